This is an optimization exercise on Yosys and OpenROAD, whose aim is a short achievable clock period and few clock cycles, not a production implementation. Where RTL was checked, it was by simulation tests only, not by an equivalence proof against the original. The runs stand in the order in which they began. Some may have run side by side, so a run need not build on the results above it, and the first need not be the original design. Some runs may be left out. An edit can pass the tests and still lose a function that they never use. The RTL of runs 10 and 15 was laid out without a check of its function. Power is estimated from default activity; no workload was simulated.

==> design.v <==
module cpu(clk,reset,in,out,N,V,Z,w,mem_addr,mem_cmd,halt);
  input clk, reset;
  input [15:0] in;
  output [15:0] out;
  output N, V, Z, w;
  output [8:0] mem_addr;
  output [1:0] mem_cmd;
  output halt;
  wire [15:0] current_instruction;
  wire [2:0] opcode;
  wire [1:0] ALUop;
  wire [1:0] nsel1, nsel2;
  wire [15:0] sximm8, sximm5;
  wire [1:0] shift;
  wire [2:0] readnum1, readnum2, writenum;
  wire write;
  wire loada, loadb, loadc, loads;
  wire [1:0] vsel;
  wire asel, bsel;
  wire [2:0] Z_out;
  wire [15:0] mdata;
  wire [8:0] PC;
  reg [8:0] next_pc;
  wire load_pc;
  wire load;
  wire load_addr;
  wire [8:0] address_out;
  wire [1:0] reset_pc;
  wire addr_sel;
  wire [15:0] data_out1, data_out2;
  wire [2:0] cond;
  wire loadab;
  wire strsel;
  wire [15:0] datapath_out;
  assign N = Z_out[1];
  assign Z = Z_out[0];
  assign V = Z_out[2];
  assign out = strsel ? data_out1 : datapath_out;
  register #(9) pc(
    .clk(clk),
    .data_in(reset ? 9'd0 : next_pc),
    .data_out(PC),
    .write_enable(load_pc | reset));
  register #(9) data_address(
    .clk(clk),
    .data_in(reset ? 9'd0 : datapath_out[8:0]),
    .data_out(address_out),
    .write_enable(load_addr | reset));
  register #(16) INSTRUCTION(
    .clk(clk),
    .data_in(in),
    .data_out(current_instruction),
    .write_enable(load));
  instruction_decoder DECODER(
    .decoder_in(current_instruction),
    .nsel1(nsel1),
    .nsel2(nsel2),
    .opcode(opcode),
    .ALUop(ALUop),
    .readnum1(readnum1),
    .readnum2(readnum2),
    .writenum(writenum),
    .shift(shift),
    .sximm8(sximm8),
    .sximm5(sximm5),
    .cond(cond));
  datapath DP(
    .clk(clk),
    .readnum1(readnum1),
    .readnum2(readnum2),
    .vsel(vsel),
    .shift(shift),
    .asel(asel),
    .bsel(bsel),
    .ALUop(ALUop),
    .loadc(loadc),
    .loads(loads),
    .writenum(writenum),
    .write(write),
    .Z_out(Z_out),
    .datapath_out(datapath_out),
    .mdata(in),
    .sximm8(sximm8),
    .sximm5(sximm5),
    .pc(PC),
    .data_out1(data_out1),
	.loadab(loadab));
  state FSM(
    .clk(clk),
    .reset(reset),
    .opcode(opcode),
    .ALUop(ALUop),
    .loadc(loadc),
    .loads(loads),
    .write(write),
    .asel(asel),
    .bsel(bsel),
    .vsel(vsel),
    .nsel1(nsel1),
    .nsel2(nsel2),
    .w(w),
    .load_ir(load),
    .load_addr(load_addr),
    .reset_pc(reset_pc),
    .addr_sel(addr_sel),
    .load_pc(load_pc),
    .mem_cmd(mem_cmd),
    .Z_in(Z_out),
    .cond(cond),
    .halt(halt),
	.loadab(loadab),
	.strsel(strsel));
  always_comb begin
      case(reset_pc)
        2'b00: next_pc = PC + 1;
        2'b01: next_pc = 9'd0;
        2'b10: next_pc = PC + sximm8[8:0];
        2'b11: next_pc = data_out1[8:0];
      endcase
  end
  assign mem_addr = addr_sel ? PC : address_out;
endmodule
module register(clk, data_in, data_out, write_enable);
  parameter n = 1;
  input clk;
  input write_enable;
  input [n-1:0] data_in;
  output reg [n-1:0] data_out;
  always_ff @(posedge clk) begin
    if (write_enable) begin
      data_out <= data_in;
    end
  end
endmodule
module regfile(
		data_in,
		writenum,
		write,
		readnum1,
		readnum2,
		clk,
		data_out1,
		data_out2);
	input [15:0] data_in;
	input [2:0] writenum, readnum1, readnum2;
	input write;
	input clk;
	output reg [15:0] data_out1, data_out2;
	reg [15:0] R0, R1, R2, R3, R4, R5, R6, R7;
	always_ff @(posedge clk) begin
		if (write) begin
			case(writenum)
				3'd0: R0 <= data_in;
				3'd1: R1 <= data_in;
				3'd2: R2 <= data_in;
				3'd3: R3 <= data_in;
				3'd4: R4 <= data_in;
				3'd5: R5 <= data_in;
				3'd6: R6 <= data_in;
				3'd7: R7 <= data_in;
			endcase
		end
	end
	always_comb begin
		case(readnum1)
			3'd0: data_out1 = R0;
			3'd1: data_out1 = R1;
			3'd2: data_out1 = R2;
			3'd3: data_out1 = R3;
			3'd4: data_out1 = R4;
			3'd5: data_out1 = R5;
			3'd6: data_out1 = R6;
			3'd7: data_out1 = R7;
			default: data_out1 = 16'dx;
		endcase
	end
	always_comb begin
		case(readnum2)
			3'd0: data_out2 = R0;
			3'd1: data_out2 = R1;
			3'd2: data_out2 = R2;
			3'd3: data_out2 = R3;
			3'd4: data_out2 = R4;
			3'd5: data_out2 = R5;
			3'd6: data_out2 = R6;
			3'd7: data_out2 = R7;
			default: data_out2 = 16'dx;
		endcase
	end
endmodule
module shifter(in,shift,sout);
    input [15:0] in;
    input [1:0] shift;
    output reg [15:0] sout;
    always_comb begin
        case(shift)
            2'b00 : sout = in;
            2'b01 : begin
                        sout[15:1] = in[14:0];
                        sout[0] = 1'b0;
                    end
            2'b10 : begin
                        sout[14:0] = in[15:1];
                        sout[15] = 1'b0;
                    end
            2'b11 : begin
                        sout[14:0] = in[15:1];
                        sout[15] = in[15];
                    end
            default : sout = 16'bxxxxxxxxxxxxxxxx;
        endcase
    end
endmodule  
module ALU(Ain,Bin,ALUop,out,Z);
    input [15:0] Ain, Bin;
    input [1:0] ALUop;
    output reg [15:0] out;
    output reg [2:0] Z;
    always_comb begin
        case(ALUop)
			2'b00: begin
				out = Ain + Bin;
				Z[2] = ~(Ain[15] ^ Bin[15]) & (Ain[15] ^ out[15]);
			end
			2'b01: begin
				out = Ain - Bin;
				Z[2] = (Ain[15] ^ Bin[15]) & (Ain[15] ^ out[15]);
			end
			2'b10: begin
				out = Ain & Bin;
				Z[2] = 1'b0;
			end
			2'b11: begin
				out = ~Bin;
				Z[2] = 1'b0;
			end
			default : begin
				out = 16'bxxxxxxxxxxxxxxxx;
				Z[2] = 1'b0;
			end
        endcase
		Z[0] = out == 16'd0;
		Z[1] = out[15];
    end
endmodule
module datapath(
		clk,
		readnum1,
		readnum2,
		vsel,
		shift,
		asel,
		bsel,
		ALUop,
		loadc,
		loads,
		loadab,
		writenum,
		write,
		Z_out,
		datapath_out,
		mdata,
		sximm8,
		sximm5,
		pc,
		data_out1);
	input clk;
	input loadab;
	input [2:0] readnum1, readnum2, writenum;
	input [1:0] vsel;
	input loadc, loads;
	input [1:0] shift;
	input asel, bsel;
	input [1:0] ALUop;
	input write;
	input [15:0] mdata;
	input [15:0] sximm8;
	input [15:0] sximm5;
	input [8:0] pc;
	output reg [15:0] datapath_out;
	output reg [2:0] Z_out;
	output reg [15:0] data_out1;
	reg [15:0] data_out2;
	reg [15:0] data_in;
	wire [15:0] sout;
	reg [15:0] aout;
	wire [15:0] Ain, Bin;
	wire [2:0] Z;
	wire [15:0] out;
	wire [15:0] sin;
	regfile REGFILE(
		.data_in(data_in),
		.writenum(writenum),
		.write(write),
		.readnum1(readnum1),
		.readnum2(readnum2),
		.clk(clk),
		.data_out1(data_out1),
		.data_out2(data_out2)
	);
	register #(16) A(
		.clk(clk),
		.data_in(data_out2),
		.data_out(aout),
		.write_enable(loadab));
	register #(16) B(
		.clk(clk),
		.data_in(data_out1),
		.data_out(sin),
		.write_enable(loadab));
	shifter SHIFTER(
		.in(sin),
		.shift(shift),
		.sout(sout)
	);
	ALU alu(
		.Ain(Ain),
		.Bin(Bin),
		.ALUop(ALUop),
		.out(out),
		.Z(Z)
	);
	register #(16) C(
		.clk(clk),
		.data_in(out),
		.data_out(datapath_out),
		.write_enable(loadc)
	);
	register #(3) status(
		.clk(clk),
		.data_in(Z),
		.data_out(Z_out),
		.write_enable(loads)
	);
	always_comb begin
		case(vsel)
			2'b00: data_in = mdata;
			2'b01: data_in = sximm8;
			2'b10: data_in = {8'b0,pc[7:0]};
			2'b11: data_in = datapath_out;
			default: data_in = 16'bx;
		endcase
	end
	assign Ain = (asel) ? 16'd0 : aout;
	assign Bin = (bsel) ? sximm5 : sout;
endmodule
module instruction_decoder(
		decoder_in,
		nsel1,
		opcode,
		ALUop,
		readnum1,
		readnum2,
		writenum,
		shift,
		sximm8,
		sximm5,
		cond,
		nsel2);
    input [15:0] decoder_in;
    input [1:0] nsel1, nsel2;
    output [1:0] ALUop, shift;
    output [15:0] sximm8, sximm5;
    output [2:0] cond;
    output reg [2:0] readnum1, readnum2, writenum, opcode;
    wire [2:0] Rn, Rd, Rm;
    wire [4:0] imm5;
    wire [7:0] imm8;
    reg [2:0] register;
    assign Rn = decoder_in[10:8];
    assign Rd = decoder_in[7:5];
    assign Rm = decoder_in[2:0];
    assign cond = decoder_in[10:8];
    always_comb begin
        case(nsel1)
            2'b00 : register = Rm;
            2'b01 : register = Rd;
            2'b10 : register = Rn;
            default: register = 2'bxx;
        endcase
    end
    always_comb begin
        case(nsel2)
            2'b00 : readnum2 = Rm;
            2'b01 : readnum2 = Rd;
            2'b10 : readnum2 = Rn;
            default: readnum2 = 2'bxx;
        endcase
    end
    assign readnum1 = register;
    assign writenum  = register; 
    assign opcode = decoder_in[15:13];
    assign ALUop = decoder_in[12:11];
    assign shift = decoder_in[15:13] === 3'b100 ? 2'b00 : decoder_in[4:3];
    assign imm8 = decoder_in[7:0];
    assign imm5 = decoder_in[4:0];
    sign_extend #(5) imm5_assign(
        .imm_in(imm5),
        .sximm_out(sximm5)
    );
    sign_extend #(8) imm8_assign(
        .imm_in(imm8),
        .sximm_out(sximm8)
    );
endmodule
module sign_extend(imm_in, sximm_out);
    parameter n = 1;
    input [n-1:0] imm_in;
    output [15:0] sximm_out;
    assign sximm_out = {{(16-n){imm_in[n-1]}}, imm_in};
endmodule
module state(
    clk,
    reset,
    opcode,
    ALUop,
    loadc,
    loads,
	loadab,
    write,
    asel,
    bsel,
    vsel,
    nsel1,
    nsel2,
    w,
    addr_sel,
    load_addr,
    reset_pc,
    load_pc,
    mem_cmd,
    load_ir,
    Z_in,
    cond,
    halt,
	strsel);
  output reg loadc;
  output reg loads;
  output reg loadab;
  output reg write;
  output reg asel;
  output reg bsel;
  output reg [1:0] vsel;
  output reg [1:0] nsel1, nsel2;
  output reg w;
  output reg addr_sel;
  output reg load_addr;
  output reg [1:0] reset_pc;
  output reg [1:0] mem_cmd;
  output reg load_pc;
  output reg load_ir;
  output reg halt;
  input clk;
  input reset;
  output reg strsel;
  input [2:0] opcode;
  input [1:0] ALUop;
  input [2:0] Z_in;
  input [2:0] cond;
  reg [3:0] state;
  wire [3:0] present_state;
  assign present_state = state;
  always_ff @(posedge clk) begin
    if (reset) begin
      state <= 4'd11;
    end else begin
      case(state)
        4'd11: begin
          state <= 4'd06;
        end
        4'd00: begin
          if (opcode !== 3'b111) begin
            if ({opcode,ALUop} === 5'b10100
              | {opcode,ALUop} === 5'b10110
              | {opcode,ALUop} === 5'b10101
              | {opcode,ALUop} === 5'b01100
              | {opcode,ALUop} === 5'b10000
			  | {opcode,ALUop} === 5'b11000
			  | {opcode,ALUop} === 5'b10111) begin
			  state <= 4'd03;
            end else if (opcode === 3'b001) begin
              case(cond)
                3'b000: state <= 4'd12;
                3'b001: state <= Z_in[0] ? 4'd12 : 4'd06;
                3'b010: state <= ~Z_in[0] ? 4'd12 : 4'd06;
                3'b011: state <= Z_in[1] ^ Z_in[2] ? 4'd12 : 4'd06;
                3'b100: state <= Z_in[0] | (Z_in[1] ^ Z_in[2]) ? 4'd12 : 4'd06;
                default: state <= 5'dx;
              endcase
            end else if (opcode === 3'b010) begin
              case(ALUop)
                2'b11: state <= 4'd12;
                2'b00: state <= 4'd06;
                2'b10: state <= 4'd13;
              endcase
            end else if ({opcode,ALUop} === 5'b11010) begin
              state<= 4'd07;
            end else begin
              state <= 4'd04;
            end
          end
        end
        4'd03: begin
          if ({opcode,ALUop} === 5'b10101) begin
            state <= 4'd07;
          end else if ({opcode,ALUop} === 5'b01100
                     | {opcode,ALUop} === 5'b10000) begin
            state <= 4'd08;
          end else begin
            state <= 4'd04;
          end 
        end
        4'd10: begin
          state <= 4'd09;
        end
        4'd04: begin
          if ({opcode,ALUop} === 5'b01011) begin
            state <= 4'd12;
          end else if ({opcode,ALUop} === 5'b01010) begin
            state <= 4'd13;
          end else if ({opcode,ALUop} === 5'b01100) begin
            state <= 4'd06;
          end else begin
            state <= 4'd07;
          end
        end
        4'd06: begin
          state <= 4'd07;
        end
        4'd07: begin
		  state <= 4'd00;
        end
        4'd08: begin
          state <=4'd09;
        end
        4'd09: begin
          if ({opcode,ALUop} === 5'b10000) begin
            state <= 4'd06;
          end else begin
            state <= 4'd04;
          end
        end
        4'd12: begin
          state <= 4'd06;
        end
        4'd13: begin
          state <= 4'd06;
        end
        default: begin
          state <= 3'bxxx;
        end
      endcase
    end
  end
  always_comb begin
    loadc = 1'b0;
    loads = 1'b0;
    write = 1'b0;
    asel = 1'b0;
    bsel = 1'b0;
    vsel = 1'b0;
    nsel1 = 2'b0;
    nsel2 = 2'b0;
    w = 1'b0;
    load_pc = 1'b0;
    reset_pc = 2'b00;
    addr_sel = 1'b0;
    load_ir = 1'b0;
    mem_cmd = 2'b00;
    load_addr = 1'b0;
    halt = 1'b0;
	loadab = 1'b0;
	strsel = 1'b0;
    case(state)
      4'd11: begin
        load_pc <= 1'b1;
        reset_pc <= 2'b01;
        addr_sel = 1'b1;
        mem_cmd = 2'b01;
      end
      4'd00: begin
        w = 1'b1;
        halt = opcode === 3'b111;
        nsel2 = 2'd2;
        nsel1 = {opcode,ALUop} === 5'b10000 ? 2'd1 : 2'd0;
        loadab = 1'b1;
        if ({opcode,ALUop} === 5'b11010) begin
            vsel = 2'b01;
            nsel1 = 2'd2;
            addr_sel = 1'b1;
            mem_cmd = 2'b01;
            write = 1'b1;
        end else if ({opcode, ALUop} === 5'b01011
                    || {opcode, ALUop} === 5'b01010) begin
            write = 1'b1;
            vsel = 2'd2;
            nsel1 = 2'd2;
        end else if ({opcode, ALUop} === 5'b01000) begin
            nsel1 = 3'd1;
            reset_pc = 2'd3;
            load_pc = 1'b1;
        end
      end
      4'd03: begin
        case({opcode,ALUop})
          5'b10101: begin
            loads = 1'b1;
            addr_sel = 1'b1;
            mem_cmd = 2'b01;
          end
          5'b11000: begin
            asel = 1'b1;
            loadc = 1'b1;
          end
          5'b10100: begin
            loadc = 1'b1;
          end
          5'b10110: begin
            loadc = 1'b1;
          end
          5'b10111: begin
            loadc = 1'b1;
          end
          5'b01100: begin
            loadc = 1'b1;
            bsel = 1'b1;
          end
          5'b10000: begin
            loadc = 1'b1;
            bsel = 1'b1;
          end
          default: begin
            loadc = 1'bx;
          end
        endcase
      end
      4'd04: begin
        write = 1'b1;
        case({opcode,ALUop})
          5'b11010: begin
            vsel = 2'b01;
            nsel1 = 2'd2;
            addr_sel = 1'b1;
            mem_cmd = 2'b01;
          end
          5'b11000: begin
            vsel = 2'b11;
            nsel1 = 2'd1;
            addr_sel = 1'b1;
            mem_cmd = 2'b01;
          end
          5'b10111: begin
            vsel = 2'b11;
            nsel1 = 2'd1;
            addr_sel = 1'b1;
            mem_cmd = 2'b01;
          end
          5'b10110: begin
            vsel = 2'b11;
            nsel1 = 2'd1;
            addr_sel = 1'b1;
            mem_cmd = 2'b01;
          end
          5'b10100: begin
            vsel = 2'b11;
            nsel1 = 2'd1;
            addr_sel = 1'b1;
            mem_cmd = 2'b01;
          end
          5'b01100: begin
            vsel = 2'd0;
            nsel1 = 2'd1;
            addr_sel = 1'b0;
            mem_cmd = opcode === 3'b011 ? 2'b01 : 2'b10;
          end
          5'b01011: begin
            nsel1 = 2'd2;
            vsel = 2'd2;
          end
          5'b01010: begin
            nsel1 = 2'd2;
            vsel = 2'd2;
          end
          default: begin
            vsel = 2'bxx;
            nsel1 = 2'd1;
          end
        endcase
      end
      4'd05: begin
        load_pc = 1'b1;
        addr_sel = 1'b1;
        mem_cmd = 2'b01;
      end
      4'd06: begin
        addr_sel = 1'b1;
        mem_cmd = 2'b01;
      end
      4'd07: begin
	  	load_pc = 1'b1;
        load_ir = 1'b1;
        addr_sel = 1'b1;
        mem_cmd = 2'b01;
      end
      4'd08: begin
        load_addr = 1'b1;
        addr_sel = 1'b0;
        mem_cmd = 2'b01;
      end
      4'd09: begin
        addr_sel = 1'b0;
		nsel1 = 3'd1;
		strsel = opcode === 3'b100;
        mem_cmd = opcode === 3'b011 ? 2'b01 : 2'b10;
      end
      4'd10: begin
        bsel = 1'b0;
        asel = 1'b1;
        loadc = 1'b1;
		nsel1 = 3'd1;
      end
      4'd12: begin
        reset_pc = 2'd2;
        load_pc = 1'b1;
      end
      4'd13: begin
        nsel1 = 3'd1;
        reset_pc = 2'd3;
        load_pc = 1'b1;
      end
      default: begin
        loadc = 1'bx;
        loads = 1'bx;
      end
    endcase
  end
endmodule
==> run.sh <==
#!/bin/bash
# synth_recipe.tcl (not shown) runs the flow's synth.tcl, then flattens the netlist and writes it again
# the make line also repeats each setting of config.mk as NAME=value (left out here)
make -C /OpenROAD-flow-scripts/flow DESIGN_CONFIG=/design/flow/config.mk WORK_HOME=/design/flow/orfs CLKGATE_MAP_FILE= SYNTH_SCRIPT=/design/flow/synth_recipe.tcl finish
==> config.mk <==
export PLATFORM = sky130hd
export DESIGN_NAME = cpu
export DESIGN_NICKNAME = cpu
export VERILOG_FILES = /design/flow/design.v
export SDC_FILE = /design/flow/constraint.sdc
export NUM_CORES = 4
export LEC_CHECK = 0
export CAP_MARGIN = 20
export CORE_MARGIN = 2
export CORE_UTILIZATION = 40
export SLEW_MARGIN = 20
==> constraint.sdc <==
create_clock -name core_clock -period 8.0 [get_ports {clk}]
set_input_delay 1.6000 -clock core_clock [delete_from_list [all_inputs] [get_ports {clk}]]
set_output_delay 1.6000 -clock core_clock [all_outputs]
set_load 0.01 [all_outputs]
==> results of run 1 <==
[per-layer routing]
layer / wire [µm] / vias to the layer above
met2: 21110 / 623
met4: 1332 / 0
met3: 3657 / 94
met1: 19270 / 5728
met5: 0 / -
li1: - / 5420
[power groups by stage]
stage | clock network, mW | registers, mW | logic, mW
floorplan | 0 | 1.37 | 0.634
global placement | 0 | 1.41 | 0.923
detailed placement | 0 | 1.41 | 0.931
CTS | 1.23 | 1.39 | 0.937
global route | 1.28 | 1.40 | 1.02
finish | 1.22 | 1.39 | 0.955
[flip-flops by register name, indices dropped and copies added, names as in the netlist]
name                   count
data_address.data_out      9
DP.REGFILE.R5             16
FSM.state                  4
DP.REGFILE.R7             16
DP.REGFILE.R1             16
DP.A.data_out             16
DP.REGFILE.R3             16
INSTRUCTION.data_out      16
DP.REGFILE.R6             16
DP.REGFILE.R0             16
DP.C.data_out             16
DP.status.data_out         3
DP.REGFILE.R2             16
DP.REGFILE.R4             16
pc.data_out                9
DP.B.data_out             16
[placed cells by master, fill, tap and decap left out, types with 7 or more instances in the layout]
| cell | Yosys | layout |
|---|---|---|
| o22ai_1 | 18 | 18 |
| edfxtp_1 | 213 | 213 |
| mux4_2 | 9 | 9 |
| nand2b_1 | 11 | 11 |
| o211ai_1 | 18 | 18 |
| xnor2_1 | 16 | 16 |
| buf_4 | 1 | 35 |
| nor2b_1 | 21 | 21 |
| mux2_2 | 20 | 20 |
| a221oi_1 | 15 | 15 |
| o22a_1 | 8 | 8 |
| o31ai_1 | 18 | 18 |
| nor4_1 | 12 | 8 |
| ha_1 | 42 | 42 |
| nand2_1 | 194 | 194 |
| nor3_1 | 34 | 30 |
| a22oi_1 | 19 | 19 |
| a211oi_1 | 17 | 17 |
| o21ai_0 | 62 | 60 |
| a31oi_1 | 26 | 25 |
| a21oi_1 | 105 | 105 |
| nand3_1 | 57 | 57 |
| clkbuf_16 | 0 | 25 |
| a21o_1 | 17 | 17 |
| mux2i_1 | 24 | 21 |
| clkdlybuf4s50_1 | 0 | 49 |
| inv_1 | 48 | 48 |
| nor2_1 | 160 | 160 |
| o21bai_1 | 8 | 8 |
| o21ai_1 | 10 | 11 |
| and3_1 | 7 | 7 |
| and2_1 | 22 | 22 |
[area by class of cell]
cell class                 count  area, µm²
antenna                        1      2.502
fill                        3192      18080
inverter                      48      180.2
tap                          448      560.5
multi-input combinational   1081       6770
sequential                   217       6476
clock inverter                16      226.5
timing repair buffer          85      760.7
clock buffer                  28      646.9
[synthesized netlist by cell type (18+ instances only)]
master      n
clkbuf_1   80
a22oi_1    19
o31ai_1    18
nand3_1    57
mux2i_1    24
o22ai_1    18
mux2_2     20
a21oi_1   105
o21ai_0    62
inv_1      48
a31oi_1    26
nor3_1     34
o211ai_1   18
and2_1     22
nor2b_1    21
edfxtp_1  213
ha_1       42
nand2_1   194
nor2_1    160
[stage by stage]
stage	setup slack, ns	hold WS (ns)
6_report	0.7825	0.5997
5_1_grt	0.4565	0.6281
4_1_cts	1.035	0.6081
3_5_place_dp	1.108	0.5924
3_3_place_gp	1.152	0.5769
2_1_floorplan	2.764	0.5398
[logic make-up (layout without fill, tap and decap cells)]
group | Yosys count | count (layout) | synth area share [%]
xor+xnor | 22 | 22 | 1.404
buf+inv | 145 | 177 | 4.120
compound gates | 395 | 395 | 19.11
flops | 217 | 217 | 47.17
fa+ha+maj | 44 | 44 | 4.047
simple gates | 561 | 561 | 18.78
mux | 59 | 59 | 5.359
other cells | 0 | 1 | 0
[worst max-delay path, cell delays in order, from the launching register on]
cell and delay [ns]:
edfxtp_1 0.76, nor3b_1 0.73, nor2_1 0.40, inv_1 0.20
ha_1 0.76, o21ai_0 0.37, nand2_1 0.14, nand2_1 0.09
ha_1 0.49, nor3_1 0.46, nand3_1 0.14, a311oi_1 0.41
a22oi_1 0.25, a21boi_1 0.31, a211oi_1 0.17, o311a_1 0.35
o21a_1 0.20, o31ai_1 0.43, and4b_1 0.25
[worst min path at each step]
stage	slack, ns	endpoint
after global routing	0.63	DP.A.data_out[13]
after CTS	0.61	DP.A.data_out[13]
after floorplan	0.54	DP.A.data_out[13]
after detailed placement	0.59	DP.A.data_out[13]
after global placement	0.58	DP.A.data_out[1]
final	0.60	DP.A.data_out[14]
==> results.cfg, run 1 <==
[clocking]
numCtsBuffers = 24
h-tree-depth = 1
insertion_delay_ns = 0.53
cts_hold_buf = 0
cts_tree = yes
postCtsSetupBuffers = 0
clk_pin_slew_ns = 0.06
clkSinkCount = 217
clockRootBuffer = clkbuf_16
clockBufferDepth = 3
cts.repair.resized = 0

[logic_synthesis]
ys_warn_count = 13
synth-edff-count = 213
netlist_area_um2 = 13730
synth_cell_types = 83
syn_inst = 1443
synth.avg_cell_area_um2 = 9.514
synth_nets = 1504
ys.flop_type = edfxtp_1
ys_async_sr_fraction_pct = 0
synth.ff_latch_count = 217
synth_area_leader_cell = edfxtp_1
synthTopCellsByArea = edfxtp_1 (47%), nand2_1 (5.3%), nor2_1 (4.4%), a21oi_1 (3.8%), ha_1 (3.8%)
synth_top_area_share_pct = 46.59
ys_seq_area_share_pct = 47.17

[worst_setup_path]
end_kind = register
reg2reg_from = INSTRUCTION.data_out[15]
reg2reg_to = DP.status.data_out[0]
crit_start = INSTRUCTION.data_out[15]
reg2regPathDepth = 18
cp-endpoint = DP.status.data_out[0]
critPathLaunchType = register
crit_type = register to register
cp_max_fo = 31
cp.required_ns = 8.27
r2r_setup_slack_ns = 0.78
crit_arrival_ns = 7.49

[pwr]
peakVddDrop_uv = 157.5
p_sw_share_pct = 32.00
power.share.clock_pct = 34.2
p_total_mw = 3.566
combPwrFrac_pct = 26.8
p_int_mw = 2.425
power_leakage_nw = 5.618
pwr-share-seq_pct = 39.0
switchingPower_mw = 1.141
power.density_nw_per_um2 = 228.3

[worst_hold_path]
hold_start = DP.REGFILE.R0[14]
hold_path_depth = 2
hp-class = register to register

[global_route]
grt_max_degree = 39
gr-usage-all-layers_pct = 24.76
grt-busiest-layer = met2
antenna_found_initial = 0
grt_pass1_vias = 11113
gr-usage-met3_pct = 3.188
use_met1_pct = 34.59
grt.overflow.total = 0
met2_usage_pct = 40.15
grt_pass1_wl_um = 68230

[detailed_routing]
wl_um = 45370
drc = 0
routed_via_density = 6.167
vias = 11865
first_pass_iters = 6
detail-route-antenna-nets = 0
drt-wirelength-per-cell_um = 23.58
drtIter0Drc = 1367

[floorplan]
dieArea_um2 = 35820
initial_core_util_pct = 40.74
rows = 67
io_pins = 50
fp.dieW_um = 189.3
core_area_um2 = 33700
die_h_um = 189.3

[layout]
finalInstanceArea_um2 = 15620
stdcell_count = 1924
layout.nets = 1518
fin_util_pct = 46.36
drive_gt1_share_pct = 8.814
area_growth_pct = 13.81

[sta]
rsz0062_at_grt = false
final-setup-viol-count = 0
tightest_slew_ns = 1.152
drv_slew = 0
fmax_ghz = 0.1386
finalHoldViolations = 0
fin_crit_sh_pct = 90.22
finalSetupTns_ns = 0
relSlewSlack_pct = 22.92
min_period_ns = 7.217
clock_skew_ns = 0.01798

[placement]
gp_congestion = 0.9458
placed_cells = 1878
portBuffers = 49
dpl_cell_area_um2 = 14740
hpwl_um = 32860

[job]
cap_violations = 0

[outcome]
outcome = timing/DRC/antenna clean
Testbench counts, summed over its fixed seeds: cycles 81,145.
==> run 2, diff against run 1 <==
==> design.v (replaced) <==
module cpu(clk,reset,in,out,N,V,Z,w,mem_addr,mem_cmd,halt);
  input clk, reset;
  input [15:0] in;
  output [15:0] out;
  output N, V, Z, w;
  output [8:0] mem_addr;
  output [1:0] mem_cmd;
  output halt;
  reg [15:0] rf [0:7];
  reg fN, fV, fZ;
  reg p_ld, p_st;           
  reg p_f;                  
  reg [8:0] p_a;            
  reg [2:0] p_rd;           
  reg [15:0] sd;            
  reg [8:0] fpc;            
  reg hold;                 
  reg hp;                   
  reg halt_r;
  reg i_f;                  
  reg [8:0] i_pc;           
  reg i_ld;                 
  reg i_kill;               
  reg [2:0] i_rd;
  reg x_v;
  reg [15:0] x_a, x_b, x_c;
  reg [2:0] x_ra, x_rb, x_rc;
  reg x_pa, x_pb, x_pc;     
  reg [1:0] x_sh;
  reg x_sub, x_and, x_not, x_pass;
  reg x_cmp;
  reg x_wr;
  reg [2:0] x_rd;
  reg x_jmp, x_jreg;
  reg [2:0] x_cond;
  reg [8:0] x_tgt;
  reg x_slow, x_st;
  reg [2:0] x_ldrd;
  reg [15:0] bs;
  always @* begin
    case (x_sh)
      2'b00: bs = x_b;
      2'b01: bs = {x_b[14:0], 1'b0};
      2'b10: bs = {1'b0, x_b[15:1]};
      default: bs = {x_b[15], x_b[15:1]};
    endcase
  end
  wire [15:0] sum = x_a + (x_sub ? ~bs : bs) + {15'd0, x_sub};
  wire [15:0] x_res = x_and ? (x_a & bs) :
                      x_not ? ~bs :
                      x_pass ? bs : sum;
  reg taken;
  always @* begin
    case (x_cond)
      3'b000: taken = 1'b1;
      3'b001: taken = fZ;
      3'b010: taken = ~fZ;
      3'b011: taken = fN ^ fV;
      3'b100: taken = fZ | (fN ^ fV);
      default: taken = 1'b0;
    endcase
  end
  wire pdata = p_ld | p_st;
  wire x_jt = x_v & x_jmp & taken;
  wire x_stall = x_v & (x_pa | x_pb | x_pc | (x_jt & pdata));
  wire x_ex = x_v & ~x_stall;
  wire redirect = x_ex & x_jmp & taken;
  wire [8:0] tgt = x_jreg ? x_c[8:0] : x_tgt;
  wire xw = x_ex & x_wr;
  wire fetch_now = redirect | p_f;
  wire [8:0] fa = redirect ? tgt : fpc;
  assign mem_addr = redirect ? tgt : (pdata ? p_a : fpc);
  assign mem_cmd = p_st ? 2'b10 : 2'b01;
  assign out = sd;
  assign halt = halt_r;
  assign w = halt_r;
  assign N = fN;
  assign V = fV;
  assign Z = fZ;
  wire dv = i_f & ~redirect & ~hp;
  wire [4:0] op = in[15:11];
  wire d_movi = op == 5'b11010;
  wire d_mov  = op == 5'b11000;
  wire d_add  = op == 5'b10100;
  wire d_cmp  = op == 5'b10101;
  wire d_and  = op == 5'b10110;
  wire d_mvn  = op == 5'b10111;
  wire d_ldr  = op == 5'b01100;
  wire d_str  = op == 5'b10000;
  wire d_b    = op == 5'b00100;
  wire d_bl   = op == 5'b01011;
  wire d_bx   = op == 5'b01000;
  wire d_blx  = op == 5'b01010;
  wire d_halt = in[15:13] == 3'b111;
  wire d_mem  = d_ldr | d_str;
  wire d_breg = d_mov | d_add | d_cmp | d_and | d_mvn;
  wire [2:0] rn = in[10:8];
  wire [2:0] rd = in[7:5];
  wire [2:0] rm = in[2:0];
  wire [15:0] sx5 = {{11{in[4]}}, in[4:0]};
  wire [15:0] sx8 = {{8{in[7]}}, in[7:0]};
  wire [8:0] pc1 = i_pc + 9'd1;
  wire [15:0] link = {8'd0, pc1[7:0]};
  wire blx_same = d_blx & (rn == rd);
  wire fw_n = xw & (x_rd == rn);
  wire fw_m = xw & (x_rd == rm);
  wire fw_d = xw & (x_rd == rd);
  wire [15:0] rd_n = fw_n ? x_res : rf[rn];
  wire [15:0] rd_m = fw_m ? x_res : rf[rm];
  wire [15:0] rd_d = fw_d ? x_res : rf[rd];
  wire xl = x_ex & x_slow & ~x_st;
  wire pn_n = ~fw_n & ((p_ld & (p_rd == rn)) | (xl & (x_ldrd == rn)));
  wire pn_m = ~fw_m & ((p_ld & (p_rd == rm)) | (xl & (x_ldrd == rm)));
  wire pn_d = ~fw_d & ((p_ld & (p_rd == rd)) | (xl & (x_ldrd == rd)));
  wire xs = x_ex & x_slow;
  wire d_slow = fw_n | pn_n | (d_str & pn_d) | xs;
  wire [8:0] d_da = rf[rn][8:0] + sx5[8:0];
  wire d_memfast = dv & d_mem & ~d_slow;
  wire d_memslow = dv & d_mem & d_slow;
  wire hold_n = d_memslow | (hold & ~xs);
  wire hp_n = hp | (dv & d_halt);
  always @(posedge clk) begin
    if (xw) rf[x_rd] <= x_res;
    if (i_ld & ~i_kill & ~(xw & (x_rd == i_rd))) rf[i_rd] <= in;
    if (x_ex & x_cmp) begin
      fN <= sum[15];
      fZ <= sum == 16'd0;
      fV <= (x_a[15] ^ bs[15]) & (x_a[15] ^ sum[15]);
    end
    i_pc <= fa;
    i_rd <= p_rd;
    i_kill <= xw & (x_rd == p_rd);
    if (xs) begin
      p_a <= x_res[8:0];
      p_rd <= x_ldrd;
      sd <= x_c;
    end else begin
      p_a <= d_da;
      p_rd <= rd;
      sd <= rd_d;
    end
    if (x_stall) begin
      if (x_pa & i_ld & ~i_kill & (i_rd == x_ra)) begin x_a <= in; x_pa <= 1'b0; end
      if (x_pb & i_ld & ~i_kill & (i_rd == x_rb)) begin x_b <= in; x_pb <= 1'b0; end
      if (x_pc & i_ld & ~i_kill & (i_rd == x_rc)) begin x_c <= in; x_pc <= 1'b0; end
    end else begin
      x_a <= rd_n;
      x_b <= d_breg ? rd_m : d_movi ? sx8 : (d_bl | d_blx) ? link : sx5;
      x_c <= blx_same ? link : rd_d;
      x_ra <= rn;
      x_rb <= rm;
      x_rc <= rd;
      x_pa <= pn_n & (d_add | d_cmp | d_and | d_mem);
      x_pb <= pn_m & d_breg;
      x_pc <= pn_d & (d_str | d_bx | (d_blx & ~blx_same));
      x_sh <= d_breg ? in[4:3] : 2'b00;
      x_sub <= d_cmp;
      x_and <= d_and;
      x_not <= d_mvn;
      x_pass <= d_movi | d_mov | d_bl | d_blx;
      x_cmp <= d_cmp;
      x_wr <= d_movi | d_mov | d_add | d_and | d_mvn | d_bl | d_blx;
      x_rd <= (d_movi | d_bl | d_blx) ? rn : rd;
      x_jmp <= d_b | d_bl | d_bx | d_blx;
      x_jreg <= d_bx | d_blx;
      x_cond <= d_b ? rn : 3'b000;
      x_tgt <= pc1 + sx8[8:0];
      x_slow <= d_mem & d_slow;
      x_st <= d_str;
      x_ldrd <= rd;
    end
    if (reset) begin
      p_ld <= 1'b0;
      p_st <= 1'b0;
      p_f <= 1'b1;
      fpc <= 9'd0;
      hold <= 1'b0;
      hp <= 1'b0;
      halt_r <= 1'b0;
      i_f <= 1'b0;
      i_ld <= 1'b0;
      x_v <= 1'b0;
    end else begin
      fpc <= fetch_now ? fa + 9'd1 : fpc;
      i_f <= fetch_now;
      i_ld <= p_ld;
      hold <= hold_n;
      hp <= hp_n;
      halt_r <= halt_r | (hp_n & ~xs);
      if (xs) begin
        p_ld <= ~x_st;
        p_st <= x_st;
        p_f <= 1'b0;
      end else if (d_memfast) begin
        p_ld <= d_ldr;
        p_st <= d_str;
        p_f <= 1'b0;
      end else begin
        p_ld <= 1'b0;
        p_st <= 1'b0;
        p_f <= ~(hold_n | hp_n);
      end
      if (!x_stall) x_v <= dv & ~d_halt;
    end
  end
endmodule
--- a/config.mk
+++ b/config.mk
@@ -5,7 +5,9 @@
 export SDC_FILE = /design/flow/constraint.sdc
 export NUM_CORES = 4
 export LEC_CHECK = 0
+export ABC_CLOCK_PERIOD_IN_PS = 2500
 export CAP_MARGIN = 20
 export CORE_MARGIN = 2
 export CORE_UTILIZATION = 40
+export SETUP_SLACK_MARGIN = 5
 export SLEW_MARGIN = 20
==> run 2 against run 1 <==
Net effect: synthesized area grew 34%; utilization grew 11 points; sequential power rose by 28%; design area is 66% higher; die area is 33% higher; worst setup slack better by 2.9 ns; non-clock buffer count grew 241; wire length rose by 57%; synthesized cell count is 12% higher; clock power up 23%; global-route usage up 2.5 points; worst hold slack got worse by 0.14 ns; highest routed layer unchanged.
==> results.cfg, run 2 <==
[sta]
rsz0062_at_grt = true
clock_skew_ns = 0.03211
whs_ns = 0.4629
finalHoldViolations = 0
drv_slew = 0
relSlewSlack_pct = 40.63
min_period_ns = 4.353
tightest_slew_ns = 0.8813
finalSetupTns_ns = 0
fmax_ghz = 0.2297
fin_crit_sh_pct = 54.41
final-setup-viol-count = 0

[detailed_routing]
routed_via_density = 6.290
drtIter0Drc = 2049
wl_um = 71350
first_pass_iters = 6
vias = 15561
drc = 0
drt-wirelength-per-cell_um = 28.84
detail-route-antenna-nets = 0

[logic_synthesis]
synth_area_leader_cell = edfxtp_1
synth.avg_cell_area_um2 = 11.34
synth_commonest_cells = edfxtp_1 (217), nand2_1 (176), mux2_2 (121)
ys.flop_type = edfxtp_1
synth.ff_latch_count = 276
syn_inst = 1623
synthTopCellsByArea = edfxtp_1 (35%), mux4_2 (12%), mux2_2 (7.4%), dfxtp_1 (6.4%), nand2_1 (3.6%)
netlist_area_um2 = 18410
ys_async_sr_fraction_pct = 0
yosysMostFrequentCell = edfxtp_1
synth_cell_types = 84
ys_seq_area_share_pct = 41.81
ys_warn_count = 1
synth_top_area_share_pct = 35.39
synth-edff-count = 217
synth_nets = 1677

[global_route]
gr-usage-all-layers_pct = 27.31
grt_max_degree = 53
antenna_found_initial = 0
grt_pass1_vias = 14637
grt_pass1_wl_um = 96800
grt.overflow.total = 0

[worst_setup_path]
crit_top_cell = buf_6
critPathLaunchType = register
crit_arrival_ns = 2.75
slowest_stage = or4b_4
cp_max_fo = 4
cp.required_ns = 6.40
cp_num_buf_inv = 3
end_kind = output port
crit_path_cell_trace = nor4b_4 > nand2_2 > or4b_4 > buf_6 > buf_6 > a31oi_4 > buf_6
cpLargestDelayFamily = simple AND/OR/NAND/NOR gates
cp_slowest_stage_delay_ns = 0.58
crit_type = register to output port

[layout]
largest_register = rf
layout.nets = 1904
antenna_cells = 0
fillers = 3510
layout_common_cells = edfxtp_1 (217), nand2_1 (147), buf_4 (131), mux2_4 (102), mux4_2 (96)
drive_gt1_share_pct = 47.01
stdcell_count = 2474
area_growth_pct = 40.89
layout_commonest_cell = edfxtp_1
largest_reg_flops = 128

[pwr]
pwr-share-seq_pct = 33.6
p_total_mw = 5.307
combPwrFrac_pct = 38.2
peakVddDrop_uv = 172.9
power.share.clock_pct = 28.3
power_leakage_nw = 10.02
p_sw_share_pct = 31.28
switchingPower_mw = 1.660
p_int_mw = 3.647
power.density_nw_per_um2 = 204.6

[floorplan]
io_pins = 50
fp.dieW_um = 218.5
core_area_um2 = 45380
initial_core_util_pct = 40.57
rows = 78
die_h_um = 218.5
dieArea_um2 = 47760

[placement]
portBuffers = 49
hpwl_um = 38710
placed_cells = 2170
gp_congestion = 0.8979

[clocking]
clockRootBuffer = clkbuf_16
insertion_delay_ns = 0.60
clk_pin_slew_ns = 0.07
h-tree-depth = 1
cts_hold_buf = 0
clockBufferDepth = 3
numCtsBuffers = 31
clkSinkCount = 276
cts_tree = yes

[outcome]
outcome = timing/DRC/antenna clean

[job]
cap_violations = 0

[worst_hold_path]
hp-class = register to register
[run 2: changes by cell type in the layout (fill, tap and decap cells not counted), moves of 34 or more]
cell and change:
xor2_1 +34, mux4_2 +87, buf_6 +80, mux2i_1 +39
o21ai_0 -46, clkdlybuf4s50_1 -47, mux2_4 +102, buf_12 +40
nand2_1 -47, a21oi_1 -68, buf_4 +96, nor2_1 -80
dfxtp_1 +54
[run 2: power groups by stage]
stage,Combinational [mW],Sequential [mW],Clock [mW]
4_1_cts,1.75,1.78,1.50
6_report,2.02,1.78,1.50
5_1_grt,2.11,1.79,1.56
3_5_place_dp,1.24,1.81,0
2_1_floorplan,0.992,1.77,0
3_3_place_gp,1.22,1.81,0
[run 2: cell type report]
cell class                 instances  area (µm²)  share of cell area, %
multi-input combinational       1187       12350                  47.62
sequential                       276        7699                  29.68
timing repair buffer             326        3968                  15.30
clock buffer                      41       854.6                  3.295
tap                              600       750.7                  2.894
clock inverter                    16       191.4                 0.7380
inverter                          27       117.6                 0.4534
timing repair inverter             1       5.005                0.01929
[run 2: path summary, 6_finish.rpt]
kind	from	to	slack, ns	depth (start not counted)
max	x_pa	mem_addr[2]	3.65	7
min	x_c[12]	sd[12]	0.46	2
min reg2reg	x_c[12]	sd[12]	0.46	2
max reg2reg	x_sh[0]	x_c[11]	4.27	15
[run 2: worst min-delay path, delay by kind of cell (launching register included)]
kind               cells  cell delay, ns
DFF                    1            0.32
AOI/OAI and AO/OA      1            0.05
and+or+nand+nor        1            0.06
[run 2: routing by layer]
metal | wire length, µm | part of all wire, % | GRT usage, % | vias to the layer above
met3 | 6852 | 9.6 | 4.454 | 253
met5 | 0 | 0 | 0 | -
met2 | 32900 | 46 | 44.50 | 916
met4 | 4237 | 5.9 | 9.841 | 0
li1 | - | - | - | 6617
met1 | 27360 | 38 | 36.69 | 7775
[run 2: repair_timing]
action,4_1_cts,5_1_grt
gates cloned,23,17
pin swaps,90,99
setup endpoints to repair,470,382
gates resized for setup,435,159
buffers inserted,146,61
[run 2: cells by family (layout without fill, tap and decap cells)]
logic type	Yosys count	count (layout)	synth area share, %
DFF	276	276	41.81
AOI/OAI and AO/OA	302	306	11.28
xor gates and xnor gates	101	101	4.805
muxes	303	303	24.39
adders and majority gates	36	36	2.569
and+or+nand+nor	437	441	11.26
buffers and inverters	168	411	3.887
[run 2: stage by stage]
step / instance area (µm²) / setup WS [ns] / utilization [%]
after floorplan: 19510 / 4.157 / -
after global placement: 20010 / 3.053 / 44.10
after detailed placement: 20040 / 2.929 / 44.15
after CTS: 24370 / 3.718 / 53.70
after global routing: 25940 / 3.619 / 57.16
final: 25940 / 3.647 / 57.16
Testbench counts for the RTL of run 2, summed over its fixed seeds: cycles 27,218.
==> run 3, diff against run 2 <==
--- a/config.mk
+++ b/config.mk
@@ -8,6 +8,7 @@
 export ABC_CLOCK_PERIOD_IN_PS = 2500
 export CAP_MARGIN = 20
 export CORE_MARGIN = 2
-export CORE_UTILIZATION = 40
+export CORE_UTILIZATION = 55
 export SETUP_SLACK_MARGIN = 5
 export SLEW_MARGIN = 20
+export TNS_END_PERCENT = 100
==> run 3 against run 2 <==
Net effect: critical path depth up 1; clock power about the same; utilization up 19 points; power increased by 0.45%; largest power group unchanged; critical endpoint is now mem_addr[4]; highest routed layer is now met5; synthesized cell count stayed put; sequential share of layout area increased by 1.3 points; sequential power is essentially flat; worst setup slack better by 0.18 ns; register-to-register slack got worse by 0.12 ns; sequential cell count is the same; fmax rose by 4.4%; synthesized area did not move.
==> results.cfg, run 3 <==
[worst_setup_path]
crit_arrival_ns = 2.57
cp.required_ns = 6.40
crit_cells = 8
cpLargestDelayFamily = simple AND/OR/NAND/NOR gates
crit_type = register to output port
end_kind = output port
critPathLaunchType = register
cp_slowest_stage_delay_ns = 0.53
crit_path_cell_trace = nor4b_4 > buf_4 > nand2_4 > or4b_4 > buf_12 > nor2_4 > a31oi_4 > buf_2
reg2regPathDepth = 10
cp_num_buf_inv = 3
slowest_stage = or4b_4
cp_max_fo = 4

[placement]
gp_congestion = 0.8999
dp_slack_ns = 2.925
portBuffers = 49
placed_cells = 2011
hpwl_um = 37680

[pwr]
power.density_nw_per_um2 = 214.5
p_sw_share_pct = 31.10
pwr-share-seq_pct = 33.5
power.share.clock_pct = 28.2
combPwrFrac_pct = 38.3
power_leakage_nw = 9.539
p_int_mw = 3.673
switchingPower_mw = 1.658
peakVddDrop_uv = 193.8
p_total_mw = 5.330

[worst_hold_path]
hp-class = register to register
hold_path_depth = 2

[layout]
stdcell_count = 2287
largest_register = rf
layout_commonest_cell = edfxtp_1
area_growth_pct = 35.01
largest_reg_flops = 128
drive_gt1_share_pct = 44.52
layout_common_cells = edfxtp_1 (217), nand2_1 (154), buf_4 (139), mux4_2 (96), nor2_1 (81)
layout.nets = 1873

[logic_synthesis]
ys_async_sr_fraction_pct = 0
synth.avg_cell_area_um2 = 11.34
synth-edff-count = 217
synth_area_leader_cell = edfxtp_1
ys_seq_area_share_pct = 41.81
synthTopCellsByArea = edfxtp_1 (35%), mux4_2 (12%), mux2_2 (7.4%), dfxtp_1 (6.4%), nand2_1 (3.6%)
synth_commonest_cells = edfxtp_1 (217), nand2_1 (176), mux2_2 (121)
syn_inst = 1623
synth_cell_types = 84
yosysMostFrequentCell = edfxtp_1
ys.flop_type = edfxtp_1
ys_warn_count = 1
netlist_area_um2 = 18410
synth_nets = 1677
synth_top_area_share_pct = 35.39
synth.ff_latch_count = 276

[detailed_routing]
vias = 15503
drc = 0
routed_via_density = 6.779
drtIter0Drc = 1811
drt-wirelength-per-cell_um = 29.56
detail-route-antenna-nets = 0
wl_um = 67600
first_pass_iters = 6

[floorplan]
io_pins = 50
core_area_um2 = 32780
die_h_um = 187.0
rows = 66
initial_core_util_pct = 56.16
dieArea_um2 = 34950
fp.dieW_um = 187.0

[job]
cap_violations = 0

[sta]
min_period_ns = 4.170
rsz0062_at_grt = true
clock_skew_ns = 0.02269
finalSetupTns_ns = 0
finalHoldViolations = 0
tightest_slew_ns = 1.180
worst_slack_ns = 3.830
relSlewSlack_pct = 21.32
final-setup-viol-count = 0
fin_crit_sh_pct = 52.12
whs_ns = 0.4666
drv_slew = 0
fmax_ghz = 0.2398

[global_route]
grt_pass1_vias = 14584
grt_pass1_wl_um = 93430
grt_max_degree = 50
grt.overflow.total = 0
antenna_found_initial = 2
gr-usage-all-layers_pct = 35.73

[clocking]
h-tree-depth = 2
insertion_delay_ns = 0.54
numCtsBuffers = 34
clkSinkCount = 276
cts_tree = yes
clk_pin_slew_ns = 0.06
clockRootBuffer = clkbuf_16
clockBufferDepth = 3

[outcome]
outcome = timing/DRC/antenna clean
==> run 3: per-stage QoR <==
step | cell area (µm²) | util (%)
floorplan | 19510 | -
global placement | 19820 | 60.46
detailed placement | 19830 | 60.48
CTS | 23550 | 71.83
global route | 24860 | 75.81
finish | 24860 | 75.81
==> run 3: worst paths after layout <==
kind | start | end | slack [ns]
hold reg to reg | x_c[11] | sd[11] | 0.47
hold / removal | x_c[11] | sd[11] | 0.47
setup / recovery | x_pa | mem_addr[4] | 3.83
setup reg to reg | fZ | x_b[13] | 4.15
==> run 3: layout make-up <==
class	instances	area (µm²)
Clock inverter	23	201.4
Clock buffer	38	865.8
Antenna cell	1	2.502
Inverter	27	101.3
Timing Repair Buffer	294	3406
Fill cell	2055	7929
Sequential cell	276	7697
Multi-Input combinational cell	1186	12030
Tap cell	442	553.0
==> run 3: kinds of logic (layout without fill, tap and decap cells) <==
group	Yosys count	after routing	share of synthesized area [%]
xor gates and xnor gates	101	101	4.805
AOI/OAI and AO/OA	302	305	11.28
and+or+nand+nor	437	441	11.26
DFF	276	276	41.81
buffers and inverters	168	382	3.887
muxes	303	303	24.39
other	0	1	0
adders and majority gates	36	36	2.569
==> run 3: power groups by stage <==
| stage | Clock (mW) | Combinational, mW | Sequential [mW] |
|---|---|---|---|
| 2_1_floorplan | 0 | 0.992 | 1.77 |
| 3_3_place_gp | 0 | 1.22 | 1.81 |
| 3_5_place_dp | 0 | 1.24 | 1.81 |
| 4_1_cts | 1.51 | 1.72 | 1.78 |
| 5_1_grt | 1.56 | 2.13 | 1.79 |
| 6_report | 1.50 | 2.04 | 1.79 |
==> run 3: repair_timing <==
action | 4_1_cts | 5_1_grt
setup buffers | 128 | 58
resized for setup | 324 | 140
hold buffers | 0 | 0
setup endpoints to repair | 432 | 410
pin swaps | 93 | 64
cloned | 19 | 9
hold endpoints to repair | 0 | 0
==> run 3: layer usage <==
metal	global-route usage, %	share of wire [%]	routed length [µm]
met3	5.985	9.7	6586
met1	48.45	38	25770
met2	58.39	47	31980
met5	0	0.019	13
met4	12.52	4.8	3249
==> run 3: tightest hold or removal path, delay by kind of cell, from the launching register on <==
family             cells  cell delay (ns)
AOI/OAI and AO/OA      1             0.06
and+or+nand+nor        1             0.04
DFF                    1             0.32
==> run 4, diff against run 3 <==
==> design.v (replaced) <==
module cpu(clk,reset,in,out,N,V,Z,w,mem_addr,mem_cmd,halt);
  input clk, reset;
  input [15:0] in;
  output [15:0] out;
  output N, V, Z, w;
  output [8:0] mem_addr;
  output [1:0] mem_cmd;
  output halt;
  reg [15:0] rf [0:7];
  reg fN, fV, fZ, fLT;      
  reg [8:0] ma;             
  reg mst;                  
  reg pk_f;                 
  reg pk_ld;                
  reg [2:0] p_rd;           
  reg [15:0] sd;            
  reg [8:0] nf;             
  reg hold;                 
  reg hp;                   
  reg halt_r;
  reg i_f;                  
  reg [8:0] i_pc;           
  reg i_ld;                 
  reg i_kill;               
  reg [2:0] i_rd;
  reg x_v;
  reg [15:0] x_a, x_b, x_c;   
  reg [2:0] x_ra, x_rb, x_rc;
  reg x_pa, x_pb, x_pc;     
  reg [1:0] x_sh;
  reg x_inv;
  reg x_cin, x_and, x_pass;
  reg x_cmp;
  reg x_wr;
  reg [2:0] x_rd;
  reg x_slow, x_st;
  reg [2:0] x_ldrd;
  reg x_jx;                 
  wire [15:0] sum;
  ksadd #(16, 4) alu_add(.a(x_a), .b(x_b), .cin(x_cin), .s(sum));
  wire [15:0] x_res = x_and ? (x_a & x_b) : x_pass ? x_b : sum;
  wire x_stall = x_v & (x_pa | x_pb | x_pc);
  wire x_ex = x_v & ~x_stall;
  wire xw = x_ex & x_wr;
  wire xs = x_ex & x_slow;
  wire xj = x_ex & x_jx;
  wire xl = xs & ~x_st;
  wire c_N = sum[15];
  wire c_Z = &(x_a ^ x_b);
  wire c_V = ~(x_a[15] ^ x_b[15]) & (x_a[15] ^ sum[15]);
  wire c_LT = c_N ^ c_V;
  wire new_fl = x_ex & x_cmp;
  wire fz_n = new_fl ? c_Z : fZ;
  wire flt_n = new_fl ? c_LT : fLT;
  assign mem_addr = ma;
  assign mem_cmd = mst ? 2'b10 : 2'b01;
  assign out = sd;
  assign halt = halt_r;
  assign w = halt_r;
  assign N = fN;
  assign V = fV;
  assign Z = fZ;
  wire dv = i_f & ~hp;
  wire [4:0] op = in[15:11];
  wire d_movi = op == 5'b11010;
  wire d_mov  = op == 5'b11000;
  wire d_add  = op == 5'b10100;
  wire d_cmp  = op == 5'b10101;
  wire d_and  = op == 5'b10110;
  wire d_mvn  = op == 5'b10111;
  wire d_ldr  = op == 5'b01100;
  wire d_str  = op == 5'b10000;
  wire d_b    = op == 5'b00100;
  wire d_bl   = op == 5'b01011;
  wire d_bx   = op == 5'b01000;
  wire d_blx  = op == 5'b01010;
  wire d_halt = in[15:13] == 3'b111;
  wire d_mem  = d_ldr | d_str;
  wire d_breg = d_mov | d_add | d_cmp | d_and | d_mvn;
  wire d_jreg = d_bx | d_blx;
  wire [2:0] rn = in[10:8];
  wire [2:0] rd = in[7:5];
  wire [2:0] rm = in[2:0];
  wire [15:0] sx5 = {{11{in[4]}}, in[4:0]};
  wire [15:0] sx8 = {{8{in[7]}}, in[7:0]};
  wire [8:0] pc1;
  ksadd #(9, 4) pc_inc(.a(i_pc), .b(9'd0), .cin(1'b1), .s(pc1));
  wire [15:0] link = {8'd0, pc1[7:0]};
  wire blx_same = d_blx & (rn == rd);
  wire fw_n = xw & (x_rd == rn);
  wire fw_m = xw & (x_rd == rm);
  wire fw_d = xw & (x_rd == rd);
  wire [15:0] rd_n = fw_n ? x_res : rf[rn];
  wire [15:0] rd_m = fw_m ? x_res : rf[rm];
  wire [15:0] rd_d = fw_d ? x_res : rf[rd];
  wire pn_n = ~fw_n & ((pk_ld & (p_rd == rn)) | (xl & (x_ldrd == rn)));
  wire pn_m = ~fw_m & ((pk_ld & (p_rd == rm)) | (xl & (x_ldrd == rm)));
  wire pn_d = ~fw_d & ((pk_ld & (p_rd == rd)) | (xl & (x_ldrd == rd)));
  wire [1:0] sh = in[4:3];
  wire inv = d_cmp | d_mvn;
  reg [15:0] bsh;
  always @* begin
    case (sh)
      2'b00: bsh = rd_m;
      2'b01: bsh = {rd_m[14:0], 1'b0};
      2'b10: bsh = {1'b0, rd_m[15:1]};
      default: bsh = {rd_m[15], rd_m[15:1]};
    endcase
  end
  reg [15:0] ish;           
  always @* begin
    case (x_sh)
      2'b00: ish = in;
      2'b01: ish = {in[14:0], 1'b0};
      2'b10: ish = {1'b0, in[15:1]};
      default: ish = {in[15], in[15:1]};
    endcase
  end
  wire d_slow = fw_n | pn_n | (d_str & pn_d) | xs;
  wire [8:0] d_da;
  ksadd #(9, 4) da_add(.a(rf[rn][8:0]), .b(sx5[8:0]), .cin(1'b0), .s(d_da));
  wire d_memfast = dv & d_mem & ~d_slow;
  wire d_memslow = dv & d_mem & d_slow;
  reg cond_ok;
  always @* begin
    case (rn)
      3'b000: cond_ok = 1'b1;
      3'b001: cond_ok = fz_n;
      3'b010: cond_ok = ~fz_n;
      3'b011: cond_ok = flt_n;
      3'b100: cond_ok = fz_n | flt_n;
      default: cond_ok = 1'b0;
    endcase
  end
  wire jwait = d_jreg & ~blx_same & ((fw_d & ~x_pass) | pn_d);
  wire d_tk = dv & ((d_b & cond_ok) | d_bl | (d_jreg & ~jwait));
  wire d_jw = dv & jwait;
  wire [8:0] bt;
  ksadd #(9, 4) bt_add(.a(pc1), .b(sx8[8:0]), .cin(1'b0), .s(bt));
  wire [8:0] jt = blx_same ? {1'b0, pc1[7:0]} : fw_d ? x_b[8:0] : rf[rd][8:0];
  wire [8:0] tgt = d_jreg ? jt : bt;
  wire [8:0] ma1;
  ksadd #(9, 4) ma_inc(.a(ma), .b(9'd0), .cin(1'b1), .s(ma1));
  wire [8:0] nf_seq = pk_f ? ma1 : nf;
  wire [8:0] nf_n = xj ? x_c[8:0] : d_tk ? tgt : nf_seq;
  wire hold_n = d_memslow | d_jw | (hold & ~(xs | xj));
  wire hp_n = hp | (dv & d_halt);
  always @(posedge clk) begin
    if (xw) rf[x_rd] <= x_res;
    if (i_ld & ~i_kill & ~(xw & (x_rd == i_rd))) rf[i_rd] <= in;
    if (new_fl) begin
      fN <= c_N;
      fZ <= c_Z;
      fV <= c_V;
      fLT <= c_LT;
    end
    i_pc <= ma;
    i_rd <= p_rd;
    i_kill <= xw & (x_rd == p_rd);
    nf <= nf_n;
    if (xs) begin
      ma <= x_res[8:0];
      p_rd <= x_ldrd;
      sd <= x_c;
    end else if (d_memfast) begin
      ma <= d_da;
      p_rd <= rd;
      sd <= rd_d;
    end else begin
      ma <= nf_n;
    end
    if (x_stall) begin
      if (x_pa & i_ld & ~i_kill & (i_rd == x_ra)) begin x_a <= in; x_pa <= 1'b0; end
      if (x_pb & i_ld & ~i_kill & (i_rd == x_rb)) begin x_b <= x_inv ? ~ish : ish; x_pb <= 1'b0; end
      if (x_pc & i_ld & ~i_kill & (i_rd == x_rc)) begin x_c <= in; x_pc <= 1'b0; end
    end else begin
      x_a <= rd_n;
      x_b <= d_breg ? (inv ? ~bsh : bsh) : d_movi ? sx8 : (d_bl | d_blx) ? link : sx5;
      x_c <= rd_d;
      x_ra <= rn;
      x_rb <= rm;
      x_rc <= rd;
      x_pa <= pn_n & (d_add | d_cmp | d_and | d_mem);
      x_pb <= pn_m & d_breg;
      x_pc <= pn_d & (d_str | (d_jreg & ~blx_same));
      x_sh <= sh;
      x_inv <= inv;
      x_cin <= d_cmp;
      x_and <= d_and;
      x_pass <= d_movi | d_mov | d_mvn | d_bl | d_blx;
      x_cmp <= d_cmp;
      x_wr <= d_movi | d_mov | d_add | d_and | d_mvn | d_bl | d_blx;
      x_rd <= (d_movi | d_bl | d_blx) ? rn : rd;
      x_slow <= d_mem & d_slow;
      x_st <= d_str;
      x_ldrd <= rd;
      x_jx <= jwait;
    end
    if (reset) begin
      mst <= 1'b0;
      pk_ld <= 1'b0;
      pk_f <= 1'b1;
      ma <= 9'd0;
      nf <= 9'd0;
      hold <= 1'b0;
      hp <= 1'b0;
      halt_r <= 1'b0;
      i_f <= 1'b0;
      i_ld <= 1'b0;
      x_v <= 1'b0;
    end else begin
      i_f <= pk_f & ~(d_tk | d_jw);
      i_ld <= pk_ld;
      hold <= hold_n;
      hp <= hp_n;
      halt_r <= halt_r | (hp_n & ~xs);
      if (xs) begin
        mst <= x_st;
        pk_ld <= ~x_st;
        pk_f <= 1'b0;
      end else if (d_memfast) begin
        mst <= d_str;
        pk_ld <= d_ldr;
        pk_f <= 1'b0;
      end else begin
        mst <= 1'b0;
        pk_ld <= 1'b0;
        pk_f <= ~(hold_n | hp_n);
      end
      if (!x_stall) x_v <= dv & ~d_halt;
    end
  end
endmodule
module ksadd #(parameter W = 16, parameter L = 4) (a, b, cin, s);
  input [W-1:0] a, b;
  input cin;
  output [W-1:0] s;
  wire [W-1:0] p = a ^ b;
  wire [(L+1)*W-1:0] G, P;
  assign G[W-1:0] = a & b;
  assign P[W-1:0] = p;
  genvar l, i;
  generate
    for (l = 0; l < L; l = l + 1) begin : lev
      for (i = 0; i < W; i = i + 1) begin : bt
        if (i >= (1 << l)) begin : comb
          assign G[(l+1)*W+i] = G[l*W+i] | (P[l*W+i] & G[l*W+i-(1<<l)]);
          assign P[(l+1)*W+i] = P[l*W+i] & P[l*W+i-(1<<l)];
        end else begin : pass
          assign G[(l+1)*W+i] = G[l*W+i];
          assign P[(l+1)*W+i] = P[l*W+i];
        end
      end
    end
  endgenerate
  wire [W-1:0] c;
  assign c[0] = cin;
  generate
    for (i = 1; i < W; i = i + 1) begin : carry
      assign c[i] = G[L*W+i-1] | (P[L*W+i-1] & cin);
    end
  endgenerate
  assign s = p ^ c;
endmodule
==> run 4 against run 3 <==
Net effect: still clean on timing, DRC and antenna; synthesized area is 0.46% higher; non-clock buffer count is 39 lower; die area is 0.44% higher; sequential share of layout area is 0.26 points higher; synthesized cell count is 15% higher; combinational power is 35% lower; global-route usage is 5.9 points higher; clock-buffer cell count is 1 lower; register-to-register slack better by 0.45 ns; design area is 3.1% lower; wire length is 10% higher; critical path type is now input pin to register; largest power group is now sequential cells.
==> results.cfg, run 4 <==
[clocking]
insertion_delay_ns = 0.60
clkSinkCount = 264
cts_tree = yes
cts_hold_buf = 0
clk_pin_slew_ns = 0.07
clockBufferDepth = 3
numCtsBuffers = 30
clockRootBuffer = clkbuf_16
h-tree-depth = 1

[sta]
min_period_ns = 3.832
final-setup-viol-count = 0
fmax_ghz = 0.2609
rsz0062_at_grt = true
tightest_slew_ns = 1.073
worst_slack_ns = 4.168
whs_ns = 0.3973
finalSetupTns_ns = 0
clock_skew_ns = 0.02661
finalHoldViolations = 0
drv_slew = 0
fin_crit_sh_pct = 47.90
relSlewSlack_pct = 28.48

[worst_setup_path]
critPathLaunchType = input pin
crit_type = input pin to register
crit_arrival_ns = 4.31
slowest_stage = mux4_2
reg2regPathDepth = 12
cp_slowest_stage_delay_ns = 0.57
end_kind = register
cp_max_fo = 6
cp.required_ns = 8.47
crit_path_cell_trace = buf_16 > mux4_2 > nand2_2 > nand2_4 > ha_4 > inv_2 > fa_2 > nor2b_4 > o21ai_2 > a21oi_2 > o21ai_2 > a21boi_2 > o21a_1 > or3_4 > a31oi_4 > o32ai_2
crit_top_cell = o21ai_2

[layout]
layout_common_cells = nand2_1 (276), edfxtp_1 (222), o21ai_0 (165), buf_4 (130), mux4_2 (98)
drive_gt1_share_pct = 31.08
layout_commonest_cell = nand2_1
largest_reg_flops = 128
stdcell_count = 2456
antenna_cells = 0
largest_register = rf
area_growth_pct = 30.21
layout.nets = 2039
fin_util_pct = 72.36
finalInstanceArea_um2 = 24080

[logic_synthesis]
synth_area_leader_cell = edfxtp_1
netlist_area_um2 = 18490
ys.flop_type = edfxtp_1
yosys.area_share.simple_pct = 13.98
yosysMostFrequentCell = nand2_1
synthAdderAreaFrac_pct = 2.625
synth_commonest_cells = nand2_1 (288), edfxtp_1 (222), o21ai_0 (204)
ys_async_sr_fraction_pct = 0
syn_inst = 1861
muxShareOfSynthArea_pct = 16.48
ys_seq_area_share_pct = 40.59
yosys.area_share.xor_xnor_pct = 4.973
synth_compound_area_share_pct = 16.95
ys_warn_count = 1
synth-edff-count = 222
synth_top_area_share_pct = 36.05
synth_nets = 1916
synth_top_family_by_area = compound AO/OA/AOI/OAI gates
synthTopCellsByArea = edfxtp_1 (36%), mux4_2 (12%), nand2_1 (5.8%), o21ai_0 (5.5%), dfxtp_1 (4.5%)
synth.ff_latch_count = 264
synth_cell_types = 89
synth.avg_cell_area_um2 = 9.938

[floorplan]
io_pins = 50
dieArea_um2 = 35110
initial_core_util_pct = 55.57
fp.dieW_um = 187.4
die_h_um = 187.4
rows = 67
core_area_um2 = 33280

[placement]
gp_congestion = 0.9506
portBuffers = 49
hpwl_um = 43490
dp_slack_ns = 2.729
placed_cells = 2237
dpl_cell_area_um2 = 19690

[pwr]
p_sw_share_pct = 32.13
power.share.clock_pct = 32.3
switchingPower_mw = 1.419
p_int_mw = 2.997
p_total_mw = 4.415
power.density_nw_per_um2 = 183.3
power_leakage_nw = 8.798
pwr-share-seq_pct = 37.6
peakVddDrop_uv = 180.0
combPwrFrac_pct = 30.1

[detailed_routing]
detail-route-antenna-nets = 0
drtIter0Drc = 2407
vias = 17155
wl_um = 74500
drt-wirelength-per-cell_um = 30.33
drc = 0
first_pass_iters = 8
routed_via_density = 6.985

[global_route]
grt.overflow.total = 0
grt_pass1_vias = 16405
grt_pass1_wl_um = 107300
gr-usage-all-layers_pct = 41.60
grt_max_degree = 56
antenna_found_initial = 1

[worst_hold_path]
hp-class = register to register
hold_path_depth = 0

[outcome]
outcome = timing/DRC/antenna clean

[job]
cap_violations = 0
==> run 4: routing by layer <==
metal  vias up  part of all wire, %  global-route usage (%)
li1       7220                    -                       -
met1      8274                   36                   54.48
met2      1340                   45                   64.98
met3       319                   13                   11.11
met4         2                  5.9                   19.23
met5         -                0.060                       0
==> run 4: worst paths after layout <==
path,from,to,slack (ns)
setup / recovery,in[8],ma[8],4.17
setup reg to reg,i_pc[0],ma[8],4.60
hold reg to reg,ma[5],i_pc[5],0.40
hold / removal,ma[5],i_pc[5],0.40
==> run 4: critical path: cells and delay by family <==
family | cells | cell delay (ns)
AO/OA/AOI/OAI | 7 | 0.94
adder cells (fa/ha/maj) | 2 | 0.39
buffers and inverters | 2 | 0.18
multiplexers | 1 | 0.57
AND/OR/NAND/NOR | 4 | 0.63
==> run 4: power groups by stage <==
stage / Clock [mW] / Combinational, mW / Sequential (mW)
after detailed placement: 0 / 0.955 / 1.69
after floorplan: 0 / 0.698 / 1.66
after CTS: 1.41 / 1.20 / 1.66
after global routing: 1.47 / 1.39 / 1.66
after global placement: 0 / 0.942 / 1.69
final: 1.42 / 1.33 / 1.66
==> run 4: logic make-up (layout without fill, tap and decap cells) <==
group | count (synthesis) | after routing
multiplexers | 179 | 179
AND/OR/NAND/NOR | 573 | 574
XOR/XNOR | 105 | 105
buffers and inverters | 206 | 352
adder cells (fa/ha/maj) | 37 | 37
flip-flops | 264 | 264
AO/OA/AOI/OAI | 497 | 497
==> run 4: area by class of cell <==
type | instances | area, µm²
Inverter | 40 | 171.4
Sequential cell | 264 | 7521
Timing Repair inverter | 1 | 7.507
Clock buffer | 37 | 808.3
Tap cell | 448 | 560.5
Multi-Input combinational cell | 1392 | 11740
Fill cell | 2376 | 9199
Clock inverter | 19 | 176.4
Timing Repair Buffer | 255 | 3100
==> run 4: repair_timing <==
action                     4_1_cts  5_1_grt
setup buffers                  108       29
setup endpoints to repair      406      160
gates resized for setup        338       76
gates cloned                    24        1
pin swaps                       79       55
Testbench counts for the RTL of run 4, summed over its fixed seeds: cycles 27,218.
==> run 5, diff against run 4 <==
--- a/design.v
+++ b/design.v
@@ -50,8 +50,6 @@
   wire c_V = ~(x_a[15] ^ x_b[15]) & (x_a[15] ^ sum[15]);
   wire c_LT = c_N ^ c_V;
   wire new_fl = x_ex & x_cmp;
-  wire fz_n = new_fl ? c_Z : fZ;
-  wire flt_n = new_fl ? c_LT : fLT;
   assign mem_addr = ma;
   assign mem_cmd = mst ? 2'b10 : 2'b01;
   assign out = sd;
@@ -91,22 +89,23 @@
   wire fw_m = xw & (x_rd == rm);
   wire fw_d = xw & (x_rd == rd);
   wire [15:0] rd_n = fw_n ? x_res : rf[rn];
-  wire [15:0] rd_m = fw_m ? x_res : rf[rm];
   wire [15:0] rd_d = fw_d ? x_res : rf[rd];
   wire pn_n = ~fw_n & ((pk_ld & (p_rd == rn)) | (xl & (x_ldrd == rn)));
   wire pn_m = ~fw_m & ((pk_ld & (p_rd == rm)) | (xl & (x_ldrd == rm)));
   wire pn_d = ~fw_d & ((pk_ld & (p_rd == rd)) | (xl & (x_ldrd == rd)));
   wire [1:0] sh = in[4:3];
   wire inv = d_cmp | d_mvn;
-  reg [15:0] bsh;
+  reg [15:0] bsh, fsh;      
   always @* begin
     case (sh)
-      2'b00: bsh = rd_m;
-      2'b01: bsh = {rd_m[14:0], 1'b0};
-      2'b10: bsh = {1'b0, rd_m[15:1]};
-      default: bsh = {rd_m[15], rd_m[15:1]};
+      2'b00: begin bsh = rf[rm]; fsh = x_res; end
+      2'b01: begin bsh = {rf[rm][14:0], 1'b0}; fsh = {x_res[14:0], 1'b0}; end
+      2'b10: begin bsh = {1'b0, rf[rm][15:1]}; fsh = {1'b0, x_res[15:1]}; end
+      default: begin bsh = {rf[rm][15], rf[rm][15:1]}; fsh = {x_res[15], x_res[15:1]}; end
     endcase
   end
+  wire [15:0] b_rf = d_breg ? (inv ? ~bsh : bsh) : d_movi ? sx8 : (d_bl | d_blx) ? link : sx5;
+  wire [15:0] b_fw = inv ? ~fsh : fsh;
   reg [15:0] ish;           
   always @* begin
     case (x_sh)
@@ -117,21 +116,24 @@
     endcase
   end
   wire d_slow = fw_n | pn_n | (d_str & pn_d) | xs;
-  wire [8:0] d_da;
-  ksadd #(9, 4) da_add(.a(rf[rn][8:0]), .b(sx5[8:0]), .cin(1'b0), .s(d_da));
+  wire [8:0] base = rf[rn][8:0];
+  wire [5:0] da_lo;
+  ksadd #(6, 3) da_lo_add(.a({1'b0, base[4:0]}), .b({1'b0, in[4:0]}), .cin(1'b0), .s(da_lo));
+  wire [3:0] hi_p, hi_m;
+  ksadd #(4, 2) hi_inc(.a(base[8:5]), .b(4'd0), .cin(1'b1), .s(hi_p));
+  ksadd #(4, 2) hi_dec(.a(base[8:5]), .b(4'b1111), .cin(1'b0), .s(hi_m));
+  wire [3:0] da_hi = in[4] ? (da_lo[5] ? base[8:5] : hi_m) : (da_lo[5] ? hi_p : base[8:5]);
+  wire [8:0] d_da = {da_hi, da_lo[4:0]};
   wire d_memfast = dv & d_mem & ~d_slow;
   wire d_memslow = dv & d_mem & d_slow;
-  reg cond_ok;
-  always @* begin
-    case (rn)
-      3'b000: cond_ok = 1'b1;
-      3'b001: cond_ok = fz_n;
-      3'b010: cond_ok = ~fz_n;
-      3'b011: cond_ok = flt_n;
-      3'b100: cond_ok = fz_n | flt_n;
-      default: cond_ok = 1'b0;
-    endcase
-  end
+  wire c_al = rn == 3'b000;
+  wire c_eq = rn == 3'b001;
+  wire c_ne = rn == 3'b010;
+  wire c_lt = rn == 3'b011;
+  wire c_le = rn == 3'b100;
+  wire ok_old = c_al | (c_eq & fZ) | (c_ne & ~fZ) | (c_lt & fLT) | (c_le & (fZ | fLT));
+  wire ok_new = c_al | (c_eq & c_Z) | (c_ne & ~c_Z) | (c_lt & c_LT) | (c_le & (c_Z | c_LT));
+  wire cond_ok = new_fl ? ok_new : ok_old;
   wire jwait = d_jreg & ~blx_same & ((fw_d & ~x_pass) | pn_d);
   wire d_tk = dv & ((d_b & cond_ok) | d_bl | (d_jreg & ~jwait));
   wire d_jw = dv & jwait;
@@ -143,6 +145,7 @@
   ksadd #(9, 4) ma_inc(.a(ma), .b(9'd0), .cin(1'b1), .s(ma1));
   wire [8:0] nf_seq = pk_f ? ma1 : nf;
   wire [8:0] nf_n = xj ? x_c[8:0] : d_tk ? tgt : nf_seq;
+  wire [8:0] ma_base = xs ? x_res[8:0] : xj ? x_c[8:0] : nf_seq;
   wire hold_n = d_memslow | d_jw | (hold & ~(xs | xj));
   wire hp_n = hp | (dv & d_halt);
   always @(posedge clk) begin
@@ -158,16 +161,15 @@
     i_rd <= p_rd;
     i_kill <= xw & (x_rd == p_rd);
     nf <= nf_n;
+    if (d_memfast) ma <= d_da;
+    else if (d_tk & ~xs) ma <= tgt;
+    else ma <= ma_base;
     if (xs) begin
-      ma <= x_res[8:0];
       p_rd <= x_ldrd;
       sd <= x_c;
-    end else if (d_memfast) begin
-      ma <= d_da;
+    end else begin
       p_rd <= rd;
       sd <= rd_d;
-    end else begin
-      ma <= nf_n;
     end
     if (x_stall) begin
       if (x_pa & i_ld & ~i_kill & (i_rd == x_ra)) begin x_a <= in; x_pa <= 1'b0; end
@@ -175,7 +177,7 @@
       if (x_pc & i_ld & ~i_kill & (i_rd == x_rc)) begin x_c <= in; x_pc <= 1'b0; end
     end else begin
       x_a <= rd_n;
-      x_b <= d_breg ? (inv ? ~bsh : bsh) : d_movi ? sx8 : (d_bl | d_blx) ? link : sx5;
+      x_b <= (fw_m & d_breg) ? b_fw : b_rf;
       x_c <= rd_d;
       x_ra <= rn;
       x_rb <= rm;
==> run 5 against run 4 <==
Net effect: critical endpoint unchanged; design area about the same; still clean; wire length down 0.89%; sequential power about the same; utilization down 0.17 points; synthesized cell count up 0.97%; sequential share of layout area down 0.73 points; via count down 0.36%.
==> results.cfg, run 5 <==
[worst_setup_path]
crit_path_cell_trace = buf_16 > mux4_2 > mux2i_4 > inv_2 > ha_4 > a21o_1 > a21oi_4 > o21bai_4 > a21oi_4 > mux2i_1 > xor2_1 > a21oi_1 > o221a_2
cpLargestDelayFamily = multiplexers
crit_type = input pin to register
r2r_setup_slack_ns = 4.81
reg2reg_from = i_pc[0]
slowest_stage = mux4_2
reg2regPathDepth = 11
cp.required_ns = 8.49
cp_num_buf_inv = 2
end_kind = register
cp_max_fo = 5
reg2reg_to = nf[8]
crit_arrival_ns = 4.02
cp_slowest_stage_delay_ns = 0.53
critPathLaunchType = input pin
crit_top_cell = a21oi_4

[sta]
worst_slack_ns = 4.468
fin_crit_sh_pct = 44.16
min_period_ns = 3.532
finalSetupTns_ns = 0
final-setup-viol-count = 0
finalHoldViolations = 0
fmax_ghz = 0.2831
clock_skew_ns = 0.03076
tightest_slew_ns = 0.8713
drv_slew = 0
whs_ns = 0.3960
rsz0062_at_grt = true
relSlewSlack_pct = 41.91

[floorplan]
fp.dieW_um = 187.5
io_pins = 50
initial_core_util_pct = 55.51
core_area_um2 = 33360
rows = 67
die_h_um = 187.5
dieArea_um2 = 35160

[logic_synthesis]
synth-edff-count = 205
synth.ff_latch_count = 264
netlist_area_um2 = 18520
ys_async_sr_fraction_pct = 0
ys_seq_area_share_pct = 39.61
synth_commonest_cells = nand2_1 (278), o21ai_0 (206), edfxtp_1 (205)
synth.avg_cell_area_um2 = 9.857
synthTopCellsByArea = edfxtp_1 (33%), mux4_2 (12%), dfxtp_1 (6.4%), nand2_1 (5.6%), o21ai_0 (5.6%)
syn_inst = 1879
synth_top_area_share_pct = 33.24
synth_cell_types = 84
synth_area_leader_cell = edfxtp_1
synth_nets = 1933
ys.flop_type = edfxtp_1
ys_warn_count = 1
yosysMostFrequentCell = nand2_1

[worst_hold_path]
hold_path_depth = 0
worstHoldEndpoint = i_pc[7]
hold_start = ma[7]
hp-class = register to register

[global_route]
antenna_found_initial = 1
grt.overflow.total = 0
grt_max_degree = 58
grt_pass1_wl_um = 104100
gr-usage-all-layers_pct = 40.49
grt_pass1_vias = 15773

[clocking]
cts_tree = yes
h-tree-depth = 1
insertion_delay_ns = 0.60
clockBufferDepth = 3
cts_hold_buf = 0
clockRootBuffer = clkbuf_16
clk_pin_slew_ns = 0.06
numCtsBuffers = 31
clkSinkCount = 264

[placement]
dp_slack_ns = 2.769
hpwl_um = 43350
portBuffers = 49
gp_congestion = 0.9574
dpl_cell_area_um2 = 19430

[layout]
largest_reg_flops = 128
layout.nets = 2038
seq_area_um2 = 7346
fillers = 2456
multi_input_comb_area_um2 = 11970
drive_gt1_share_pct = 30.73
area_growth_pct = 30.03
largest_register = rf
layout_common_cells = nand2_1 (261), edfxtp_1 (205), o21ai_0 (168), buf_4 (127), mux4_2 (96)
layout_commonest_cell = nand2_1
finalInstanceArea_um2 = 24080

[detailed_routing]
routed_via_density = 6.954
drt-wirelength-per-cell_um = 30.04
first_pass_iters = 8
vias = 17094
detail-route-antenna-nets = 0
wl_um = 73840
drc = 0
drtIter0Drc = 2243

[pwr]
power_leakage_nw = 8.896
peakVddDrop_uv = 201.1
power.density_nw_per_um2 = 191.2

[job]
cap_violations = 0

[outcome]
outcome = timing/DRC/antenna clean
run 5: changes by cell type in the layout (fill, tap and decap cells not counted), moves of 8 or more:
cell      change
mux2i_1      +19
a211oi_1      +8
nor3_1       -10
nor2_2        +9
nand2_1      -15
a21oi_2       -9
edfxtp_1     -17
xnor2_1       -9
dfxtp_1      +19
nor2_1       -14
run 5: worst max path at each step:
stage          slack, ns  cells after the start      end    from
2_1_floorplan       3.59                     15    ma[8]   in[8]
3_3_place_gp        2.80                      9  x_b[12]  in[13]
3_5_place_dp        2.77                      9  x_b[12]  in[13]
4_1_cts             4.46                     13    ma[8]   in[8]
5_1_grt             4.34                     13    ma[8]   in[8]
6_report            4.47                     13    ma[8]   in[8]
run 5: cells by family (layout without fill, tap and decap cells):
| logic type | Yosys count | count (layout) | share of synthesized area, % |
|---|---|---|---|
| flip-flops | 264 | 264 | 39.61 |
| AO/OA/AOI/OAI | 514 | 517 | 17.83 |
| XOR/XNOR | 98 | 98 | 4.634 |
| AND/OR/NAND/NOR | 560 | 563 | 13.69 |
| other | 0 | 2 | 0 |
| adder cells (fa/ha/maj) | 36 | 36 | 2.554 |
| multiplexers | 195 | 195 | 17.17 |
| buffers and inverters | 212 | 335 | 4.513 |
run 5: metal layers:
layer	track usage (%)	routed length, µm	vias to the layer above	part of all wire (%)
met4	20.23	4215	0	5.7
met1	53.92	27580	8285	37
met3	10.07	9081	315	12
met2	62.10	32960	1168	45
li1	-	-	7326	-
met5	0	0	-	0
run 5: cell type report:
cell class | count | area share, %
Antenna cell | 2 | 0.02078
Inverter | 33 | 0.6494
Tap cell | 448 | 2.327
Sequential cell | 264 | 30.50
Clock buffer | 46 | 3.886
Clock inverter | 11 | 0.7533
Timing Repair Buffer | 245 | 12.15
Multi-Input combinational cell | 1409 | 49.71
run 5: what timing repair did:
action,4_1_cts,5_1_grt
setup buffers,96,42
gates cloned,20,6
resized for setup,316,130
endpoints found under the setup margin,343,138
pin swaps,55,61
run 5: where the power goes:
group / internal (mW) / leakage (nW) / switching [mW]
clock network: 0.964 / 0.552 / 0.599
registers: 1.60 / 2.47 / 0.0705
logic: 0.605 / 5.87 / 0.770
run 5: metrics by stage:
step                      total power [mW]  utilization (%)  instances
final                                4.605            72.19       2458
after floorplan                      2.383                -       1879
after CTS                            4.440            68.92       2408
after detailed placement             2.686            58.24       2235
after global routing                 4.736            72.17       2456
after global placement               2.672            58.23       2235
Testbench counts for the RTL of run 5, summed over its fixed seeds: cycles 27,218.
==> run 6, diff against run 5 <==
==> config.mk (replaced) <==
export PLATFORM = sky130hd
export DESIGN_NAME = cpu
export DESIGN_NICKNAME = cpu
export VERILOG_FILES = /design/flow/design.v
export SDC_FILE = /design/flow/constraint.sdc
export NUM_CORES = 4
export LEC_CHECK = 0
export ABC_CLOCK_PERIOD_IN_PS = 1000
export CAP_MARGIN = 20
export CORE_MARGIN = 2
export CORE_UTILIZATION = 55
export SETUP_SLACK_MARGIN = 5
export SLEW_MARGIN = 20
==> run 6 against run 5 <==
Net effect: still clean; power unchanged; die area unchanged; global-route usage unchanged; synthesized cell count unchanged; wire length unchanged; clock skew unchanged; critical path type unchanged.
==> results.cfg, run 6 <==
[logic_synthesis]
ys_async_sr_fraction_pct = 0
synth.avg_cell_area_um2 = 9.857
syn_inst = 1879
yosysMostFrequentCell = nand2_1
synth.ff_latch_count = 264
ys_seq_area_share_pct = 39.61
synth-edff-count = 205
synth_top_area_share_pct = 33.24
synth_area_leader_cell = edfxtp_1
synth_cell_types = 84
synth_commonest_cells = nand2_1 (278), o21ai_0 (206), edfxtp_1 (205)
synth_nets = 1933
synthTopCellsByArea = edfxtp_1 (33%), mux4_2 (12%), dfxtp_1 (6.4%), nand2_1 (5.6%), o21ai_0 (5.6%)
ys_warn_count = 1
netlist_area_um2 = 18520
ys.flop_type = edfxtp_1

[worst_setup_path]
reg2reg_from = i_pc[0]
crit_start = in[8]
cp_num_buf_inv = 2
cpLargestDelayFamily = multiplexers
crit_type = input pin to register
slowest_stage = mux4_2
r2r_setup_slack_ns = 4.81
crit_path_cell_trace = buf_16 > mux4_2 > mux2i_4 > inv_2 > ha_4 > a21o_1 > a21oi_4 > o21bai_4 > a21oi_4 > mux2i_1 > xor2_1 > a21oi_1 > o221a_2
critPathLaunchType = input pin
cp_max_fo = 5
reg2reg_to = nf[8]
cp_slowest_stage_delay_ns = 0.53
reg2regPathDepth = 11
crit_arrival_ns = 4.02
crit_top_cell = a21oi_4
cp.required_ns = 8.49
end_kind = register

[global_route]
grt_max_degree = 58
antenna_found_initial = 1
gr-usage-all-layers_pct = 40.49
grt.overflow.total = 0
grt_pass1_vias = 15773
grt_pass1_wl_um = 104100

[floorplan]
die_h_um = 187.5
fp.dieW_um = 187.5
rows = 67
dieArea_um2 = 35160
core_area_um2 = 33360
initial_core_util_pct = 55.51
io_pins = 50

[sta]
worst_slack_ns = 4.468
finalHoldViolations = 0
tightest_slew_ns = 0.8713
clock_skew_ns = 0.03076
rsz0062_at_grt = true
final-setup-viol-count = 0
fmax_ghz = 0.2831
min_period_ns = 3.532
finalSetupTns_ns = 0
relSlewSlack_pct = 41.91
fin_crit_sh_pct = 44.16
drv_slew = 0

[detailed_routing]
wl_um = 73840
detail-route-antenna-nets = 0
drtIter0Drc = 2243
drt-wirelength-per-cell_um = 30.04
routed_via_density = 6.954
first_pass_iters = 8
vias = 17094
drc = 0

[worst_hold_path]
worstHoldEndpoint = i_pc[7]
hold_start = ma[7]
hp-class = register to register
hold_path_depth = 0

[clocking]
clkSinkCount = 264
clockBufferDepth = 3
clockRootBuffer = clkbuf_16
cts_tree = yes
numCtsBuffers = 31
insertion_delay_ns = 0.60
cts_hold_buf = 0
clk_pin_slew_ns = 0.06
h-tree-depth = 1

[layout]
drive_gt1_share_pct = 30.73
layout_commonest_cell = nand2_1
largest_register = rf
largest_reg_flops = 128
area_growth_pct = 30.03
layout_common_cells = nand2_1 (261), edfxtp_1 (205), o21ai_0 (168), buf_4 (127), mux4_2 (96)
fillers = 2456
layout.nets = 2038

[pwr]
p_total_mw = 4.605
power_leakage_nw = 8.896
peakVddDrop_uv = 201.1
power.density_nw_per_um2 = 191.2

[placement]
gp_congestion = 0.9574
hpwl_um = 43350
portBuffers = 49
dp_slack_ns = 2.769

[job]
cap_violations = 0

[outcome]
outcome = timing/DRC/antenna clean
## run 6: area by class of cell
cell class | instances | area, µm² | share of cell area, %
Clock buffer | 46 | 935.9 | 3.886
Timing Repair Buffer | 245 | 2927 | 12.15
Tap cell | 448 | 560.5 | 2.327
Clock inverter | 11 | 181.4 | 0.7533
Multi-Input combinational cell | 1409 | 11970 | 49.71
Antenna cell | 2 | 5.005 | 0.02078
Sequential cell | 264 | 7346 | 30.50
Inverter | 33 | 156.4 | 0.6494
## run 6: cells by family (layout without fill, tap and decap cells)
family	count (synthesis)	count (layout)	share of synthesized area (%)
compound gates	514	517	17.83
xor+xnor	98	98	4.634
fa+ha+maj	36	36	2.554
buf+inv	212	335	4.513
flops	264	264	39.61
mux	195	195	17.17
other cells	0	2	0
simple gates	560	563	13.69
## run 6: worst max path at each step
stage	cells past startpoint	slack (ns)	to
after floorplan	15	3.59	ma[8]
after global placement	9	2.80	x_b[12]
after detailed placement	9	2.77	x_b[12]
after CTS	13	4.46	ma[8]
after global routing	13	4.34	ma[8]
final	13	4.47	ma[8]
## run 6: routing by layer
layer  share of wire (%)  track usage [%]
met1                  37            53.92
met2                  45            62.10
met3                  12            10.07
met4                 5.7            20.23
met5                   0                0
## run 6: through the flow
step / area [µm²] / hold WS (ns) / utilization, % / cells
2_1_floorplan: 19120 / 0.3290 / - / 1879
3_3_place_gp: 19430 / 0.4075 / 58.23 / 2235
3_5_place_dp: 19430 / 0.4091 / 58.24 / 2235
4_1_cts: 23000 / 0.3960 / 68.92 / 2408
5_1_grt: 24080 / 0.3981 / 72.17 / 2456
6_report: 24080 / 0.3960 / 72.19 / 2458
## run 6: report_power, final
part           switching [mW]  total [mW]  internal [mW]
Combinational           0.770        1.37          0.605
Clock                   0.599        1.56          0.964
Sequential             0.0705        1.67           1.60
## run 6: timing repair
action	4_1_cts	5_1_grt
pin swaps	55	61
endpoints found under the setup margin	343	138
setup buffers	96	42
gates resized for setup	316	130
gates cloned	20	6
==> run 7, diff against run 6 <==
==> flow/run.sh (new file) <==
#!/bin/bash
# The standard layout, except that synthesis leaves adders as plain gates for
# abc instead of mapping them to full/half-adder cells (ADDER_MAP_FILE empty):
# the design's adders are written as parallel-prefix logic, which the
# full-adder cells would turn back into carry chains.
set -euo pipefail
bash standard.sh ADDER_MAP_FILE= finish > flow_make.log 2>&1
==> standard.sh (new file) <==
#!/bin/bash
# synth_recipe.tcl (not shown) runs the flow's synth.tcl, then flattens the netlist and writes it again
# the make line also repeats each setting of config.mk as NAME=value (left out here)
make -C /OpenROAD-flow-scripts/flow DESIGN_CONFIG=/design/flow/config.mk WORK_HOME=/design/flow/orfs CLKGATE_MAP_FILE= SYNTH_SCRIPT=/design/flow/synth_recipe.tcl "${@:-finish}"
--- a/config.mk
+++ b/config.mk
@@ -5,9 +5,10 @@
 export SDC_FILE = /design/flow/constraint.sdc
 export NUM_CORES = 4
 export LEC_CHECK = 0
-export ABC_CLOCK_PERIOD_IN_PS = 1000
+export ABC_CLOCK_PERIOD_IN_PS = 2500
 export CAP_MARGIN = 20
 export CORE_MARGIN = 2
 export CORE_UTILIZATION = 55
 export SETUP_SLACK_MARGIN = 5
 export SLEW_MARGIN = 20
+export TNS_END_PERCENT = 100
removed: run.sh
==> run 7 against run 6 <==
Net effect: critical path depth decreased by 2; still clean; critical endpoint unchanged; sequential share of layout area decreased by 2.0 points; combinational power increased by 15%; wire length increased by 6.1%.
==> results.cfg, run 7 <==
[clocking]
clockRootBuffer = clkbuf_16
clockBufferDepth = 3
clkSinkCount = 264
h-tree-depth = 1
numCtsBuffers = 31
clk_pin_slew_ns = 0.06
cts_tree = yes
insertion_delay_ns = 0.61

[placement]
portBuffers = 49
gp_congestion = 0.9102
hpwl_um = 43640

[sta]
whs_ns = 0.3964
fin_crit_sh_pct = 44.05
relSlewSlack_pct = 23.84
clock_skew_ns = 0.02019
tightest_slew_ns = 1.142
drv_slew = 0
final-setup-viol-count = 0
rsz0062_at_grt = true
min_period_ns = 3.524
fmax_ghz = 0.2838
finalSetupTns_ns = 0
finalHoldViolations = 0

[logic_synthesis]
synth-edff-count = 205
muxShareOfSynthArea_pct = 15.84
ys_async_sr_fraction_pct = 0
synth_commonest_cells = nor2_1 (255), a21oi_1 (220), nand2_1 (212)
ys_seq_area_share_pct = 38.44
syn_inst = 2058
synth_cell_types = 91
netlist_area_um2 = 19090
synth_area_leader_cell = edfxtp_1
synth_top_area_share_pct = 32.25
synthTopCellsByArea = edfxtp_1 (32%), mux4_2 (11%), dfxtp_1 (6.2%), a21oi_1 (5.8%), nor2_1 (5.0%)
yosys.area_share.xor_xnor_pct = 6.044
ys.flop_type = edfxtp_1
yosys.area_share.simple_pct = 15.57
synthAdderAreaFrac_pct = 0.4326
synth_compound_area_share_pct = 18.67
yosysMostFrequentCell = nor2_1
synth_top_family_by_area = compound AO/OA/AOI/OAI gates
ys_warn_count = 1
synth_nets = 2076
synth.avg_cell_area_um2 = 9.275
synth.ff_latch_count = 264

[layout]
largest_register = rf
drive_gt1_share_pct = 35.49
fin_util_pct = 75.10
fillers = 2367
multi_input_comb_area_um2 = 12910
layout_commonest_cell = nor2_1
largest_reg_flops = 128
seq_area_um2 = 7350
layout_common_cells = nor2_1 (240), buf_4 (210), edfxtp_1 (205), nand2_1 (186), a21oi_1 (169)
area_growth_pct = 35.23
layout.nets = 2248

[detailed_routing]
drt-wirelength-per-cell_um = 28.90
routed_via_density = 7.020
first_pass_iters = 6
wl_um = 78360
drtIter0Drc = 2706
drc = 0
vias = 19030
detail-route-antenna-nets = 0

[floorplan]
dieArea_um2 = 36210
fp.dieW_um = 190.3
rows = 68
initial_core_util_pct = 55.53
io_pins = 50
die_h_um = 190.3
core_area_um2 = 34370

[worst_setup_path]
crit_arrival_ns = 4.04
reg2regPathDepth = 11
critPathLaunchType = input pin
slowest_stage = mux4_2
crit_type = input pin to register
cp.required_ns = 8.51
end_kind = register
reg2reg_from = x_b[5]
crit_path_cell_trace = buf_16 > mux4_2 > mux2i_4 > o22a_1 > a31oi_4 > a21o_4 > nor4b_4 > nand2_1 > o31a_1 > xnor2_1 > a221oi_2
crit_start = in[8]
cp_max_fo = 8
cp_slowest_stage_delay_ns = 0.58

[global_route]
gr-usage-all-layers_pct = 41.72
grt.overflow.total = 0
grt_pass1_vias = 17284
grt_pass1_wl_um = 111200
antenna_found_initial = 1
grt_max_degree = 66

[worst_hold_path]
hp-class = register to register
hold_start = ma[4]
hold_path_depth = 0

[outcome]
outcome = timing/DRC/antenna clean

[pwr]
peakVddDrop_uv = 206.2
power.density_nw_per_um2 = 183.0
power_leakage_nw = 9.685

[job]
cap_violations = 0
## run 7: final cells by class
class	instances	area share, %
diodes	2	0.01939
clock buffers	42	3.451
clock inverters	15	0.6204
inverters	31	0.5186
multi-input cells	1551	50.02
flip-flops and latches	264	28.47
well taps	455	2.205
repair buffers	350	14.67
repair inverters	1	0.02908
## run 7: per-stage QoR
| step | total power [mW] | cells | worst slack, ns | instance area, µm² |
|---|---|---|---|---|
| final | 4.723 | 2711 | 4.476 | 25810 |
| after global routing | 4.849 | 2709 | 4.407 | 25810 |
| after CTS | 4.462 | 2615 | 4.532 | 24180 |
| after detailed placement | 2.726 | 2399 | 2.285 | 20210 |
| after global placement | 2.706 | 2399 | 2.314 | 20210 |
| after floorplan | 2.427 | 2058 | 4.128 | 19940 |
## run 7: critical path: cells and delay by family
kind	cells	cell delay (ns)
AO/OA/AOI/OAI	5	1.01
multiplexers	2	0.80
AND/OR/NAND/NOR	2	0.35
XOR/XNOR	1	0.16
buffers and inverters	1	0.12
## run 7: layer usage
layer | wire (µm) | track usage, %
met5 | 11 | 0
met4 | 4903 | 19.77
met3 | 10310 | 8.116
met2 | 34590 | 64.20
met1 | 28540 | 57.08
## run 7: cell families after synthesis
| family | Yosys count |
|---|---|
| AND/OR/NAND/NOR | 666 |
| adder cells (fa/ha/maj) | 8 |
| XOR/XNOR | 130 |
| AO/OA/AOI/OAI | 564 |
| flip-flops | 264 |
| buffers and inverters | 246 |
| multiplexers | 180 |
## run 7: timing repair
| item | in CTS | in global routing |
|---|---|---|
| hold buffers | 0 | 0 |
| endpoints found under the setup margin | 386 | 222 |
| resized for setup | 371 | 186 |
| pin swaps | 103 | 118 |
| cloned | 20 | 4 |
| buffers inserted | 139 | 90 |
## run 7: final timing paths
| kind | endpoint | slack, ns |
|---|---|---|
| min | i_pc[4] | 0.40 |
| max reg2reg | x_b[13] | 4.56 |
| min reg2reg | i_pc[4] | 0.40 |
| max | ma[8] | 4.48 |
## run 7: where the power goes
| group | leakage, nW | switching [mW] | internal [mW] |
|---|---|---|---|
| Sequential | 2.47 | 0.0809 | 1.59 |
| Clock | 0.520 | 0.610 | 0.875 |
| Combinational | 6.69 | 0.856 | 0.712 |
==> run 8, diff against run 7 <==
--- a/design.v
+++ b/design.v
@@ -23,6 +23,9 @@
   reg i_ld;                 
   reg i_kill;               
   reg [2:0] i_rd;
+  reg [15:0] ir;
+  reg ir_v;
+  reg [8:0] ir_pc;
   reg x_v;
   reg [15:0] x_a, x_b, x_c;   
   reg [2:0] x_ra, x_rb, x_rc;
@@ -37,8 +40,9 @@
   reg [2:0] x_ldrd;
   reg x_jx;                 
   wire [15:0] sum;
-  ksadd #(16, 4) alu_add(.a(x_a), .b(x_b), .cin(x_cin), .s(sum));
-  wire [15:0] x_res = x_and ? (x_a & x_b) : x_pass ? x_b : sum;
+  wire [15:0] bx = x_inv ? ~x_b : x_b;    
+  ksadd #(16, 4) alu_add(.a(x_a), .b(bx), .cin(x_cin), .s(sum));
+  wire [15:0] x_res = x_and ? (x_a & x_b) : x_pass ? bx : sum;
   wire x_stall = x_v & (x_pa | x_pb | x_pc);
   wire x_ex = x_v & ~x_stall;
   wire xw = x_ex & x_wr;
@@ -46,8 +50,8 @@
   wire xj = x_ex & x_jx;
   wire xl = xs & ~x_st;
   wire c_N = sum[15];
-  wire c_Z = &(x_a ^ x_b);
-  wire c_V = ~(x_a[15] ^ x_b[15]) & (x_a[15] ^ sum[15]);
+  wire c_Z = x_a == x_b;
+  wire c_V = (x_a[15] ^ x_b[15]) & (x_a[15] ^ sum[15]);
   wire c_LT = c_N ^ c_V;
   wire new_fl = x_ex & x_cmp;
   assign mem_addr = ma;
@@ -58,8 +62,9 @@
   assign N = fN;
   assign V = fV;
   assign Z = fZ;
-  wire dv = i_f & ~hp;
-  wire [4:0] op = in[15:11];
+  wire dv = ir_v & ~hp;
+  wire dgo = dv & ~x_stall;    
+  wire [4:0] op = ir[15:11];
   wire d_movi = op == 5'b11010;
   wire d_mov  = op == 5'b11000;
   wire d_add  = op == 5'b10100;
@@ -72,40 +77,43 @@
   wire d_bl   = op == 5'b01011;
   wire d_bx   = op == 5'b01000;
   wire d_blx  = op == 5'b01010;
-  wire d_halt = in[15:13] == 3'b111;
+  wire d_halt = ir[15:13] == 3'b111;
   wire d_mem  = d_ldr | d_str;
   wire d_breg = d_mov | d_add | d_cmp | d_and | d_mvn;
   wire d_jreg = d_bx | d_blx;
-  wire [2:0] rn = in[10:8];
-  wire [2:0] rd = in[7:5];
-  wire [2:0] rm = in[2:0];
-  wire [15:0] sx5 = {{11{in[4]}}, in[4:0]};
-  wire [15:0] sx8 = {{8{in[7]}}, in[7:0]};
+  wire [2:0] rn = ir[10:8];
+  wire [2:0] rd = ir[7:5];
+  wire [2:0] rm = ir[2:0];
+  wire [15:0] sx5 = {{11{ir[4]}}, ir[4:0]};
+  wire [15:0] sx8 = {{8{ir[7]}}, ir[7:0]};
   wire [8:0] pc1;
-  ksadd #(9, 4) pc_inc(.a(i_pc), .b(9'd0), .cin(1'b1), .s(pc1));
+  ksadd #(9, 4) pc_inc(.a(ir_pc), .b(9'd0), .cin(1'b1), .s(pc1));
   wire [15:0] link = {8'd0, pc1[7:0]};
   wire blx_same = d_blx & (rn == rd);
   wire fw_n = xw & (x_rd == rn);
   wire fw_m = xw & (x_rd == rm);
   wire fw_d = xw & (x_rd == rd);
-  wire [15:0] rd_n = fw_n ? x_res : rf[rn];
-  wire [15:0] rd_d = fw_d ? x_res : rf[rd];
+  wire ldn_n = i_ld & ~i_kill & (i_rd == rn);
+  wire ldn_m = i_ld & ~i_kill & (i_rd == rm);
+  wire ldn_d = i_ld & ~i_kill & (i_rd == rd);
+  wire [15:0] rf_m = ldn_m ? in : rf[rm];
+  wire [15:0] rd_n = fw_n ? x_res : ldn_n ? in : rf[rn];
+  wire [15:0] rd_d = fw_d ? x_res : ldn_d ? in : rf[rd];
   wire pn_n = ~fw_n & ((pk_ld & (p_rd == rn)) | (xl & (x_ldrd == rn)));
   wire pn_m = ~fw_m & ((pk_ld & (p_rd == rm)) | (xl & (x_ldrd == rm)));
   wire pn_d = ~fw_d & ((pk_ld & (p_rd == rd)) | (xl & (x_ldrd == rd)));
-  wire [1:0] sh = in[4:3];
+  wire [1:0] sh = ir[4:3];
   wire inv = d_cmp | d_mvn;
   reg [15:0] bsh, fsh;      
   always @* begin
     case (sh)
-      2'b00: begin bsh = rf[rm]; fsh = x_res; end
-      2'b01: begin bsh = {rf[rm][14:0], 1'b0}; fsh = {x_res[14:0], 1'b0}; end
-      2'b10: begin bsh = {1'b0, rf[rm][15:1]}; fsh = {1'b0, x_res[15:1]}; end
-      default: begin bsh = {rf[rm][15], rf[rm][15:1]}; fsh = {x_res[15], x_res[15:1]}; end
+      2'b00: begin bsh = rf_m; fsh = x_res; end
+      2'b01: begin bsh = {rf_m[14:0], 1'b0}; fsh = {x_res[14:0], 1'b0}; end
+      2'b10: begin bsh = {1'b0, rf_m[15:1]}; fsh = {1'b0, x_res[15:1]}; end
+      default: begin bsh = {rf_m[15], rf_m[15:1]}; fsh = {x_res[15], x_res[15:1]}; end
     endcase
   end
-  wire [15:0] b_rf = d_breg ? (inv ? ~bsh : bsh) : d_movi ? sx8 : (d_bl | d_blx) ? link : sx5;
-  wire [15:0] b_fw = inv ? ~fsh : fsh;
+  wire [15:0] b_rf = d_breg ? bsh : d_movi ? sx8 : (d_bl | d_blx) ? link : sx5;
   reg [15:0] ish;           
   always @* begin
     case (x_sh)
@@ -115,17 +123,17 @@
       default: ish = {in[15], in[15:1]};
     endcase
   end
-  wire d_slow = fw_n | pn_n | (d_str & pn_d) | xs;
+  wire d_slow = fw_n | pn_n | ldn_n | (d_str & pn_d) | xs;
   wire [8:0] base = rf[rn][8:0];
   wire [5:0] da_lo;
-  ksadd #(6, 3) da_lo_add(.a({1'b0, base[4:0]}), .b({1'b0, in[4:0]}), .cin(1'b0), .s(da_lo));
+  ksadd #(6, 3) da_lo_add(.a({1'b0, base[4:0]}), .b({1'b0, ir[4:0]}), .cin(1'b0), .s(da_lo));
   wire [3:0] hi_p, hi_m;
   ksadd #(4, 2) hi_inc(.a(base[8:5]), .b(4'd0), .cin(1'b1), .s(hi_p));
   ksadd #(4, 2) hi_dec(.a(base[8:5]), .b(4'b1111), .cin(1'b0), .s(hi_m));
-  wire [3:0] da_hi = in[4] ? (da_lo[5] ? base[8:5] : hi_m) : (da_lo[5] ? hi_p : base[8:5]);
+  wire [3:0] da_hi = ir[4] ? (da_lo[5] ? base[8:5] : hi_m) : (da_lo[5] ? hi_p : base[8:5]);
   wire [8:0] d_da = {da_hi, da_lo[4:0]};
-  wire d_memfast = dv & d_mem & ~d_slow;
-  wire d_memslow = dv & d_mem & d_slow;
+  wire d_memfast = dgo & d_mem & ~d_slow;
+  wire d_memslow = dgo & d_mem & d_slow;
   wire c_al = rn == 3'b000;
   wire c_eq = rn == 3'b001;
   wire c_ne = rn == 3'b010;
@@ -134,9 +142,9 @@
   wire ok_old = c_al | (c_eq & fZ) | (c_ne & ~fZ) | (c_lt & fLT) | (c_le & (fZ | fLT));
   wire ok_new = c_al | (c_eq & c_Z) | (c_ne & ~c_Z) | (c_lt & c_LT) | (c_le & (c_Z | c_LT));
   wire cond_ok = new_fl ? ok_new : ok_old;
-  wire jwait = d_jreg & ~blx_same & ((fw_d & ~x_pass) | pn_d);
-  wire d_tk = dv & ((d_b & cond_ok) | d_bl | (d_jreg & ~jwait));
-  wire d_jw = dv & jwait;
+  wire jwait = d_jreg & ~blx_same & ((fw_d & (~x_pass | x_inv)) | pn_d | ldn_d);
+  wire d_tk = dgo & ((d_b & cond_ok) | d_bl | (d_jreg & ~jwait));
+  wire d_jw = dgo & jwait;
   wire [8:0] bt;
   ksadd #(9, 4) bt_add(.a(pc1), .b(sx8[8:0]), .cin(1'b0), .s(bt));
   wire [8:0] jt = blx_same ? {1'b0, pc1[7:0]} : fw_d ? x_b[8:0] : rf[rd][8:0];
@@ -147,7 +155,7 @@
   wire [8:0] nf_n = xj ? x_c[8:0] : d_tk ? tgt : nf_seq;
   wire [8:0] ma_base = xs ? x_res[8:0] : xj ? x_c[8:0] : nf_seq;
   wire hold_n = d_memslow | d_jw | (hold & ~(xs | xj));
-  wire hp_n = hp | (dv & d_halt);
+  wire hp_n = hp | (dgo & d_halt);
   always @(posedge clk) begin
     if (xw) rf[x_rd] <= x_res;
     if (i_ld & ~i_kill & ~(xw & (x_rd == i_rd))) rf[i_rd] <= in;
@@ -171,13 +179,17 @@
       p_rd <= rd;
       sd <= rd_d;
     end
+    if (~(ir_v & x_stall)) begin
+      ir <= in;
+      ir_pc <= i_pc;
+    end
     if (x_stall) begin
-      if (x_pa & i_ld & ~i_kill & (i_rd == x_ra)) begin x_a <= in; x_pa <= 1'b0; end
-      if (x_pb & i_ld & ~i_kill & (i_rd == x_rb)) begin x_b <= x_inv ? ~ish : ish; x_pb <= 1'b0; end
-      if (x_pc & i_ld & ~i_kill & (i_rd == x_rc)) begin x_c <= in; x_pc <= 1'b0; end
+      if (x_pa & i_ld & ~i_kill & (i_rd == x_ra) & ~(pk_ld & (p_rd == x_ra))) begin x_a <= in; x_pa <= 1'b0; end
+      if (x_pb & i_ld & ~i_kill & (i_rd == x_rb) & ~(pk_ld & (p_rd == x_rb))) begin x_b <= ish; x_pb <= 1'b0; end
+      if (x_pc & i_ld & ~i_kill & (i_rd == x_rc) & ~(pk_ld & (p_rd == x_rc))) begin x_c <= in; x_pc <= 1'b0; end
     end else begin
       x_a <= rd_n;
-      x_b <= (fw_m & d_breg) ? b_fw : b_rf;
+      x_b <= (fw_m & d_breg) ? fsh : b_rf;
       x_c <= rd_d;
       x_ra <= rn;
       x_rb <= rm;
@@ -209,9 +221,11 @@
       halt_r <= 1'b0;
       i_f <= 1'b0;
       i_ld <= 1'b0;
+      ir_v <= 1'b0;
       x_v <= 1'b0;
     end else begin
       i_f <= pk_f & ~(d_tk | d_jw);
+      if (~(ir_v & x_stall)) ir_v <= i_f & ~(d_tk | d_jw);
       i_ld <= pk_ld;
       hold <= hold_n;
       hp <= hp_n;
@@ -229,7 +243,7 @@
         pk_ld <= 1'b0;
         pk_f <= ~(hold_n | hp_n);
       end
-      if (!x_stall) x_v <= dv & ~d_halt;
+      if (!x_stall) x_v <= dgo & ~d_halt;
     end
   end
 endmodule
==> run.sh (new file) <==
#!/bin/bash
# synth_recipe.tcl (not shown) runs the flow's synth.tcl, then flattens the netlist and writes it again
# the make line also repeats each setting of config.mk as NAME=value (left out here)
make -C /OpenROAD-flow-scripts/flow DESIGN_CONFIG=/design/flow/config.mk WORK_HOME=/design/flow/orfs CLKGATE_MAP_FILE= SYNTH_SCRIPT=/design/flow/synth_recipe.tcl finish
removed: flow/run.sh
removed: standard.sh
==> run 8 against run 7 <==
Net effect: worst setup slack gained 0.053 ns; worst hold slack got worse by 0.0021 ns; die area grew 5.8%; critical path depth grew 3; utilization down 6.8 points; critical path type is now register to register; clock-buffer cell count rose by 9; largest power group unchanged; first-iteration DRC count fell by 8.3%; wire length down 8.4%; sequential power up 13%; power rose by 8.7%; global-route usage fell by 4.8 points.
==> results.cfg, run 8 <==
[outcome]
outcome = timing/DRC/antenna clean

[floorplan]
rows = 70
fp.dieW_um = 195.7
die_h_um = 195.7
io_pins = 50
core_area_um2 = 36430
dieArea_um2 = 38320
initial_core_util_pct = 55.50

[layout]
largest_register = rf
stdcell_count = 2605
drive_gt1_share_pct = 28.69
area_growth_pct = 23.01
largest_reg_flops = 128
layout.nets = 2181
fillers = 2812
antenna_cells = 0
layout_commonest_cell = edfxtp_1
layout_common_cells = edfxtp_1 (230), nand2_1 (219), nor2_1 (180), buf_4 (136), a21oi_1 (123)

[clocking]
numCtsBuffers = 36
clkSinkCount = 299
clk_pin_slew_ns = 0.06
cts_hold_buf = 0
cts_tree = yes
insertion_delay_ns = 0.57
clockBufferDepth = 3
clockRootBuffer = clkbuf_16
h-tree-depth = 2

[sta]
rsz0062_at_grt = true
tightest_slew_ns = 1.079
fin_crit_sh_pct = 43.39
final-setup-viol-count = 0
relSlewSlack_pct = 27.99
clock_skew_ns = 0.02495
fmax_ghz = 0.2881
finalSetupTns_ns = 0
finalHoldViolations = 0
drv_slew = 0
min_period_ns = 3.471

[logic_synthesis]
synth-edff-count = 230
synth.ff_latch_count = 299
synth_top_area_share_pct = 34.15
ys_async_sr_fraction_pct = 0
ys.flop_type = edfxtp_1
synth_nets = 2083
synth_commonest_cells = edfxtp_1 (230), nand2_1 (226), nor2_1 (186)
ys_warn_count = 1
netlist_area_um2 = 20220
synth.avg_cell_area_um2 = 10.05
synthTopCellsByArea = edfxtp_1 (34%), mux4_2 (11%), dfxtp_1 (6.8%), nand2_1 (4.2%), o21ai_0 (4.2%)
yosysMostFrequentCell = edfxtp_1
ys_seq_area_share_pct = 40.99
synth_area_leader_cell = edfxtp_1
synth_cell_types = 89
syn_inst = 2013

[worst_setup_path]
crit_arrival_ns = 3.78
cp_max_fo = 6
reg2reg_from = x_inv
cp_num_buf_inv = 4
crit_type = register to register
crit_top_cell = buf_6
critPathLaunchType = register
r2r_setup_slack_ns = 4.53
crit_path_cell_trace = buf_6 > buf_12 > buf_8 > xor2_4 > ha_4 > or3_1 > a211o_4 > a21o_4 > buf_6 > a311oi_2 > o31a_2 > nand3_2 > a22oi_2 > a21oi_2
cpLargestDelayFamily = compound AO/OA/AOI/OAI gates
end_kind = register
reg2regPathDepth = 14
reg2reg_to = x_b[9]
slowest_stage = edfxtp_1
cp.required_ns = 8.31
cp_slowest_stage_delay_ns = 0.42

[detailed_routing]
vias = 17572
drc = 0
first_pass_iters = 5
detail-route-antenna-nets = 0
drt-wirelength-per-cell_um = 27.56
wl_um = 71800
drtIter0Drc = 2482
routed_via_density = 6.745

[pwr]
peakVddDrop_uv = 189.3
power_leakage_nw = 9.136
power.density_nw_per_um2 = 206.4

[global_route]
grt.overflow.total = 0
grt_pass1_vias = 16551
antenna_found_initial = 0
grt_max_degree = 46
grt_pass1_wl_um = 104700
gr-usage-all-layers_pct = 36.90

[worst_hold_path]
worstHoldEndpoint = i_pc[1]
hold_start = ma[1]
hp-class = register to register
hold_path_depth = 0

[placement]
placed_cells = 2406
hpwl_um = 47070
gp_congestion = 0.9255
portBuffers = 49

[job]
cap_violations = 0
run 8: worst reg2reg max path, delay by kind of cell, from the launching register on:
family,cells,cell delay (ns)
adders and majority gates,1,0.19
and+or+nand+nor,2,0.45
buffers and inverters,4,0.58
xor gates and xnor gates,1,0.19
DFF,1,0.42
AOI/OAI and AO/OA,6,1.40
run 8: timing repair:
item,CTS,global route
gates cloned,2,1
pin swaps,51,60
buffers inserted,69,63
gates resized for setup,206,151
setup endpoints to repair,359,242
run 8: area by class of cell:
type | instances | area (µm²) | share of cell area [%]
sequential | 299 | 8304 | 33.38
timing repair buffer | 237 | 2231 | 8.968
tap | 468 | 585.6 | 2.354
clock inverter | 13 | 175.2 | 0.7042
clock buffer | 51 | 1028 | 4.135
multi-input combinational | 1499 | 12400 | 49.86
inverter | 38 | 148.9 | 0.5986
run 8: cells by family after synthesis:
logic type	share of synthesized area [%]
flip-flops	40.98
AND/OR/NAND/NOR	12.89
multiplexers	17.35
AO/OA/AOI/OAI	15.98
buffers and inverters	4.300
XOR/XNOR	5.067
adder cells (fa/ha/maj)	3.428
run 8: power by group:
group / total (mW) / switching, mW / leakage [nW] / internal [mW]
logic: 1.53 / 0.817 / 5.71 / 0.716
clock network: 1.72 / 0.692 / 0.590 / 1.03
registers: 1.88 / 0.0799 / 2.83 / 1.80
total: 5.13 / 1.59 / 9.14 / 3.55
run 8: routing by layer:
layer | wire (µm) | track usage, % | up-vias
li1 | - | - | 7736
met1 | 28410 | 51.34 | 8554
met2 | 32830 | 57.42 | 1064
met3 | 7195 | 6.361 | 218
met4 | 3363 | 15.91 | 0
met5 | 0 | 0 | -
run 8: metrics by stage:
step | hold slack, ns | utilization (%) | total power [mW] | instance area [µm²] | worst slack [ns]
after floorplan | 0.3290 | - | 2.620 | 20400 | 4.694
after global placement | 0.3859 | 58.00 | 2.943 | 21130 | 3.904
after detailed placement | 0.3896 | 58.05 | 2.960 | 21150 | 3.842
after CTS | 0.3949 | 65.07 | 4.895 | 23710 | 4.601
after global routing | 0.4032 | 68.27 | 5.292 | 24880 | 4.440
final | 0.3943 | 68.27 | 5.135 | 24880 | 4.529
run 8: how the worst max path moves through the flow:
| stage | startpoint | end | slack [ns] | cells past startpoint |
|---|---|---|---|---|
| 2_1_floorplan | x_inv | x_a[15] | 4.69 | 13 |
| 3_3_place_gp | x_inv | x_c[9] | 3.90 | 11 |
| 3_5_place_dp | x_inv | x_c[9] | 3.84 | 11 |
| 4_1_cts | x_inv | x_a[15] | 4.60 | 12 |
| 5_1_grt | x_inv | x_b[9] | 4.44 | 14 |
| 6_report | x_inv | x_b[9] | 4.53 | 14 |
Testbench counts for the RTL of run 8, summed over its fixed seeds: cycles 29,654.
==> run 9, diff against run 8 <==
--- a/design.v
+++ b/design.v
@@ -26,6 +26,7 @@
   reg [15:0] ir;
   reg ir_v;
   reg [8:0] ir_pc;
+  reg [15:0] pre_n, pre_m, pre_d;    
   reg x_v;
   reg [15:0] x_a, x_b, x_c;   
   reg [2:0] x_ra, x_rb, x_rc;
@@ -52,7 +53,8 @@
   wire c_N = sum[15];
   wire c_Z = x_a == x_b;
   wire c_V = (x_a[15] ^ x_b[15]) & (x_a[15] ^ sum[15]);
-  wire c_LT = c_N ^ c_V;
+  wire c_LT;                
+  slt16 cmp_lt(.a(x_a), .b(x_b), .lt(c_LT));
   wire new_fl = x_ex & x_cmp;
   assign mem_addr = ma;
   assign mem_cmd = mst ? 2'b10 : 2'b01;
@@ -96,9 +98,9 @@
   wire ldn_n = i_ld & ~i_kill & (i_rd == rn);
   wire ldn_m = i_ld & ~i_kill & (i_rd == rm);
   wire ldn_d = i_ld & ~i_kill & (i_rd == rd);
-  wire [15:0] rf_m = ldn_m ? in : rf[rm];
-  wire [15:0] rd_n = fw_n ? x_res : ldn_n ? in : rf[rn];
-  wire [15:0] rd_d = fw_d ? x_res : ldn_d ? in : rf[rd];
+  wire [15:0] rf_m = ldn_m ? in : pre_m;
+  wire [15:0] rd_n = fw_n ? x_res : ldn_n ? in : pre_n;
+  wire [15:0] rd_d = fw_d ? x_res : ldn_d ? in : pre_d;
   wire pn_n = ~fw_n & ((pk_ld & (p_rd == rn)) | (xl & (x_ldrd == rn)));
   wire pn_m = ~fw_m & ((pk_ld & (p_rd == rm)) | (xl & (x_ldrd == rm)));
   wire pn_d = ~fw_d & ((pk_ld & (p_rd == rd)) | (xl & (x_ldrd == rd)));
@@ -124,7 +126,7 @@
     endcase
   end
   wire d_slow = fw_n | pn_n | ldn_n | (d_str & pn_d) | xs;
-  wire [8:0] base = rf[rn][8:0];
+  wire [8:0] base = pre_n[8:0];
   wire [5:0] da_lo;
   ksadd #(6, 3) da_lo_add(.a({1'b0, base[4:0]}), .b({1'b0, ir[4:0]}), .cin(1'b0), .s(da_lo));
   wire [3:0] hi_p, hi_m;
@@ -147,7 +149,7 @@
   wire d_jw = dgo & jwait;
   wire [8:0] bt;
   ksadd #(9, 4) bt_add(.a(pc1), .b(sx8[8:0]), .cin(1'b0), .s(bt));
-  wire [8:0] jt = blx_same ? {1'b0, pc1[7:0]} : fw_d ? x_b[8:0] : rf[rd][8:0];
+  wire [8:0] jt = blx_same ? {1'b0, pc1[7:0]} : fw_d ? x_b[8:0] : pre_d[8:0];
   wire [8:0] tgt = d_jreg ? jt : bt;
   wire [8:0] ma1;
   ksadd #(9, 4) ma_inc(.a(ma), .b(9'd0), .cin(1'b1), .s(ma1));
@@ -182,6 +184,13 @@
     if (~(ir_v & x_stall)) begin
       ir <= in;
       ir_pc <= i_pc;
+      pre_n <= (xw & (x_rd == in[10:8])) ? x_res : rf[in[10:8]];
+      pre_m <= (xw & (x_rd == in[2:0])) ? x_res : rf[in[2:0]];
+      pre_d <= (xw & (x_rd == in[7:5])) ? x_res : rf[in[7:5]];
+    end else begin
+      if (ldn_n) pre_n <= in;
+      if (ldn_m) pre_m <= in;
+      if (ldn_d) pre_d <= in;
     end
     if (x_stall) begin
       if (x_pa & i_ld & ~i_kill & (i_rd == x_ra) & ~(pk_ld & (p_rd == x_ra))) begin x_a <= in; x_pa <= 1'b0; end
@@ -278,3 +287,30 @@
   endgenerate
   assign s = p ^ c;
 endmodule
+module slt16(a, b, lt);
+  input [15:0] a, b;
+  output lt;
+  wire [15:0] ua = {~a[15], a[14:0]};
+  wire [15:0] ub = {~b[15], b[14:0]};
+  wire [15:0] l1 = ~ua & ub;
+  wire [15:0] e1 = ~(ua ^ ub);
+  wire [7:0] l2, e2;
+  wire [3:0] l3, e3;
+  wire [1:0] l4, e4;
+  genvar i;
+  generate
+    for (i = 0; i < 8; i = i + 1) begin : t2
+      assign l2[i] = l1[2*i+1] | (e1[2*i+1] & l1[2*i]);
+      assign e2[i] = e1[2*i+1] & e1[2*i];
+    end
+    for (i = 0; i < 4; i = i + 1) begin : t3
+      assign l3[i] = l2[2*i+1] | (e2[2*i+1] & l2[2*i]);
+      assign e3[i] = e2[2*i+1] & e2[2*i];
+    end
+    for (i = 0; i < 2; i = i + 1) begin : t4
+      assign l4[i] = l3[2*i+1] | (e3[2*i+1] & l3[2*i]);
+      assign e4[i] = e3[2*i+1] & e3[2*i];
+    end
+  endgenerate
+  assign lt = l4[1] | (e4[1] & l4[0]);
+endmodule
==> run 9 against run 8 <==
Net effect: design area increased by 12%; sequential power is 12% higher; critical path type unchanged; synthesized cell count rose by 12%; largest power group unchanged; via count rose by 12%; highest routed layer unchanged; power grew 12%; still clean on timing, DRC and antenna; clock skew rose by 0.0069 ns; register-to-register slack hardly changed; worst hold slack worse by 0.0032 ns.
==> results.cfg, run 9 <==
[sta]
finalHoldViolations = 0
clock_skew_ns = 0.03190
relSlewSlack_pct = 24.47
rsz0062_at_grt = true
min_period_ns = 3.468
drv_slew = 0
worst_slack_ns = 4.532
fin_crit_sh_pct = 43.35
final-setup-viol-count = 0
whs_ns = 0.3911
tightest_slew_ns = 1.133
fmax_ghz = 0.2884
finalSetupTns_ns = 0

[layout]
largest_reg_flops = 128
drive_gt1_share_pct = 29.17
layout_commonest_cell = nand2_1
seq_area_um2 = 9081
multi_input_comb_area_um2 = 13510
layout.nets = 2494
fillers = 3012
largest_register = rf
stdcell_count = 2966
antenna_cells = 0
layout_common_cells = nand2_1 (340), edfxtp_1 (230), buf_4 (161), o21ai_0 (139), nor2_1 (121)
area_growth_pct = 25.20

[detailed_routing]
routed_via_density = 6.627
first_pass_iters = 6
wl_um = 80710
drt-wirelength-per-cell_um = 27.21
detail-route-antenna-nets = 0
drtIter0Drc = 2299
vias = 19657
drc = 0

[placement]
portBuffers = 49
dp_slack_ns = 3.660
gp_congestion = 0.9149
hpwl_um = 48530
placed_cells = 2691

[logic_synthesis]
ys_warn_count = 1
ys_async_sr_fraction_pct = 0
yosysMostFrequentCell = nand2_1
syn_inst = 2264
synth_top_area_share_pct = 31.02
netlist_area_um2 = 22270
ys.flop_type = edfxtp_1
synth.avg_cell_area_um2 = 9.835
synth_area_leader_cell = edfxtp_1
synth-edff-count = 230
ys_seq_area_share_pct = 40.73
synthTopCellsByArea = edfxtp_1 (31%), mux4_2 (9.9%), dfxtp_1 (9.7%), nand2_1 (5.9%), o21ai_0 (5.4%)
synth_cell_types = 79
synth_nets = 2349
synth_commonest_cells = nand2_1 (348), o21ai_0 (241), edfxtp_1 (230)
synth.ff_latch_count = 338

[clocking]
cts_tree = yes
clockBufferDepth = 3
clockRootBuffer = clkbuf_16
h-tree-depth = 2
cts_hold_buf = 0
numCtsBuffers = 40
insertion_delay_ns = 0.59
clk_pin_slew_ns = 0.06
clkSinkCount = 338

[pwr]
power.density_nw_per_um2 = 206.3
peakVddDrop_uv = 166.5
power_leakage_nw = 10.67

[worst_setup_path]
critPathLaunchType = register
slowest_stage = edfxtp_1
cp_max_fo = 7
cp.required_ns = 8.32
crit_arrival_ns = 3.78
crit_path_cell_trace = buf_12 > buf_8 > xor2_2 > ha_1 > a21o_1 > buf_4 > a21oi_4 > nand4_1 > nand2_2 > mux2_4 > a2111oi_4 > buf_6 > nor3_1 > o31a_1
crit_type = register to register
cp_slowest_stage_delay_ns = 0.44
end_kind = register

[global_route]
grt_pass1_wl_um = 116600
use_met1_pct = 50.29
grt-busiest-layer = met2
gr-usage-all-layers_pct = 37.53
gr-usage-met3_pct = 5.274
met2_usage_pct = 60.58
grt_max_degree = 73
grt_pass1_vias = 18598
antenna_found_initial = 0
grt.overflow.total = 0

[job]
cap_violations = 0

[floorplan]
initial_core_util_pct = 55.91
core_area_um2 = 39820
die_h_um = 205.2
rows = 73
io_pins = 50
fp.dieW_um = 205.2
dieArea_um2 = 42110

[worst_hold_path]
hp-class = register to register

[outcome]
outcome = timing/DRC/antenna clean
[run 9: cell types whose count changed after synthesis, moves of 13 or more]
cell | before | now
a21oi_1 | 161 | 102
buf_1 | 15 | 39
buf_2 | 26 | 4
clkbuf_1 | 130 | 157
dfxtp_1 | 69 | 108
ha_1 | 49 | 64
inv_1 | 36 | 49
mux2i_1 | 70 | 95
nand2_1 | 226 | 348
nor2_1 | 186 | 125
o211ai_1 | 9 | 59
o21ai_0 | 169 | 241
[run 9: worst paths after layout]
check	start	to	slack, ns	depth (start not counted)
setup / recovery	x_inv	x_b[15]	4.53	14
hold / removal	ma[8]	i_pc[8]	0.39	0
setup reg to reg	x_inv	x_b[15]	4.53	14
hold reg to reg	ma[8]	i_pc[8]	0.39	0
[run 9: final cells by class]
type,instances,share of cell area (%)
clock inverters,20,0.5386
flip-flops and latches,338,32.57
multi-input cells,1674,48.46
repair buffers,305,11.17
inverters,50,0.7136
clock buffers,54,4.187
well taps,525,2.356
[run 9: stage by stage]
| stage | total power [mW] | util [%] | instance area (µm²) |
|---|---|---|---|
| after floorplan | 2.865 | - | 22570 |
| after global placement | 3.201 | 58.38 | 23250 |
| after detailed placement | 3.226 | 58.39 | 23250 |
| after CTS | 5.438 | 67.03 | 26690 |
| after global routing | 5.930 | 70.00 | 27880 |
| final | 5.750 | 70.00 | 27880 |
[run 9: critical path, delay by kind of cell, from the launching register on]
family | cells | cell delay [ns]
compound gates | 4 | 0.95
buf+inv | 4 | 0.64
mux | 1 | 0.33
simple gates | 3 | 0.32
flops | 1 | 0.44
fa+ha+maj | 1 | 0.36
xor+xnor | 1 | 0.18
[run 9: kinds of logic after synthesis]
| group | synth area share (%) |
|---|---|
| xor+xnor | 4.877 |
| simple gates | 13.13 |
| flops | 40.73 |
| mux | 17.42 |
| fa+ha+maj | 3.866 |
| compound gates | 15.64 |
| buf+inv | 4.338 |
[run 9: where the power goes]
group | total [mW] | switching [mW] | internal [mW]
clock | 1.84 | 0.779 | 1.06
sequential | 2.11 | 0.0951 | 2.01
combinational | 1.80 | 0.928 | 0.872
[run 9: layer usage]
metal	vias to the layer above	wire (µm)
met1	9570	31320
met5	-	0
met4	0	3851
met3	244	7921
li1	8665	-
met2	1178	37620
[run 9: repair_timing]
action,in CTS,in global routing
endpoints found under the setup margin,425,236
cloned,7,7
setup buffers,119,68
endpoints found under the hold margin,0,0
gates resized for setup,300,139
pin swaps,92,59
Testbench counts for the RTL of run 9, summed over its fixed seeds: cycles 29,654.
==> run 10, diff against run 9 <==
--- a/design.v
+++ b/design.v
@@ -26,6 +26,7 @@
   reg [15:0] ir;
   reg ir_v;
   reg [8:0] ir_pc;
+  reg ir_tk;                
   reg [15:0] pre_n, pre_m, pre_d;    
   reg x_v;
   reg [15:0] x_a, x_b, x_c;   
@@ -145,7 +146,7 @@
   wire ok_new = c_al | (c_eq & c_Z) | (c_ne & ~c_Z) | (c_lt & c_LT) | (c_le & (c_Z | c_LT));
   wire cond_ok = new_fl ? ok_new : ok_old;
   wire jwait = d_jreg & ~blx_same & ((fw_d & (~x_pass | x_inv)) | pn_d | ldn_d);
-  wire d_tk = dgo & ((d_b & cond_ok) | d_bl | (d_jreg & ~jwait));
+  wire d_tk = dgo & ~ir_tk & ((d_b & cond_ok) | d_bl | (d_jreg & ~jwait));
   wire d_jw = dgo & jwait;
   wire [8:0] bt;
   ksadd #(9, 4) bt_add(.a(pc1), .b(sx8[8:0]), .cin(1'b0), .s(bt));
@@ -154,10 +155,15 @@
   wire [8:0] ma1;
   ksadd #(9, 4) ma_inc(.a(ma), .b(9'd0), .cin(1'b1), .s(ma1));
   wire [8:0] nf_seq = pk_f ? ma1 : nf;
-  wire [8:0] nf_n = xj ? x_c[8:0] : d_tk ? tgt : nf_seq;
+  wire hp_n = hp | (dgo & d_halt);
+  wire i_uc = ((in[15:11] == 5'b00100) & (in[10:8] == 3'b000)) | (in[15:11] == 5'b01011);
+  wire i_tk = i_f & i_uc & ~(d_tk | d_jw | xj | hp_n);
+  wire [8:0] i_pc1, i_bt;
+  ksadd #(9, 4) ipc_inc(.a(i_pc), .b(9'd0), .cin(1'b1), .s(i_pc1));
+  ksadd #(9, 4) ibt_add(.a(i_pc1), .b({in[7], in[7:0]}), .cin(1'b0), .s(i_bt));
+  wire [8:0] nf_n = xj ? x_c[8:0] : d_tk ? tgt : i_tk ? i_bt : nf_seq;
   wire [8:0] ma_base = xs ? x_res[8:0] : xj ? x_c[8:0] : nf_seq;
   wire hold_n = d_memslow | d_jw | (hold & ~(xs | xj));
-  wire hp_n = hp | (dgo & d_halt);
   always @(posedge clk) begin
     if (xw) rf[x_rd] <= x_res;
     if (i_ld & ~i_kill & ~(xw & (x_rd == i_rd))) rf[i_rd] <= in;
@@ -173,6 +179,7 @@
     nf <= nf_n;
     if (d_memfast) ma <= d_da;
     else if (d_tk & ~xs) ma <= tgt;
+    else if (i_tk & ~xs) ma <= i_bt;
     else ma <= ma_base;
     if (xs) begin
       p_rd <= x_ldrd;
@@ -184,6 +191,7 @@
     if (~(ir_v & x_stall)) begin
       ir <= in;
       ir_pc <= i_pc;
+      ir_tk <= i_tk;
       pre_n <= (xw & (x_rd == in[10:8])) ? x_res : rf[in[10:8]];
       pre_m <= (xw & (x_rd == in[2:0])) ? x_res : rf[in[2:0]];
       pre_d <= (xw & (x_rd == in[7:5])) ? x_res : rf[in[7:5]];
@@ -233,7 +241,7 @@
       ir_v <= 1'b0;
       x_v <= 1'b0;
     end else begin
-      i_f <= pk_f & ~(d_tk | d_jw);
+      i_f <= pk_f & ~(d_tk | d_jw | i_tk);
       if (~(ir_v & x_stall)) ir_v <= i_f & ~(d_tk | d_jw);
       i_ld <= pk_ld;
       hold <= hold_n;
==> flow/run.sh (new file) <==
#!/bin/bash
# The standard layout, except that synthesis leaves adders as plain gates for
# abc instead of mapping them to full/half-adder cells (ADDER_MAP_FILE empty):
# the design's adders are written as parallel-prefix logic, which the
# full-adder cells would turn back into carry chains.
set -euo pipefail
bash standard.sh ADDER_MAP_FILE= finish > flow_make.log 2>&1
==> standard.sh (new file) <==
#!/bin/bash
# synth_recipe.tcl (not shown) runs the flow's synth.tcl, then flattens the netlist and writes it again
# the make line also repeats each setting of config.mk as NAME=value (left out here)
make -C /OpenROAD-flow-scripts/flow DESIGN_CONFIG=/design/flow/config.mk WORK_HOME=/design/flow/orfs CLKGATE_MAP_FILE= SYNTH_SCRIPT=/design/flow/synth_recipe.tcl "${@:-finish}"
removed: run.sh
==> run 10 against run 9 <==
Net effect: first-iteration DRC count grew 27%; worst hold slack improved by 0.0052 ns; die area rose by 7.8%; cell count rose by 14%; global-route usage is 2.3 points higher; utilization increased by 3.8 points; sequential power about the same; still clean on timing, DRC and antenna; via count is 17% higher; clock-buffer cell count grew 3; critical path depth down 1; fmax fell by 11%; non-clock buffer count is 92 higher.
==> results.cfg, run 10 <==
[detailed_routing]
drc = 0
drt-wirelength-per-cell_um = 27.75
routed_via_density = 6.812
detail-route-antenna-nets = 0
drtIter0Drc = 2925
vias = 22983
wl_um = 93640
first_pass_iters = 6

[outcome]
outcome = timing/DRC/antenna clean

[pwr]
power.density_nw_per_um2 = 190.9
p_sw_share_pct = 32.40
power.share.clock_pct = 28.7
combPwrFrac_pct = 36.3
peakVddDrop_uv = 226.5
switchingPower_mw = 1.965
pwr-share-seq_pct = 35.0
p_int_mw = 4.099
power_leakage_nw = 12.03

[logic_synthesis]
synth_compound_area_share_pct = 18.82
synth.avg_cell_area_um2 = 9.321
ys_seq_area_share_pct = 37.85
ys_async_sr_fraction_pct = 0
synth_top_area_share_pct = 28.86
synthTopCellsByArea = edfxtp_1 (29%), dfxtp_1 (9.0%), mux4_2 (9.0%), mux2i_1 (4.9%), a21oi_1 (4.8%)
synth_commonest_cells = nor2_1 (286), nand2_1 (251), a21oi_1 (231), edfxtp_1 (231), clkbuf_1 (185)
netlist_area_um2 = 24040
yosys.area_share.xor_xnor_pct = 5.648
synthAdderAreaFrac_pct = 0.7964
muxShareOfSynthArea_pct = 17.15
synth_top_family_by_area = compound AO/OA/AOI/OAI gates
synth_area_leader_cell = edfxtp_1
yosysMostFrequentCell = nor2_1
synth.ff_latch_count = 339
syn_inst = 2579
ys.flop_type = edfxtp_1
yosys.area_share.simple_pct = 14.82
ys_warn_count = 1
synth_cell_types = 95
synth-edff-count = 231
synth_nets = 2597

[sta]
clock_skew_ns = 0.02364
min_period_ns = 3.878
rsz0062_at_grt = true
drv_slew = 0
relSlewSlack_pct = 33.40
tightest_slew_ns = 0.9990
fin_crit_sh_pct = 48.47
finalHoldViolations = 0
finalSetupTns_ns = 0
final-setup-viol-count = 0
fmax_ghz = 0.2579

[clocking]
numCtsBuffers = 39
clkSinkCount = 339
clockBufferDepth = 3
clk_pin_slew_ns = 0.06
cts_tree = yes
clockRootBuffer = clkbuf_16
h-tree-depth = 2
insertion_delay_ns = 0.58

[worst_setup_path]
cp.required_ns = 8.45
cp_num_buf_inv = 1
end_kind = register
critPathLaunchType = input pin
cp_max_fo = 3
cpLargestDelayFamily = compound AO/OA/AOI/OAI gates
crit_arrival_ns = 4.33
crit_path_cell_trace = buf_16 > or2_4 > maj3_2 > a21oi_4 > nor3b_2 > o31ai_1 > a21o_1 > a31oi_4 > maj3_2 > xnor2_1 > and2_1 > or4_1 > a32o_1
crit_type = input pin to register
slowest_stage = or4_1
crit_top_cell = maj3_2
r2r_setup_slack_ns = 4.19
cp_slowest_stage_delay_ns = 0.42

[floorplan]
initial_core_util_pct = 55.80
core_area_um2 = 43080
dieArea_um2 = 45390
fp.dieW_um = 213.1
die_h_um = 213.1
io_pins = 50
rows = 76

[placement]
portBuffers = 49
hpwl_um = 54100
gp_congestion = 0.9520
placed_cells = 3013

[global_route]
antenna_found_initial = 1
grt_pass1_vias = 21588
gr-usage-all-layers_pct = 39.80
grt_pass1_wl_um = 134000
grt_max_degree = 85
grt.overflow.total = 0

[layout]
largest_register = rf
layout.nets = 2775
fillers = 3062
stdcell_count = 3374
layout_common_cells = nor2_1 (277), edfxtp_1 (231), nand2_1 (221), buf_4 (199), a21oi_1 (121)
drive_gt1_share_pct = 34.76
largest_reg_flops = 128
area_growth_pct = 32.18
layout_commonest_cell = nor2_1

[worst_hold_path]
hp-class = register to register

[job]
cap_violations = 0
## run 10: worst reg2reg max path, cell delays in order (launching register included)
cell and delay, ns:
edfxtp_1 0.51, buf_6 0.18, xnor2_2 0.12, a21oi_2 0.20, o211ai_1 0.17, a41oi_2 0.25
buf_6 0.17, o2bb2a_4 0.18, a41o_4 0.31, o221a_4 0.30, mux2i_2 0.16, a211oi_2 0.35
nor3_2 0.10, buf_6 0.16, buf_6 0.13, a211o_1 0.25, a21boi_1 0.11
## run 10: path summary, 6_finish.rpt
| path | from | endpoint | cells after the start |
|---|---|---|---|
| worst min register to register | ma[6] | i_pc[6] | 0 |
| worst max-delay path | in[0] | ma[7] | 13 |
| worst max register to register | x_b[1] | x_b[13] | 16 |
| worst min-delay path | ma[6] | i_pc[6] | 0 |
## run 10: power groups by stage
stage	Sequential, mW	Combinational [mW]	Clock (mW)
after detailed placement	2.19	1.22	0
after global routing	2.13	2.30	1.82
after global placement	2.19	1.19	0
after CTS	2.11	1.88	1.74
final	2.12	2.20	1.74
after floorplan	2.09	1.01	0
## run 10: kinds of logic after synthesis
| family | after synthesis |
|---|---|
| mux | 283 |
| compound gates | 705 |
| flops | 339 |
| simple gates | 779 |
| fa+ha+maj | 19 |
| xor+xnor | 155 |
| buf+inv | 299 |
## run 10: cell type report
class,count,area (µm²),share of cell area [%]
multi-input combinational,1942,16110,50.69
sequential,339,9112,28.68
timing repair buffer,397,4447,14.00
clock buffer,57,1094,3.442
tap,585,732.0,2.304
inverter,37,156.4,0.4922
clock inverter,15,115.1,0.3623
timing repair inverter,1,8.758,0.02757
antenna,1,2.502,0.007876
## run 10: metal layers
layer | share of wire, % | global-route usage [%] | vias to the layer above
li1 | - | - | 9936
met1 | 39 | 53.55 | 11231
met2 | 46 | 64.05 | 1480
met3 | 10 | 6.236 | 336
met4 | 5.1 | 17.10 | 0
met5 | 0 | 0 | -
## run 10: stage by stage
| stage | util [%] | total power [mW] | hold WS (ns) | instance area [µm²] | setup WS [ns] |
|---|---|---|---|---|---|
| finish | 73.76 | 6.064 | 0.3962 | 31770 | 4.122 |
| global route | 73.76 | 6.237 | 0.3996 | 31770 | 4.061 |
| CTS | 70.25 | 5.728 | 0.3934 | 30260 | 4.200 |
| detailed placement | 58.59 | 3.414 | 0.3880 | 25240 | 2.660 |
| global placement | 58.59 | 3.378 | 0.3919 | 25240 | 2.692 |
| floorplan | - | 3.100 | 0.3290 | 24920 | 3.760 |
## run 10: timing repair
| action | CTS | global route |
|---|---|---|
| endpoints found under the setup margin | 425 | 338 |
| resized for setup | 439 | 231 |
| gates cloned | 21 | 4 |
| buffers inserted | 212 | 51 |
| pin swaps | 118 | 83 |
| hold buffers | 0 | 0 |
==> run 11, diff against run 10 <==
--- a/design.v
+++ b/design.v
@@ -42,9 +42,8 @@
   reg [2:0] x_ldrd;
   reg x_jx;                 
   wire [15:0] sum;
-  wire [15:0] bx = x_inv ? ~x_b : x_b;    
-  ksadd #(16, 4) alu_add(.a(x_a), .b(bx), .cin(x_cin), .s(sum));
-  wire [15:0] x_res = x_and ? (x_a & x_b) : x_pass ? bx : sum;
+  ksadd #(16, 4) alu_add(.a(x_a), .b(x_b), .cin(x_cin), .s(sum));
+  wire [15:0] x_res = x_and ? (x_a & x_b) : x_pass ? x_b : sum;
   wire x_stall = x_v & (x_pa | x_pb | x_pc);
   wire x_ex = x_v & ~x_stall;
   wire xw = x_ex & x_wr;
@@ -52,10 +51,10 @@
   wire xj = x_ex & x_jx;
   wire xl = xs & ~x_st;
   wire c_N = sum[15];
-  wire c_Z = x_a == x_b;
-  wire c_V = (x_a[15] ^ x_b[15]) & (x_a[15] ^ sum[15]);
+  wire c_Z = &(x_a ^ x_b);
+  wire c_V = ~(x_a[15] ^ x_b[15]) & (x_a[15] ^ sum[15]);
   wire c_LT;                
-  slt16 cmp_lt(.a(x_a), .b(x_b), .lt(c_LT));
+  slt16 cmp_lt(.a(x_a), .b(~x_b), .lt(c_LT));
   wire new_fl = x_ex & x_cmp;
   assign mem_addr = ma;
   assign mem_cmd = mst ? 2'b10 : 2'b01;
@@ -116,7 +115,7 @@
       default: begin bsh = {rf_m[15], rf_m[15:1]}; fsh = {x_res[15], x_res[15:1]}; end
     endcase
   end
-  wire [15:0] b_rf = d_breg ? bsh : d_movi ? sx8 : (d_bl | d_blx) ? link : sx5;
+  wire [15:0] b_rf = d_breg ? (inv ? ~bsh : bsh) : d_movi ? sx8 : (d_bl | d_blx) ? link : sx5;
   reg [15:0] ish;           
   always @* begin
     case (x_sh)
@@ -202,11 +201,11 @@
     end
     if (x_stall) begin
       if (x_pa & i_ld & ~i_kill & (i_rd == x_ra) & ~(pk_ld & (p_rd == x_ra))) begin x_a <= in; x_pa <= 1'b0; end
-      if (x_pb & i_ld & ~i_kill & (i_rd == x_rb) & ~(pk_ld & (p_rd == x_rb))) begin x_b <= ish; x_pb <= 1'b0; end
+      if (x_pb & i_ld & ~i_kill & (i_rd == x_rb) & ~(pk_ld & (p_rd == x_rb))) begin x_b <= x_inv ? ~ish : ish; x_pb <= 1'b0; end
       if (x_pc & i_ld & ~i_kill & (i_rd == x_rc) & ~(pk_ld & (p_rd == x_rc))) begin x_c <= in; x_pc <= 1'b0; end
     end else begin
       x_a <= rd_n;
-      x_b <= (fw_m & d_breg) ? fsh : b_rf;
+      x_b <= (fw_m & d_breg) ? (inv ? ~fsh : fsh) : b_rf;
       x_c <= rd_d;
       x_ra <= rn;
       x_rb <= rm;
==> run.sh (new file) <==
#!/bin/bash
# synth_recipe.tcl (not shown) runs the flow's synth.tcl, then flattens the netlist and writes it again
# the make line also repeats each setting of config.mk as NAME=value (left out here)
make -C /OpenROAD-flow-scripts/flow DESIGN_CONFIG=/design/flow/config.mk WORK_HOME=/design/flow/orfs CLKGATE_MAP_FILE= SYNTH_SCRIPT=/design/flow/synth_recipe.tcl finish
removed: flow/run.sh
removed: standard.sh
==> run 11 against run 10 <==
Net effect: still clean; cell count decreased by 9.9%; synthesized cell count decreased by 6.8%; critical path depth decreased by 3; worst hold slack improved by 0.0054 ns; first-iteration DRC count decreased by 25%; clock skew about the same; sequential cell count unchanged; non-clock buffer count decreased by 141; power decreased by 9.3%; wire length decreased by 12%; sequential share of layout area increased by 3.9 points; largest cell class unchanged; highest routed layer unchanged.
==> results.cfg, run 11 <==
[layout]
layout.nets = 2556
fillers = 3206
largest_register = rf
area_growth_pct = 21.47
layout_common_cells = nand2_1 (407), o21ai_0 (232), edfxtp_1 (231), buf_4 (137), dfxtp_1 (98)
layout_commonest_cell = nand2_1
drive_gt1_share_pct = 25.99
largest_reg_flops = 128
antenna_cells = 0

[pwr]
peakVddDrop_uv = 179.6
power_leakage_nw = 10.79
power.density_nw_per_um2 = 196.6

[global_route]
grt_max_degree = 71
grt.overflow.total = 0
gr-usage-all-layers_pct = 36.97
grt_pass1_vias = 18934
grt_pass1_wl_um = 120400
antenna_found_initial = 1

[sta]
finalHoldViolations = 0
tightest_slew_ns = 1.215
clock_skew_ns = 0.02394
worst_slack_ns = 4.610
min_period_ns = 3.390
rsz0062_at_grt = true
final-setup-viol-count = 0
fmax_ghz = 0.2950
finalSetupTns_ns = 0
fin_crit_sh_pct = 42.37
drv_slew = 0
relSlewSlack_pct = 18.92

[floorplan]
fp.dieW_um = 208.6
dieArea_um2 = 43530
initial_core_util_pct = 56.03
rows = 74
die_h_um = 208.6
io_pins = 50
core_area_um2 = 41110

[worst_setup_path]
r2r_setup_slack_ns = 4.62
end_kind = register
crit_arrival_ns = 3.84
reg2reg_from = x_b[0]
critPathLaunchType = input pin
reg2regPathDepth = 15
crit_type = input pin to register
cp.required_ns = 8.45
cp_max_fo = 5
reg2reg_to = x_b[15]

[logic_synthesis]
synth_commonest_cells = nand2_1 (420), o21ai_0 (281), edfxtp_1 (231)
synth_top_area_share_pct = 30.12
yosysMostFrequentCell = nand2_1
ys_async_sr_fraction_pct = 0
synth.avg_cell_area_um2 = 9.585
netlist_area_um2 = 23030
ys.flop_type = edfxtp_1
synth_nets = 2482
synth.ff_latch_count = 339
ys_warn_count = 1
synthTopCellsByArea = edfxtp_1 (30%), dfxtp_1 (9.4%), mux4_2 (9.4%), nand2_1 (6.8%), o21ai_0 (6.1%)
synth_area_leader_cell = edfxtp_1
synth-edff-count = 231
ys_seq_area_share_pct = 39.50
synth_cell_types = 84
syn_inst = 2403

[placement]
hpwl_um = 50860
gp_congestion = 0.9037
dp_slack_ns = 3.115
portBuffers = 49

[clocking]
clk_pin_slew_ns = 0.06
clockBufferDepth = 3
cts_tree = yes
clkSinkCount = 339
insertion_delay_ns = 0.59
numCtsBuffers = 40
clockRootBuffer = clkbuf_16
h-tree-depth = 2
cts_hold_buf = 0

[detailed_routing]
first_pass_iters = 7
wl_met3_um = 8152
drt-wirelength-per-cell_um = 27.15
routed_via_density = 6.635
vias = 20177
drt-met1-wl_um = 32180
detail-route-antenna-nets = 0
drc = 0
top_layer = met4
drtIter0Drc = 2190
met2_length_um = 38390
wl_um = 82570

[job]
cap_violations = 0

[outcome]
outcome = timing/DRC/antenna clean

[worst_hold_path]
hp-class = register to register
hold_start = ma[8]
worstHoldEndpoint = i_pc[8]
hold_path_depth = 0
## run 11: cell count changes after synthesis, moves of 21 or more
cell      previous run  this run
nor2_1             286        97
nand2_1            251       420
a21oi_1            231        97
o21ai_0            147       281
ha_1                 0        57
inv_1               33        61
nor2b_1             35        12
a211oi_1            40        19
## run 11: what timing repair did
item,in CTS,in global routing
pin swaps,91,66
gates cloned,8,2
resized for setup,267,146
setup buffers,92,43
endpoints found under the setup margin,257,158
## run 11: kinds of logic (layout without fill, tap and decap cells)
kind of cell	count (synthesis)	after routing	share of synthesized area (%)
AOI/OAI and AO/OA	609	609	16.06
xor gates and xnor gates	155	155	5.894
adders and majority gates	61	61	3.444
buffers and inverters	288	392	4.873
DFF	339	339	39.50
muxes	261	261	16.87
and+or+nand+nor	690	692	13.36
## run 11: layout make-up
class / instances / area, µm² / share of cell area [%]
Inverter: 62 / 236.5 / 0.8452
Multi-Input combinational cell: 1778 / 14060 / 50.26
Clock buffer: 55 / 1140 / 4.074
Timing Repair Buffer: 256 / 2569 / 9.181
Clock inverter: 19 / 193.9 / 0.6931
Tap cell: 532 / 665.6 / 2.379
Sequential cell: 339 / 9111 / 32.56
## run 11: power by group
| group | switching, mW | total [mW] | internal [mW] |
|---|---|---|---|
| Sequential | 0.0935 | 2.11 | 2.02 |
| Combinational | 0.836 | 1.51 | 0.673 |
| Clock | 0.780 | 1.88 | 1.10 |
| Total | 1.71 | 5.50 | 3.79 |
## run 11: worst max-delay path: stages
cell	delay, ns
buf_6	0.10
buf_12	0.11
or4b_4	0.54
o41ai_4	0.30
and3_4	0.27
o21ai_4	0.10
nor2_4	0.27
mux2_4	0.34
o221ai_2	0.12
o21ai_1	0.09
## run 11: per-layer routing
layer	up-vias	global-route usage [%]
li1	8926	-
met1	9917	49.44
met2	1104	60.13
met3	230	6.177
met4	0	15.20
met5	-	0
## run 11: metrics by stage
step	std cells	utilization (%)	total power, mW	area, µm²	hold WS [ns]
after floorplan	2403	-	2.901	23320	0.3290
after global placement	2822	58.37	3.234	24000	0.3958
after detailed placement	2822	58.38	3.260	24000	0.3947
after CTS	2996	65.77	5.316	27040	0.4012
after global routing	3041	68.06	5.677	27980	0.4075
final	3041	68.06	5.501	27980	0.4016
## run 11: worst max-delay path by stage
stage	start	end	cells after the start
2_1_floorplan	in[14]	ma[1]	10
3_3_place_gp	in[13]	ma[7]	10
3_5_place_dp	in[13]	ma[7]	10
4_1_cts	in[0]	ma[8]	14
5_1_grt	x_b[0]	x_b[15]	15
6_report	in[11]	ma[7]	10
Testbench counts for the RTL of run 11, summed over its fixed seeds: cycles 29,260.
==> run 12, diff against run 11 <==
==> design.v (replaced) <==
module cpu(clk,reset,in,out,N,V,Z,w,mem_addr,mem_cmd,halt);
  input clk, reset;
  input [15:0] in;
  output [15:0] out;
  output N, V, Z, w;
  output [8:0] mem_addr;
  output [1:0] mem_cmd;
  output halt;
  reg [15:0] rf [0:7];
  reg fN, fV, fZ, fLT;      
  reg [8:0] ma;             
  reg mst;                  
  reg pk_f;                 
  reg pk_ld;                
  reg [2:0] p_rd;           
  reg [15:0] sd;            
  reg [8:0] nf;             
  reg hold;                 
  reg hp;                   
  reg halt_r;
  reg i_f;                  
  reg [8:0] i_pc;           
  reg i_ld;                 
  reg i_kill;               
  reg [2:0] i_rd;
  reg x_v;
  reg [15:0] x_a, x_b, x_c;   
  reg [2:0] x_ra, x_rb, x_rc;
  reg x_pa, x_pb, x_pc;     
  reg [1:0] x_sh;
  reg x_inv;
  reg x_cin, x_and, x_pass;
  reg x_cmp;
  reg x_wr;
  reg [2:0] x_rd;
  reg x_slow, x_st;
  reg [2:0] x_ldrd;
  reg x_jx;                 
  wire [15:0] sum;
  ksadd #(16, 4) alu_add(.a(x_a), .b(x_b), .cin(x_cin), .s(sum));
  wire [15:0] x_res = x_and ? (x_a & x_b) : x_pass ? x_b : sum;
  wire x_stall = x_v & (x_pa | x_pb | x_pc);
  wire x_ex = x_v & ~x_stall;
  wire xw = x_ex & x_wr;
  wire xs = x_ex & x_slow;
  wire xj = x_ex & x_jx;
  wire xl = xs & ~x_st;
  wire c_N = sum[15];
  wire c_Z = &(x_a ^ x_b);
  wire c_V = ~(x_a[15] ^ x_b[15]) & (x_a[15] ^ sum[15]);
  wire c_LT = c_N ^ c_V;
  wire new_fl = x_ex & x_cmp;
  assign mem_addr = ma;
  assign mem_cmd = mst ? 2'b10 : 2'b01;
  assign out = sd;
  assign halt = halt_r;
  assign w = halt_r;
  assign N = fN;
  assign V = fV;
  assign Z = fZ;
  wire dv = i_f & ~hp;
  wire [4:0] op = in[15:11];
  wire d_movi = op == 5'b11010;
  wire d_mov  = op == 5'b11000;
  wire d_add  = op == 5'b10100;
  wire d_cmp  = op == 5'b10101;
  wire d_and  = op == 5'b10110;
  wire d_mvn  = op == 5'b10111;
  wire d_ldr  = op == 5'b01100;
  wire d_str  = op == 5'b10000;
  wire d_b    = op == 5'b00100;
  wire d_bl   = op == 5'b01011;
  wire d_bx   = op == 5'b01000;
  wire d_blx  = op == 5'b01010;
  wire d_halt = in[15:13] == 3'b111;
  wire d_mem  = d_ldr | d_str;
  wire d_breg = d_mov | d_add | d_cmp | d_and | d_mvn;
  wire d_jreg = d_bx | d_blx;
  wire [2:0] rn = in[10:8];
  wire [2:0] rd = in[7:5];
  wire [2:0] rm = in[2:0];
  wire [15:0] sx5 = {{11{in[4]}}, in[4:0]};
  wire [15:0] sx8 = {{8{in[7]}}, in[7:0]};
  wire [8:0] pc1;
  ksadd #(9, 4) pc_inc(.a(i_pc), .b(9'd0), .cin(1'b1), .s(pc1));
  wire [15:0] link = {8'd0, pc1[7:0]};
  wire blx_same = d_blx & (rn == rd);
  wire fw_n = xw & (x_rd == rn);
  wire fw_m = xw & (x_rd == rm);
  wire fw_d = xw & (x_rd == rd);
  wire [15:0] rd_n = fw_n ? x_res : rf[rn];
  wire [15:0] rd_d = fw_d ? x_res : rf[rd];
  wire pn_n = ~fw_n & ((pk_ld & (p_rd == rn)) | (xl & (x_ldrd == rn)));
  wire pn_m = ~fw_m & ((pk_ld & (p_rd == rm)) | (xl & (x_ldrd == rm)));
  wire pn_d = ~fw_d & ((pk_ld & (p_rd == rd)) | (xl & (x_ldrd == rd)));
  wire [1:0] sh = in[4:3];
  wire inv = d_cmp | d_mvn;
  reg [15:0] bsh, fsh;      
  always @* begin
    case (sh)
      2'b00: begin bsh = rf[rm]; fsh = x_res; end
      2'b01: begin bsh = {rf[rm][14:0], 1'b0}; fsh = {x_res[14:0], 1'b0}; end
      2'b10: begin bsh = {1'b0, rf[rm][15:1]}; fsh = {1'b0, x_res[15:1]}; end
      default: begin bsh = {rf[rm][15], rf[rm][15:1]}; fsh = {x_res[15], x_res[15:1]}; end
    endcase
  end
  wire [15:0] b_rf = d_breg ? (inv ? ~bsh : bsh) : d_movi ? sx8 : (d_bl | d_blx) ? link : sx5;
  wire [15:0] b_fw = inv ? ~fsh : fsh;
  reg [15:0] ish;           
  always @* begin
    case (x_sh)
      2'b00: ish = in;
      2'b01: ish = {in[14:0], 1'b0};
      2'b10: ish = {1'b0, in[15:1]};
      default: ish = {in[15], in[15:1]};
    endcase
  end
  wire d_slow = fw_n | pn_n | (d_str & pn_d) | xs;
  wire [8:0] base = rf[rn][8:0];
  wire [5:0] da_lo;
  ksadd #(6, 3) da_lo_add(.a({1'b0, base[4:0]}), .b({1'b0, in[4:0]}), .cin(1'b0), .s(da_lo));
  wire [3:0] hi_p, hi_m;
  ksadd #(4, 2) hi_inc(.a(base[8:5]), .b(4'd0), .cin(1'b1), .s(hi_p));
  ksadd #(4, 2) hi_dec(.a(base[8:5]), .b(4'b1111), .cin(1'b0), .s(hi_m));
  wire [3:0] da_hi = in[4] ? (da_lo[5] ? base[8:5] : hi_m) : (da_lo[5] ? hi_p : base[8:5]);
  wire [8:0] d_da = {da_hi, da_lo[4:0]};
  wire d_memfast = dv & d_mem & ~d_slow;
  wire d_memslow = dv & d_mem & d_slow;
  wire c_al = rn == 3'b000;
  wire c_eq = rn == 3'b001;
  wire c_ne = rn == 3'b010;
  wire c_lt = rn == 3'b011;
  wire c_le = rn == 3'b100;
  wire ok_old = c_al | (c_eq & fZ) | (c_ne & ~fZ) | (c_lt & fLT) | (c_le & (fZ | fLT));
  wire ok_new = c_al | (c_eq & c_Z) | (c_ne & ~c_Z) | (c_lt & c_LT) | (c_le & (c_Z | c_LT));
  wire cond_ok = new_fl ? ok_new : ok_old;
  wire jwait = d_jreg & ~blx_same & ((fw_d & ~x_pass) | pn_d);
  wire d_tk = dv & ((d_b & cond_ok) | d_bl | (d_jreg & ~jwait));
  wire d_jw = dv & jwait;
  wire [8:0] bt;
  ksadd #(9, 4) bt_add(.a(pc1), .b(sx8[8:0]), .cin(1'b0), .s(bt));
  wire [8:0] jt = blx_same ? {1'b0, pc1[7:0]} : fw_d ? x_b[8:0] : rf[rd][8:0];
  wire [8:0] tgt = d_jreg ? jt : bt;
  wire [8:0] ma1;
  ksadd #(9, 4) ma_inc(.a(ma), .b(9'd0), .cin(1'b1), .s(ma1));
  wire [8:0] nf_seq = pk_f ? ma1 : nf;
  wire [8:0] nf_n = xj ? x_c[8:0] : d_tk ? tgt : nf_seq;
  wire [8:0] ma_base = xs ? x_res[8:0] : xj ? x_c[8:0] : nf_seq;
  wire hold_n = d_memslow | d_jw | (hold & ~(xs | xj));
  wire hp_n = hp | (dv & d_halt);
  always @(posedge clk) begin
    if (xw) rf[x_rd] <= x_res;
    if (i_ld & ~i_kill & ~(xw & (x_rd == i_rd))) rf[i_rd] <= in;
    if (new_fl) begin
      fN <= c_N;
      fZ <= c_Z;
      fV <= c_V;
      fLT <= c_LT;
    end
    i_pc <= ma;
    i_rd <= p_rd;
    i_kill <= xw & (x_rd == p_rd);
    nf <= nf_n;
    if (d_memfast) ma <= d_da;
    else if (d_tk & ~xs) ma <= tgt;
    else ma <= ma_base;
    if (xs) begin
      p_rd <= x_ldrd;
      sd <= x_c;
    end else begin
      p_rd <= rd;
      sd <= rd_d;
    end
    if (x_stall) begin
      if (x_pa & i_ld & ~i_kill & (i_rd == x_ra) & ~(pk_ld & (p_rd == x_ra))) begin x_a <= in; x_pa <= 1'b0; end
      if (x_pb & i_ld & ~i_kill & (i_rd == x_rb) & ~(pk_ld & (p_rd == x_rb))) begin x_b <= x_inv ? ~ish : ish; x_pb <= 1'b0; end
      if (x_pc & i_ld & ~i_kill & (i_rd == x_rc) & ~(pk_ld & (p_rd == x_rc))) begin x_c <= in; x_pc <= 1'b0; end
    end else begin
      x_a <= rd_n;
      x_b <= (fw_m & d_breg) ? b_fw : b_rf;
      x_c <= rd_d;
      x_ra <= rn;
      x_rb <= rm;
      x_rc <= rd;
      x_pa <= pn_n & (d_add | d_cmp | d_and | d_mem);
      x_pb <= pn_m & d_breg;
      x_pc <= pn_d & (d_str | (d_jreg & ~blx_same));
      x_sh <= sh;
      x_inv <= inv;
      x_cin <= d_cmp;
      x_and <= d_and;
      x_pass <= d_movi | d_mov | d_mvn | d_bl | d_blx;
      x_cmp <= d_cmp;
      x_wr <= d_movi | d_mov | d_add | d_and | d_mvn | d_bl | d_blx;
      x_rd <= (d_movi | d_bl | d_blx) ? rn : rd;
      x_slow <= d_mem & d_slow;
      x_st <= d_str;
      x_ldrd <= rd;
      x_jx <= jwait;
    end
    if (reset) begin
      mst <= 1'b0;
      pk_ld <= 1'b0;
      pk_f <= 1'b1;
      ma <= 9'd0;
      nf <= 9'd0;
      hold <= 1'b0;
      hp <= 1'b0;
      halt_r <= 1'b0;
      i_f <= 1'b0;
      i_ld <= 1'b0;
      x_v <= 1'b0;
    end else begin
      i_f <= pk_f & ~(d_tk | d_jw);
      i_ld <= pk_ld;
      hold <= hold_n;
      hp <= hp_n;
      halt_r <= halt_r | (hp_n & ~xs);
      if (xs) begin
        mst <= x_st;
        pk_ld <= ~x_st;
        pk_f <= 1'b0;
      end else if (d_memfast) begin
        mst <= d_str;
        pk_ld <= d_ldr;
        pk_f <= 1'b0;
      end else begin
        mst <= 1'b0;
        pk_ld <= 1'b0;
        pk_f <= ~(hold_n | hp_n);
      end
      if (!x_stall) x_v <= dv & ~d_halt;
    end
  end
endmodule
module ksadd #(parameter W = 16, parameter L = 4) (a, b, cin, s);
  input [W-1:0] a, b;
  input cin;
  output [W-1:0] s;
  wire [W-1:0] p = a ^ b;
  wire [(L+1)*W-1:0] G, P;
  assign G[W-1:0] = a & b;
  assign P[W-1:0] = p;
  genvar l, i;
  generate
    for (l = 0; l < L; l = l + 1) begin : lev
      for (i = 0; i < W; i = i + 1) begin : bt
        if (i >= (1 << l)) begin : comb
          assign G[(l+1)*W+i] = G[l*W+i] | (P[l*W+i] & G[l*W+i-(1<<l)]);
          assign P[(l+1)*W+i] = P[l*W+i] & P[l*W+i-(1<<l)];
        end else begin : pass
          assign G[(l+1)*W+i] = G[l*W+i];
          assign P[(l+1)*W+i] = P[l*W+i];
        end
      end
    end
  endgenerate
  wire [W-1:0] c;
  assign c[0] = cin;
  generate
    for (i = 1; i < W; i = i + 1) begin : carry
      assign c[i] = G[L*W+i-1] | (P[L*W+i-1] & cin);
    end
  endgenerate
  assign s = p ^ c;
endmodule
==> run 12 against run 11 <==
Net effect: synthesized cell count down 18%; worst hold slack worse by 0.021 ns; highest routed layer unchanged; cell count down 15%; via count down 12%.
==> results.cfg, run 12 <==
[floorplan]
initial_core_util_pct = 55.67
core_area_um2 = 34460
rows = 68
dieArea_um2 = 36390
die_h_um = 190.8
fp.dieW_um = 190.8
io_pins = 50

[clocking]
h-tree-depth = 1
cts_hold_buf = 0
clockBufferDepth = 3
clk_pin_slew_ns = 0.06
clockRootBuffer = clkbuf_16
cts_tree = yes
clkSinkCount = 264
numCtsBuffers = 31
insertion_delay_ns = 0.61

[layout]
drive_gt1_share_pct = 32.92
finalInstanceArea_um2 = 24970
stdcell_count = 2575
layout_common_cells = nand2_1 (252), edfxtp_1 (205), buf_4 (163), o21ai_0 (152), nor2_1 (130)
fillers = 2508
area_growth_pct = 30.16
largest_reg_flops = 128
largest_register = rf
layout_commonest_cell = nand2_1
antenna_cells = 0
fin_util_pct = 72.46
layout.nets = 2150

[outcome]
outcome = timing/DRC/antenna clean

[placement]
placed_cells = 2315
portBuffers = 49
hpwl_um = 44750
dpl_cell_area_um2 = 20120
gp_congestion = 0.9522

[logic_synthesis]
synth_cell_types = 110
syn_inst = 1960
yosysMostFrequentCell = nand2_1
netlist_area_um2 = 19180
ys_seq_area_share_pct = 38.25
synth_area_leader_cell = edfxtp_1
synth.avg_cell_area_um2 = 9.787
ys_warn_count = 1
synth_nets = 2014
synth.ff_latch_count = 264
synth_top_area_share_pct = 32.09
ys_async_sr_fraction_pct = 0
synth-edff-count = 205
synth_commonest_cells = nand2_1 (268), edfxtp_1 (205), o21ai_0 (193)
ys.flop_type = edfxtp_1
synthTopCellsByArea = edfxtp_1 (32%), mux4_2 (11%), dfxtp_1 (6.2%), nand2_1 (5.2%), o21ai_0 (5.0%)

[detailed_routing]
drtIter0Drc = 2364
drc = 0
wl_um = 75700
first_pass_iters = 6
vias = 17655
routed_via_density = 6.856
detail-route-antenna-nets = 0
drt-wirelength-per-cell_um = 29.40

[sta]
fin_crit_sh_pct = 44.69
whs_ns = 0.3802
drv_slew = 0
finalSetupTns_ns = 0
finalHoldViolations = 0
rsz0062_at_grt = true
tightest_slew_ns = 1.079
min_period_ns = 3.575
fmax_ghz = 0.2797
clock_skew_ns = 0.02620
final-setup-viol-count = 0
relSlewSlack_pct = 27.90

[worst_setup_path]
crit_type = input pin to register
reg2reg_to = ma[5]
cp_max_fo = 33
reg2regPathDepth = 12
crit_start = in[9]
end_kind = register
cp-endpoint = ma[8]
critPathLaunchType = input pin
r2r_setup_slack_ns = 4.72
cp.required_ns = 8.50
crit_arrival_ns = 4.07
reg2reg_from = x_b[6]

[pwr]
power.density_nw_per_um2 = 186.8
power_leakage_nw = 9.171
peakVddDrop_uv = 201.0

[worst_hold_path]
hold_start = ma[8]
hp-class = register to register

[global_route]
antenna_found_initial = 1
grt.overflow.total = 0
grt_pass1_vias = 16519
grt_max_degree = 61
gr-usage-all-layers_pct = 40.87
grt_pass1_wl_um = 108700

[job]
cap_violations = 0
run 12: per-layer routing:
layer	wire length (µm)	part of all wire (%)	track usage [%]	up-vias
met5	0	0	0	-
met4	4850	6.4	22.90	0
met3	8147	11	9.349	289
met2	34440	45	63.63	1137
met1	28260	37	52.73	8612
li1	-	-	-	7617
run 12: worst max-delay path: stages:
cell and delay (ns):
buf_12 0.19, buf_6 0.24, mux4_2 0.36, mux2i_4 0.24, inv_1 0.11, ha_4 0.31, a21oi_4 0.07, o21ai_4 0.28
nor2_2 0.06, a21oi_1 0.15, xor2_1 0.21, a21oi_2 0.08, o32ai_1 0.12
run 12: worst min-delay path by stage:
stage / end / slack, ns / cells after the start
6_report: i_pc[8] / 0.38 / 0
3_3_place_gp: i_pc[8] / 0.38 / 0
5_1_grt: i_pc[8] / 0.39 / 0
3_5_place_dp: i_pc[8] / 0.38 / 0
4_1_cts: i_pc[8] / 0.38 / 0
2_1_floorplan: i_rd[0] / 0.33 / 0
run 12: cell families after synthesis:
group	share of synthesized area (%)
AND/OR/NAND/NOR	14.83
AO/OA/AOI/OAI	17.42
flip-flops	38.25
buffers and inverters	4.859
multiplexers	17.25
XOR/XNOR	4.931
adder cells (fa/ha/maj)	2.466
run 12: metrics by stage:
| step | setup slack, ns | power (mW) |
|---|---|---|
| CTS | 4.477 | 4.487 |
| global placement | 3.082 | 2.794 |
| global route | 4.307 | 4.808 |
| floorplan | 3.894 | 2.495 |
| detailed placement | 3.016 | 2.814 |
| finish | 4.425 | 4.665 |
run 12: layout make-up:
type | instances | area (µm²) | area share [%]
Multi-Input combinational cell | 1476 | 12550 | 50.26
Sequential cell | 264 | 7347 | 29.43
Timing Repair Buffer | 286 | 3322 | 13.30
Clock buffer | 42 | 883.3 | 3.538
Tap cell | 455 | 569.3 | 2.280
Inverter | 34 | 138.9 | 0.5563
Clock inverter | 15 | 136.4 | 0.5462
Timing Repair inverter | 3 | 22.52 | 0.09020
run 12: what timing repair did:
action / in CTS / in global routing
buffers inserted: 129 / 48
cloned: 23 / 3
pin swaps: 70 / 65
endpoints found under the setup margin: 381 / 158
gates resized for setup: 321 / 113
run 12: where the power goes:
group,switching [mW],internal (mW)
Clock,0.606,0.836
Sequential,0.0659,1.60
Combinational,0.857,0.696
Total,1.53,3.14
Testbench counts for the RTL of run 12, summed over its fixed seeds: cycles 27,218.
==> run 13, diff against run 12 <==
--- a/config.mk
+++ b/config.mk
@@ -8,7 +8,7 @@
 export ABC_CLOCK_PERIOD_IN_PS = 2500
 export CAP_MARGIN = 20
 export CORE_MARGIN = 2
-export CORE_UTILIZATION = 55
+export CORE_UTILIZATION = 65
 export SETUP_SLACK_MARGIN = 5
 export SLEW_MARGIN = 20
 export TNS_END_PERCENT = 100
==> run 13 against run 12 <==
Net effect: cell count shrank 2.1%; die area fell by 15%; highest routed layer is now met5; clock skew up 0.049 ns; critical path type unchanged; global-route usage increased by 8.1 points; wire length increased by 12%; utilization increased by 15 points; first-iteration DRC count rose by 89%.
==> results.cfg, run 13 <==
[clocking]
clockRootBuffer = clkbuf_16
numCtsBuffers = 30
h-tree-depth = 1
insertion_delay_ns = 0.64
cts_tree = yes
clk_pin_slew_ns = 0.06
clockBufferDepth = 3
clkSinkCount = 264

[detailed_routing]
drt-wirelength-per-cell_um = 33.73
vias = 20005
drtIter0Drc = 4467
routed_via_density = 7.938
detail-route-antenna-nets = 0
drc = 0
wl_um = 85010
first_pass_iters = 8

[worst_setup_path]
crit_path_cell_trace = buf_16 > buf_16 > buf_4 > buf_12 > mux4_2 > mux2i_2 > nand4_1 > nor2_2 > a21oi_2 > xor2_1 > a21oi_1 > o32ai_1
cpLargestDelayFamily = multiplexers
end_kind = register
crit_top_cell = buf_16
cp.required_ns = 8.45
cp_slowest_stage_delay_ns = 0.56
crit_type = input pin to register
cp_max_fo = 7
cp_num_buf_inv = 4
critPathLaunchType = input pin
crit_arrival_ns = 4.10
slowest_stage = mux4_2
r2r_setup_slack_ns = 4.64

[global_route]
gr-usage-all-layers_pct = 48.94
grt.overflow.total = 0
grt_pass1_vias = 17849
grt_pass1_wl_um = 111900
antenna_found_initial = 7
grt_max_degree = 61

[logic_synthesis]
synth_top_area_share_pct = 32.09
syn_inst = 1960
ys_seq_area_share_pct = 38.25
synth_compound_area_share_pct = 17.42
synthTopCellsByArea = edfxtp_1 (32%), mux4_2 (11%), dfxtp_1 (6.2%), nand2_1 (5.2%), o21ai_0 (5.0%)
synth-edff-count = 205
ys_async_sr_fraction_pct = 0
yosys.area_share.simple_pct = 14.83
yosys.area_share.xor_xnor_pct = 4.931
synth_nets = 2014
muxShareOfSynthArea_pct = 17.25
synth.ff_latch_count = 264
yosysMostFrequentCell = nand2_1
netlist_area_um2 = 19180
synth.avg_cell_area_um2 = 9.787
ys.flop_type = edfxtp_1
synthAdderAreaFrac_pct = 2.466
synth_cell_types = 110
ys_warn_count = 1
synth_area_leader_cell = edfxtp_1
synth_top_family_by_area = compound AO/OA/AOI/OAI gates
synth_commonest_cells = nand2_1 (268), edfxtp_1 (205), o21ai_0 (193)

[sta]
whs_ns = 0.3880
fmax_ghz = 0.2744
min_period_ns = 3.644
finalSetupTns_ns = 0
final-setup-viol-count = 0
tightest_slew_ns = 1.218
rsz0062_at_grt = true
finalHoldViolations = 0
drv_slew = 0
clock_skew_ns = 0.07499
relSlewSlack_pct = 18.54
fin_crit_sh_pct = 45.56

[layout]
stdcell_count = 2520
layout_commonest_cell = nand2_1
drive_gt1_share_pct = 34.41
largest_reg_flops = 128
area_growth_pct = 31.11
finalInstanceArea_um2 = 25150
layout.nets = 2161
largest_register = rf
layout_common_cells = nand2_1 (253), edfxtp_1 (205), buf_4 (158), o21ai_0 (134), nor2_1 (127)
fin_util_pct = 87.15

[floorplan]
initial_core_util_pct = 66.47
rows = 62
fp.dieW_um = 175.8
dieArea_um2 = 30900
io_pins = 50
core_area_um2 = 28860
die_h_um = 175.8

[worst_hold_path]
hp-class = register to register

[pwr]
power.density_nw_per_um2 = 188.7
peakVddDrop_uv = 196.9
p_sw_share_pct = 34.15
power_leakage_nw = 9.309
p_int_mw = 3.125
combPwrFrac_pct = 34.9
switchingPower_mw = 1.621
power.share.clock_pct = 29.8
pwr-share-seq_pct = 35.3

[outcome]
outcome = timing/DRC/antenna clean

[placement]
dpl_cell_area_um2 = 20050
gp_congestion = 0.9961
placed_cells = 2245
hpwl_um = 43110
portBuffers = 49

[job]
cap_violations = 0
[run 13: worst paths after layout]
| path | startpoint | to | cells after the start |
|---|---|---|---|
| max reg2reg | x_b[3] | x_b[8] | 9 |
| min reg2reg | ma[8] | i_pc[8] | 0 |
| min | ma[8] | i_pc[8] | 0 |
| max | in[8] | ma[8] | 12 |
[run 13: kinds of logic after synthesis]
| family | after synthesis |
|---|---|
| compound gates | 514 |
| xor+xnor | 108 |
| fa+ha+maj | 36 |
| buf+inv | 221 |
| flops | 264 |
| mux | 210 |
| simple gates | 607 |
[run 13: metal layers]
| metal | wire length, µm | GRT usage, % |
|---|---|---|
| met5 | 10 | 0 |
| met4 | 8712 | 33.44 |
| met3 | 14230 | 15.71 |
| met2 | 35490 | 74.41 |
| met1 | 26570 | 59.69 |
[run 13: layout make-up]
| type | instances | area, µm² |
|---|---|---|
| inverters | 34 | 146.4 |
| well taps | 384 | 480.5 |
| clock buffers | 40 | 842.1 |
| fillers | 1357 | 3707 |
| diodes | 6 | 15.01 |
| repair inverters | 4 | 25.02 |
| repair buffers | 294 | 3500 |
| clock inverters | 15 | 136.4 |
| flip-flops and latches | 264 | 7351 |
| multi-input cells | 1479 | 12650 |
[run 13: power groups by stage]
stage	sequential, mW	clock [mW]	combinational (mW)
2_1_floorplan	1.66	0	0.831
3_3_place_gp	1.69	0	1.07
3_5_place_dp	1.70	0	1.10
4_1_cts	1.67	1.38	1.36
5_1_grt	1.68	1.44	1.70
6_report	1.67	1.41	1.66
[run 13: per-stage QoR]
step                      total power, mW  worst slack [ns]
after floorplan                     2.495             3.894
after global placement              2.764             3.021
after detailed placement            2.794             2.960
after CTS                           4.408             4.443
after global routing                4.818             4.360
final                               4.746             4.356
[run 13: what timing repair did]
item                       CTS  global route
hold buffers                 0             0
gates resized for setup    334           151
pin swaps                   81            80
cloned                      29             3
setup endpoints to repair  378           184
buffers inserted           110            72
==> run 14, diff against run 13 <==
--- a/config.mk
+++ b/config.mk
@@ -8,7 +8,7 @@
 export ABC_CLOCK_PERIOD_IN_PS = 2500
 export CAP_MARGIN = 20
 export CORE_MARGIN = 2
-export CORE_UTILIZATION = 65
+export CORE_UTILIZATION = 75
 export SETUP_SLACK_MARGIN = 5
 export SLEW_MARGIN = 20
 export TNS_END_PERCENT = 100
==> run 14 against run 13 <==
Net effect: the flow now stops in global routing (5_1_grt); synthesized area is the same; synthesized cell count is the same.
==> results.cfg, run 14 <==
[floorplan]
initial_core_util_pct = 76.18
fp.dieW_um = 163.9
die_h_um = 163.9
rows = 58
io_pins = 50

[clocking]
clockRootBuffer = clkbuf_16
h-tree-depth = 1
numCtsBuffers = 29
clockBufferDepth = 3
cts_hold_buf = 0
clkSinkCount = 264

[logic_synthesis]
synth_nets = 2014
ys.flop_type = edfxtp_1
ys_warn_count = 1
muxShareOfSynthArea_pct = 17.25
synth_cell_types = 110
synthAdderAreaFrac_pct = 2.466
synthTopCellsByArea = edfxtp_1 (32%), mux4_2 (11%), dfxtp_1 (6.2%), nand2_1 (5.2%), o21ai_0 (5.0%)
ys_seq_area_share_pct = 38.25
synth.ff_latch_count = 264
yosys.area_share.xor_xnor_pct = 4.931
synth_area_leader_cell = edfxtp_1
synth.avg_cell_area_um2 = 9.787
synth-edff-count = 205
yosysMostFrequentCell = nand2_1
synth_top_area_share_pct = 32.09
synth_top_family_by_area = compound AO/OA/AOI/OAI gates
yosys.area_share.simple_pct = 14.83
netlist_area_um2 = 19180
synth_commonest_cells = nand2_1 (268), edfxtp_1 (205), o21ai_0 (193)
syn_inst = 1960
ys_async_sr_fraction_pct = 0
synth_compound_area_share_pct = 17.42

[global_route]
grt_pass1_wl_um = 155600
grt_pass1_vias = 23536
grt_max_degree = 61
gr-usage-all-layers_pct = 79.34
grt.overflow.total = 11

[placement]
placed_cells = 2190
gp_congestion = 1.053
hpwl_um = 43220
portBuffers = 49

[outcome]
error = [ERROR GRT-0116] Global routing finished with congestion. Check the congestion regions in the DRC Viewer.
haltStage = global routing (5_1_grt)
outcome = stopped before the end
## run 14: worst max-delay path by stage
| stage | from | endpoint | slack (ns) | depth (start not counted) |
|---|---|---|---|---|
| after CTS | in[8] | ma[8] | 4.36 | 14 |
| after detailed placement | in[14] | x_b[10] | 2.91 | 11 |
| after global placement | in[14] | x_b[10] | 3.02 | 11 |
| after floorplan | in[8] | ma[8] | 3.89 | 15 |
## run 14: what timing repair did
action / CTS
buffers inserted: 128
setup endpoints to repair: 379
cloned: 27
gates resized for setup: 333
pin swaps: 73
## run 14: cell families after synthesis
family / Yosys count
flip-flops: 264
XOR/XNOR: 108
buffers and inverters: 221
multiplexers: 210
AO/OA/AOI/OAI: 514
adder cells (fa/ha/maj): 36
AND/OR/NAND/NOR: 607
## run 14: stage by stage
step	area (µm²)	power, mW	hold slack [ns]	setup WS (ns)
2_1_floorplan	19890	2.495	0.3290	3.894
3_3_place_gp	19940	2.745	0.3990	3.023
3_5_place_dp	19940	2.795	0.3931	2.909
4_1_cts	23790	4.303	0.3965	4.363
## run 14: power groups by stage
stage	clock network [mW]	registers (mW)	logic, mW
detailed placement	0	1.70	1.10
floorplan	0	1.66	0.831
global placement	0	1.69	1.05
CTS	1.25	1.67	1.38
## run 14: layer usage
metal / GRT overflow / GRT usage [%]
met1: 0 / 81.90
met2: 2 / 92.88
met3: 1 / 65.23
met4: 8 / 75.80
met5: 0 / 39.58
==> run 15, diff against run 14 <==
--- a/design.v
+++ b/design.v
@@ -137,8 +137,12 @@
   wire jwait = d_jreg & ~blx_same & ((fw_d & ~x_pass) | pn_d);
   wire d_tk = dv & ((d_b & cond_ok) | d_bl | (d_jreg & ~jwait));
   wire d_jw = dv & jwait;
-  wire [8:0] bt;
-  ksadd #(9, 4) bt_add(.a(pc1), .b(sx8[8:0]), .cin(1'b0), .s(bt));
+  wire [4:0] bt_lo;
+  ksadd #(5, 3) bt_lo_add(.a({1'b0, pc1[3:0]}), .b({1'b0, in[3:0]}), .cin(1'b0), .s(bt_lo));
+  wire [4:0] bt_h0, bt_h1;
+  ksadd #(5, 3) bt_h0_add(.a(pc1[8:4]), .b({in[7], in[7:4]}), .cin(1'b0), .s(bt_h0));
+  ksadd #(5, 3) bt_h1_add(.a(pc1[8:4]), .b({in[7], in[7:4]}), .cin(1'b1), .s(bt_h1));
+  wire [8:0] bt = {bt_lo[4] ? bt_h1 : bt_h0, bt_lo[3:0]};
   wire [8:0] jt = blx_same ? {1'b0, pc1[7:0]} : fw_d ? x_b[8:0] : rf[rd][8:0];
   wire [8:0] tgt = d_jreg ? jt : bt;
   wire [8:0] ma1;
--- a/config.mk
+++ b/config.mk
@@ -8,7 +8,7 @@
 export ABC_CLOCK_PERIOD_IN_PS = 2500
 export CAP_MARGIN = 20
 export CORE_MARGIN = 2
-export CORE_UTILIZATION = 75
+export CORE_UTILIZATION = 55
 export SETUP_SLACK_MARGIN = 5
 export SLEW_MARGIN = 20
 export TNS_END_PERCENT = 100
==> run 15 against run 14 <==
Net effect: now clean on timing, DRC and antenna; synthesized area shrank 3.3%; synthesized cell count shrank 2.7%.
==> results.cfg, run 15 <==
[outcome]
outcome = timing/DRC/antenna clean

[logic_synthesis]
synth-edff-count = 205
synth.ff_latch_count = 264
synth_area_leader_cell = edfxtp_1
ys.flop_type = edfxtp_1
ys_async_sr_fraction_pct = 0
synth_cell_types = 96
synth_top_area_share_pct = 33.19
synth.avg_cell_area_um2 = 9.725
synth_commonest_cells = nand2_1 (290), edfxtp_1 (205), o21ai_0 (159)
syn_inst = 1907
yosysMostFrequentCell = nand2_1
netlist_area_um2 = 18550
synth_nets = 1962
synthTopCellsByArea = edfxtp_1 (33%), mux4_2 (12%), dfxtp_1 (6.4%), nand2_1 (5.9%), o21ai_0 (4.3%)
ys_seq_area_share_pct = 39.56
ys_warn_count = 1

[layout]
drive_gt1_share_pct = 29.95
layout.nets = 2050
largest_reg_flops = 128
fillers = 2566
fin_util_pct = 70.46
layout_commonest_cell = nand2_1
layout_common_cells = nand2_1 (276), edfxtp_1 (205), buf_4 (128), o21ai_0 (124), nor2_1 (120)
area_growth_pct = 26.77
finalInstanceArea_um2 = 23510
largest_register = rf

[floorplan]
dieArea_um2 = 35200
rows = 67
core_area_um2 = 33360
initial_core_util_pct = 55.58
io_pins = 50
fp.dieW_um = 187.6
die_h_um = 187.6

[clocking]
clk_pin_slew_ns = 0.07
numCtsBuffers = 31
cts_hold_buf = 0
clockBufferDepth = 3
h-tree-depth = 1
insertion_delay_ns = 0.61
cts_tree = yes
clockRootBuffer = clkbuf_16
clkSinkCount = 264

[global_route]
grt_pass1_vias = 15249
gr-usage-all-layers_pct = 38.63
grt_max_degree = 65
grt.overflow.total = 0
antenna_found_initial = 3
grt_pass1_wl_um = 100300

[sta]
finalHoldViolations = 0
fin_crit_sh_pct = 45.25
worst_slack_ns = 4.380
final-setup-viol-count = 0
tightest_slew_ns = 0.9900
min_period_ns = 3.620
clock_skew_ns = 0.01538
rsz0062_at_grt = true
finalSetupTns_ns = 0
drv_slew = 0
relSlewSlack_pct = 33.84
fmax_ghz = 0.2762

[pwr]
p_total_mw = 4.533
power_leakage_nw = 8.515
peakVddDrop_uv = 184.6
power.density_nw_per_um2 = 192.8

[placement]
dp_slack_ns = 2.748
dpl_cell_area_um2 = 19480
portBuffers = 49
gp_congestion = 0.9462
hpwl_um = 43720

[worst_hold_path]
hp-class = register to register

[worst_setup_path]
end_kind = register
crit_arrival_ns = 4.13
crit_type = input pin to register
cp_max_fo = 8
cp.required_ns = 8.51
critPathLaunchType = input pin

[job]
cap_violations = 0

[detailed_routing]
first_pass_iters = 6
wl_um = 71600
vias = 16804
drc = 0
drt-wirelength-per-cell_um = 28.99
drtIter0Drc = 2290
detail-route-antenna-nets = 0
routed_via_density = 6.803
run 15: kinds of logic after synthesis:
group                      Yosys count  synth area share [%]
and+or+nand+nor                    583                 13.90
AOI/OAI and AO/OA                  499                 16.64
DFF                                264                 39.56
buffers and inverters              212                 4.608
muxes                              192                 16.99
xor gates and xnor gates           119                 5.620
adders and majority gates           38                 2.672
run 15: metrics by stage:
stage          hold WS (ns)  instances
3_5_place_dp         0.3888       2269
2_1_floorplan        0.3290       1907
6_report             0.3886       2470
5_1_grt              0.4029       2468
4_1_cts              0.3918       2391
3_3_place_gp         0.3765       2269
run 15: what timing repair did:
action                                 4_1_cts  5_1_grt
gates resized for setup                    220      179
pin swaps                                   25       55
cloned                                      11        9
setup endpoints to repair                  363       85
endpoints found under the hold margin        0        0
setup buffers                               53       68
run 15: final timing paths:
path	start	endpoint	slack, ns	cells past startpoint
setup / recovery	in[8]	ma[8]	4.38	13
hold / removal	ma[8]	i_pc[8]	0.39	0
setup reg to reg	x_b[8]	nf[1]	4.70	11
hold reg to reg	ma[8]	i_pc[8]	0.39	0
run 15: metal layers:
layer	vias to the layer above	global-route usage [%]	share of wire, %
met5	-	0	0.018
met4	2	20.20	6.9
met3	278	7.393	11
met2	1154	59.62	45
met1	8081	52.11	37
li1	7289	-	-
run 15: layout make-up:
cell class / instances / area [µm²] / area share, %
Timing Repair Buffer: 234 / 2639 / 11.22
Sequential cell: 264 / 7345 / 31.24
Antenna cell: 2 / 5.005 / 0.02129
Tap cell: 448 / 560.5 / 2.384
Inverter: 30 / 128.9 / 0.5482
Multi-Input combinational cell: 1433 / 11810 / 50.25
Clock inverter: 9 / 66.31 / 0.2821
Clock buffer: 49 / 947.2 / 4.029
Timing Repair inverter: 1 / 6.256 / 0.02661
run 15: where the power goes:
group          internal (mW)  leakage (nW)  total (mW)  switching (mW)
clock                  0.815         0.503        1.43           0.618
combinational          0.608          5.54        1.42           0.816
sequential              1.61          2.47        1.68          0.0687
run 15: critical path: stages:
cell	delay, ns
buf_16	0.13
mux4_2	0.55
mux2i_4	0.23
inv_2	0.07
ha_4	0.21
a21o_1	0.18
a21oi_4	0.17
o21bai_4	0.09
a21oi_4	0.17
buf_6	0.14
mux2i_2	0.21
xor2_1	0.11
a211oi_2	0.24
==> run 16, diff against run 15 <==
--- a/design.v
+++ b/design.v
@@ -116,14 +116,20 @@
     endcase
   end
   wire d_slow = fw_n | pn_n | (d_str & pn_d) | xs;
-  wire [8:0] base = rf[rn][8:0];
-  wire [5:0] da_lo;
-  ksadd #(6, 3) da_lo_add(.a({1'b0, base[4:0]}), .b({1'b0, in[4:0]}), .cin(1'b0), .s(da_lo));
-  wire [3:0] hi_p, hi_m;
-  ksadd #(4, 2) hi_inc(.a(base[8:5]), .b(4'd0), .cin(1'b1), .s(hi_p));
-  ksadd #(4, 2) hi_dec(.a(base[8:5]), .b(4'b1111), .cin(1'b0), .s(hi_m));
-  wire [3:0] da_hi = in[4] ? (da_lo[5] ? base[8:5] : hi_m) : (da_lo[5] ? hi_p : base[8:5]);
-  wire [8:0] d_da = {da_hi, da_lo[4:0]};
+  wire [8:0] da_k [0:7];
+  genvar dk;
+  generate
+    for (dk = 0; dk < 8; dk = dk + 1) begin : dak
+      wire [5:0] lo;
+      ksadd #(6, 3) lo_add(.a({1'b0, rf[dk][4:0]}), .b({1'b0, in[4:0]}), .cin(1'b0), .s(lo));
+      wire [3:0] hp, hm;
+      ksadd #(4, 2) h_inc(.a(rf[dk][8:5]), .b(4'd0), .cin(1'b1), .s(hp));
+      ksadd #(4, 2) h_dec(.a(rf[dk][8:5]), .b(4'b1111), .cin(1'b0), .s(hm));
+      wire [3:0] hi = in[4] ? (lo[5] ? rf[dk][8:5] : hm) : (lo[5] ? hp : rf[dk][8:5]);
+      assign da_k[dk] = {hi, lo[4:0]};
+    end
+  endgenerate
+  wire [8:0] d_da = da_k[rn];
   wire d_memfast = dv & d_mem & ~d_slow;
   wire d_memslow = dv & d_mem & d_slow;
   wire c_al = rn == 3'b000;
@@ -137,12 +143,8 @@
   wire jwait = d_jreg & ~blx_same & ((fw_d & ~x_pass) | pn_d);
   wire d_tk = dv & ((d_b & cond_ok) | d_bl | (d_jreg & ~jwait));
   wire d_jw = dv & jwait;
-  wire [4:0] bt_lo;
-  ksadd #(5, 3) bt_lo_add(.a({1'b0, pc1[3:0]}), .b({1'b0, in[3:0]}), .cin(1'b0), .s(bt_lo));
-  wire [4:0] bt_h0, bt_h1;
-  ksadd #(5, 3) bt_h0_add(.a(pc1[8:4]), .b({in[7], in[7:4]}), .cin(1'b0), .s(bt_h0));
-  ksadd #(5, 3) bt_h1_add(.a(pc1[8:4]), .b({in[7], in[7:4]}), .cin(1'b1), .s(bt_h1));
-  wire [8:0] bt = {bt_lo[4] ? bt_h1 : bt_h0, bt_lo[3:0]};
+  wire [8:0] bt;
+  ksadd #(9, 4) bt_add(.a(pc1), .b(sx8[8:0]), .cin(1'b0), .s(bt));
   wire [8:0] jt = blx_same ? {1'b0, pc1[7:0]} : fw_d ? x_b[8:0] : rf[rd][8:0];
   wire [8:0] tgt = d_jreg ? jt : bt;
   wire [8:0] ma1;
==> run 16 against run 15 <==
Net effect: cell count increased by 20%; via count grew 25%; utilization grew 3.1 points; power increased by 6.9%; non-clock buffer count increased by 74; first-iteration DRC count is 44% higher; still clean; critical path type unchanged; clock power up 9%; sequential cell count did not move.
==> results.cfg, run 16 <==
[outcome]
outcome = timing/DRC/antenna clean

[logic_synthesis]
synth-edff-count = 205
synth_cell_types = 92
ys_warn_count = 1
synth_nets = 2383
synth_area_leader_cell = edfxtp_1
ys.flop_type = edfxtp_1
synth_top_area_share_pct = 29.10
synthTopCellsByArea = edfxtp_1 (29%), mux4_2 (10%), nand2_1 (5.9%), o21ai_0 (5.7%), dfxtp_1 (5.6%)
synth_commonest_cells = nand2_1 (334), o21ai_0 (241), edfxtp_1 (205)
ys_async_sr_fraction_pct = 0
synth.ff_latch_count = 264
yosysMostFrequentCell = nand2_1
ys_seq_area_share_pct = 34.69
synth.avg_cell_area_um2 = 9.306
syn_inst = 2273
netlist_area_um2 = 21150

[sta]
min_period_ns = 3.589
worst_slack_ns = 4.411
tightest_slew_ns = 1.122
fmax_ghz = 0.2786
relSlewSlack_pct = 25.19
fin_crit_sh_pct = 44.86
drv_slew = 0
final-setup-viol-count = 0
rsz0062_at_grt = true
finalHoldViolations = 0
finalSetupTns_ns = 0
clock_skew_ns = 0.04198

[pwr]
power.share.clock_pct = 32.2
pwr-share-seq_pct = 34.5
combPwrFrac_pct = 33.2
switchingPower_mw = 1.637
p_sw_share_pct = 33.79
power.density_nw_per_um2 = 174.4
power_leakage_nw = 10.28
peakVddDrop_uv = 182.7
p_int_mw = 3.207

[detailed_routing]
routed_via_density = 7.081
detail-route-antenna-nets = 0
wl_um = 91040
wl_met3_um = 11780
drtIter0Drc = 3290
met2_length_um = 39560
top_layer = met4
first_pass_iters = 8
drt-met1-wl_um = 32980
drt-wirelength-per-cell_um = 30.73
drc = 0
vias = 20975

[layout]
antenna_cells = 0
stdcell_count = 2962
layout.nets = 2536
layout_common_cells = nand2_1 (321), edfxtp_1 (205), buf_4 (177), o21ai_0 (159), nor2_1 (136)
largest_register = rf
drive_gt1_share_pct = 31.99
area_growth_pct = 31.33
largest_reg_flops = 128
fillers = 2664
layout_commonest_cell = nand2_1

[worst_setup_path]
reg2regPathDepth = 13
crit_arrival_ns = 4.02
cp_max_fo = 8
slowest_stage = nor4_4
crit_path_cell_trace = buf_16 > buf_16 > ha_4 > a21o_1 > a21oi_4 > o21bai_4 > a21oi_4 > mux2_4 > a311oi_2 > nand4_1 > nor4_4 > a211oi_2
reg2reg_to = nf[7]
end_kind = register
r2r_setup_slack_ns = 4.66
crit_type = input pin to register
reg2reg_from = i_pc[0]
cp_slowest_stage_delay_ns = 0.38
cpLargestDelayFamily = compound AO/OA/AOI/OAI gates
cp_num_buf_inv = 2
cp.required_ns = 8.43
critPathLaunchType = input pin

[clocking]
cts_hold_buf = 0
insertion_delay_ns = 0.58
numCtsBuffers = 34
clk_pin_slew_ns = 0.06
h-tree-depth = 2
clkSinkCount = 264
clockBufferDepth = 3
cts_tree = yes
clockRootBuffer = clkbuf_16

[global_route]
grt_pass1_wl_um = 129600
gr-usage-all-layers_pct = 43.70
antenna_found_initial = 0
grt_pass1_vias = 19400
grt.overflow.total = 0
grt_max_degree = 69

[placement]
portBuffers = 49
placed_cells = 2684
hpwl_um = 54620
dp_slack_ns = 2.393
gp_congestion = 0.9809

[job]
cap_violations = 0

[floorplan]
dieArea_um2 = 40040
die_h_um = 200.1
core_area_um2 = 37760
initial_core_util_pct = 56.03
io_pins = 50
rows = 71
fp.dieW_um = 200.1

[worst_hold_path]
worstHoldEndpoint = i_pc[3]
hp-class = register to register
hold_path_depth = 0
hold_start = ma[3]
-- run 16: metrics by stage --
step | area, µm² | hold WS (ns) | utilization, % | power [mW]
2_1_floorplan | 21890 | 0.3290 | - | 2.472
3_3_place_gp | 22240 | 0.4260 | 58.91 | 2.831
5_1_grt | 27780 | 0.4110 | 73.58 | 4.982
4_1_cts | 26290 | 0.4073 | 69.62 | 4.618
6_report | 27780 | 0.4116 | 73.58 | 4.844
3_5_place_dp | 22240 | 0.4341 | 58.91 | 2.850
-- run 16: cells by family (layout without fill, tap and decap cells) --
logic type / count (synthesis) / count (layout) / synth area share, %
multiplexers: 206 / 206 / 15.77
AO/OA/AOI/OAI: 615 / 615 / 17.89
adder cells (fa/ha/maj): 92 / 92 / 5.797
XOR/XNOR: 158 / 158 / 6.542
flip-flops: 264 / 264 / 34.69
buffers and inverters: 240 / 416 / 4.436
AND/OR/NAND/NOR: 698 / 700 / 14.88
-- run 16: worst max path at each step --
stage,from,end,slack (ns),cells past startpoint
finish,in[0],ma[6],4.41,12
global route,in[0],ma[6],4.37,12
global placement,in[13],x_b[14],2.47,8
CTS,in[0],ma[6],4.50,12
detailed placement,in[13],x_b[14],2.39,8
floorplan,in[0],x_b[7],4.25,10
-- run 16: area by class of cell --
| class | instances | area [µm²] | area share, % |
|---|---|---|---|
| inverter | 46 | 207.7 | 0.7476 |
| multi-input combinational | 1771 | 14930 | 53.75 |
| sequential | 264 | 7350 | 26.46 |
| clock inverter | 15 | 151.4 | 0.5450 |
| clock buffer | 46 | 948.4 | 3.414 |
| timing repair inverter | 1 | 5.005 | 0.01802 |
| tap | 511 | 639.4 | 2.301 |
| timing repair buffer | 308 | 3548 | 12.77 |
-- run 16: what timing repair did --
| action | in CTS | in global routing |
|---|---|---|
| gates cloned | 25 | 2 |
| hold endpoints to repair | 0 | 0 |
| pin swaps | 83 | 95 |
| gates resized for setup | 350 | 204 |
| setup buffers | 120 | 69 |
| setup endpoints to repair | 216 | 211 |
-- run 16: metal layers --
| layer | vias up | GRT usage (%) |
|---|---|---|
| li1 | 8777 | - |
| met5 | - | 0 |
| met3 | 464 | 10.62 |
| met1 | 10054 | 56.85 |
| met2 | 1680 | 66.75 |
| met4 | 0 | 25.29 |
-- run 16: power groups by stage --
stage	registers (mW)	logic (mW)	clock network, mW
6_report	1.67	1.61	1.56
3_5_place_dp	1.70	1.15	0
5_1_grt	1.68	1.68	1.62
4_1_cts	1.67	1.38	1.56
3_3_place_gp	1.70	1.13	0
2_1_floorplan	1.66	0.810	0
Testbench counts for the RTL of run 16, summed over its fixed seeds: cycles 27,218.
==> run 17, diff against run 16 <==
--- a/design.v
+++ b/design.v
@@ -143,8 +143,12 @@
   wire jwait = d_jreg & ~blx_same & ((fw_d & ~x_pass) | pn_d);
   wire d_tk = dv & ((d_b & cond_ok) | d_bl | (d_jreg & ~jwait));
   wire d_jw = dv & jwait;
-  wire [8:0] bt;
-  ksadd #(9, 4) bt_add(.a(pc1), .b(sx8[8:0]), .cin(1'b0), .s(bt));
+  wire [4:0] bt_lo;
+  ksadd #(5, 3) bt_lo_add(.a({1'b0, pc1[3:0]}), .b({1'b0, in[3:0]}), .cin(1'b0), .s(bt_lo));
+  wire [4:0] bt_h0, bt_h1;
+  ksadd #(5, 3) bt_h0_add(.a(pc1[8:4]), .b({in[7], in[7:4]}), .cin(1'b0), .s(bt_h0));
+  ksadd #(5, 3) bt_h1_add(.a(pc1[8:4]), .b({in[7], in[7:4]}), .cin(1'b1), .s(bt_h1));
+  wire [8:0] bt = {bt_lo[4] ? bt_h1 : bt_h0, bt_lo[3:0]};
   wire [8:0] jt = blx_same ? {1'b0, pc1[7:0]} : fw_d ? x_b[8:0] : rf[rd][8:0];
   wire [8:0] tgt = d_jreg ? jt : bt;
   wire [8:0] ma1;
==> run 17 against run 16 <==
Net effect: global-route usage about the same; fmax hardly changed; highest routed layer is now met5; first-iteration DRC count decreased by 9.2%; utilization down 1.1 points; clock skew decreased by 0.028 ns; largest cell class unchanged; sequential power hardly changed; design area down 1.5%; still clean on timing, DRC and antenna.
==> results.cfg, run 17 <==
[sta]
final-setup-viol-count = 0
drv_slew = 0
rsz0062_at_grt = true
fin_crit_sh_pct = 44.83
fmax_ghz = 0.2788
min_period_ns = 3.587
clock_skew_ns = 0.01350
relSlewSlack_pct = 16.93
finalSetupTns_ns = 0
tightest_slew_ns = 1.245
finalHoldViolations = 0

[clocking]
cts_hold_buf = 0
clockRootBuffer = clkbuf_16
clockBufferDepth = 3
numCtsBuffers = 31
cts_tree = yes
clkSinkCount = 264
insertion_delay_ns = 0.61
h-tree-depth = 1
clk_pin_slew_ns = 0.06

[pwr]
p_total_mw = 4.630
peakVddDrop_uv = 182.1
power_leakage_nw = 10.23
power.density_nw_per_um2 = 169.2

[detailed_routing]
wl_um = 89920
detail-route-antenna-nets = 0
first_pass_iters = 8
vias = 20521
drtIter0Drc = 2987
routed_via_density = 7.079
drt-wirelength-per-cell_um = 31.02
drc = 0

[floorplan]
die_h_um = 199.9
dieArea_um2 = 39960
core_area_um2 = 37760
rows = 71
io_pins = 50
fp.dieW_um = 199.9
initial_core_util_pct = 55.90

[worst_setup_path]
crit_arrival_ns = 4.08
cp.required_ns = 8.49
crit_type = input pin to register
cp_max_fo = 8
end_kind = register
critPathLaunchType = input pin

[logic_synthesis]
synth_cell_types = 94
yosysMostFrequentCell = nand2_1
ys_warn_count = 1
ys.flop_type = edfxtp_1
synth_commonest_cells = nand2_1 (330), o21ai_0 (241), edfxtp_1 (205)
syn_inst = 2225
synth_area_leader_cell = edfxtp_1
synth_top_area_share_pct = 29.17
synth.avg_cell_area_um2 = 9.486
ys_seq_area_share_pct = 34.76
synth_nets = 2336
netlist_area_um2 = 21110
synth.ff_latch_count = 264
ys_async_sr_fraction_pct = 0
synth-edff-count = 205
synthTopCellsByArea = edfxtp_1 (29%), mux4_2 (10%), nand2_1 (5.9%), o21ai_0 (5.7%), dfxtp_1 (5.6%)

[layout]
layout_common_cells = nand2_1 (319), edfxtp_1 (205), o21ai_0 (186), buf_4 (158), xnor2_1 (109)
finalInstanceArea_um2 = 27370
fillers = 2722
largest_reg_flops = 128
largest_register = rf
layout.nets = 2473
drive_gt1_share_pct = 30.71
area_growth_pct = 29.67
layout_commonest_cell = nand2_1

[global_route]
gr-usage-all-layers_pct = 43.72
grt_pass1_wl_um = 125800
grt_max_degree = 50
antenna_found_initial = 3
grt.overflow.total = 0
grt_pass1_vias = 18621

[placement]
gp_congestion = 1.017
portBuffers = 49
dpl_cell_area_um2 = 22220
hpwl_um = 53820

[job]
cap_violations = 0

[worst_hold_path]
hp-class = register to register

[outcome]
outcome = timing/DRC/antenna clean
-- run 17: worst paths after layout --
kind,startpoint,to,slack (ns),cells past startpoint
worst max-delay path,in[1],ma[7],4.41,12
worst min-delay path,ma[2],i_pc[2],0.40,0
worst max register to register,i_pc[0],ma[5],4.57,12
worst min register to register,ma[2],i_pc[2],0.40,0
-- run 17: cells by family (layout without fill, tap and decap cells) --
kind of cell,Yosys count,in the layout,share of synthesized area (%)
flip-flops,264,264,34.76
adder cells (fa/ha/maj),93,93,5.869
AND/OR/NAND/NOR,642,645,13.82
AO/OA/AOI/OAI,605,605,18.00
buffers and inverters,241,400,4.565
other,0,1,0
multiplexers,219,219,16.30
XOR/XNOR,161,161,6.681
-- run 17: per-layer routing --
| metal | track usage (%) | part of all wire, % |
|---|---|---|
| met1 | 57.75 | 36 |
| met2 | 64.17 | 42 |
| met3 | 13.42 | 14 |
| met4 | 24.28 | 6.9 |
| met5 | 0 | 0.026 |
-- run 17: where the power goes --
group          switching, mW  total [mW]  internal, mW
combinational          0.882        1.54         0.657
sequential            0.0724        1.68          1.60
clock                  0.620        1.42         0.796
total                   1.57        4.63          3.06
-- run 17: layout make-up --
class,count,area [µm²],area share (%)
Sequential cell,264,7348,26.85
Timing Repair Buffer,288,3402,12.43
Multi-Input combinational cell,1723,14730,53.81
Clock buffer,43,879.6,3.214
Timing Repair inverter,2,16.27,0.05943
Clock inverter,15,101.3,0.3703
Inverter,52,252.7,0.9235
Tap cell,511,639.4,2.336
Antenna cell,1,2.502,0.009144
-- run 17: timing repair --
action                                  in CTS  in global routing
cloned                                      22                  4
endpoints found under the setup margin     376                215
setup buffers                              119                 60
gates resized for setup                    395                133
pin swaps                                   94                 85
-- run 17: through the flow --
| stage | std cells | worst slack, ns | util (%) | hold slack [ns] |
|---|---|---|---|---|
| finish | 2899 | 4.413 | 72.49 | 0.4015 |
| global route | 2898 | 4.352 | 72.48 | 0.4084 |
| CTS | 2834 | 4.529 | 69.51 | 0.4033 |
| detailed placement | 2635 | 2.823 | 58.85 | 0.4065 |
| global placement | 2635 | 2.846 | 58.85 | 0.4101 |
| floorplan | 2225 | 4.199 | - | 0.3290 |
-- run 17: critical path: stages --
cell      delay [ns]
buf_16          0.14
buf_16          0.15
ha_4            0.20
a21o_1          0.16
a21oi_2         0.16
o21bai_2        0.11
a21oi_4         0.24
mux2i_1         0.29
xnor2_1         0.18
o22ai_1         0.13
or4_4           0.44
a211o_1         0.26
Testbench counts for the RTL of run 17, summed over its fixed seeds: cycles 27,218.

## static timing again, ports no longer ideal
How much do the figures lean on ideal ports? The routed layouts below were timed once more, with nothing changed but the port constraints.
Step 1, drivers: a clkbuf_16 drives clk and a buf_2 each remaining input, both assumed.
Step 2 moves the port delays by t, midway between the first and last clock arrival at a register: inputs arrive t later, outputs are due t later. That takes back most of the time a late clock gives input paths.
Three values: ideal ports, drivers, drivers and shift; two values: the first two.
| run | t, ns | slack for setup (ns) | worst setup path at the end | slew at the worst register clock pin (ns) |
|---|---|---|---|---|
| run 1 | 0.574 | 0.783 / 0.783 / 0.783 | register to register | 0.07 / 0.07 |
| run 2 | 0.641 | 3.647 / 3.589 / 3.806 | input to register | 0.07 / 0.07 |
| run 3 | 0.583 | 3.830 / 3.776 / 3.839 | input to register | 0.07 / 0.07 |
| run 4 | 0.649 | 4.168 / 3.964 / 3.315 | input to register | 0.07 / 0.07 |
| run 5 | 0.645 | 4.468 / 4.279 / 3.633 | input to register | 0.07 / 0.07 |
| run 6 | 0.645 | 4.468 / 4.279 / 3.633 | input to register | 0.07 / 0.07 |
| run 7 | 0.658 | 4.476 / 4.275 / 3.617 | input to register | 0.06 / 0.06 |
| run 8 | 0.619 | 4.529 / 4.529 / 4.060 | input to register | 0.06 / 0.06 |
| run 9 | 0.631 | 4.532 / 4.532 / 4.112 | input to register | 0.07 / 0.07 |
| run 10 | 0.631 | 4.122 / 4.114 / 3.484 | input to register | 0.07 / 0.07 |
| run 11 | 0.637 | 4.610 / 4.617 / 4.001 | input to register | 0.06 / 0.06 |
| run 12 | 0.657 | 4.425 / 4.357 / 3.700 | input to register | 0.07 / 0.07 |
| run 13 | 0.660 | 4.356 / 4.143 / 3.482 | input to register | 0.08 / 0.08 |
| run 15 | 0.651 | 4.380 / 4.161 / 3.509 | input to register | 0.07 / 0.07 |
| run 16 | 0.627 | 4.411 / 4.331 / 3.704 | input to register | 0.07 / 0.07 |
| run 17 | 0.653 | 4.413 / 4.299 / 3.645 | input to register | 0.07 / 0.07 |
After both steps every run listed still meets setup and hold. The setup slack of run 13, which loses most, moves by -0.213 ns with the drivers and by -0.874 ns with both steps.
